This is an optimization exercise on Yosys and OpenROAD, whose aim is small area and a short achievable clock period, not a production implementation.
RTL that was checked went through simulation tests only; none was proved equivalent to the original.
Order is by start time. A run may have started before the one above it ended, and the first run may already hold edits.
Some runs may be left out. An edit can pass the tests and still lose a function that they never use.
The RTL of runs 4, 8 to 11, 13 to 16 and 18 was laid out without a check of its function.

==> design.v <==
module dit_fft_8(clk,rst_n,in1r,in1i,in2r,in2i,in3r,in3i,in4r,in4i,in5r,in5i,in6r,in6i,in7r,in7i,in8r,in8i,y1r,y1i,y2r,y2i,y3r,y3i,y4r,y4i,y5r,y5i,y6r,y6i,y7r,y7i,y8r,y8i,write,start,ready);
input clk,rst_n,write,start;
input [15:0] in1r,in2r,in3r,in4r,in5r,in6r,in7r,in8r;
input [15:0] in1i,in2i,in3i,in4i,in5i,in6i,in7i,in8i;
output [15:0] y1r,y2r,y3r,y4r,y5r,y6r,y7r,y8r,y1i,y2i,y3i,y4i,y5i,y6i,y7i,y8i;
output ready;
reg write_n,start_n,ready;
wire [15:0] in1r,in2r,in3r,in4r,in5r,in6r,in7r,in8r,in1i,in2i,in3i,in4i,in5i,in6i,in7i,in8i;
wire [15:0] y1r,y2r,y3r,y4r,y5r,y6r,y7r,y8r,y1i,y2i,y3i,y4i,y5i,y6i,y7i,y8i;
wire signed [15:0] inc1_r,inc2_r,inc3_r,inc4_r,inc5_r,inc6_r,inc7_r,inc8_r,inc1_i,inc2_i,inc3_i,inc4_i,inc5_i,inc6_i,inc7_i,inc8_i;
reg signed [15:0] in11r,in11i,in12r,in12i,in13r,in13i,in14r,in14i,in15r,in15i,in16r,in16i,in17r,in17i,in18r,in18i;
wire [15:0] f1r,f1i,f2r,f2i,f3r,f3i,f4r,f4i,f5r,f5i,f6r,f6i,f7r,f7i,f8r,f8i;
reg signed [15:0]  m1r,m1i,m2r,m2i,m3r,m3i,m4r,m4i,m5r,m5i,m6r,m6i,m7r,m7i,m8r,m8i;
reg signed [15:0]  n1r,n1i,n2r,n2i,n3r,n3i,n4r,n4i,n5r,n5i,n6r,n6i,n7r,n7i,n8r,n8i;
wire signed [15:0] twi_1r,twi_1i,twi_2r,twi_2i,twi_3r,twi_3i,twi_4r,twi_4i,twi_5r,twi_5i,twi_6r,twi_6i,twi_7r,twi_7i,twi_8r,twi_8i;
two_comp c0i(in1i,in2i,in3i,in4i,in5i,in6i,in7i,in8i,inc1_i,inc2_i,inc3_i,inc4_i,inc5_i,inc6_i,inc7_i,inc8_i);
two_comp c0r(in1r,in2r,in3r,in4r,in5r,in6r,in7r,in8r,inc1_r,inc2_r,inc3_r,inc4_r,inc5_r,inc6_r,inc7_r,inc8_r);
inv_comp d0r(n1r,n2r,n3r,n4r,n5r,n6r,n7r,n8r,f1r,f2r,f3r,f4r,f5r,f6r,f7r,f8r);
inv_comp d0i(n1i,n2i,n3i,n4i,n5i,n6i,n7i,n8i,f1i,f2i,f3i,f4i,f5i,f6i,f7i,f8i);
bfly_stage4 S0(m1r,m1i,m3r,m3i,m5r,m5i,m7r,m7i,twi_1r,twi_1i,twi_2r,twi_2i,twi_3r,twi_3i,twi_4r,twi_4i);
bfly_stage4 S1(m2r,m2i,m4r,m4i,m6r,m6i,m8r,m8i,twi_5r,twi_5i,twi_6r,twi_6i,twi_7r,twi_7i,twi_8r,twi_8i);
assign y1r = f1r;
assign y2r = f2r;
assign y3r = f3r;
assign y4r = f4r;
assign y5r = f5r;
assign y6r = f6r;
assign y7r = f7r;
assign y8r = f8r;
assign y1i = f1i;
assign y2i = f2i;
assign y3i = f3i;
assign y4i = f4i;
assign y5i = f5i;
assign y6i = f6i;
assign y7i = f7i;
assign y8i = f8i;
always@(posedge clk) begin
if (~rst_n) begin
	ready <=1'b0;
	write_n <= 1'b0;
	start_n <= 1'b0;
end
else begin
	write_n <= write;
	start_n <= start;
        if (start_n) begin
		n1r <= twi_1r + twi_5r;
		n1i <= twi_1i + twi_5i;
		n2i <= twi_2i - ((twi_6r>>>1)+(twi_6r>>>2)-(twi_6r>>>4)+(twi_6r>>>5)-(twi_6r>>>6)+(twi_6r>>>7)-(twi_6r>>>8)) + ((twi_6i>>>1)+(twi_6i>>>2)-(twi_6i>>>4)+(twi_6i>>>5)-(twi_6i>>>6)+(twi_6i>>>7)-(twi_6i>>>8)) ;
 		n2r <= twi_2r + ((twi_6r>>>1)+(twi_6r>>>2)-(twi_6r>>>4)+(twi_6r>>>5)-(twi_6r>>>6)+(twi_6r>>>7)-(twi_6r>>>8)) + ((twi_6i>>>1)+(twi_6i>>>2)-(twi_6i>>>4)+(twi_6i>>>5)-(twi_6i>>>6)+(twi_6i>>>7)-(twi_6i>>>8))   ;
		n3r <= twi_3r + twi_7i;
 		n3i <= twi_3i - twi_7r;
 		n4r <= twi_4r + ((twi_8i>>>1)+(twi_8i>>>2)-(twi_8i>>>4)+(twi_8i>>>5)-(twi_8i>>>6)+(twi_8i>>>7)-(twi_8i>>>8)) - ((twi_8r>>>1)+(twi_8r>>>2)-(twi_8r>>>4)+(twi_8r>>>5)-(twi_8r>>>6)+(twi_8r>>>7)-(twi_8r>>>8)) ;
 		n4i <= twi_4i - ((twi_8i>>>1)+(twi_8i>>>2)-(twi_8i>>>4)+(twi_8i>>>5)-(twi_8i>>>6)+(twi_8i>>>7)-(twi_8i>>>8)) - ((twi_8r>>>1)+(twi_8r>>>2)-(twi_8r>>>4)+(twi_8r>>>5)-(twi_8r>>>6)+(twi_8r>>>7)-(twi_8r>>>8)) ;
 		n5r <= twi_1r - twi_5r;
		n5i <= twi_1i - twi_5i;
		n6i <= twi_2i + ((twi_6r>>>1)+(twi_6r>>>2)-(twi_6r>>>4)+(twi_6r>>>5)-(twi_6r>>>6)+(twi_6r>>>7)-(twi_6r>>>8)) - ((twi_6i>>>1)+(twi_6i>>>2)-(twi_6i>>>4)+(twi_6i>>>5)-(twi_6i>>>6)+(twi_6i>>>7)-(twi_6i>>>8)) ;
		n6r <= twi_2r - ((twi_6i>>>1)+(twi_6i>>>2)-(twi_6i>>>4)+(twi_6i>>>5)-(twi_6i>>>6)+(twi_6i>>>7)-(twi_6i>>>8)) - ((twi_6r>>>1)+(twi_6r>>>2)-(twi_6r>>>4)+(twi_6r>>>5)-(twi_6r>>>6)+(twi_6r>>>7)-(twi_6r>>>8)) ;
 		n7r <= twi_3r - twi_7i;
		n7i <= twi_3i + twi_7r;
		n8r <= twi_4r - ((twi_8i>>>1)+(twi_8i>>>2)-(twi_8i>>>4)+(twi_8i>>>5)-(twi_8i>>>6)+(twi_8i>>>7)-(twi_8i>>>8)) + ((twi_8r>>>1)+(twi_8r>>>2)-(twi_8r>>>4)+(twi_8r>>>5)-(twi_8r>>>6)+(twi_8r>>>7)-(twi_8r>>>8)) ;
 		n8i <= twi_4i + ((twi_8i>>>1)+(twi_8i>>>2)-(twi_8i>>>4)+(twi_8i>>>5)-(twi_8i>>>6)+(twi_8i>>>7)-(twi_8i>>>8)) + ((twi_8r>>>1)+(twi_8r>>>2)-(twi_8r>>>4)+(twi_8r>>>5)-(twi_8r>>>6)+(twi_8r>>>7)-(twi_8r>>>8)) ;
        	ready <= 1'b1;
        end
        else begin
        if (write_n) begin
        	m1r <= inc1_r;
        	m2r <= inc2_r;
        	m3r <= inc3_r;
        	m4r <= inc4_r;
        	m5r <= inc5_r;
        	m6r <= inc6_r;
        	m7r <= inc7_r;
        	m8r <= inc8_r;
        	m1i <= inc1_i;
        	m2i <= inc2_i;
        	m3i <= inc3_i;
        	m4i <= inc4_i;
        	m5i <= inc5_i;
        	m6i <= inc6_i;
        	m7i <= inc7_i;
        	m8i <= inc8_i;
        end
        ready <= 1'b0;
end
end
end
endmodule
module bfly_stage4(a1_r,a1_i,a2_r,a2_i,a3_r,a3_i,a4_r,a4_i,inX1r,inX1i,inX2r,inX2i,inX3r,inX3i,inX4r,inX4i);
input [15:0] a1_r,a1_i,a2_r,a2_i,a3_r,a3_i,a4_r,a4_i;
output [15:0] inX1r,inX1i,inX2r,inX2i,inX3r,inX3i,inX4r,inX4i;
wire signed [15:0] a1_r,a1_i,a2_r,a2_i,a3_r,a3_i,a4_r,a4_i;
wire signed [15:0] inX1r,inX1i,inX2r,inX2i,inX3r,inX3i,inX4r,inX4i;
assign inX1r = a1_r + a2_r + a3_r + a4_r;
assign inX1i = a1_i + a2_i + a3_i + a4_i;
assign inX2i = a1_i - a2_r - a3_i + a4_r;
assign inX2r = a1_r + a2_i - a3_r - a4_i;
assign inX3r = a1_r - a2_r + a3_r - a4_r;
assign inX3i = a1_i - a2_i + a3_i - a4_i;
assign inX4r = a1_r - a2_i - a3_r + a4_i;
assign inX4i = a1_i + a2_r - a3_i - a4_r ;
endmodule
module two_comp(ip1,ip2,ip3,ip4,ip5,ip6,ip7,ip8,op1,op2,op3,op4,op5,op6,op7,op8);
	input [15:0] ip1,ip2,ip3,ip4,ip5,ip6,ip7,ip8;
	output [15:0] op1,op2,op3,op4,op5,op6,op7,op8;
	reg  [15:0] op1,op2,op3,op4,op5,op6,op7,op8;
	reg  [14:0] val;
	always @* begin
	if (ip1[15]== 1) begin
		val = ~(ip1)+1'b1;
		op1 = {1'b1,val};
	end
	else begin
		op1 = ip1;
	end
	if (ip2[15]== 1) begin
		val = ~(ip2)+1'b1;
		op2 = {1'b1,val};
	end
	else begin
		op2 = ip2;
	end
	if (ip3[15]== 1) begin
		val = ~(ip3)+1'b1;
		op3 = {1'b1,val};
	end
	else begin
		op3 = ip3;
	end
	if (ip4[15]== 1) begin
		val = ~(ip4)+1'b1;
		op4 = {1'b1,val};
	end
	else begin
		op4 = ip4;
	end
	if (ip5[15]== 1) begin
		val = ~(ip5)+1'b1;
		op5 = {1'b1,val};
	end
	else begin
		op5 = ip5;
	end
	if (ip6[15]== 1) begin
		val = ~(ip6)+1'b1;
		op6 = {1'b1,val};
	end
	else begin
		op6 = ip6;
	end
	if (ip7[15]== 1) begin
		val = ~(ip7)+1'b1;
		op7 = {1'b1,val};
	end
	else begin
		op7 = ip7;
	end
	if (ip8[15]== 1) begin
		val = ~(ip8)+1'b1;
		op8 = {1'b1,val};
	end
	else begin
		op8 = ip8;
	end
	end
endmodule
module inv_comp(ip1,ip2,ip3,ip4,ip5,ip6,ip7,ip8,op1,op2,op3,op4,op5,op6,op7,op8);
	input [15:0] ip1,ip2,ip3,ip4,ip5,ip6,ip7,ip8;
	output [15:0] op1,op2,op3,op4,op5,op6,op7,op8;
	wire signed [15:0] ip1,ip2,ip3,ip4,ip5,ip6,ip7,ip8;
	reg  [15:0] op1,op2,op3,op4,op5,op6,op7,op8;
	reg  [14:0] val;
	always @* begin
	if (ip1[15]== 1) begin
		val = ip1-1;
		op1 = {1'b1,~val};
	end
	else begin
		op1 = ip1;
	end
	if (ip2[15]== 1) begin
		val = ip2-1;
		op2 = {1'b1,~val};
	end
	else begin
		op2 = ip2;
	end
	if (ip3[15]== 1) begin
		val = ip3-1;
		op3 = {1'b1,~val};
	end
	else begin
		op3 = ip3;
	end
	if (ip4[15]== 1) begin
		val = ip4-1;
		op4 = {1'b1,~val};
	end
	else begin
		op4 = ip4;
	end
	if (ip5[15]== 1) begin
		val = ip5-1;
		op5 = {1'b1,~val};
	end
	else begin
		op5 = ip5;
	end
	if (ip6[15]== 1) begin
		val = ip6-1;
		op6 = {1'b1,~val};
	end
	else begin
		op6 = ip6;
	end
	if (ip7[15]== 1) begin
		val = ip7-1;
		op7 = {1'b1,~val};
	end
	else begin
		op7 = ip7;
	end
	if (ip8[15]== 1) begin
		val = ip8-1;
		op8 = {1'b1,~val};
	end
	else begin
		op8 = ip8;
	end
	end
endmodule
==> run.sh <==
#!/bin/bash
# synth_recipe.tcl (not shown) runs the flow's synth.tcl, then flattens the netlist and writes it again
# the make line also repeats each setting of config.mk as NAME=value (left out here)
make -C /OpenROAD-flow-scripts/flow DESIGN_CONFIG=/design/flow/config.mk WORK_HOME=/design/flow/orfs CLKGATE_MAP_FILE= SYNTH_SCRIPT=/design/flow/synth_recipe.tcl finish
==> config.mk <==
export PLATFORM = sky130hd
export DESIGN_NAME = dit_fft_8
export DESIGN_NICKNAME = dit_fft_8
export VERILOG_FILES = /design/flow/design.v
export SDC_FILE = /design/flow/constraint.sdc
export NUM_CORES = 4
export LEC_CHECK = 0
export CAP_MARGIN = 20
export CORE_MARGIN = 2
export CORE_UTILIZATION = 40
export SLEW_MARGIN = 20
==> constraint.sdc <==
create_clock -name core_clock -period 10.0 [get_ports {clk}]
set_input_delay 2.0000 -clock core_clock [delete_from_list [all_inputs] [get_ports {clk}]]
set_output_delay 2.0000 -clock core_clock [all_outputs]
set_load 0.01 [all_outputs]
==> results of run 1 <==
## per-layer routing
layer  global-route usage [%]  vias to the layer above  part of all wire, %
met4                    11.65                       12                  5.2
met2                    40.69                     1625                   44
met3                    8.164                      281                  9.1
li1                         -                    24370                    -
met5                        0                        -                0.032
met1                    34.07                    25370                   42
## critical path: cells and delay by family, from the launching register on
family                     cells  cell delay, ps
xor gates and xnor gates       3             500
DFF                            1             560
buffers and inverters          9             840
adders and majority gates     10            3980
AOI/OAI and AO/OA             11            1800
muxes                          1             350
and+or+nand+nor                5            1390
## timing repair
action	CTS	global route
buffers inserted	3	23
hold buffers	0	0
gates resized for setup	23	182
pin swaps	4	85
endpoints found under the hold margin	0	0
endpoints found under the setup margin	9	41
## stage by stage
| step | worst slack, ps | cell area, um2 |
|---|---|---|
| final | 312.6 | 80830 |
| after global routing | -93.66 | 80820 |
| after CTS | 0.3597 | 79730 |
| after detailed placement | -221.3 | 77590 |
| after global placement | -145.3 | 77590 |
| after floorplan | 199.1 | 66910 |
## cell type report
type                       instances  share of cell area [%]
antenna                            4                 0.01238
clock buffer                      70                   1.957
clock inverter                    44                  0.5217
inverter                        1026                   4.765
multi-input combinational       5033                   59.78
sequential                       510                   18.91
tap                             2204                   3.412
timing repair buffer             970                   10.64
## path summary, 6_finish.rpt
check	startpoint	end	slack, ps	depth (start not counted)
worst max-delay path	m6r[1]	n6r[15]	310	39
worst min-delay path	start_n	ready	530	1
worst max register to register	m6r[1]	n6r[15]	310	39
worst min register to register	start_n	ready	530	1
## synthesized netlist by cell type, types with 99 or more instances
| cell type | number |
|---|---|
| o21ai_0 | 307 |
| inv_1 | 1022 |
| o31ai_1 | 116 |
| xor2_1 | 258 |
| a21oi_1 | 303 |
| fa_1 | 758 |
| nand3_1 | 99 |
| nor3_1 | 154 |
| a21o_1 | 121 |
| xnor2_1 | 759 |
| nor2_1 | 264 |
| edfxtp_1 | 507 |
| o21bai_1 | 99 |
| nand2_1 | 390 |
| ha_1 | 675 |
## logic make-up after synthesis
kind of cell | share of synthesized area, %
adders and majority gates | 35.39
and+or+nand+nor | 9.320
AOI/OAI and AO/OA | 12.32
buffers and inverters | 6.500
xor gates and xnor gates | 13.47
DFF | 22.84
muxes | 0.1533
==> reports/summary.txt, run 1 <==
OUTCOME
---------------------------------------------------------------------------------------
Status ...................................................................  timing/DRC/antenna clean

TIMING
---------------------------------------------------------------------------------------
# setup viols final ......................................................            0
Final critical delay including setup and external delays .................      9687 ps
Transition time at the pin with the least slew margin ....................      1187 ps
Number of failing hold endpoints at the final stage ......................            0
Worst clock skew .........................................................     37.40 ps
Final Max Tran Viols .....................................................            0
Period utilisation layout ................................................       96.87%
Worst hold slack after final layout ......................................     525.9 ps
RSZ-0062 raised after global routing .....................................         true
Sum Neg Setup Slack ......................................................         0 ps
Maximum achievable frequency .............................................    103.2 MHz
Slew headroom ............................................................       20.57%

SYNTH
---------------------------------------------------------------------------------------
Average cell area after synthesis ........................................    10.04 um2
Synthesized instance count ...............................................        6,666
Summed instance area of the synthesized netlist ..........................   66,910 um2
Library cell occupying the most area in the post-synthesis netlist .......     edfxtp_1
Ys Warns .................................................................            3
Primary FF master, synth .................................................     edfxtp_1
Share of the synthesized area in the top cell type .......................       22.75%
Seq cells post-synth .....................................................          510
Number of synthesized flops with an enable pin ...........................          507
Sequential area share after synthesis ....................................       22.84%
Cell types with the largest area share after synthesis ................... edfxtp_1 (23%), fa_1 (23%), ha_1 (13%), xnor2_1 (9.9%), inv_1 (5.7%)
Share of async-settable or async-resettable flops after synthesis ........           0%
Count of different cell masters after synthesis ..........................           80

CLOCK NETWORK
---------------------------------------------------------------------------------------
Sinks on Clock Net .......................................................          510
Reg clk slew, reported paths .............................................        70 ps
Inserted Clock Buffers ...................................................           61
Worst-skew pair later-pin latency ........................................       710 ps
Largest buffer count on any clock path ...................................            3
Buffer type at the clock tree root .......................................    clkbuf_16
CTS tree .................................................................          yes
Htree depth ..............................................................            2

GRT
---------------------------------------------------------------------------------------
Remaining global-route overflow ..........................................            0
GRT Overall Usage ........................................................       26.41%
Via count of the first global-routing pass ...............................       52,080
Largest net degree at the start of global routing ........................          136
Wire length of the first global-routing pass .............................   329,000 um
Initial antenna violation count ..........................................           13

LAYOUT
---------------------------------------------------------------------------------------
Area Overhead vs Synth ...................................................       20.81%
Seq. cell area ...........................................................   15,280 um2
Count of nets after finishing ............................................        9,295
Multi-input logic area ...................................................   48,320 um2
Fraction of final layout cells sized beyond drive strength 1 .............       10.05%
Most common cell after layout, fill and taps aside .......................        inv_1
Leading cell types in the layout, fill and taps excluded ................. inv_1 (1,014), fa_1 (741), xnor2_1 (736)
Core utilization of the finished layout ..................................       48.50%
Number of fill cells in the layout .......................................       15,620
Final instance count without filler cells ................................        9,861

FLOORPLANNING
---------------------------------------------------------------------------------------
Area of the die ..........................................................  170,600 um2
Core ar. .................................................................  166,700 um2
Chip width ...............................................................     413.0 um
Count of pins on the block boundary ......................................          517
Die span in y ............................................................     413.0 um
Starting density of the core .............................................       40.15%
FP Rows ..................................................................          150

DRT
---------------------------------------------------------------------------------------
Total via count after detailed routing ...................................       51,650
Routed via count divided by cell count ...................................        5.238
Post-route antenna net violation count ...................................            0
Number of violations reported at the end of detailed-routing iteration 0 .        3,679
WL/cell ..................................................................     23.02 um
DR DRC count .............................................................            0
Final WL .................................................................   227,000 um
DRT Pass-1 Iters .........................................................            6

SETUP PATH
---------------------------------------------------------------------------------------
Slowest stage cell on the critical path ..................................        or4_4
Crit path required time ..................................................    10,430 ps
CP peak stage delay ......................................................       600 ps
Worst Path Max Fanout ....................................................            5
Kind of end point of the critical path ...................................    flip-flop
Startpoint types .........................................................    flip-flop
Crit Path Class .......................................................... flip-flop to flip-flop
Signal arrival time at the worst endpoint ................................    10,120 ps

MIN PATH
---------------------------------------------------------------------------------------
Hold Crit Class .......................................................... flip-flop to flip-flop

PLACED DESIGN
---------------------------------------------------------------------------------------
Global placement routability congestion ..................................       0.9850
Input/output buffers .....................................................          516
Final HPWL DP ............................................................   199,300 um
Inst Count DP ............................................................        9,717

FLOW RUN
---------------------------------------------------------------------------------------
Count of max-cap constraint violations ...................................            0

Power of run 1 is not shown: default switching activity piles up to over one toggle a cycle in this logic, so the estimate is an artifact.
## Run 2: large edit since run 1, in outline
design.v: 232 -> 4862 lines; modules unchanged: 0
  dit_fft_8: edited, 89 -> 4850 lines, shown in part
  fa: new, 6 lines
  ha: new, 6 lines
  removed: bfly_stage4, two_comp, inv_comp
==> module dit_fft_8 as of run 2, first 36 of 4850 lines <==
module dit_fft_8(clk,rst_n,in1r,in1i,in2r,in2i,in3r,in3i,in4r,in4i,in5r,in5i,in6r,in6i,in7r,in7i,in8r,in8i,y1r,y1i,y2r,y2i,y3r,y3i,y4r,y4i,y5r,y5i,y6r,y6i,y7r,y7i,y8r,y8i,write,start,ready);
input clk,rst_n,write,start;
input [15:0] in1r,in2r,in3r,in4r,in5r,in6r,in7r,in8r;
input [15:0] in1i,in2i,in3i,in4i,in5i,in6i,in7i,in8i;
output [15:0] y1r,y2r,y3r,y4r,y5r,y6r,y7r,y8r,y1i,y2i,y3i,y4i,y5i,y6i,y7i,y8i;
output reg ready;
reg write_n, start_n;
function [15:0] sm;
	input [15:0] x;
	sm = x[15] ? {1'b1, ~x[14:0] + 15'd1} : x;
endfunction
wire in1r_z = ~|in1r[14:0];
wire [15:0] in1r_v = {in1r[15] & ~in1r_z, in1r[14:0] ^ {15{in1r[15]}}};
wire in1i_z = ~|in1i[14:0];
wire [15:0] in1i_v = {in1i[15] & ~in1i_z, in1i[14:0] ^ {15{in1i[15]}}};
wire in2r_z = ~|in2r[14:0];
wire [15:0] in2r_v = {in2r[15] & ~in2r_z, in2r[14:0] ^ {15{in2r[15]}}};
wire in2i_z = ~|in2i[14:0];
wire [15:0] in2i_v = {in2i[15] & ~in2i_z, in2i[14:0] ^ {15{in2i[15]}}};
wire in3r_z = ~|in3r[14:0];
wire [15:0] in3r_v = {in3r[15] & ~in3r_z, in3r[14:0] ^ {15{in3r[15]}}};
wire in3i_z = ~|in3i[14:0];
wire [15:0] in3i_v = {in3i[15] & ~in3i_z, in3i[14:0] ^ {15{in3i[15]}}};
wire in4r_z = ~|in4r[14:0];
wire [15:0] in4r_v = {in4r[15] & ~in4r_z, in4r[14:0] ^ {15{in4r[15]}}};
wire in4i_z = ~|in4i[14:0];
wire [15:0] in4i_v = {in4i[15] & ~in4i_z, in4i[14:0] ^ {15{in4i[15]}}};
wire in5r_z = ~|in5r[14:0];
wire [15:0] in5r_v = {in5r[15] & ~in5r_z, in5r[14:0] ^ {15{in5r[15]}}};
wire in5i_z = ~|in5i[14:0];
wire [15:0] in5i_v = {in5i[15] & ~in5i_z, in5i[14:0] ^ {15{in5i[15]}}};
wire in6r_z = ~|in6r[14:0];
wire [15:0] in6r_v = {in6r[15] & ~in6r_z, in6r[14:0] ^ {15{in6r[15]}}};
wire in6i_z = ~|in6i[14:0];
wire [15:0] in6i_v = {in6i[15] & ~in6i_z, in6i[14:0] ^ {15{in6i[15]}}};
wire in7r_z = ~|in7r[14:0];
==> module fa as of run 2 <==
module fa(a, b, c, s, co);
input a, b, c;
output s, co;
assign s = a ^ b ^ c;
assign co = (a & b) | (a & c) | (b & c);
endmodule
==> module ha as of run 2 <==
module ha(a, b, s, co);
input a, b;
output s, co;
assign s = a ^ b;
assign co = a & b;
endmodule
--- a/config.mk
+++ b/config.mk
@@ -9,3 +9,4 @@
 export CORE_MARGIN = 2
 export CORE_UTILIZATION = 40
 export SLEW_MARGIN = 20
+export SYNTH_HIERARCHICAL = 1
==> reports/summary.txt, run 2 <==
SETUP PATH
---------------------------------------------------------------------------------------
Worst path most repeated cell ............................................         fa_1
Crit path required time ..................................................    10,430 ps
Cell breakdown of the critical path ...................................... clkdlybuf4s50_1, buf_4, xor2_1, inv_1, fa_1, fa_1, inv_1, ha_1, ha_1, nand2_1, o31ai_1, a221oi_1, fa_1, xnor2_1, xnor2_1
Buf/Inv on CP ............................................................            4
Signal arrival time at the worst endpoint ................................      7660 ps
Crit Path Class .......................................................... primary input to flip-flop
Startpoint types ......................................................... primary input
Worst Path Max Fanout ....................................................           13
Slowest stage cell on the critical path .................................. clkdlybuf4s50_1
CP peak stage delay ......................................................      1170 ps
Top cell family by delay on the critical path ............................  adder cells
Kind of end point of the critical path ...................................    flip-flop

DRT
---------------------------------------------------------------------------------------
WL/cell ..................................................................     23.95 um
DRT Pass-1 Iters .........................................................            5
Routed via count divided by cell count ...................................        5.107
Total via count after detailed routing ...................................       43,050
Final WL .................................................................   201,900 um
DR DRC count .............................................................            0
Post-route antenna net violation count ...................................            0
Number of violations reported at the end of detailed-routing iteration 0 .        3,389

FLOORPLANNING
---------------------------------------------------------------------------------------
Starting density of the core .............................................       40.39%
Core ar. .................................................................  165,400 um2
Chip width ...............................................................     412.6 um
Die span in y ............................................................     412.6 um
Area of the die ..........................................................  170,300 um2
Count of pins on the block boundary ......................................          517
FP Rows ..................................................................          149

LAYOUT
---------------------------------------------------------------------------------------
Multi-input logic area ...................................................   46,760 um2
Fraction of final layout cells sized beyond drive strength 1 .............       2.869%
Leading cell types in the layout, fill and taps excluded ................. fa_1 (1,233), inv_1 (1,187), ha_1 (670)
Seq. cell area ...........................................................   15,160 um2
Area Overhead vs Synth ...................................................       14.91%
Most common cell after layout, fill and taps aside .......................         fa_1
Number of fill cells in the layout .......................................       15,120
Count of nets after finishing ............................................        8,356

CLOCK NETWORK
---------------------------------------------------------------------------------------
CTS tree .................................................................          yes
Number of buffers added for setup after CTS ..............................            0
Buffer type at the clock tree root .......................................    clkbuf_16
Inserted Clock Buffers ...................................................           61
Largest buffer count on any clock path ...................................            3
Sinks on Clock Net .......................................................          506
Number of hold-repair buffers added at the cts stage .....................            0
Worst-skew pair later-pin latency ........................................       700 ps
CTS resizes ..............................................................            0
Reg clk slew, reported paths .............................................        60 ps
Htree depth ..............................................................            2

GRT
---------------------------------------------------------------------------------------
Remaining global-route overflow ..........................................            0
Via count of the first global-routing pass ...............................       46,200
Largest net degree at the start of global routing ........................          133
GRT Overall Usage ........................................................       24.11%
Wire length of the first global-routing pass .............................   298,800 um
Initial antenna violation count ..........................................            5

TIMING
---------------------------------------------------------------------------------------
Slew headroom ............................................................       25.66%
Maximum achievable frequency .............................................    138.3 MHz
Transition time at the pin with the least slew margin ....................      1111 ps
Sum Neg Setup Slack ......................................................         0 ps
# setup viols final ......................................................            0
Period utilisation layout ................................................       72.31%
Final Max Tran Viols .....................................................            0
RSZ-0062 raised after global routing .....................................        false
Worst clock skew .........................................................     68.09 ps
Final critical delay including setup and external delays .................      7231 ps
Number of failing hold endpoints at the final stage ......................            0
Smallest setup slack after layout ........................................      2769 ps

SYNTH
---------------------------------------------------------------------------------------
Number of synthesized flops with an enable pin ...........................          503
Sequential area share after synthesis ....................................       22.70%
Count of different cell masters after synthesis ..........................           56
Primary FF master, synth .................................................     edfxtp_1
Most numerous cell types in the synthesized netlist ...................... fa_1 (1,233), inv_1 (1,187), ha_1 (670)
Synthesized instance count ...............................................        5,657
Share of the synthesized area in the top cell type .......................       36.96%
Most common cell in the netlist ..........................................         fa_1
Share of async-settable or async-resettable flops after synthesis ........           0%
Library cell occupying the most area in the post-synthesis netlist .......         fa_1
Seq cells post-synth .....................................................          506
Cell types with the largest area share after synthesis ................... fa_1 (37%), edfxtp_1 (23%), ha_1 (13%), inv_1 (6.7%), xnor2_1 (4.7%)
Average cell area after synthesis ........................................    11.81 um2
Summed instance area of the synthesized netlist ..........................   66,790 um2
Ys Warns .................................................................            7

PLACED DESIGN
---------------------------------------------------------------------------------------
Pre-CTS setup slack ......................................................      2099 ps
Final HPWL DP ............................................................   179,400 um
Input/output buffers .....................................................          516
Global placement routability congestion ..................................       0.9942

FLOW RUN
---------------------------------------------------------------------------------------
Count of max-cap constraint violations ...................................            0

OUTCOME
---------------------------------------------------------------------------------------
Status ...................................................................  timing/DRC/antenna clean

MIN PATH
---------------------------------------------------------------------------------------
Hold Crit Class .......................................................... flip-flop to flip-flop

run 2: cell types whose count changed in the layout (fill, tap and decap cells not counted), moves of 99 or more:
cell     before   now
inv_1      1014  1187
xor2_1      238   354
buf_4       451    30
a21oi_1     281   148
xnor2_1     736   362
o21ai_0     289   156
nor2_1      262   104
nor3_1      149    50
nand2_1     390   188
fa_1        741  1233
run 2: final timing paths:
kind / from / endpoint / slack, ps / cells after the start
min reg2reg: start_n / ready / 540 / 1
min: start_n / ready / 540 / 1
max: in1i[15] / E1i[15] / 2770 / 15
max reg2reg: O3i[12] / X3r[15] / 3290 / 16
run 2: cells by family (layout without fill, tap and decap cells):
logic type	count (synthesis)	in the layout	synth area share, %
adder cells (fa/ha/maj)	1903	1903	49.51
buffers and inverters	1283	1845	7.418
flip-flops	506	506	22.70
other	1	23	0.005614
AO/OA/AOI/OAI	652	652	6.444
AND/OR/NAND/NOR	596	596	4.533
XOR/XNOR	716	716	9.389
run 2: area by class of cell:
| type | instances | area share [%] |
|---|---|---|
| Antenna cell | 1 | 0.003260 |
| Clock buffer | 65 | 2.008 |
| Clock inverter | 45 | 0.8786 |
| Inverter | 1187 | 5.805 |
| Multi-Input combinational cell | 3889 | 60.92 |
| Sequential cell | 506 | 19.76 |
| Tap cell | 2189 | 3.568 |
| Timing Repair Buffer | 548 | 7.055 |
run 2: modules after synthesis, one instance, submodules excluded:
module / times used / cells / flops+latches / cell area [um2]
dit_fft_8: 1 / 4525 / 506 / 45470
ha: 178 / 1 / 0 / 12.51
fa: 954 / 1 / 0 / 20.02
run 2: metrics by stage:
step / utilization, % / area [um2] / hold slack [ps] / std cells
after floorplan: - / 66870 / 465.3 / 5678
after global placement: 45.08 / 74550 / 516.9 / 8319
after detailed placement: 45.08 / 74550 / 527.5 / 8319
after CTS: 46.42 / 76760 / 537.8 / 8429
after global routing: 46.41 / 76750 / 552.9 / 8429
final: 46.42 / 76750 / 538.2 / 8430
run 2: per-layer routing:
metal  routed length (um)  vias to the layer above  global-route usage (%)
met5                    9                        -                       0
met4                 6545                        2                   6.922
met3                11790                      215                   3.715
met2                93760                     1304                   38.87
met1                89780                    22250                   33.72
li1                     -                    19280                       -
Power of run 2 is left out for the same reason.
==> run 3: changes to the inputs <==
--- a/config.mk
+++ b/config.mk
@@ -8,5 +8,6 @@
 export CAP_MARGIN = 20
 export CORE_MARGIN = 2
 export CORE_UTILIZATION = 40
+export SETUP_SLACK_MARGIN = 4.5
 export SLEW_MARGIN = 20
 export SYNTH_HIERARCHICAL = 1
==> reports/summary.txt, run 3 <==
PLACED DESIGN
---------------------------------------------------------------------------------------
Placed instance area .....................................................   77,490 um2
Final HPWL DP ............................................................   181,600 um
Input/output buffers .....................................................          516
Global placement routability congestion ..................................       0.9821

CLOCK NETWORK
---------------------------------------------------------------------------------------
Sinks on Clock Net .......................................................          506
Reg clk slew, reported paths .............................................        60 ps
CTS tree .................................................................          yes
Buffer type at the clock tree root .......................................    clkbuf_16
Number of hold-repair buffers added at the cts stage .....................            0
Inserted Clock Buffers ...................................................           67
Largest buffer count on any clock path ...................................            3
Worst-skew pair later-pin latency ........................................       680 ps
Htree depth ..............................................................            3

SYNTH
---------------------------------------------------------------------------------------
Simple-gate share of the synthesized area ................................       4.533%
Sequential area share after synthesis ....................................       22.70%
Proportion of synthesized area in mux cells ..............................           0%
Synthesized instance count ...............................................        5,657
Number of synthesized flops with an enable pin ...........................          503
Combinational family with the most area after synthesis ..................  adder cells
Post-synthesis compound-gate area fraction ...............................       6.444%
Ys Warns .................................................................            7
Average cell area after synthesis ........................................    11.81 um2
Count of different cell masters after synthesis ..........................           56
Share of async-settable or async-resettable flops after synthesis ........           0%
Cell types with the largest area share after synthesis ................... fa_1 (37%), edfxtp_1 (23%), ha_1 (13%), inv_1 (6.7%), xnor2_1 (4.7%)
Seq cells post-synth .....................................................          506
Library cell occupying the most area in the post-synthesis netlist .......         fa_1
Xor/xnor cell area share of the yosys netlist ............................       9.389%
Share of the synthesized area in the top cell type .......................       36.96%
Adder and majority gate portion of the synthesized area ..................       49.51%
Primary FF master, synth .................................................     edfxtp_1
Most numerous cell types in the synthesized netlist ...................... fa_1 (1,233), inv_1 (1,187), ha_1 (670)
Summed instance area of the synthesized netlist ..........................   66,790 um2
Most common cell in the netlist ..........................................         fa_1

TIMING
---------------------------------------------------------------------------------------
# setup viols final ......................................................            0
Transition time at the pin with the least slew margin ....................      1101 ps
RSZ-0062 raised after global routing .....................................         true
Number of failing hold endpoints at the final stage ......................            0
Worst hold slack after final layout ......................................     519.1 ps
Period utilisation layout ................................................       61.69%
Final Max Tran Viols .....................................................            0
Maximum achievable frequency .............................................    162.1 MHz
Slew headroom ............................................................       26.37%
Sum Neg Setup Slack ......................................................         0 ps
Worst clock skew .........................................................     43.63 ps
Final critical delay including setup and external delays .................      6169 ps

DRT
---------------------------------------------------------------------------------------
Post-route antenna net violation count ...................................            0
DR DRC count .............................................................            0
Number of violations reported at the end of detailed-routing iteration 0 .        3,603
DRT Pass-1 Iters .........................................................            5
Final WL .................................................................   217,300 um
Routed via count divided by cell count ...................................        5.137
WL/cell ..................................................................     24.35 um
Total via count after detailed routing ...................................       45,830

SETUP PATH
---------------------------------------------------------------------------------------
Crit path required time ..................................................    10,380 ps
Setup slack on the worst flop-to-flop path ...............................      3830 ps
Worst Path Max Fanout ....................................................            4
Crit Path Class .......................................................... flip-flop to flip-flop
Capturing element of the worst setup path ................................      X1r[14]
Startpoint types .........................................................    flip-flop
CP Launch Point ..........................................................       O1r[3]
Worst Reg2Reg Path Length in Cells .......................................           19
Origin of the critical flop-to-flop path .................................       O1r[3]
Kind of end point of the critical path ...................................    flip-flop
Signal arrival time at the worst endpoint ................................      6550 ps
Worst flop-to-flop path endpoint .........................................      X1r[14]

MIN PATH
---------------------------------------------------------------------------------------
Number of cells on the worst hold path ...................................            1
Start point of the worst hold path .......................................      start_n
Hold Crit Class .......................................................... flip-flop to flip-flop

LAYOUT
---------------------------------------------------------------------------------------
Area Overhead vs Synth ...................................................       31.55%
Fraction of final layout cells sized beyond drive strength 1 .............       21.08%
Number of fill cells in the layout .......................................       13,880
Inserted Diodes ..........................................................            0
Leading cell types in the layout, fill and taps excluded ................. inv_1 (1,111), fa_1 (1,060), ha_1 (568)
Most common cell after layout, fill and taps aside .......................        inv_1
Count of nets after finishing ............................................        8,846
Final instance area ......................................................   87,870 um2

GRT
---------------------------------------------------------------------------------------
Remaining global-route overflow ..........................................            0
Via count of the first global-routing pass ...............................       48,490
GRT Overall Usage ........................................................       25.41%
Largest net degree at the start of global routing ........................          152
Wire length of the first global-routing pass .............................   311,900 um
Initial antenna violation count ..........................................            5

FLOORPLANNING
---------------------------------------------------------------------------------------
Count of pins on the block boundary ......................................          517
Core ar. .................................................................  165,400 um2
FP Rows ..................................................................          149
Die span in y ............................................................     412.6 um
Starting density of the core .............................................       40.39%
Chip width ...............................................................     412.6 um
Area of the die ..........................................................  170,300 um2

FLOW RUN
---------------------------------------------------------------------------------------
Count of max-cap constraint violations ...................................            0

OUTCOME
---------------------------------------------------------------------------------------
Status ...................................................................  timing/DRC/antenna clean

## run 3: worst min path at each step
stage                       end
after global placement    ready
after floorplan           ready
after global routing      ready
final                     ready
after detailed placement  ready
after CTS                 ready
## run 3: per-layer routing
layer  vias to the layer above  global-route usage [%]  part of all wire (%)
li1                      20180                       -                     -
met1                     23760                   34.48                    42
met2                      1566                   41.51                    47
met3                       333                   3.490                   6.2
met4                         2                   9.634                   4.5
met5                         -                       0                0.0055
## run 3: cell type report
| class | instances | area (um2) | share of cell area (%) |
|---|---|---|---|
| sequential | 506 | 15160 | 17.26 |
| inverter | 1187 | 4456 | 5.071 |
| clock inverter | 39 | 491.7 | 0.5596 |
| multi-input combinational | 3889 | 52870 | 60.17 |
| tap | 2189 | 2739 | 3.117 |
| timing repair buffer | 1032 | 10390 | 11.82 |
| clock buffer | 80 | 1757 | 1.999 |
## run 3: repair_timing
action,4_1_cts,5_1_grt
buffers inserted,247,238
endpoints found under the hold margin,0,0
endpoints found under the setup margin,246,182
pin swaps,200,195
resized for setup,515,344
cloned,2,7
## run 3: cells by family after synthesis
| kind of cell | after synthesis |
|---|---|
| compound gates | 652 |
| other cells | 1 |
| flops | 506 |
| simple gates | 596 |
| buf+inv | 1283 |
| xor+xnor | 716 |
| fa+ha+maj | 1903 |
## run 3: through the flow
stage               std cells  setup slack [ps]  utilization, %
detailed placement       8309              2799           46.86
floorplan                5678              3821               -
global placement         8309              2873           46.87
finish                   8922              3831           53.14
global route             8922              3713           53.14
CTS                      8677              3839           50.79
## run 3: modules after synthesis, one instance, submodules excluded
module,copies in the design,flip-flops and latches
dit_fft_8,1,506
fa,954,0
ha,178,0
## run 3: critical path, stage by stage (launching register included)
cell and delay, ps:
edfxtp_1 470, buf_6 160, fa_1 490, inv_2 50, fa_2 360, fa_2 370
fa_2 580, inv_2 40, fa_1 480, inv_2 40, fa_2 510, fa_1 510
inv_2 50, ha_4 250, and3b_2 200, a211oi_4 50, o31a_1 260, buf_6 140
o31ai_4 320, fa_2 540
Power of run 3 is left out for the same reason.
==> run 4: changes to the inputs <==
--- a/design.v
+++ b/design.v
@@ -9,6 +9,21 @@
 	input [15:0] x;
 	sm = x[15] ? {1'b1, ~x[14:0] + 15'd1} : x;
 endfunction
+function [15:0] tosm;
+	input [15:0] x;
+	reg [15:0] o;
+	reg g1, g2, g3;
+	integer i;
+	begin
+		g1 = |x[3:0];
+		g2 = g1 | (|x[7:4]);
+		g3 = g2 | (|x[11:8]);
+		o[0] = 1'b0;
+		for (i = 1; i < 16; i = i + 1)
+			o[i] = (i % 4 == 0) ? (i == 4 ? g1 : (i == 8 ? g2 : g3)) : (o[i-1] | x[i-1]);
+		tosm = {x[15], x[14:0] ^ ({15{x[15]}} & o[14:0])};
+	end
+endfunction
 wire in1r_z = ~|in1r[14:0];
 wire [15:0] in1r_v = {in1r[15] & ~in1r_z, in1r[14:0] ^ {15{in1r[15]}}};
 wire in1i_z = ~|in1i[14:0];
@@ -4831,22 +4846,22 @@
 		end
 	end
 end
-assign y1r = sm(X0r);
-assign y1i = sm(X0i);
-assign y2r = sm(X1r);
-assign y2i = sm(X1i);
-assign y3r = sm(X2r);
-assign y3i = sm(X2i);
-assign y4r = sm(X3r);
-assign y4i = sm(X3i);
-assign y5r = sm(X4r);
-assign y5i = sm(X4i);
-assign y6r = sm(X5r);
-assign y6i = sm(X5i);
-assign y7r = sm(X6r);
-assign y7i = sm(X6i);
-assign y8r = sm(X7r);
-assign y8i = sm(X7i);
+assign y1r = tosm(X0r);
+assign y1i = tosm(X0i);
+assign y2r = tosm(X1r);
+assign y2i = tosm(X1i);
+assign y3r = tosm(X2r);
+assign y3i = tosm(X2i);
+assign y4r = tosm(X3r);
+assign y4i = tosm(X3i);
+assign y5r = tosm(X4r);
+assign y5i = tosm(X4i);
+assign y6r = tosm(X5r);
+assign y6i = tosm(X5i);
+assign y7r = tosm(X6r);
+assign y7i = tosm(X6i);
+assign y8r = tosm(X7r);
+assign y8i = tosm(X7i);
 endmodule
 module fa(a, b, c, s, co);
 input a, b, c;
==> flow/run.sh (new file) <==
#!/bin/bash
# The standard layout, with small buffers on the ports (timing repair
# upsizes the ones that need it). make's full output goes to make.log here;
# ORFS keeps each step's own log under orfs/logs.
set -euo pipefail
export BUFFER_PORTS_ARGS="-buffer_cell sky130_fd_sc_hd__buf_2"
bash standard.sh > make.log 2>&1
==> standard.sh (new file) <==
#!/bin/bash
# synth_recipe.tcl (not shown) runs the flow's synth.tcl, then flattens the netlist and writes it again
# the make line also repeats each setting of config.mk as NAME=value (left out here)
make -C /OpenROAD-flow-scripts/flow DESIGN_CONFIG=/design/flow/config.mk WORK_HOME=/design/flow/orfs CLKGATE_MAP_FILE= SYNTH_SCRIPT=/design/flow/synth_recipe.tcl "${@:-finish}"
removed: run.sh
==> reports/summary.txt, run 4 <==
FLOORPLANNING
---------------------------------------------------------------------------------------
FP Rows ..................................................................          148
Area of the die ..........................................................  167,500 um2
Chip width ...............................................................     409.3 um
Core ar. .................................................................  163,000 um2
Die span in y ............................................................     409.3 um
Starting density of the core .............................................       40.31%
Count of pins on the block boundary ......................................          517

CLOCK NETWORK
---------------------------------------------------------------------------------------
Largest buffer count on any clock path ...................................            3
Htree depth ..............................................................            3
Inserted Clock Buffers ...................................................           68
Sinks on Clock Net .......................................................          507
Worst-skew pair later-pin latency ........................................       680 ps
Buffer type at the clock tree root .......................................    clkbuf_16
Reg clk slew, reported paths .............................................        50 ps
CTS tree .................................................................          yes
Number of hold-repair buffers added at the cts stage .....................            0

SETUP PATH
---------------------------------------------------------------------------------------
Startpoint types .........................................................    flip-flop
Slowest stage cell on the critical path ..................................         fa_2
Cell breakdown of the critical path ...................................... buf_6, buf_6, fa_1, fa_1, inv_1, fa_1, fa_2, fa_1, fa_2, fa_1, ha_1, a21o_1, a21oi_2, a211oi_4, o41a_1, fa_2, xnor2_1
Buf/Inv on CP ............................................................            3
Signal arrival time at the worst endpoint ................................      6570 ps
Top cell family by delay on the critical path ............................  adder cells
Kind of end point of the critical path ...................................    flip-flop
CP peak stage delay ......................................................       640 ps
Worst Reg2Reg Path Length in Cells .......................................           17
Setup slack on the worst flop-to-flop path ...............................      3830 ps
Worst flop-to-flop path endpoint .........................................      X3i[15]
Crit path required time ..................................................    10,400 ps
Worst path most repeated cell ............................................         fa_1
Crit Path Class .......................................................... flip-flop to flip-flop
Worst Path Max Fanout ....................................................            4
Origin of the critical flop-to-flop path .................................       O3r[9]

SYNTH
---------------------------------------------------------------------------------------
Combinational family with the most area after synthesis ..................  adder cells
Number of synthesized flops with an enable pin ...........................          504
Post-synthesis compound-gate area fraction ...............................       5.798%
Share of async-settable or async-resettable flops after synthesis ........           0%
Summed instance area of the synthesized netlist ..........................   65,690 um2
Primary FF master, synth .................................................     edfxtp_1
Xor/xnor cell area share of the yosys netlist ............................       9.759%
Average cell area after synthesis ........................................    12.02 um2
Library cell occupying the most area in the post-synthesis netlist .......         fa_1
Proportion of synthesized area in mux cells ..............................           0%
Count of different cell masters after synthesis ..........................           56
Cell types with the largest area share after synthesis ................... fa_1 (38%), edfxtp_1 (23%), ha_1 (12%), inv_1 (6.7%), xor2_1 (4.9%)
Most common cell in the netlist ..........................................         fa_1
Seq cells post-synth .....................................................          507
Sequential area share after synthesis ....................................       23.13%
Adder and majority gate portion of the synthesized area ..................       50.06%
Simple-gate share of the synthesized area ................................       3.813%
Synthesized instance count ...............................................        5,465
Share of the synthesized area in the top cell type .......................       37.60%
Ys Warns .................................................................            7
Most numerous cell types in the synthesized netlist ...................... fa_1 (1,234), inv_1 (1,172), ha_1 (654)

PLACED DESIGN
---------------------------------------------------------------------------------------
Pre-CTS setup slack ......................................................      2735 ps
Final HPWL DP ............................................................   178,200 um
Global placement routability congestion ..................................       0.9840
Input/output buffers .....................................................          516
Placed instance area .....................................................   73,590 um2

TIMING
---------------------------------------------------------------------------------------
Slew headroom ............................................................       27.57%
Number of failing hold endpoints at the final stage ......................            0
Transition time at the pin with the least slew margin ....................      1078 ps
Maximum achievable frequency .............................................    162.0 MHz
Sum Neg Setup Slack ......................................................         0 ps
Worst clock skew .........................................................     30.90 ps
RSZ-0062 raised after global routing .....................................         true
Final Max Tran Viols .....................................................            0
Smallest setup slack after layout ........................................      3828 ps
Final critical delay including setup and external delays .................      6172 ps
# setup viols final ......................................................            0
Period utilisation layout ................................................       61.72%
Worst hold slack after final layout ......................................     521.3 ps

OUTCOME
---------------------------------------------------------------------------------------
Status ...................................................................  timing/DRC/antenna clean

DRT
---------------------------------------------------------------------------------------
Post-route antenna net violation count ...................................            0
DRT Pass-1 Iters .........................................................            5
Routed via count divided by cell count ...................................        5.051
Number of violations reported at the end of detailed-routing iteration 0 .        2,937
Final WL .................................................................   211,300 um
DR DRC count .............................................................            0
Total via count after detailed routing ...................................       43,620
WL/cell ..................................................................     24.47 um

MIN PATH
---------------------------------------------------------------------------------------
End point of the most critical hold path .................................        ready
Hold Crit Class .......................................................... flip-flop to flip-flop
Number of cells on the worst hold path ...................................            1
Start point of the worst hold path .......................................      start_n

LAYOUT
---------------------------------------------------------------------------------------
Final instance area ......................................................   83,180 um2
Leading cell types in the layout, fill and taps excluded ................. inv_1 (1,101), fa_1 (1,081), ha_1 (544)
Area Overhead vs Synth ...................................................       26.62%
Most common cell after layout, fill and taps aside .......................        inv_1
Fraction of final layout cells sized beyond drive strength 1 .............       26.85%
Count of nets after finishing ............................................        8,554

FLOW RUN
---------------------------------------------------------------------------------------
Count of max-cap constraint violations ...................................            0

GRT
---------------------------------------------------------------------------------------
Wire length of the first global-routing pass .............................   304,300 um
Via count of the first global-routing pass ...............................       46,600
GRT Overall Usage ........................................................       25.22%
Initial antenna violation count ..........................................            8
Largest net degree at the start of global routing ........................          142
Remaining global-route overflow ..........................................            0

[run 4: how the worst max path moves through the flow]
stage / start / slack, ps / to / cells past startpoint
3_3_place_gp: in1r[15] / 2790 / E1r[15] / 15
5_1_grt: O1r[7] / 3660 / X5r[15] / 19
3_5_place_dp: in1r[15] / 2740 / E1r[15] / 15
4_1_cts: O3r[3] / 3850 / X7i[14] / 18
2_1_floorplan: rst_n / 3820 / E0i[0] / 2
6_report: O3r[9] / 3830 / X3i[15] / 17
[run 4: logic make-up (layout without fill, tap and decap cells)]
family	Yosys count	after routing
other	1	24
xor gates and xnor gates	732	732
buffers and inverters	1264	2237
AOI/OAI and AO/OA	591	591
DFF	507	507
adders and majority gates	1888	1888
and+or+nand+nor	482	482
[run 4: layout make-up]
class                      instances  area (um2)
fill                           14180       79780
multi-input combinational       3715       51440
sequential                       507       15190
timing repair buffer             942        7184
inverter                        1172        4404
tap                             2175        2721
clock buffer                      80        1768
clock inverter                    43       456.7
antenna                            2       5.005
[run 4: per-module statistics from Yosys, one instance, submodules excluded]
| module | flops+latches | times used |
|---|---|---|
| ha | 0 | 178 |
| dit_fft_8 | 507 | 1 |
| fa | 0 | 954 |
[run 4: layer usage]
| layer | GRT usage, % | wire [um] |
|---|---|---|
| met1 | 33.60 | 87740 |
| met2 | 42.01 | 102500 |
| met5 | 0 | 38 |
| met4 | 8.164 | 7468 |
| met3 | 4.120 | 13580 |
[run 4: through the flow]
step | utilization, % | instances
after floorplan | - | 5486
after global placement | 45.15 | 8103
after detailed placement | 45.16 | 8103
after CTS | 49.20 | 8465
after global routing | 51.04 | 8634
final | 51.04 | 8636
[run 4: worst reg2reg max path, stage by stage (launching register included)]
cell	delay, ps
edfxtp_1	500
buf_6	190
buf_6	110
fa_1	400
fa_1	410
inv_1	90
fa_1	430
fa_2	400
fa_1	520
fa_2	640
fa_1	460
ha_1	400
a21o_1	260
a21oi_2	180
a211oi_4	70
o41a_1	350
fa_2	350
xnor2_1	150
[run 4: repair_timing]
action / 4_1_cts / 5_1_grt
gates cloned: 8 / 3
resized for setup: 413 / 249
buffers inserted: 231 / 166
setup endpoints to repair: 247 / 166
pin swaps: 151 / 167
Power of run 4 is left out for the same reason.
--- run 5: outline of the changes from run 4 ---
design.v: 4877 -> 5117 lines; modules unchanged: 2
  dit_fft_8: edited, 4865 -> 5105 lines, shown in part
==> module dit_fft_8, changes in run 5, first 54 of 3761 lines <==
@@ -2729,20 +2729,32 @@
 assign nO3i[14] = nO3i_p[14] ^ g2353;
 assign nO3i[15] = nO3i_p[15] ^ g2367;
 reg [15:0] E0r, E0i, E1r, E1i, E2r, E2i, E3r, E3i, O0r, O0i, O1r, O1i, O2r, O2i, O3r, O3i;
-wire s2369, c2370;
-fa us2369 (1'b1, O1r[1], O1r[2], s2369, c2370);
+wire [15:0] nNE0r = E0r;
+wire [15:0] nNE0i = E0i;
+wire [15:0] nNO0r = O0r;
+wire [15:0] nNO0i = O0i;
+wire [15:0] nNE2r = E2r;
+wire [15:0] nNE2i = E2i;
+wire [15:0] nNO2r = O2r;
+wire [15:0] nNO2i = O2i;
+wire [15:0] nNE1r = E1r;
+wire [15:0] nNE1i = E1i;
+wire [15:0] nNE3r = E3r;
+wire [15:0] nNE3i = E3i;
+wire s2369 = ~(O1r[1] ^ O1r[2]);
+wire c2370 = O1r[1] | O1r[2];
 wire s2371, c2372;
 fa us2371 (O1r[4], O1r[6], O1r[8], s2371, c2372);
 wire s2373, c2374;
 fa us2373 (O1r[5], O1r[7], s2369, s2373, c2374);
-wire s2375, c2376;
-fa us2375 (1'b1, O1r[2], O1r[3], s2375, c2376);
+wire s2375 = ~(O1r[2] ^ O1r[3]);
+wire c2376 = O1r[2] | O1r[3];
 wire s2377, c2378;
 fa us2377 (O1r[5], O1r[7], O1r[9], s2377, c2378);
 wire s2379, c2380;
 fa us2379 (O1r[6], O1r[8], c2370, s2379, c2380);
 wire s2381, c2382;
-fa us2381 (c2372, ~s2375, s2377, s2381, c2382);
+fa us2381 (~s2375, c2372, s2377, s2381, c2382);
 wire s2383, c2384;
 ha us2383 (c2374, s2379, s2383, c2384);
 wire s2385, c2386;
@@ -2752,9 +2764,9 @@
 wire s2389, c2390;
 fa us2389 (O1r[9], c2376, s2385, s2389, c2390);
 wire s2391, c2392;
-fa us2391 (c2378, s2387, c2382, s2391, c2392);
+fa us2391 (c2378, s2387, ~c2380, s2391, c2392);
 wire s2393, c2394;
-fa us2393 (c2380, s2389, c2384, s2393, c2394);
+fa us2393 (~c2382, c2384, s2389, s2393, c2394);
 wire s2395, c2396;
 fa us2395 (O1r[4], O1r[5], O1r[8], s2395, c2396);
 wire s2397, c2398;
@@ -2764,7 +2776,7 @@
 wire s2401, c2402;
 fa us2401 (c2388, s2397, ~c2390, s2401, c2402);
 wire s2403, c2404;
==> reports/summary.txt, run 5 <==
OUTCOME
---------------------------------------------------------------------------------------
Status ...................................................................  timing/DRC/antenna clean

PLACED DESIGN
---------------------------------------------------------------------------------------
Inst Count DP ............................................................        9,175
Final HPWL DP ............................................................   192,700 um
Input/output buffers .....................................................          516
Global placement routability congestion ..................................       0.9553

SETUP PATH
---------------------------------------------------------------------------------------
Slowest stage cell on the critical path ..................................     edfxtp_1
Setup slack on the worst flop-to-flop path ...............................      4340 ps
Kind of end point of the critical path ...................................  output port
Worst flop-to-flop path endpoint .........................................      NS3[14]
Worst path most repeated cell ............................................         ha_4
Top cell family by delay on the critical path ............................ multiplexers
Startpoint types .........................................................    flip-flop
Signal arrival time at the worst endpoint ................................      3710 ps
Origin of the critical flop-to-flop path .................................       O3r[5]
Worst Reg2Reg Path Length in Cells .......................................           18
Crit Path Class .......................................................... flip-flop to output port
CP peak stage delay ......................................................       400 ps
Worst Path Max Fanout ....................................................            7
Cell breakdown of the critical path ...................................... inv_2, ha_4, inv_4, ha_4, nand4_1, a221oi_4, o21ai_2, mux2_4, nand2_8, mux2i_4, xor2_2, buf_2
Buf/Inv on CP ............................................................            3
Crit path required time ..................................................      8000 ps

DRT
---------------------------------------------------------------------------------------
Routed via count divided by cell count ...................................        5.192
Total via count after detailed routing ...................................       51,560
Post-route antenna net violation count ...................................            0
Final WL .................................................................   239,800 um
DR DRC count .............................................................            0
Number of violations reported at the end of detailed-routing iteration 0 .        3,049
WL/cell ..................................................................     24.15 um
DRT Pass-1 Iters .........................................................            5

LAYOUT
---------------------------------------------------------------------------------------
Final instance count without filler cells ................................        9,931
Leading cell types in the layout, fill and taps excluded ................. inv_1 (1,193), fa_1 (890), ha_1 (584)
Area Overhead vs Synth ...................................................       35.01%
Number of fill cells in the layout .......................................       14,790
Count of nets after finishing ............................................        9,702
Fraction of final layout cells sized beyond drive strength 1 .............       35.77%
Most common cell after layout, fill and taps aside .......................        inv_1

SYNTH
---------------------------------------------------------------------------------------
Cell types with the largest area share after synthesis ................... fa_1 (29%), edfxtp_1 (22%), ha_1 (16%), inv_1 (7.5%), xor2_1 (4.7%)
Average cell area after synthesis ........................................    10.89 um2
Share of the synthesized area in the top cell type .......................       28.51%
Summed instance area of the synthesized netlist ..........................   69,660 um2
Synthesized instance count ...............................................        6,395
Most numerous cell types in the synthesized netlist ...................... inv_1 (1,395), fa_1 (992), ha_1 (896)
Seq cells post-synth .....................................................          509
Ys Warns .................................................................            7
Sequential area share after synthesis ....................................       21.90%
Most common cell in the netlist ..........................................        inv_1
Share of async-settable or async-resettable flops after synthesis ........           0%
Primary FF master, synth .................................................     edfxtp_1
Count of different cell masters after synthesis ..........................           74
Number of synthesized flops with an enable pin ...........................          506
Library cell occupying the most area in the post-synthesis netlist .......         fa_1

CLOCK NETWORK
---------------------------------------------------------------------------------------
Reg clk slew, reported paths .............................................        70 ps
Buffer type at the clock tree root .......................................    clkbuf_16
Worst-skew pair later-pin latency ........................................       700 ps
Sinks on Clock Net .......................................................          509
CTS tree .................................................................          yes
Inserted Clock Buffers ...................................................           58
Htree depth ..............................................................            2
Largest buffer count on any clock path ...................................            3

TIMING
---------------------------------------------------------------------------------------
Period utilisation layout ................................................       57.14%
Final Max Tran Viols .....................................................            0
Transition time at the pin with the least slew margin ....................      1226 ps
# setup viols final ......................................................            0
Number of failing hold endpoints at the final stage ......................            0
RSZ-0062 raised after global routing .....................................         true
Maximum achievable frequency .............................................    175.0 MHz
Slew headroom ............................................................       18.25%
Sum Neg Setup Slack ......................................................         0 ps
Final critical delay including setup and external delays .................      5714 ps
Worst clock skew .........................................................     49.04 ps

GRT
---------------------------------------------------------------------------------------
Initial antenna violation count ..........................................           10
Remaining global-route overflow ..........................................            0
Wire length of the first global-routing pass .............................   344,000 um
GRT Overall Usage ........................................................       26.23%
Via count of the first global-routing pass ...............................       53,820
Largest net degree at the start of global routing ........................          136

FLOORPLANNING
---------------------------------------------------------------------------------------
Starting density of the core .............................................       40.17%
FP Rows ..................................................................          153
Core ar. .................................................................  173,400 um2
Count of pins on the block boundary ......................................          517
Area of the die ..........................................................  177,500 um2
Die span in y ............................................................     421.3 um
Chip width ...............................................................     421.3 um

MIN PATH
---------------------------------------------------------------------------------------
End point of the most critical hold path .................................      NE2r[1]
Number of cells on the worst hold path ...................................            0
Start point of the worst hold path .......................................       E2r[1]
Hold Crit Class .......................................................... flip-flop to flip-flop

FLOW RUN
---------------------------------------------------------------------------------------
Count of max-cap constraint violations ...................................            0

-- run 5: what timing repair did --
item | CTS | global route
setup buffers | 355 | 270
hold endpoints to repair | 0 | 0
hold buffers | 0 | 0
pin swaps | 330 | 470
gates cloned | 17 | 2
resized for setup | 911 | 720
endpoints found under the setup margin | 387 | 295
-- run 5: cells by family after synthesis --
family          share of synthesized area (%)
flops                                   21.90
other cells                          0.005383
xor+xnor                                8.361
mux                                     3.175
simple gates                            5.126
buf+inv                                 8.416
fa+ha+maj                               44.60
compound gates                          8.420
-- run 5: cell type report --
cell class / count / area (um2) / area share [%]
antenna: 5 / 12.51 / 0.01330
clock buffer: 62 / 1466 / 1.559
clock inverter: 45 / 386.6 / 0.4111
inverter: 1424 / 5423 / 5.766
multi-input combinational: 4379 / 59410 / 63.17
sequential: 509 / 15250 / 16.22
tap: 2325 / 2909 / 3.093
timing repair buffer: 1181 / 9176 / 9.757
timing repair inverter: 1 / 11.26 / 0.01197
-- run 5: routing by layer --
metal	global-route usage, %	wire length (um)
met5	0	23
met4	12.29	14720
met3	2.958	10660
met2	45.09	117700
met1	33.02	96780
-- run 5: through the flow --
step | hold WS [ps] | utilization, % | setup WS (ps) | area [um2]
floorplan | 400.3 | - | 3821 | 72730
global placement | 400.7 | 44.66 | 2782 | 77450
detailed placement | 404.5 | 44.66 | 2760 | 77460
CTS | 413.3 | 50.67 | 4248 | 87880
global route | 419.3 | 54.22 | 4160 | 94040
finish | 413.0 | 54.23 | 4286 | 94050
-- run 5: worst max-delay path by stage --
stage	startpoint	endpoint	slack [ps]	depth (start not counted)
floorplan	rst_n	E0i[0]	3820	2
global placement	in4r[15]	O2r[15]	2780	17
detailed placement	in4r[15]	O2r[15]	2760	17
CTS	NE3i[0]	y8i[8]	4250	12
global route	O3r[5]	NS3[14]	4160	18
finish	NE2i[5]	y7i[7]	4290	12
-- run 5: modules after synthesis, one instance, submodules excluded --
module / cells inside / flops+latches / area (um2) / copies in the design
dit_fft_8: 5393 / 509 / 51000 / 1
ha: 1 / 0 / 12.51 / 186
fa: 1 / 0 / 20.02 / 816
Power of run 5 is left out for the same reason.
==> run 6: changes to the inputs <==
--- a/config.mk
+++ b/config.mk
@@ -8,6 +8,6 @@
 export CAP_MARGIN = 20
 export CORE_MARGIN = 2
 export CORE_UTILIZATION = 40
-export SETUP_SLACK_MARGIN = 4.5
+export SETUP_SLACK_MARGIN = 3.0
 export SLEW_MARGIN = 20
 export SYNTH_HIERARCHICAL = 1
==> reports/summary.txt, run 6 <==
CLOCK NETWORK
---------------------------------------------------------------------------------------
Buffer type at the clock tree root .......................................    clkbuf_16
CTS tree .................................................................          yes
Worst-skew pair later-pin latency ........................................       740 ps
Reg clk slew, reported paths .............................................        60 ps
Number of buffers added for setup after CTS ..............................            0
Inserted Clock Buffers ...................................................           60
Htree depth ..............................................................            2
Number of hold-repair buffers added at the cts stage .....................            0
Sinks on Clock Net .......................................................          509
CTS resizes ..............................................................            0
Largest buffer count on any clock path ...................................            3

PLACED DESIGN
---------------------------------------------------------------------------------------
Pre-CTS setup slack ......................................................      2673 ps
Inst Count DP ............................................................        9,169
Final HPWL DP ............................................................   191,700 um
Global placement routability congestion ..................................        1.006
Input/output buffers .....................................................          516

LAYOUT
---------------------------------------------------------------------------------------
Area Overhead vs Synth ...................................................       10.82%
Final instance count without filler cells ................................        9,287
Seq. cell area ...........................................................   15,250 um2
Number of fill cells in the layout .......................................       16,530
Leading cell types in the layout, fill and taps excluded ................. inv_1 (1,395), fa_1 (992), ha_1 (896)
Core utilization of the finished layout ..................................       44.51%
Multi-input logic area ...................................................   48,640 um2
Count of nets after finishing ............................................        9,054
Most common cell after layout, fill and taps aside .......................        inv_1
Fraction of final layout cells sized beyond drive strength 1 .............       10.91%

TIMING
---------------------------------------------------------------------------------------
Maximum achievable frequency .............................................    148.2 MHz
Transition time at the pin with the least slew margin ....................      1173 ps
# setup viols final ......................................................            0
Slew headroom ............................................................       21.53%
Sum Neg Setup Slack ......................................................         0 ps
Number of failing hold endpoints at the final stage ......................            0
Final critical delay including setup and external delays .................      6749 ps
Final Max Tran Viols .....................................................            0
Period utilisation layout ................................................       67.49%
RSZ-0062 raised after global routing .....................................        false
Worst clock skew .........................................................     101.7 ps
Smallest setup slack after layout ........................................      3251 ps

GRT
---------------------------------------------------------------------------------------
GRT Overall Usage ........................................................       24.45%
Remaining global-route overflow ..........................................            0
Via count of the first global-routing pass ...............................       50,010
Largest net degree at the start of global routing ........................          161
Wire length of the first global-routing pass .............................   321,000 um
Initial antenna violation count ..........................................            6

FLOORPLANNING
---------------------------------------------------------------------------------------
Die span in y ............................................................     421.3 um
Area of the die ..........................................................  177,500 um2
FP Rows ..................................................................          153
Chip width ...............................................................     421.3 um
Core ar. .................................................................  173,400 um2
Starting density of the core .............................................       40.17%
Count of pins on the block boundary ......................................          517

SETUP PATH
---------------------------------------------------------------------------------------
Signal arrival time at the worst endpoint ................................      4750 ps
Buf/Inv on CP ............................................................            2
Worst Path Max Fanout ....................................................           15
Crit Path Class .......................................................... flip-flop to output port
Slowest stage cell on the critical path ..................................      xnor2_1
Crit path required time ..................................................      8000 ps
Kind of end point of the critical path ...................................  output port
Cell breakdown of the critical path ...................................... inv_1, ha_1, nor3_1, nand2_1, nor4_1, or4b_1, nand3_2, mux2i_1, xnor2_1, buf_2
Startpoint types .........................................................    flip-flop
CP peak stage delay ......................................................       870 ps
Setup slack on the worst flop-to-flop path ...............................      3630 ps
Top cell family by delay on the critical path ............................ simple AND/OR/NAND/NOR gates

DRT
---------------------------------------------------------------------------------------
Routed via count divided by cell count ...................................        5.123
Total via count after detailed routing ...................................       47,580
DRT Pass-1 Iters .........................................................            5
Number of violations reported at the end of detailed-routing iteration 0 .        2,922
Post-route antenna net violation count ...................................            0
Final WL .................................................................   218,300 um
WL/cell ..................................................................     23.51 um
DR DRC count .............................................................            0

SYNTH
---------------------------------------------------------------------------------------
Share of the synthesized area in the top cell type .......................       28.51%
Average cell area after synthesis ........................................    10.89 um2
Count of different cell masters after synthesis ..........................           74
Most numerous cell types in the synthesized netlist ...................... inv_1 (1,395), fa_1 (992), ha_1 (896)
Primary FF master, synth .................................................     edfxtp_1
Synthesized instance count ...............................................        6,395
Number of synthesized flops with an enable pin ...........................          506
Library cell occupying the most area in the post-synthesis netlist .......         fa_1
Sequential area share after synthesis ....................................       21.90%
Summed instance area of the synthesized netlist ..........................   69,660 um2
Cell types with the largest area share after synthesis ................... fa_1 (29%), edfxtp_1 (22%), ha_1 (16%), inv_1 (7.5%), xor2_1 (4.7%)
Ys Warns .................................................................            7
Most common cell in the netlist ..........................................        inv_1
Share of async-settable or async-resettable flops after synthesis ........           0%
Seq cells post-synth .....................................................          509

FLOW RUN
---------------------------------------------------------------------------------------
Count of max-cap constraint violations ...................................            0

OUTCOME
---------------------------------------------------------------------------------------
Status ...................................................................  timing/DRC/antenna clean

MIN PATH
---------------------------------------------------------------------------------------
Hold Crit Class .......................................................... flip-flop to flip-flop

==> run 6: cell counts after synthesis <==
Identical to the previous run, type by type.
==> run 6: metal layers <==
layer / routed length [um] / up-vias / track usage, %
met5: 41 / - / 0
met4: 11060 / 6 / 10.39
met3: 9544 / 287 / 2.738
met2: 105400 / 1223 / 41.50
met1: 92230 / 24050 / 31.64
li1: - / 22010 / -
==> run 6: worst reg2reg max path: stages (launching register included) <==
cell	delay, ps
edfxtp_1	650
fa_1	520
fa_1	370
inv_1	80
fa_1	420
fa_1	640
inv_1	100
fa_1	510
inv_1	50
fa_1	530
inv_1	60
ha_1	270
nand2_1	50
o21ai_1	200
a21boi_0	190
o21ai_1	290
nand3_1	180
a311oi_1	380
fa_1	560
==> run 6: logic make-up after synthesis <==
family | count (synthesis) | share of synthesized area, %
AO/OA/AOI/OAI | 885 | 8.420
XOR/XNOR | 654 | 8.361
adder cells (fa/ha/maj) | 1888 | 44.60
buffers and inverters | 1521 | 8.416
flip-flops | 509 | 21.90
multiplexers | 220 | 3.175
other | 1 | 0.005383
AND/OR/NAND/NOR | 717 | 5.126
==> run 6: area by class of cell <==
class,count,area share [%]
Multi-Input combinational cell,4372,63.00
Sequential cell,509,19.76
Inverter,1424,6.923
Clock buffer,64,1.964
Antenna cell,4,0.01296
Timing Repair Buffer,539,3.601
Tap cell,2325,3.768
Clock inverter,50,0.9756
==> run 6: stage by stage <==
step                      cell area [um2]  hold slack, ps
after floorplan                     69700           400.3
after global placement              74880           400.8
after detailed placement            74900           404.5
after CTS                           77170           398.2
after global routing                77200           409.5
final                               77210           410.1
==> run 6: per-module statistics from Yosys, one instance, submodules excluded <==
module / cells / copies in the design / flops+latches / cell area [um2]
dit_fft_8: 5393 / 1 / 509 / 51000
fa: 1 / 816 / 0 / 20.02
ha: 1 / 186 / 0 / 12.51
==> run 6: worst paths after layout <==
| check | start | end | cells past startpoint |
|---|---|---|---|
| setup / recovery | NE2i[6] | y3i[1] | 10 |
| hold / removal | E0i[0] | NE0i[0] | 0 |
| setup reg to reg | O3r[8] | NS3[14] | 18 |
| hold reg to reg | E0i[0] | NE0i[0] | 0 |
Power of run 6 is left out for the same reason.
==> run 7: changes to the inputs <==
--- a/config.mk
+++ b/config.mk
@@ -8,6 +8,6 @@
 export CAP_MARGIN = 20
 export CORE_MARGIN = 2
 export CORE_UTILIZATION = 40
-export SETUP_SLACK_MARGIN = 3.0
+export SETUP_SLACK_MARGIN = 4.0
 export SLEW_MARGIN = 20
 export SYNTH_HIERARCHICAL = 1
==> reports/summary.txt, run 7 <==
SYNTH
---------------------------------------------------------------------------------------
Number of synthesized flops with an enable pin ...........................          506
Primary FF master, synth .................................................     edfxtp_1
Cell types with the largest area share after synthesis ................... fa_1 (29%), edfxtp_1 (22%), ha_1 (16%), inv_1 (7.5%), xor2_1 (4.7%)
Xor/xnor cell area share of the yosys netlist ............................       8.361%
Simple-gate share of the synthesized area ................................       5.126%
Combinational family with the most area after synthesis ..................  adder cells
Seq cells post-synth .....................................................          509
Library cell occupying the most area in the post-synthesis netlist .......         fa_1
Ys Warns .................................................................            7
Adder and majority gate portion of the synthesized area ..................       44.60%
Most common cell in the netlist ..........................................        inv_1
Average cell area after synthesis ........................................    10.89 um2
Proportion of synthesized area in mux cells ..............................       3.175%
Summed instance area of the synthesized netlist ..........................   69,660 um2
Share of the synthesized area in the top cell type .......................       28.51%
Share of async-settable or async-resettable flops after synthesis ........           0%
Count of different cell masters after synthesis ..........................           74
Sequential area share after synthesis ....................................       21.90%
Post-synthesis compound-gate area fraction ...............................       8.420%
Most numerous cell types in the synthesized netlist ...................... inv_1 (1,395), fa_1 (992), ha_1 (896)
Synthesized instance count ...............................................        6,395

TIMING
---------------------------------------------------------------------------------------
Final Max Tran Viols .....................................................            0
Sum Neg Setup Slack ......................................................         0 ps
Period utilisation layout ................................................       59.69%
Final critical delay including setup and external delays .................      5969 ps
Slew headroom ............................................................       17.08%
Maximum achievable frequency .............................................    167.5 MHz
Transition time at the pin with the least slew margin ....................      1232 ps
Worst clock skew .........................................................     32.52 ps
RSZ-0062 raised after global routing .....................................         true
# setup viols final ......................................................            0
Worst hold slack after final layout ......................................     408.5 ps
Number of failing hold endpoints at the final stage ......................            0

CLOCK NETWORK
---------------------------------------------------------------------------------------
Reg clk slew, reported paths .............................................        60 ps
Number of hold-repair buffers added at the cts stage .....................            0
Htree depth ..............................................................            3
Largest buffer count on any clock path ...................................            3
CTS tree .................................................................          yes
Worst-skew pair later-pin latency ........................................       660 ps
Sinks on Clock Net .......................................................          509
Buffer type at the clock tree root .......................................    clkbuf_16
Inserted Clock Buffers ...................................................           66

LAYOUT
---------------------------------------------------------------------------------------
Fraction of final layout cells sized beyond drive strength 1 .............       15.72%
Count of nets after finishing ............................................        9,166
Core utilization of the finished layout ..................................       46.43%
Leading cell types in the layout, fill and taps excluded ................. inv_1 (1,392), fa_1 (986), ha_1 (844)
Area Overhead vs Synth ...................................................       15.59%
Most common cell after layout, fill and taps aside .......................        inv_1

SETUP PATH
---------------------------------------------------------------------------------------
Slowest stage cell on the critical path ..................................      xnor2_2
Crit path required time ..................................................      8000 ps
Buf/Inv on CP ............................................................            2
Top cell family by delay on the critical path ............................ simple AND/OR/NAND/NOR gates
Crit Path Class .......................................................... flip-flop to output port
CP peak stage delay ......................................................       590 ps
Signal arrival time at the worst endpoint ................................      3970 ps
Startpoint types .........................................................    flip-flop
Cell breakdown of the critical path ...................................... inv_1, ha_1, o21bai_1, nor4b_4, nor4_4, a221oi_1, nand3_4, mux2i_1, xnor2_2, buf_2
Worst Path Max Fanout ....................................................           12
Kind of end point of the critical path ...................................  output port

MIN PATH
---------------------------------------------------------------------------------------
Hold Crit Class .......................................................... flip-flop to flip-flop

OUTCOME
---------------------------------------------------------------------------------------
Status ...................................................................  timing/DRC/antenna clean

GRT
---------------------------------------------------------------------------------------
Via count of the first global-routing pass ...............................       50,940
GRT Overall Usage ........................................................       24.72%
Wire length of the first global-routing pass .............................   324,700 um
Remaining global-route overflow ..........................................            0
Initial antenna violation count ..........................................           14
Largest net degree at the start of global routing ........................          158

DRT
---------------------------------------------------------------------------------------
WL/cell ..................................................................     23.50 um
Final WL .................................................................   220,900 um
Post-route antenna net violation count ...................................            0
DRT Pass-1 Iters .........................................................            7
Number of violations reported at the end of detailed-routing iteration 0 .        2,937
DR DRC count .............................................................            0
Routed via count divided by cell count ...................................        5.143
Total via count after detailed routing ...................................       48,340

FLOORPLANNING
---------------------------------------------------------------------------------------
FP Rows ..................................................................          153
Count of pins on the block boundary ......................................          517
Area of the die ..........................................................  177,500 um2
Starting density of the core .............................................       40.17%
Core ar. .................................................................  173,400 um2
Chip width ...............................................................     421.3 um
Die span in y ............................................................     421.3 um

FLOW RUN
---------------------------------------------------------------------------------------
Count of max-cap constraint violations ...................................            0

PLACED DESIGN
---------------------------------------------------------------------------------------
Global placement routability congestion ..................................        1.036
Final HPWL DP ............................................................   190,700 um
Input/output buffers .....................................................          516

## run 7: area by class of cell
type / count / area (um2)
Clock inverter: 43 / 379.1
Antenna cell: 7 / 17.52
Tap cell: 2325 / 2909
Clock buffer: 74 / 1703
Timing Repair Buffer: 643 / 3871
Fill cell: 16210 / 92910
Inverter: 1424 / 5355
Multi-Input combinational cell: 4374 / 51040
Sequential cell: 509 / 15250
## run 7: cells by family after synthesis
logic type      Yosys count
buf+inv                1521
compound gates          885
fa+ha+maj              1888
other cells               1
simple gates            717
flops                   509
xor+xnor                654
mux                     220
## run 7: Yosys stat by module (local to each module, per instance)
module | copies in the design | area (um2) | flops+latches | cells inside
dit_fft_8 | 1 | 51000 | 509 | 5393
fa | 816 | 20.02 | 0 | 1
ha | 186 | 12.51 | 0 | 1
## run 7: timing repair
action                                 CTS  global route
endpoints found under the hold margin    0             0
buffers inserted                        32            70
cloned                                   0             6
setup endpoints to repair              209           196
resized for setup                      109           202
pin swaps                               14            33
## run 7: worst reg2reg max path, stage by stage, from the launching register on
cell,delay [ps]
edfxtp_1,810
fa_1,580
fa_1,510
fa_1,410
ha_1,330
fa_1,510
inv_1,50
fa_1,470
inv_1,40
ha_1,310
a21oi_1,140
a21boi_1,230
o21ai_1,140
nand3_1,150
a311oi_2,140
fa_1,410
xnor2_1,330
## run 7: per-layer routing
layer | global-route usage, % | vias up | part of all wire (%)
li1 | - | 22190 | -
met1 | 31.89 | 24520 | 42
met2 | 42.36 | 1315 | 49
met3 | 2.514 | 316 | 4.6
met4 | 10.35 | 2 | 4.9
met5 | 0 | - | 0.0059
## run 7: stage by stage
step / cells / cell area, um2 / setup WS [ps]
6_report: 9399 / 80530 / 4031
5_1_grt: 9394 / 80510 / 3918
4_1_cts: 9316 / 78760 / 3988
3_5_place_dp: 9167 / 75810 / 2856
3_3_place_gp: 9167 / 75800 / 2945
2_1_floorplan: 6402 / 70950 / 3821
## run 7: worst paths after layout
path / startpoint / to / slack [ps] / depth (start not counted)
max: NE2i[0] / y3i[1] / 4030 / 10
min: O0r[1] / NO0r[1] / 410 / 0
max reg2reg: O3i[15] / ND3[15] / 4220 / 16
min reg2reg: O0r[1] / NO0r[1] / 410 / 0
Power of run 7 is left out for the same reason.
--- run 8: outline of the changes from run 7 ---
design.v: 5117 -> 5753 lines; modules unchanged: 2
  dit_fft_8: edited, 5105 -> 5741 lines, shown in part
==> module dit_fft_8 as of run 8, first 44 of 5741 lines <==
module dit_fft_8(clk,rst_n,in1r,in1i,in2r,in2i,in3r,in3i,in4r,in4i,in5r,in5i,in6r,in6i,in7r,in7i,in8r,in8i,y1r,y1i,y2r,y2i,y3r,y3i,y4r,y4i,y5r,y5i,y6r,y6i,y7r,y7i,y8r,y8i,write,start,ready);
input clk,rst_n,write,start;
input [15:0] in1r,in2r,in3r,in4r,in5r,in6r,in7r,in8r;
input [15:0] in1i,in2i,in3i,in4i,in5i,in6i,in7i,in8i;
output [15:0] y1r,y2r,y3r,y4r,y5r,y6r,y7r,y8r,y1i,y2i,y3i,y4i,y5i,y6i,y7i,y8i;
output reg ready;
reg write_n, start_n;
function [15:0] sm;
	input [15:0] x;
	sm = x[15] ? {1'b1, ~x[14:0] + 15'd1} : x;
endfunction
function [15:0] tosm;
	input [15:0] x;
	reg [15:0] o;
	reg g1, g2, g3;
	integer i;
	begin
		g1 = |x[3:0];
		g2 = g1 | (|x[7:4]);
		g3 = g2 | (|x[11:8]);
		o[0] = 1'b0;
		for (i = 1; i < 16; i = i + 1)
			o[i] = (i % 4 == 0) ? (i == 4 ? g1 : (i == 8 ? g2 : g3)) : (o[i-1] | x[i-1]);
		tosm = {x[15], x[14:0] ^ ({15{x[15]}} & o[14:0])};
	end
endfunction
wire in1r_z = ~|in1r[14:0];
wire [15:0] in1r_v = {in1r[15] & ~in1r_z, in1r[14:0] ^ {15{in1r[15]}}};
wire in1i_z = ~|in1i[14:0];
wire [15:0] in1i_v = {in1i[15] & ~in1i_z, in1i[14:0] ^ {15{in1i[15]}}};
wire in2r_z = ~|in2r[14:0];
wire [15:0] in2r_v = {in2r[15] & ~in2r_z, in2r[14:0] ^ {15{in2r[15]}}};
wire in2i_z = ~|in2i[14:0];
wire [15:0] in2i_v = {in2i[15] & ~in2i_z, in2i[14:0] ^ {15{in2i[15]}}};
wire in3r_z = ~|in3r[14:0];
wire [15:0] in3r_v = {in3r[15] & ~in3r_z, in3r[14:0] ^ {15{in3r[15]}}};
wire in3i_z = ~|in3i[14:0];
wire [15:0] in3i_v = {in3i[15] & ~in3i_z, in3i[14:0] ^ {15{in3i[15]}}};
wire in4r_z = ~|in4r[14:0];
wire [15:0] in4r_v = {in4r[15] & ~in4r_z, in4r[14:0] ^ {15{in4r[15]}}};
wire in4i_z = ~|in4i[14:0];
wire [15:0] in4i_v = {in4i[15] & ~in4i_z, in4i[14:0] ^ {15{in4i[15]}}};
wire in5r_z = ~|in5r[14:0];
wire [15:0] in5r_v = {in5r[15] & ~in5r_z, in5r[14:0] ^ {15{in5r[15]}}};
==> reports/summary.txt, run 8 <==
SYNTH
---------------------------------------------------------------------------------------
Sequential area share after synthesis ....................................       22.15%
Synthesized instance count ...............................................        6,327
Summed instance area of the synthesized netlist ..........................   68,320 um2
Most numerous cell types in the synthesized netlist ...................... inv_1 (1,222), fa_1 (944), ha_1 (844)
Average cell area after synthesis ........................................    10.80 um2
Library cell occupying the most area in the post-synthesis netlist .......         fa_1
Share of the synthesized area in the top cell type .......................       27.66%
Count of different cell masters after synthesis ..........................           63
Share of async-settable or async-resettable flops after synthesis ........           0%
Number of synthesized flops with an enable pin ...........................          502
Cell types with the largest area share after synthesis ................... fa_1 (28%), edfxtp_1 (22%), ha_1 (15%), inv_1 (6.7%), xnor2_1 (5.4%)
Primary FF master, synth .................................................     edfxtp_1
Ys Warns .................................................................            7
Seq cells post-synth .....................................................          505
Most common cell in the netlist ..........................................        inv_1

FLOW RUN
---------------------------------------------------------------------------------------
Count of max-cap constraint violations ...................................            0

SETUP PATH
---------------------------------------------------------------------------------------
Setup slack on the worst flop-to-flop path ...............................      4120 ps
Startpoint types .........................................................    flip-flop
Signal arrival time at the worst endpoint ................................      3940 ps
Worst Reg2Reg Path Length in Cells .......................................           21
Worst flop-to-flop path endpoint .........................................      NS1[15]
Kind of end point of the critical path ...................................  output port
Crit path required time ..................................................      8000 ps
Worst Path Max Fanout ....................................................           14
Origin of the critical flop-to-flop path .................................       O1r[5]
Crit Path Class .......................................................... flip-flop to output port

FLOORPLANNING
---------------------------------------------------------------------------------------
FP Rows ..................................................................          151
Chip width ...............................................................     417.3 um
Count of pins on the block boundary ......................................          517
Core ar. .................................................................  169,500 um2
Die span in y ............................................................     417.3 um
Area of the die ..........................................................  174,100 um2
Starting density of the core .............................................       40.31%

DRT
---------------------------------------------------------------------------------------
Number of violations reported at the end of detailed-routing iteration 0 .        3,167
DR DRC count .............................................................            0
Routed via count divided by cell count ...................................        5.185
DRT Pass-1 Iters .........................................................            7
Final WL .................................................................   216,200 um
WL/cell ..................................................................     23.48 um
Post-route antenna net violation count ...................................            0
Total via count after detailed routing ...................................       47,730

LAYOUT
---------------------------------------------------------------------------------------
Number of fill cells in the layout .......................................       15,760
Count of nets after finishing ............................................        8,986
Fraction of final layout cells sized beyond drive strength 1 .............       14.97%
Final instance area ......................................................   78,160 um2
Inserted Diodes ..........................................................            0
Area Overhead vs Synth ...................................................       14.40%
Most common cell after layout, fill and taps aside .......................        inv_1
Leading cell types in the layout, fill and taps excluded ................. inv_1 (1,208), fa_1 (931), ha_1 (792)

TIMING
---------------------------------------------------------------------------------------
Transition time at the pin with the least slew margin ....................      1030 ps
Worst clock skew .........................................................     52.23 ps
Slew headroom ............................................................       30.85%
Final critical delay including setup and external delays .................      5936 ps
Sum Neg Setup Slack ......................................................         0 ps
Period utilisation layout ................................................       59.36%
Maximum achievable frequency .............................................    168.5 MHz
Worst hold slack after final layout ......................................     407.4 ps
Final Max Tran Viols .....................................................            0
# setup viols final ......................................................            0
Number of failing hold endpoints at the final stage ......................            0
RSZ-0062 raised after global routing .....................................         true

OUTCOME
---------------------------------------------------------------------------------------
Status ...................................................................  timing/DRC/antenna clean

CLOCK NETWORK
---------------------------------------------------------------------------------------
Worst-skew pair later-pin latency ........................................       710 ps
Number of hold-repair buffers added at the cts stage .....................            0
Inserted Clock Buffers ...................................................           60
Htree depth ..............................................................            2
Buffer type at the clock tree root .......................................    clkbuf_16
CTS tree .................................................................          yes
Sinks on Clock Net .......................................................          505
Largest buffer count on any clock path ...................................            3
Reg clk slew, reported paths .............................................        70 ps

GRT
---------------------------------------------------------------------------------------
M2 GR Usage ..............................................................       42.09%
Routing usage on met1 ....................................................       31.88%
Global routing usage on met3 .............................................       2.809%
Largest net degree at the start of global routing ........................          141
Via count of the first global-routing pass ...............................       50,410
Wire length of the first global-routing pass .............................   318,500 um
Initial antenna violation count ..........................................            2
Remaining global-route overflow ..........................................            0
GRT Overall Usage ........................................................       24.75%
GRT Max-Usage Layer ......................................................         met2

PLACED DESIGN
---------------------------------------------------------------------------------------
Placed instance area .....................................................   73,640 um2
Input/output buffers .....................................................          516
Final HPWL DP ............................................................   187,700 um
Global placement routability congestion ..................................        1.027

MIN PATH
---------------------------------------------------------------------------------------
Start point of the worst hold path .......................................       E1r[9]
End point of the most critical hold path .................................      NE1r[9]
Hold Crit Class .......................................................... flip-flop to flip-flop
Number of cells on the worst hold path ...................................            0

-- run 8: per-stage QoR --
stage | setup WS, ps | std cells | util [%]
global placement | 2425 | 8973 | 43.45
global route | 3892 | 9204 | 46.12
floorplan | 3821 | 6330 | -
finish | 4064 | 9204 | 46.12
CTS | 3987 | 9162 | 45.41
detailed placement | 2721 | 8973 | 43.45
-- run 8: layout make-up --
cell class | count | area, um2 | share of cell area [%]
Multi-Input combinational cell | 4496 | 49930 | 63.88
Clock inverter | 45 | 446.7 | 0.5715
Timing Repair Buffer | 653 | 3764 | 4.815
Inverter | 1222 | 4587 | 5.869
Sequential cell | 505 | 15130 | 19.36
Tap cell | 2218 | 2775 | 3.551
Clock buffer | 65 | 1520 | 1.945
-- run 8: worst max path at each step --
stage	from	to	slack (ps)	depth (start not counted)
after global routing	O1r[5]	NS1[15]	3890	21
after CTS	NE1i[3]	y2i[9]	3990	13
after global placement	in1i[15]	E1i[10]	2420	14
after floorplan	rst_n	E0i[0]	3820	2
after detailed placement	in1i[15]	E1i[10]	2720	14
final	NE1i[3]	y2i[9]	4060	13
-- run 8: timing repair --
action                                  CTS  global route
endpoints found under the setup margin  162           152
buffers inserted                         78            42
cloned                                    1             0
resized for setup                       128           152
pin swaps                                 8            41
-- run 8: per-layer routing --
metal | wire (um) | share of wire, %
met5 | 0 | 0
met4 | 11080 | 5.1
met3 | 10510 | 4.9
met2 | 104400 | 48
met1 | 90150 | 42
-- run 8: modules after synthesis, one instance, submodules excluded --
module     flops+latches  cells inside  times used
dit_fft_8            505          5329           1
fa                     0             1         816
ha                     0             1         182
-- run 8: cells by family (layout without fill, tap and decap cells) --
| logic type | count (synthesis) | count (layout) | share of synthesized area [%] |
|---|---|---|---|
| xor+xnor | 796 | 796 | 10.20 |
| flops | 505 | 505 | 22.15 |
| compound gates | 994 | 994 | 9.313 |
| simple gates | 794 | 794 | 5.989 |
| fa+ha+maj | 1788 | 1788 | 43.12 |
| mux | 120 | 120 | 1.758 |
| buf+inv | 1329 | 1985 | 7.458 |
| other cells | 1 | 4 | 0.005489 |
-- run 8: worst max-delay path, stage by stage, from the launching register on --
cell and delay [ps]:
edfxtp_1 490, inv_1 80, ha_2 380, inv_1 80, ha_1 410, a21oi_2 250
inv_1 100, a31oi_4 230, o21ai_4 100, o211ai_4 210, buf_12 190, mux2i_2 250
xor2_1 260, buf_2 180
Power of run 8 is left out for the same reason.
--- run 9: outline of the changes from run 8 ---
design.v: 5753 -> 5169 lines; modules unchanged: 2
  dit_fft_8: edited, 5741 -> 5157 lines, shown in part
==> module dit_fft_8, changes in run 9, first 54 of 10500 lines <==
@@ -57,5633 +57,5045 @@
 wire in8i_z = ~|in8i[14:0];
 wire [15:0] in8i_v = {in8i[15] & ~in8i_z, in8i[14:0] ^ {15{in8i[15]}}};
 wire s1, c2;
-fa us1 (in1r_v[0], in1r[15], in3r_v[0], s1, c2);
+ha us1 (in1r_v[0], in1r[15], s1, c2);
 wire s3, c4;
-fa us3 (in3r[15], in5r_v[0], in5r[15], s3, c4);
+ha us3 (in1r_v[1], in5r_v[1], s3, c4);
 wire s5, c6;
-ha us5 (in7r_v[0], in7r[15], s5, c6);
+ha us5 (in1r_v[2], in5r_v[2], s5, c6);
 wire s7, c8;
-fa us7 (in1r_v[1], in3r_v[1], in5r_v[1], s7, c8);
+ha us7 (in1r_v[3], in5r_v[3], s7, c8);
 wire s9, c10;
-fa us9 (in7r_v[1], c6, c2, s9, c10);
+ha us9 (in1r_v[4], in5r_v[4], s9, c10);
 wire s11, c12;
-ha us11 (c4, s7, s11, c12);
+ha us11 (in1r_v[5], in5r_v[5], s11, c12);
 wire s13, c14;
-fa us13 (in1r_v[2], in3r_v[2], in5r_v[2], s13, c14);
+ha us13 (in1r_v[6], in5r_v[6], s13, c14);
 wire s15, c16;
-fa us15 (in7r_v[2], c8, s13, s15, c16);
+ha us15 (in1r_v[7], in5r_v[7], s15, c16);
 wire s17, c18;
-ha us17 (c12, c10, s17, c18);
+ha us17 (in1r_v[8], in5r_v[8], s17, c18);
 wire s19, c20;
-fa us19 (in1r_v[3], in3r_v[3], in5r_v[3], s19, c20);
+ha us19 (in1r_v[9], in5r_v[9], s19, c20);
 wire s21, c22;
-fa us21 (in7r_v[3], c14, s19, s21, c22);
+ha us21 (in1r_v[10], in5r_v[10], s21, c22);
 wire s23, c24;
-ha us23 (c16, s21, s23, c24);
+ha us23 (in1r_v[11], in5r_v[11], s23, c24);
 wire s25, c26;
-fa us25 (in1r_v[4], in3r_v[4], in5r_v[4], s25, c26);
+ha us25 (in1r_v[12], in5r_v[12], s25, c26);
 wire s27, c28;
-fa us27 (in7r_v[4], c20, s25, s27, c28);
+ha us27 (in1r_v[13], in5r_v[13], s27, c28);
 wire s29, c30;
-ha us29 (c22, s27, s29, c30);
-wire s31, c32;
-fa us31 (in1r_v[5], in3r_v[5], in5r_v[5], s31, c32);
-wire s33, c34;
-fa us33 (in7r_v[5], c26, s31, s33, c34);
-wire s35, c36;
-ha us35 (c28, s33, s35, c36);
-wire s37, c38;
--- a/config.mk
+++ b/config.mk
@@ -8,6 +8,6 @@
 export CAP_MARGIN = 20
 export CORE_MARGIN = 2
 export CORE_UTILIZATION = 40
-export SETUP_SLACK_MARGIN = 4.0
+export SETUP_SLACK_MARGIN = 4.3
 export SLEW_MARGIN = 20
 export SYNTH_HIERARCHICAL = 1
==> reports/summary.txt, run 9 <==
LAYOUT
---------------------------------------------------------------------------------------
Multi-input logic area ...................................................   49,510 um2
Number of fill cells in the layout .......................................       15,350
Fraction of final layout cells sized beyond drive strength 1 .............       19.88%
Area Overhead vs Synth ...................................................       19.66%
Seq. cell area ...........................................................   17,240 um2
Most common cell after layout, fill and taps aside .......................        inv_1
Leading cell types in the layout, fill and taps excluded ................. inv_1 (1,228), fa_1 (879), ha_1 (785)
Final instance count without filler cells ................................        9,176
Count of nets after finishing ............................................        8,892

TIMING
---------------------------------------------------------------------------------------
Worst hold slack after final layout ......................................     520.1 ps
Period utilisation layout ................................................       62.08%
Number of failing hold endpoints at the final stage ......................            0
Transition time at the pin with the least slew margin ....................      1077 ps
Maximum achievable frequency .............................................    161.1 MHz
# setup viols final ......................................................            0
Worst clock skew .........................................................     39.29 ps
Final Max Tran Viols .....................................................            0
Sum Neg Setup Slack ......................................................         0 ps
Slew headroom ............................................................       27.67%
RSZ-0062 raised after global routing .....................................         true
Final critical delay including setup and external delays .................      6208 ps
Smallest setup slack after layout ........................................      3792 ps

SETUP PATH
---------------------------------------------------------------------------------------
Crit path required time ..................................................      8000 ps
Kind of end point of the critical path ...................................  output port
Crit Path Class .......................................................... flip-flop to output port
Worst Reg2Reg Path Length in Cells .......................................           18
Capturing element of the worst setup path ................................       y2r[1]
Worst flop-to-flop path endpoint .........................................     NS1_1[9]
Setup slack on the worst flop-to-flop path ...............................      4310 ps
Startpoint types .........................................................    flip-flop
Signal arrival time at the worst endpoint ................................      4210 ps
Worst Path Max Fanout ....................................................            5
Origin of the critical flop-to-flop path .................................      b37i[1]
CP Launch Point ..........................................................     NS1_1[5]

MIN PATH
---------------------------------------------------------------------------------------
Number of cells on the worst hold path ...................................            1
Hold Crit Class .......................................................... flip-flop to flip-flop

CLOCK NETWORK
---------------------------------------------------------------------------------------
Buffer type at the clock tree root .......................................    clkbuf_16
CTS tree .................................................................          yes
Reg clk slew, reported paths .............................................        60 ps
Htree depth ..............................................................            3
Number of hold-repair buffers added at the cts stage .....................            0
Sinks on Clock Net .......................................................          575
Worst-skew pair later-pin latency ........................................       690 ps
Largest buffer count on any clock path ...................................            3
Inserted Clock Buffers ...................................................           75

SYNTH
---------------------------------------------------------------------------------------
Cell types with the largest area share after synthesis ................... fa_1 (26%), edfxtp_1 (25%), ha_1 (16%), inv_1 (6.9%), xor2_1 (5.0%)
Number of synthesized flops with an enable pin ...........................          572
Share of the synthesized area in the top cell type .......................       26.17%
Primary FF master, synth .................................................     edfxtp_1
Summed instance area of the synthesized netlist ..........................   68,400 um2
Library cell occupying the most area in the post-synthesis netlist .......         fa_1
Share of async-settable or async-resettable flops after synthesis ........           0%
Ys Warns .................................................................            7
Seq cells post-synth .....................................................          575
Most numerous cell types in the synthesized netlist ...................... inv_1 (1,256), fa_1 (894), ha_1 (852)
Average cell area after synthesis ........................................    11.12 um2
Count of different cell masters after synthesis ..........................           63
Most common cell in the netlist ..........................................        inv_1
Sequential area share after synthesis ....................................       25.20%
Synthesized instance count ...............................................        6,151

OUTCOME
---------------------------------------------------------------------------------------
Status ...................................................................  timing/DRC/antenna clean

DRT
---------------------------------------------------------------------------------------
Number of violations reported at the end of detailed-routing iteration 0 .        2,821
DRT Pass-1 Iters .........................................................            5
WL/cell ..................................................................     22.24 um
Total via count after detailed routing ...................................       47,210
Post-route antenna net violation count ...................................            0
Final WL .................................................................   204,100 um
DR DRC count .............................................................            0
Routed via count divided by cell count ...................................        5.145

FLOW RUN
---------------------------------------------------------------------------------------
Count of max-cap constraint violations ...................................            0

FLOORPLANNING
---------------------------------------------------------------------------------------
Chip width ...............................................................     417.5 um
Core ar. .................................................................  169,700 um2
FP Rows ..................................................................          151
Die span in y ............................................................     417.5 um
Area of the die ..........................................................  174,300 um2
Starting density of the core .............................................       40.31%
Count of pins on the block boundary ......................................          517

GRT
---------------------------------------------------------------------------------------
Via count of the first global-routing pass ...............................       49,270
Wire length of the first global-routing pass .............................   303,300 um
Remaining global-route overflow ..........................................            0
GRT Overall Usage ........................................................       23.40%
Initial antenna violation count ..........................................           29
Largest net degree at the start of global routing ........................          162

PLACED DESIGN
---------------------------------------------------------------------------------------
Final HPWL DP ............................................................   171,800 um
Input/output buffers .....................................................          516
Inst Count DP ............................................................        8,791
Pre-CTS setup slack ......................................................      3700 ps
Global placement routability congestion ..................................       0.9458

## run 9: repair_timing
action                                  CTS  global route
endpoints found under the hold margin     0             0
resized for setup                       399           283
pin swaps                               146           166
endpoints found under the setup margin  219           194
gates cloned                              6             2
setup buffers                           150            78
## run 9: layer usage
layer / wire (um) / track usage, %
met3: 9316 / 2.467
met4: 9045 / 9.258
met1: 89220 / 31.86
met5: 13 / 0
met2: 96460 / 38.37
## run 9: worst min path at each step
stage / endpoint / startpoint
6_report: ready / start_n
5_1_grt: ready / start_n
4_1_cts: ready / start_n
3_5_place_dp: ready / start_n
3_3_place_gp: ready / start_n
2_1_floorplan: ready / start_n
## run 9: cell type report
class                      count  area share (%)
multi-input combinational   4207           60.49
sequential                   575           21.06
timing repair buffer         767           6.049
inverter                    1260           5.809
tap                         2218           3.391
clock buffer                  84           2.334
clock inverter                55          0.8331
antenna                       10         0.03057
## run 9: metrics by stage
step                instance area [um2]  util [%]
detailed placement                73610     43.39
finish                            81850     48.24
global placement                  73580     43.37
CTS                               79760     47.01
global route                      81830     48.23
floorplan                         68560         -
## run 9: cells by family (layout without fill, tap and decap cells)
family | Yosys count | in the layout | synth area share (%)
adders and majority gates | 1746 | 1746 | 41.75
buffers and inverters | 1373 | 2166 | 7.674
and+or+nand+nor | 672 | 673 | 5.164
xor gates and xnor gates | 777 | 780 | 9.950
other | 0 | 10 | 0
DFF | 575 | 575 | 25.20
AOI/OAI and AO/OA | 900 | 900 | 8.665
muxes | 108 | 108 | 1.595
## run 9: critical path, stage by stage, from the launching register on
cell and delay (ps):
edfxtp_1 440, fa_1 620, ha_4 220, a21o_1 180, a31o_2 270, a221o_1 420, o21ai_4 230, xnor2_4 100
buf_6 160, inv_8 100, buf_6 120, mux2i_4 220, xor2_2 260, buf_2 190
## run 9: Yosys stat by module (local to each module, per instance)
module,area (um2),flops+latches
fa,20.02,0
dit_fft_8,53400,575
ha,12.51,0
Power of run 9 is left out for the same reason.
==> run 10: changes to the inputs <==
==> design.v: back to that of run 8 <==
==> flow/run.sh (replaced) <==
#!/bin/bash
# The standard layout, with small buffers on the ports (timing repair
# upsizes the ones that need it). make's full output goes to make.log here;
# ORFS keeps each step's own log under orfs/logs.
set -euo pipefail
export BUFFER_PORTS_ARGS="-buffer_cell sky130_fd_sc_hd__buf_1"
bash standard.sh > make.log 2>&1
--- a/config.mk
+++ b/config.mk
@@ -8,6 +8,6 @@
 export CAP_MARGIN = 20
 export CORE_MARGIN = 2
 export CORE_UTILIZATION = 40
-export SETUP_SLACK_MARGIN = 4.3
+export SETUP_SLACK_MARGIN = 4.0
 export SLEW_MARGIN = 20
 export SYNTH_HIERARCHICAL = 1
==> reports/summary.txt, run 10 <==
SYNTH
---------------------------------------------------------------------------------------
Number of synthesized flops with an enable pin ...........................          502
Library cell occupying the most area in the post-synthesis netlist .......         fa_1
Ys Warns .................................................................            7
Seq cells post-synth .....................................................          505
Share of async-settable or async-resettable flops after synthesis ........           0%
Most numerous cell types in the synthesized netlist ...................... inv_1 (1,222), fa_1 (944), ha_1 (844)
Sequential area share after synthesis ....................................       22.15%
Share of the synthesized area in the top cell type .......................       27.66%
Most common cell in the netlist ..........................................        inv_1
Synthesized instance count ...............................................        6,327
Summed instance area of the synthesized netlist ..........................   68,320 um2
Cell types with the largest area share after synthesis ................... fa_1 (28%), edfxtp_1 (22%), ha_1 (15%), inv_1 (6.7%), xnor2_1 (5.4%)
Count of different cell masters after synthesis ..........................           63
Average cell area after synthesis ........................................    10.80 um2
Primary FF master, synth .................................................     edfxtp_1

GRT
---------------------------------------------------------------------------------------
GRT Overall Usage ........................................................       24.44%
Initial antenna violation count ..........................................            6
Remaining global-route overflow ..........................................            0
Via count of the first global-routing pass ...............................       49,910
Largest net degree at the start of global routing ........................          137
Wire length of the first global-routing pass .............................   314,000 um

LAYOUT
---------------------------------------------------------------------------------------
Fraction of final layout cells sized beyond drive strength 1 .............       8.716%
Leading cell types in the layout, fill and taps excluded ................. inv_1 (1,206), fa_1 (937), ha_1 (787)
Multi-input logic area ...................................................   50,380 um2
Count of nets after finishing ............................................        9,008
Inserted Diodes ..........................................................            0
Area Overhead vs Synth ...................................................       14.54%
Most common cell after layout, fill and taps aside .......................        inv_1
Number of fill cells in the layout .......................................       15,740
Seq. cell area ...........................................................   15,130 um2

FLOORPLANNING
---------------------------------------------------------------------------------------
Area of the die ..........................................................  174,100 um2
Starting density of the core .............................................       40.31%
Core ar. .................................................................  169,500 um2
FP Rows ..................................................................          151
Chip width ...............................................................     417.3 um
Die span in y ............................................................     417.3 um
Count of pins on the block boundary ......................................          517

DRT
---------------------------------------------------------------------------------------
Final WL .................................................................   214,100 um
WL/cell ..................................................................     23.20 um
Routed via count divided by cell count ...................................        5.162
Total via count after detailed routing ...................................       47,640
DRT Pass-1 Iters .........................................................            5
DR DRC count .............................................................            0
Number of violations reported at the end of detailed-routing iteration 0 .        3,194
Post-route antenna net violation count ...................................            0

CLOCK NETWORK
---------------------------------------------------------------------------------------
Reg clk slew, reported paths .............................................        60 ps
Worst-skew pair later-pin latency ........................................       690 ps
Buffer type at the clock tree root .......................................    clkbuf_16
Number of hold-repair buffers added at the cts stage .....................            0
Htree depth ..............................................................            2
Sinks on Clock Net .......................................................          505
Inserted Clock Buffers ...................................................           59
CTS tree .................................................................          yes
Largest buffer count on any clock path ...................................            3

SETUP PATH
---------------------------------------------------------------------------------------
Buf/Inv on CP ............................................................            1
Crit Path Class .......................................................... primary input to flip-flop
Crit path required time ..................................................    10,410 ps
Cell breakdown of the critical path ...................................... buf_4, xor2_1, fa_1, fa_1, ha_1, ha_1, nand4_1, or4b_2, nand3_1, a21oi_1, xnor2_1
Top cell family by delay on the critical path ............................  adder cells
Signal arrival time at the worst endpoint ................................      6330 ps
Kind of end point of the critical path ...................................    flip-flop
CP peak stage delay ......................................................       910 ps
Worst Path Max Fanout ....................................................           20
Startpoint types ......................................................... primary input
Slowest stage cell on the critical path ..................................       xor2_1

TIMING
---------------------------------------------------------------------------------------
Final critical delay including setup and external delays .................      5916 ps
Final Max Tran Viols .....................................................            0
Slew headroom ............................................................       26.83%
Number of failing hold endpoints at the final stage ......................            0
# setup viols final ......................................................            0
Period utilisation layout ................................................       59.16%
Sum Neg Setup Slack ......................................................         0 ps
Transition time at the pin with the least slew margin ....................      1094 ps
Maximum achievable frequency .............................................    169.0 MHz
RSZ-0062 raised after global routing .....................................         true
Worst clock skew .........................................................     39.47 ps

FLOW RUN
---------------------------------------------------------------------------------------
Count of max-cap constraint violations ...................................            0

PLACED DESIGN
---------------------------------------------------------------------------------------
Global placement routability congestion ..................................        1.000
Input/output buffers .....................................................          516
Final HPWL DP ............................................................   185,100 um

OUTCOME
---------------------------------------------------------------------------------------
Status ...................................................................  timing/DRC/antenna clean

MIN PATH
---------------------------------------------------------------------------------------
Hold Crit Class .......................................................... flip-flop to flip-flop

[run 10: worst paths after layout]
kind / start / end / slack, ps / cells past startpoint
max: in1r[15] / E1r[15] / 4080 / 11
min: E1i[9] / NE1i[9] / 390 / 0
max reg2reg: O3r[4] / NS3[15] / 4140 / 21
min reg2reg: E1i[9] / NE1i[9] / 390 / 0
[run 10: per-module statistics from Yosys (local to each module, per instance)]
module     copies in the design  flops+latches  cells
fa                          816              0      1
ha                          182              0      1
dit_fft_8                     1            505   5329
[run 10: through the flow]
step | setup slack (ps) | utilization (%) | hold slack, ps | instances | instance area, um2
2_1_floorplan | 3821 | - | 400.3 | 6330 | 68670
4_1_cts | 3994 | 45.09 | 373.4 | 9171 | 76410
5_1_grt | 3828 | 46.17 | 395.0 | 9228 | 78250
3_5_place_dp | 2734 | 43.14 | 404.5 | 8987 | 73120
6_report | 4084 | 46.17 | 392.9 | 9228 | 78250
3_3_place_gp | 2783 | 43.14 | 401.0 | 8987 | 73120
[run 10: logic make-up (layout without fill, tap and decap cells)]
kind of cell,Yosys count,in the layout,share of synthesized area [%]
multiplexers,120,120,1.758
AO/OA/AOI/OAI,994,994,9.313
XOR/XNOR,796,796,10.20
AND/OR/NAND/NOR,794,794,5.989
flip-flops,505,505,22.15
adder cells (fa/ha/maj),1788,1788,43.12
other,1,4,0.005489
buffers and inverters,1329,2009,7.458
[run 10: area by class of cell]
class	instances	share of cell area (%)
clock buffer	66	1.920
clock inverter	45	0.6732
multi-input combinational	4496	64.38
timing repair buffer	676	4.266
sequential	505	19.34
tap	2218	3.547
inverter	1222	5.868
[run 10: worst reg2reg max path, cell delays in order (launching register included)]
cell	delay, ps
edfxtp_1	430
buf_4	170
fa_1	480
fa_1	380
inv_1	90
fa_1	430
fa_1	540
inv_1	60
fa_1	490
inv_1	50
fa_1	530
inv_1	60
ha_1	270
nand2_1	90
o21ai_2	70
a31o_2	280
a21boi_2	190
o21ai_2	100
a21o_1	180
a21o_1	180
fa_1	370
xnor2_1	150
[run 10: timing repair]
action | in CTS | in global routing
setup buffers | 71 | 56
endpoints found under the hold margin | 0 | 0
resized for setup | 130 | 225
setup endpoints to repair | 187 | 174
gates cloned | 2 | 1
pin swaps | 14 | 40
[run 10: per-layer routing]
layer / global-route usage, % / part of all wire (%) / vias to the layer above
met1: 31.69 / 42 / 24020
met5: 0 / 0 / -
met3: 2.546 / 4.6 / 309
li1: - / - / 22070
met2: 41.59 / 48 / 1236
met4: 10.26 / 5.2 / 0
Power of run 10 is left out for the same reason.
==> run 11: changes to the inputs <==
==> flow/run.sh (replaced) <==
#!/bin/bash
# The standard layout, with small buffers on the ports (timing repair
# upsizes the ones that need it). make's full output goes to make.log here;
# ORFS keeps each step's own log under orfs/logs.
set -euo pipefail
export BUFFER_PORTS_ARGS="-buffer_cell sky130_fd_sc_hd__buf_2"
bash standard.sh > make.log 2>&1
--- a/config.mk
+++ b/config.mk
@@ -8,6 +8,6 @@
 export CAP_MARGIN = 20
 export CORE_MARGIN = 2
 export CORE_UTILIZATION = 40
-export SETUP_SLACK_MARGIN = 4.0
+export SETUP_SLACK_MARGIN = 4.2
 export SLEW_MARGIN = 20
 export SYNTH_HIERARCHICAL = 1
==> reports/summary.txt, run 11 <==
OUTCOME
---------------------------------------------------------------------------------------
Status ...................................................................  timing/DRC/antenna clean

CLOCK NETWORK
---------------------------------------------------------------------------------------
Htree depth ..............................................................            2
Reg clk slew, reported paths .............................................        60 ps
Sinks on Clock Net .......................................................          505
CTS tree .................................................................          yes
Largest buffer count on any clock path ...................................            3
Buffer type at the clock tree root .......................................    clkbuf_16
Number of hold-repair buffers added at the cts stage .....................            0
Inserted Clock Buffers ...................................................           60
Worst-skew pair later-pin latency ........................................       710 ps

DRT
---------------------------------------------------------------------------------------
Highest signal layer in the routed design ................................         met4
DRT Pass-1 Iters .........................................................            6
Post-route antenna net violation count ...................................            0
Routed via count divided by cell count ...................................        5.195
WL/cell ..................................................................     23.57 um
DR DRC count .............................................................            0
Amount of wire on met3 after detailed routing ............................      9421 um
Total via count after detailed routing ...................................       48,430
Number of violations reported at the end of detailed-routing iteration 0 .        3,094
Final WL .................................................................   219,800 um
Sum of met2 wire segment lengths after detailed routing ..................   106,600 um
Length of routed wiring on met1 ..........................................    93,020 um

GRT
---------------------------------------------------------------------------------------
Via count of the first global-routing pass ...............................       50,510
Initial antenna violation count ..........................................            6
Remaining global-route overflow ..........................................            0
Wire length of the first global-routing pass .............................   320,000 um
GRT Overall Usage ........................................................       24.97%
Largest net degree at the start of global routing ........................          157

SYNTH
---------------------------------------------------------------------------------------
Ys Warns .................................................................            7
Cell types with the largest area share after synthesis ................... fa_1 (28%), edfxtp_1 (22%), ha_1 (15%), inv_1 (6.7%), xnor2_1 (5.4%)
Primary FF master, synth .................................................     edfxtp_1
Share of async-settable or async-resettable flops after synthesis ........           0%
Average cell area after synthesis ........................................    10.80 um2
Sequential area share after synthesis ....................................       22.15%
Share of the synthesized area in the top cell type .......................       27.66%
Most common cell in the netlist ..........................................        inv_1
Library cell occupying the most area in the post-synthesis netlist .......         fa_1
Number of synthesized flops with an enable pin ...........................          502
Seq cells post-synth .....................................................          505
Count of different cell masters after synthesis ..........................           63
Summed instance area of the synthesized netlist ..........................   68,320 um2
Synthesized instance count ...............................................        6,327
Most numerous cell types in the synthesized netlist ...................... inv_1 (1,222), fa_1 (944), ha_1 (844)

SETUP PATH
---------------------------------------------------------------------------------------
Kind of end point of the critical path ...................................  output port
Worst path most repeated cell ............................................        or3_4
Crit Path Class .......................................................... flip-flop to output port
Startpoint types .........................................................    flip-flop
Crit path required time ..................................................      8000 ps
Slowest stage cell on the critical path ..................................        or4_4
Signal arrival time at the worst endpoint ................................      3770 ps
Cell breakdown of the critical path ...................................... buf_4, or4_4, or4_4, or3_4, or3_4, or3_4, o21ai_4, xnor2_4, buf_6
Worst Path Max Fanout ....................................................            3
CP peak stage delay ......................................................       460 ps

FLOW RUN
---------------------------------------------------------------------------------------
Count of max-cap constraint violations ...................................            0

FLOORPLANNING
---------------------------------------------------------------------------------------
Count of pins on the block boundary ......................................          517
Area of the die ..........................................................  174,100 um2
Chip width ...............................................................     417.3 um
FP Rows ..................................................................          151
Starting density of the core .............................................       40.31%
Core ar. .................................................................  169,500 um2
Die span in y ............................................................     417.3 um

TIMING
---------------------------------------------------------------------------------------
Period utilisation layout ................................................       57.71%
Final critical delay including setup and external delays .................      5771 ps
RSZ-0062 raised after global routing .....................................         true
Transition time at the pin with the least slew margin ....................      1020 ps
Maximum achievable frequency .............................................    173.3 MHz
Worst clock skew .........................................................     55.01 ps
Slew headroom ............................................................       32.02%
Final Max Tran Viols .....................................................            0
Sum Neg Setup Slack ......................................................         0 ps
# setup viols final ......................................................            0
Number of failing hold endpoints at the final stage ......................            0

LAYOUT
---------------------------------------------------------------------------------------
Area Overhead vs Synth ...................................................       18.64%
Final instance count without filler cells ................................        9,323
Most common cell after layout, fill and taps aside .......................        inv_1
Count of nets after finishing ............................................        9,099
Fraction of final layout cells sized beyond drive strength 1 .............       19.32%
Number of fill cells in the layout .......................................       15,390
Leading cell types in the layout, fill and taps excluded ................. inv_1 (1,172), fa_1 (907), ha_1 (750)

PLACED DESIGN
---------------------------------------------------------------------------------------
Global placement routability congestion ..................................       0.9716
Final HPWL DP ............................................................   188,100 um
Input/output buffers .....................................................          516
Inst Count DP ............................................................        8,971

MIN PATH
---------------------------------------------------------------------------------------
Hold Crit Class .......................................................... flip-flop to flip-flop

[run 11: through the flow]
step / hold slack, ps / area, um2 / utilization (%) / setup slack [ps]
detailed placement: 404.5 / 73980 / 43.66 / 2857
floorplan: 400.3 / 69100 / - / 3821
CTS: 388.4 / 78690 / 46.43 / 4118
finish: 394.9 / 81050 / 47.83 / 4229
global placement: 400.2 / 73980 / 43.65 / 2817
global route: 410.6 / 81040 / 47.82 / 4086
[run 11: logic make-up after synthesis]
group / synth area share (%)
buffers and inverters: 7.458
AO/OA/AOI/OAI: 9.313
XOR/XNOR: 10.20
flip-flops: 22.15
AND/OR/NAND/NOR: 5.989
adder cells (fa/ha/maj): 43.12
multiplexers: 1.758
other: 0.005489
[run 11: critical path, delay by kind of cell (launching register included)]
kind	cells	cell delay, ps
buf+inv	2	320
compound gates	1	190
simple gates	5	1960
flops	1	400
xor+xnor	1	210
[run 11: timing repair]
item                       4_1_cts  5_1_grt
gates resized for setup        276      283
gates cloned                     4        2
hold endpoints to repair         0        0
setup buffers                  125      105
pin swaps                       67      144
setup endpoints to repair      244      201
[run 11: metal layers]
| metal | track usage, % | up-vias |
|---|---|---|
| met5 | 0 | - |
| met4 | 10.23 | 0 |
| met3 | 2.406 | 319 |
| met2 | 42.38 | 1251 |
| met1 | 32.73 | 24580 |
| li1 | - | 22280 |
[run 11: worst paths after layout]
check / start / to / slack (ps) / depth (start not counted)
min reg2reg: E1r[6] / NE1r[6] / 390 / 0
min: E1r[6] / NE1r[6] / 390 / 0
max: X6r[0] / y3r[14] / 4230 / 9
max reg2reg: O1r[5] / NS1[15] / 4270 / 20
[run 11: area by class of cell]
type | instances | area [um2] | area share, %
diodes | 4 | 10.01 | 0.01235
clock buffers | 67 | 1528 | 1.885
clock inverters | 45 | 515.5 | 0.6360
inverters | 1222 | 4603 | 5.679
multi-input cells | 4497 | 51680 | 63.76
flip-flops and latches | 505 | 15130 | 18.67
well taps | 2218 | 2775 | 3.424
repair buffers | 765 | 4803 | 5.926
[run 11: modules after synthesis, one instance, submodules excluded]
module / copies in the design / flip-flops and latches
dit_fft_8: 1 / 505
fa: 816 / 0
ha: 182 / 0
Power of run 11 is left out for the same reason.
## Run 12: large edit since run 11, in outline
design.v: 5753 -> 5266 lines; modules unchanged: 2
  dit_fft_8: edited, 5741 -> 5254 lines, shown in part
==> module dit_fft_8, changes in run 12, first 49 of 10525 lines <==
@@ -9,6 +9,19 @@
 	input [15:0] x;
 	sm = x[15] ? {1'b1, ~x[14:0] + 15'd1} : x;
 endfunction
+function [14:0] orpre;
+	input [14:0] x;
+	reg g1, g2, g3;
+	integer i;
+	begin
+		g1 = |x[3:0];
+		g2 = g1 | (|x[7:4]);
+		g3 = g2 | (|x[11:8]);
+		orpre[0] = 1'b0;
+		for (i = 1; i < 15; i = i + 1)
+			orpre[i] = (i % 4 == 0) ? (i == 4 ? g1 : (i == 8 ? g2 : g3)) : (orpre[i-1] | x[i-1]);
+	end
+endfunction
 function [15:0] tosm;
 	input [15:0] x;
 	reg [15:0] o;
@@ -24,14 +37,10 @@
 		tosm = {x[15], x[14:0] ^ ({15{x[15]}} & o[14:0])};
 	end
 endfunction
-wire in1r_z = ~|in1r[14:0];
-wire [15:0] in1r_v = {in1r[15] & ~in1r_z, in1r[14:0] ^ {15{in1r[15]}}};
-wire in1i_z = ~|in1i[14:0];
-wire [15:0] in1i_v = {in1i[15] & ~in1i_z, in1i[14:0] ^ {15{in1i[15]}}};
-wire in2r_z = ~|in2r[14:0];
-wire [15:0] in2r_v = {in2r[15] & ~in2r_z, in2r[14:0] ^ {15{in2r[15]}}};
-wire in2i_z = ~|in2i[14:0];
-wire [15:0] in2i_v = {in2i[15] & ~in2i_z, in2i[14:0] ^ {15{in2i[15]}}};
+wire [15:0] in1r_t = {in1r[15], in1r[14:0] ^ ({15{in1r[15]}} & orpre(in1r[14:0]))};
+wire [15:0] in1i_t = {in1i[15], in1i[14:0] ^ ({15{in1i[15]}} & orpre(in1i[14:0]))};
+wire [15:0] in2r_t = {in2r[15], in2r[14:0] ^ ({15{in2r[15]}} & orpre(in2r[14:0]))};
+wire [15:0] in2i_t = {in2i[15], in2i[14:0] ^ ({15{in2i[15]}} & orpre(in2i[14:0]))};
 wire in3r_z = ~|in3r[14:0];
 wire [15:0] in3r_v = {in3r[15] & ~in3r_z, in3r[14:0] ^ {15{in3r[15]}}};
 wire in3i_z = ~|in3i[14:0];
@@ -57,995 +66,1014 @@
 wire in8i_z = ~|in8i[14:0];
 wire [15:0] in8i_v = {in8i[15] & ~in8i_z, in8i[14:0] ^ {15{in8i[15]}}};
 wire s1, c2;
-fa us1 (in1r_v[0], in1r[15], in3r_v[0], s1, c2);
+fa us1 (in3r_v[0], in3r[15], in5r_v[0], s1, c2);
 wire s3, c4;
-fa us3 (in3r[15], in5r_v[0], in5r[15], s3, c4);
+fa us3 (in5r[15], in7r_v[0], in7r[15], s3, c4);
 wire s5, c6;
--- a/config.mk
+++ b/config.mk
@@ -8,6 +8,6 @@
 export CAP_MARGIN = 20
 export CORE_MARGIN = 2
 export CORE_UTILIZATION = 40
-export SETUP_SLACK_MARGIN = 4.2
+export SETUP_SLACK_MARGIN = 4.4
 export SLEW_MARGIN = 20
 export SYNTH_HIERARCHICAL = 1
==> reports/summary.txt, run 12 <==
CLOCK NETWORK
---------------------------------------------------------------------------------------
Largest buffer count on any clock path ...................................            3
Htree depth ..............................................................            2
Reg clk slew, reported paths .............................................        70 ps
Buffer type at the clock tree root .......................................    clkbuf_16
CTS tree .................................................................          yes
Sinks on Clock Net .......................................................          505
Inserted Clock Buffers ...................................................           61
Number of hold-repair buffers added at the cts stage .....................            0
Worst-skew pair later-pin latency ........................................       690 ps

SYNTH
---------------------------------------------------------------------------------------
Number of synthesized flops with an enable pin ...........................          502
Share of async-settable or async-resettable flops after synthesis ........           0%
Average cell area after synthesis ........................................    10.51 um2
Synthesized instance count ...............................................        6,226
Summed instance area of the synthesized netlist ..........................   65,440 um2
Ys Warns .................................................................            7
Most numerous cell types in the synthesized netlist ...................... inv_1 (1,420), fa_1 (944), ha_1 (604)
Sequential area share after synthesis ....................................       23.13%
Share of the synthesized area in the top cell type .......................       28.88%
Seq cells post-synth .....................................................          505
Most common cell in the netlist ..........................................        inv_1
Primary FF master, synth .................................................     edfxtp_1
Count of different cell masters after synthesis ..........................           68
Cell types with the largest area share after synthesis ................... fa_1 (29%), edfxtp_1 (23%), ha_1 (12%), inv_1 (8.1%), xnor2_1 (6.4%)
Library cell occupying the most area in the post-synthesis netlist .......         fa_1

LAYOUT
---------------------------------------------------------------------------------------
Number of fill cells in the layout .......................................       14,530
Leading cell types in the layout, fill and taps excluded ................. inv_1 (1,257), fa_1 (897), edfxtp_1 (502)
Multi-input logic area ...................................................   50,460 um2
Most common cell after layout, fill and taps aside .......................        inv_1
Fraction of final layout cells sized beyond drive strength 1 .............       27.65%
Count of nets after finishing ............................................        8,977
Seq. cell area ...........................................................   15,130 um2
Area Overhead vs Synth ...................................................       25.91%

GRT
---------------------------------------------------------------------------------------
Initial antenna violation count ..........................................           17
Via count of the first global-routing pass ...............................       50,550
GRT Overall Usage ........................................................       25.32%
Remaining global-route overflow ..........................................            0
Largest net degree at the start of global routing ........................          144
Wire length of the first global-routing pass .............................   314,300 um

SETUP PATH
---------------------------------------------------------------------------------------
Top cell family by delay on the critical path ............................ compound AO/OA/AOI/OAI gates
Crit Path Class .......................................................... flip-flop to output port
Worst Path Max Fanout ....................................................            5
Slowest stage cell on the critical path ..................................     edfxtp_1
Crit path required time ..................................................      8000 ps
Cell breakdown of the critical path ...................................... inv_2, ha_4, inv_4, ha_4, a21o_1, a21o_1, a221oi_4, a31o_4, xor2_4, buf_6, a21oi_1, a31oi_1, xnor2_1, buf_2
Startpoint types .........................................................    flip-flop
Buf/Inv on CP ............................................................            4
Kind of end point of the critical path ...................................  output port
Setup slack on the worst flop-to-flop path ...............................      4210 ps
Signal arrival time at the worst endpoint ................................      3850 ps
CP peak stage delay ......................................................       410 ps

TIMING
---------------------------------------------------------------------------------------
Final Max Tran Viols .....................................................            0
Smallest setup slack after layout ........................................      4154 ps
# setup viols final ......................................................            0
Number of failing hold endpoints at the final stage ......................            0
Slew headroom ............................................................       21.89%
Transition time at the pin with the least slew margin ....................      1172 ps
Maximum achievable frequency .............................................    171.0 MHz
Worst clock skew .........................................................     48.92 ps
Period utilisation layout ................................................       58.46%
Final critical delay including setup and external delays .................      5846 ps
RSZ-0062 raised after global routing .....................................         true
Sum Neg Setup Slack ......................................................         0 ps

DRT
---------------------------------------------------------------------------------------
Final WL .................................................................   215,300 um
Routed via count divided by cell count ...................................        5.124
Post-route antenna net violation count ...................................            0
DRT Pass-1 Iters .........................................................            6
WL/cell ..................................................................     22.90 um
DR DRC count .............................................................            0
Total via count after detailed routing ...................................       48,170
Number of violations reported at the end of detailed-routing iteration 0 .        3,530

PLACED DESIGN
---------------------------------------------------------------------------------------
Pre-CTS setup slack ......................................................      3214 ps
Final HPWL DP ............................................................   179,200 um
Global placement routability congestion ..................................       0.9644
Input/output buffers .....................................................          516

MIN PATH
---------------------------------------------------------------------------------------
Hold Crit Class .......................................................... flip-flop to flip-flop

FLOORPLANNING
---------------------------------------------------------------------------------------
Count of pins on the block boundary ......................................          517
Area of the die ..........................................................  166,800 um2
FP Rows ..................................................................          148
Starting density of the core .............................................       40.25%
Core ar. .................................................................  162,600 um2
Die span in y ............................................................     408.5 um
Chip width ...............................................................     408.5 um

OUTCOME
---------------------------------------------------------------------------------------
Status ...................................................................  timing/DRC/antenna clean

FLOW RUN
---------------------------------------------------------------------------------------
Count of max-cap constraint violations ...................................            0

## run 12: through the flow
step / std cells / cell area (um2) / util, % / hold slack, ps
floorplan: 6229 / 67040 / - / 400.3
global placement: 8875 / 72240 / 44.43 / 402.3
detailed placement: 8875 / 72250 / 44.44 / 404.5
CTS: 9254 / 79260 / 48.75 / 408.2
global route: 9397 / 82380 / 50.67 / 410.5
finish: 9402 / 82390 / 50.68 / 411.1
## run 12: cells by family (layout without fill, tap and decap cells)
family / count (synthesis) / count (layout) / synth area share, %
buffers and inverters: 1506 / 2494 / 8.797
adder cells (fa/ha/maj): 1548 / 1548 / 40.43
flip-flops: 505 / 505 / 23.13
other: 1 / 11 / 0.005731
AND/OR/NAND/NOR: 777 / 777 / 5.954
AO/OA/AOI/OAI: 1016 / 1016 / 9.828
XOR/XNOR: 790 / 793 / 10.59
multiplexers: 83 / 83 / 1.273
## run 12: layer usage
layer | global-route usage (%) | share of wire, % | vias up
li1 | - | - | 21920
met5 | 0 | 0.021 | -
met3 | 2.982 | 5.5 | 333
met4 | 9.238 | 4.4 | 8
met1 | 34.32 | 43 | 24440
met2 | 41.76 | 47 | 1468
## run 12: final timing paths
check	cells after the start	from	endpoint
worst max-delay path	14	NE3r[9]	y4r[7]
worst min-delay path	0	E1i[11]	NE1i[11]
worst max register to register	18	O1i[4]	ND1[15]
worst min register to register	0	E1i[11]	NE1i[11]
## run 12: final cells by class
class                           count  area share [%]
Antenna cell                        7         0.02126
Inverter                         1420           6.519
Multi-Input combinational cell   4221           61.24
Timing Repair Buffer              960           8.041
Clock inverter                     49          0.6120
Sequential cell                   505           18.37
Clock buffer                       65           1.897
Tap cell                         2175           3.303
## run 12: what timing repair did
item / 4_1_cts / 5_1_grt
gates resized for setup: 529 / 407
buffers inserted: 260 / 138
gates cloned: 5 / 3
pin swaps: 207 / 242
endpoints found under the setup margin: 246 / 226
## run 12: modules after synthesis, one instance, submodules excluded
module,area (um2),flops+latches
fa,20.02,0
ha,12.51,0
dit_fft_8,48930,505
## run 12: worst register-to-register path, cell delays in order (launching register included)
cell	delay, ps
edfxtp_1	540
buf_6	190
fa_1	400
fa_1	410
inv_1	90
fa_1	430
fa_1	450
fa_1	510
fa_1	490
inv_1	70
ha_1	300
a21o_1	180
a31o_2	230
nand4_1	80
and4b_2	290
a21oi_4	90
a31o_4	230
fa_2	350
xnor2_2	170
Power of run 12 is left out for the same reason.
==> run 13: too many edits to list; what changed since run 12 <==
design.v: 5266 -> 5268 lines; modules unchanged: 2
  dit_fft_8: edited, 5254 -> 5256 lines, shown in part
==> module dit_fft_8, changes in run 13, first 26 of 3819 lines <==
@@ -493,9 +493,9 @@
 fa us387 (~in3i_v[15], in5r_v[15], in7i_v[15], s387, c388);
 wire s389, c390;
 fa us389 (~in1r_t[15], c384, s387, s389, c390);
-wire [15:0] nE1r_a = {~c386, ~c382, ~c378, ~c374, ~c370, ~c366, ~c362, ~c358, ~c354, ~c350, ~c346, ~c342, ~c338, c334, ~s331, in1r_t[0]}, nE1r_b = {~s389, ~s385, ~s381, ~s377, ~s373, ~s369, ~s365, ~s361, ~s357, ~s353, ~s349, ~s345, ~s341, ~s337, s333, ~s327};
+wire [15:0] nE1r_a = {c386, c382, c378, c374, c370, c366, c362, c358, c354, c350, c346, c342, c338, ~c334, s331, ~in1r_t[0]}, nE1r_b = {s389, s385, s381, s377, s373, s369, s365, s361, s357, s353, s349, s345, s341, s337, ~s333, s327};
 wire [15:0] nE1r_p = nE1r_a ^ nE1r_b, nE1r_g0 = nE1r_a & nE1r_b;
-wire g391 = nE1r_g0[0] | (nE1r_p[0] & s329);
+wire g391 = nE1r_g0[0] | (nE1r_p[0] & ~s329);
 wire g392 = nE1r_g0[1] | (nE1r_p[1] & g391);
 wire p393 = nE1r_p[1] & nE1r_p[0];
 wire g394 = nE1r_g0[2] | (nE1r_p[2] & nE1r_g0[1]);
@@ -595,7 +595,7 @@
 wire g488 = g472 | (p473 & g456);
 wire p489 = p473 & p457;
 wire [15:0] nE1r;
-assign nE1r[0] = nE1r_p[0] ^ s329;
+assign nE1r[0] = nE1r_p[0] ^ ~s329;
 assign nE1r[1] = nE1r_p[1] ^ g391;
 assign nE1r[2] = nE1r_p[2] ^ g392;
 assign nE1r[3] = nE1r_p[3] ^ g422;
@@ -675,9 +675,9 @@
 fa us550 (in3r_v[15], in5i_v[15], ~in7r_v[15], s550, c551);
 wire s552, c553;
 fa us552 (~in1i_t[15], c547, s550, s552, c553);
-wire [15:0] nE1i_a = {~c549, ~c545, ~c541, ~c537, ~c533, ~c529, ~c525, ~c521, ~c517, ~c513, ~c509, ~c505, ~c501, c497, ~s494, in1i_t[0]}, nE1i_b = {~s552, ~s548, ~s544, ~s540, ~s536, ~s532, ~s528, ~s524, ~s520, ~s516, ~s512, ~s508, ~s504, ~s500, s496, ~s490};
--- a/config.mk
+++ b/config.mk
@@ -8,6 +8,6 @@
 export CAP_MARGIN = 20
 export CORE_MARGIN = 2
 export CORE_UTILIZATION = 40
-export SETUP_SLACK_MARGIN = 4.4
+export SETUP_SLACK_MARGIN = 4.2
 export SLEW_MARGIN = 20
 export SYNTH_HIERARCHICAL = 1
==> reports/summary.txt, run 13 <==
FLOORPLANNING
---------------------------------------------------------------------------------------
Die span in y ............................................................     411.9 um
Area of the die ..........................................................  169,600 um2
Core ar. .................................................................  165,200 um2
Count of pins on the block boundary ......................................          517
Starting density of the core .............................................       40.29%
Chip width ...............................................................     411.9 um
FP Rows ..................................................................          149

SYNTH
---------------------------------------------------------------------------------------
Most common cell in the netlist ..........................................        inv_1
Share of the synthesized area in the top cell type .......................       28.40%
Seq cells post-synth .....................................................          507
Primary FF master, synth .................................................     edfxtp_1
Library cell occupying the most area in the post-synthesis netlist .......         fa_1
Most numerous cell types in the synthesized netlist ...................... inv_1 (1,051), fa_1 (944), ha_1 (592)
Share of async-settable or async-resettable flops after synthesis ........           0%
Count of different cell masters after synthesis ..........................           74
Synthesized instance count ...............................................        6,306
Cell types with the largest area share after synthesis ................... fa_1 (28%), edfxtp_1 (23%), ha_1 (11%), inv_1 (5.9%), xnor2_1 (5.7%)
Average cell area after synthesis ........................................    10.55 um2
Number of synthesized flops with an enable pin ...........................          504
Summed instance area of the synthesized netlist ..........................   66,550 um2
Sequential area share after synthesis ....................................       22.83%
Ys Warns .................................................................            7

GRT
---------------------------------------------------------------------------------------
Largest net degree at the start of global routing ........................          137
Initial antenna violation count ..........................................           16
Wire length of the first global-routing pass .............................   329,800 um
Remaining global-route overflow ..........................................            0
Via count of the first global-routing pass ...............................       51,020
GRT Overall Usage ........................................................       26.32%

SETUP PATH
---------------------------------------------------------------------------------------
Crit Path Class .......................................................... flip-flop to output port
Top cell family by delay on the critical path ............................ simple AND/OR/NAND/NOR gates
Worst Path Max Fanout ....................................................            7
CP peak stage delay ......................................................       570 ps
Startpoint types .........................................................    flip-flop
Setup slack on the worst flop-to-flop path ...............................      4350 ps
Buf/Inv on CP ............................................................            3
Worst Reg2Reg Path Length in Cells .......................................           17
Worst flop-to-flop path endpoint .........................................      NS1[14]
Slowest stage cell on the critical path ..................................        or4_4
Crit path required time ..................................................      8000 ps
Origin of the critical flop-to-flop path .................................       O1r[3]
Signal arrival time at the worst endpoint ................................      3870 ps
Cell breakdown of the critical path ...................................... inv_2, ha_4, or4_4, a21oi_4, o211ai_1, nor3b_4, and3_4, nor2_4, clkinvlp_4, a2111oi_4, buf_2
Kind of end point of the critical path ...................................  output port

PLACED DESIGN
---------------------------------------------------------------------------------------
Global placement routability congestion ..................................       0.9899
Input/output buffers .....................................................          516
Final HPWL DP ............................................................   189,500 um

CLOCK NETWORK
---------------------------------------------------------------------------------------
CTS tree .................................................................          yes
Buffer type at the clock tree root .......................................    clkbuf_16
Htree depth ..............................................................            2
Sinks on Clock Net .......................................................          507
Worst-skew pair later-pin latency ........................................       720 ps
Reg clk slew, reported paths .............................................        60 ps
Largest buffer count on any clock path ...................................            3
Inserted Clock Buffers ...................................................           60
Number of hold-repair buffers added at the cts stage .....................            0

LAYOUT
---------------------------------------------------------------------------------------
Multi-input logic area ...................................................   51,410 um2
Leading cell types in the layout, fill and taps excluded ................. inv_1 (990), fa_1 (922), edfxtp_1 (504)
Seq. cell area ...........................................................   15,190 um2
Number of fill cells in the layout .......................................       15,100
Count of nets after finishing ............................................        8,870
Area Overhead vs Synth ...................................................       21.33%
Fraction of final layout cells sized beyond drive strength 1 .............       22.50%
Most common cell after layout, fill and taps aside .......................        inv_1

MIN PATH
---------------------------------------------------------------------------------------
Start point of the worst hold path .......................................       E3i[1]
Number of cells on the worst hold path ...................................            0
Hold Crit Class .......................................................... flip-flop to flip-flop
End point of the most critical hold path .................................      NE3i[1]

TIMING
---------------------------------------------------------------------------------------
Slew headroom ............................................................       30.02%
RSZ-0062 raised after global routing .....................................         true
Period utilisation layout ................................................       58.74%
Number of failing hold endpoints at the final stage ......................            0
Transition time at the pin with the least slew margin ....................      1050 ps
Final critical delay including setup and external delays .................      5874 ps
Sum Neg Setup Slack ......................................................         0 ps
# setup viols final ......................................................            0
Maximum achievable frequency .............................................    170.2 MHz
Worst hold slack after final layout ......................................     413.5 ps
Final Max Tran Viols .....................................................            0
Worst clock skew .........................................................     65.80 ps

DRT
---------------------------------------------------------------------------------------
Total via count after detailed routing ...................................       50,420
DRT Pass-1 Iters .........................................................            6
Post-route antenna net violation count ...................................            0
Final WL .................................................................   227,400 um
Amount of wire on met3 after detailed routing ............................    15,490 um
Highest signal layer in the routed design ................................         met5
WL/cell ..................................................................     24.40 um
Number of violations reported at the end of detailed-routing iteration 0 .        4,007
Length of routed wiring on met1 ..........................................    98,400 um
DR DRC count .............................................................            0
Routed via count divided by cell count ...................................        5.409
Sum of met2 wire segment lengths after detailed routing ..................   104,100 um

OUTCOME
---------------------------------------------------------------------------------------
Status ...................................................................  timing/DRC/antenna clean

FLOW RUN
---------------------------------------------------------------------------------------
Count of max-cap constraint violations ...................................            0

run 13: worst max-delay path by stage:
stage / slack (ps) / to / depth (start not counted) / startpoint
2_1_floorplan: 3820 / E0i[0] / 2 / rst_n
3_3_place_gp: 3200 / O2r[15] / 16 / in2r[0]
3_5_place_dp: 3210 / O2r[15] / 16 / in2r[0]
4_1_cts: 4100 / y8r[13] / 11 / NS3[0]
5_1_grt: 4050 / E3i[15] / 17 / in1i[1]
6_report: 4130 / y6i[8] / 11 / ND1[4]
run 13: area by class of cell:
cell class	count	area share, %
Antenna cell	5	0.01550
Clock buffer	65	1.883
Inverter	1051	4.948
Sequential cell	507	18.82
Timing Repair Buffer	819	6.524
Tap cell	2189	3.392
Clock inverter	49	0.7531
Multi-Input combinational cell	4635	63.67
run 13: what timing repair did:
item                                    4_1_cts  5_1_grt
setup buffers                               122      150
endpoints found under the setup margin      170      183
pin swaps                                    78      194
resized for setup                           343      397
cloned                                        5        5
run 13: cell families after synthesis:
| logic type | count (synthesis) | synth area share (%) |
|---|---|---|
| flops | 507 | 22.83 |
| compound gates | 1192 | 11.88 |
| fa+ha+maj | 1536 | 39.53 |
| mux | 60 | 0.9025 |
| simple gates | 1106 | 8.389 |
| buf+inv | 1167 | 6.748 |
| xor+xnor | 738 | 9.713 |
run 13: metrics by stage:
step,utilization (%),std cells,setup WS (ps),instance area [um2]
after floorplan,-,6306,3821,67450
after global placement,43.85,8919,3197,72440
after detailed placement,43.86,8919,3206,72440
after CTS,46.88,9160,4104,77440
after global routing,48.88,9318,4048,80740
final,48.88,9320,4126,80740
run 13: Yosys stat by module, one instance, submodules excluded:
module / flip-flops and latches / cells inside / copies in the design
dit_fft_8: 507 / 5484 / 1
fa: 0 / 1 / 816
ha: 0 / 1 / 6
run 13: routing by layer:
| layer | vias up | track usage, % |
|---|---|---|
| met5 | - | 0 |
| met2 | 1829 | 41.69 |
| met4 | 10 | 9.363 |
| li1 | 22720 | - |
| met3 | 327 | 4.174 |
| met1 | 25530 | 36.54 |
run 13: worst register-to-register path: stages, from the launching register on:
cell and delay, ps:
edfxtp_1 480, fa_1 520, fa_1 380, inv_1 80, fa_1 440, fa_2 600
inv_1 80, fa_1 510, inv_1 50, fa_1 480, ha_4 310, a21oi_4 70
o21ai_4 180, a31oi_4 120, o21ai_2 160, nand3_1 140, a31oi_2 250, fa_2 510
Power of run 13 is left out for the same reason.
==> run 14: changes to the inputs <==
--- a/config.mk
+++ b/config.mk
@@ -7,7 +7,8 @@
 export LEC_CHECK = 0
 export CAP_MARGIN = 20
 export CORE_MARGIN = 2
-export CORE_UTILIZATION = 40
-export SETUP_SLACK_MARGIN = 4.2
+export CORE_UTILIZATION = 60
+export PLACE_DENSITY = 0.72
+export SETUP_SLACK_MARGIN = 4.1
 export SLEW_MARGIN = 20
 export SYNTH_HIERARCHICAL = 1
==> reports/summary.txt, run 14 <==
FLOORPLANNING
---------------------------------------------------------------------------------------
Area of the die ..........................................................  113,600 um2
Chip width ...............................................................     337.0 um
FP Rows ..................................................................          122
Core ar. .................................................................  110,400 um2
Count of pins on the block boundary ......................................          517
Starting density of the core .............................................       60.30%
Die span in y ............................................................     337.0 um

CLOCK NETWORK
---------------------------------------------------------------------------------------
Htree depth ..............................................................            2
Reg clk slew, reported paths .............................................        60 ps
Worst-skew pair later-pin latency ........................................       700 ps
Sinks on Clock Net .......................................................          507
Buffer type at the clock tree root .......................................    clkbuf_16
Largest buffer count on any clock path ...................................            3
CTS tree .................................................................          yes
Inserted Clock Buffers ...................................................           59

SYNTH
---------------------------------------------------------------------------------------
Average cell area after synthesis ........................................    10.55 um2
Number of synthesized flops with an enable pin ...........................          504
Share of async-settable or async-resettable flops after synthesis ........           0%
Summed instance area of the synthesized netlist ..........................   66,550 um2
Ys Warns .................................................................            7
Share of the synthesized area in the top cell type .......................       28.40%
Most common cell in the netlist ..........................................        inv_1
Sequential area share after synthesis ....................................       22.83%
Seq cells post-synth .....................................................          507
Synthesized instance count ...............................................        6,306
Library cell occupying the most area in the post-synthesis netlist .......         fa_1
Cell types with the largest area share after synthesis ................... fa_1 (28%), edfxtp_1 (23%), ha_1 (11%), inv_1 (5.9%), xnor2_1 (5.7%)
Primary FF master, synth .................................................     edfxtp_1
Most numerous cell types in the synthesized netlist ...................... inv_1 (1,051), fa_1 (944), ha_1 (592)
Count of different cell masters after synthesis ..........................           74

TIMING
---------------------------------------------------------------------------------------
Period utilisation layout ................................................       59.44%
Number of failing hold endpoints at the final stage ......................            0
Sum Neg Setup Slack ......................................................         0 ps
RSZ-0062 raised after global routing .....................................         true
Worst clock skew .........................................................     50.40 ps
# setup viols final ......................................................            0
Slew headroom ............................................................       19.55%
Final critical delay including setup and external delays .................      5944 ps
Maximum achievable frequency .............................................    168.2 MHz
Transition time at the pin with the least slew margin ....................      1203 ps
Final Max Tran Viols .....................................................            0

DRT
---------------------------------------------------------------------------------------
Total via count after detailed routing ...................................       50,680
Routed via count divided by cell count ...................................        5.979
WL/cell ..................................................................     25.50 um
DR DRC count .............................................................            0
DRT Pass-1 Iters .........................................................            7
Final WL .................................................................   216,100 um
Number of violations reported at the end of detailed-routing iteration 0 .        4,445
Post-route antenna net violation count ...................................            0

LAYOUT
---------------------------------------------------------------------------------------
Leading cell types in the layout, fill and taps excluded ................. inv_1 (1,020), fa_1 (934), buf_2 (509)
Most common cell after layout, fill and taps aside .......................        inv_1
Count of nets after finishing ............................................        8,737
Fraction of final layout cells sized beyond drive strength 1 .............       17.46%
Area Overhead vs Synth ...................................................       14.90%

SETUP PATH
---------------------------------------------------------------------------------------
Kind of end point of the critical path ...................................  output port
CP peak stage delay ......................................................       530 ps
Cell breakdown of the critical path ...................................... buf_4, ha_4, nand2b_1, a21oi_2, o211ai_1, nor3b_4, and3_4, nor2_4, buf_4, a2111oi_1, buf_2
Startpoint types .........................................................    flip-flop
Slowest stage cell on the critical path ..................................     edfxtp_1
Buf/Inv on CP ............................................................            3
Signal arrival time at the worst endpoint ................................      3940 ps
Top cell family by delay on the critical path ............................ simple AND/OR/NAND/NOR gates
Crit Path Class .......................................................... flip-flop to output port
Worst Path Max Fanout ....................................................            8
Worst path most repeated cell ............................................        buf_4
Crit path required time ..................................................      8000 ps

FLOW RUN
---------------------------------------------------------------------------------------
Count of max-cap constraint violations ...................................            0

GRT
---------------------------------------------------------------------------------------
GRT Overall Usage ........................................................       37.72%
Remaining global-route overflow ..........................................            0
Largest net degree at the start of global routing ........................          137
Via count of the first global-routing pass ...............................       50,680
Wire length of the first global-routing pass .............................   314,100 um
Initial antenna violation count ..........................................           15

PLACED DESIGN
---------------------------------------------------------------------------------------
Global placement routability congestion ..................................        1.035
Input/output buffers .....................................................          516
Final HPWL DP ............................................................   179,200 um

OUTCOME
---------------------------------------------------------------------------------------
Status ...................................................................  timing/DRC/antenna clean

MIN PATH
---------------------------------------------------------------------------------------
Hold Crit Class .......................................................... flip-flop to flip-flop

## run 14: per-layer routing
metal | share of wire (%) | wire length, um | up-vias | GRT usage [%]
met2 | 46 | 98360 | 2341 | 58.83
met1 | 40 | 86090 | 25420 | 50.88
met5 | 0.016 | 34 | - | 0
li1 | - | - | 22440 | -
met3 | 8.2 | 17780 | 465 | 6.355
met4 | 6.4 | 13810 | 6 | 19.87
## run 14: what timing repair did
item / in CTS / in global routing
resized for setup: 196 / 240
setup buffers: 64 / 85
pin swaps: 40 / 62
hold buffers: 0 / 0
cloned: 2 / 5
setup endpoints to repair: 145 / 163
## run 14: path summary, 6_finish.rpt
| check | start | endpoint | slack (ps) | depth (start not counted) |
|---|---|---|---|---|
| setup / recovery | NE3r[0] | y8r[3] | 4060 | 11 |
| hold / removal | E3i[3] | NE3i[3] | 410 | 0 |
| setup reg to reg | O1r[3] | NS1[14] | 4150 | 17 |
| hold reg to reg | E3i[3] | NE3i[3] | 410 | 0 |
## run 14: modules after synthesis, one instance, submodules excluded
module / copies in the design / area (um2)
dit_fft_8: 1 / 50140
fa: 816 / 20.02
ha: 6 / 12.51
## run 14: cells by family (layout without fill, tap and decap cells)
group / after synthesis / in the layout / share of synthesized area (%)
adder cells (fa/ha/maj): 1536 / 1536 / 39.53
XOR/XNOR: 738 / 738 / 9.713
other: 0 / 4 / 0
flip-flops: 507 / 507 / 22.83
buffers and inverters: 1167 / 1840 / 6.748
AO/OA/AOI/OAI: 1192 / 1194 / 11.88
multiplexers: 60 / 60 / 0.9025
AND/OR/NAND/NOR: 1106 / 1108 / 8.389
## run 14: layout make-up
cell class	instances	area, um2
multi-input cells	4636	49450
fillers	8508	33900
flip-flops and latches	507	15190
repair buffers	686	4078
inverters	1051	3950
well taps	1488	1862
clock buffers	69	1514
clock inverters	34	406.6
diodes	4	10.01
## run 14: worst reg2reg max path: cells and delay by family, from the launching register on
kind            cells  cell delay (ps)
buf+inv             3              210
flops               1              490
simple gates        1              150
fa+ha+maj           8             3820
compound gates      5              890
## run 14: through the flow
| stage | cell area (um2) | setup WS [ps] | std cells | utilization [%] | hold WS [ps] |
|---|---|---|---|---|---|
| 3_5_place_dp | 71070 | 3286 | 8212 | 64.40 | 404.5 |
| 3_3_place_gp | 71070 | 3361 | 8212 | 64.40 | 402.3 |
| 2_1_floorplan | 66990 | 3821 | 6306 | - | 400.3 |
| 4_1_cts | 74460 | 4095 | 8381 | 67.47 | 415.7 |
| 6_report | 76460 | 4056 | 8475 | 69.28 | 413.3 |
| 5_1_grt | 76450 | 3907 | 8471 | 69.28 | 415.5 |
Power of run 14 is left out for the same reason.
==> run 15: changes to the inputs <==
--- a/design.v
+++ b/design.v
@@ -11,15 +11,19 @@
 endfunction
 function [14:0] orpre;
 	input [14:0] x;
-	reg g1, g2, g3;
-	integer i;
+	reg a0, a1, a2;
+	reg [3:0] gp;
+	integer i, j;
 	begin
-		g1 = |x[3:0];
-		g2 = g1 | (|x[7:4]);
-		g3 = g2 | (|x[11:8]);
-		orpre[0] = 1'b0;
-		for (i = 1; i < 15; i = i + 1)
-			orpre[i] = (i % 4 == 0) ? (i == 4 ? g1 : (i == 8 ? g2 : g3)) : (orpre[i-1] | x[i-1]);
+		a0 = |x[3:0];
+		a1 = |x[7:4];
+		a2 = |x[11:8];
+		gp = {a0 | a1 | a2, a0 | a1, a0, 1'b0};
+		for (i = 0; i < 15; i = i + 1) begin
+			orpre[i] = gp[i / 4];
+			for (j = (i / 4) * 4; j < i; j = j + 1)
+				orpre[i] = orpre[i] | x[j];
+		end
 	end
 endfunction
 function [15:0] tosm;
--- a/config.mk
+++ b/config.mk
@@ -7,8 +7,7 @@
 export LEC_CHECK = 0
 export CAP_MARGIN = 20
 export CORE_MARGIN = 2
-export CORE_UTILIZATION = 60
-export PLACE_DENSITY = 0.72
-export SETUP_SLACK_MARGIN = 4.1
+export CORE_UTILIZATION = 40
+export SETUP_SLACK_MARGIN = 4.0
 export SLEW_MARGIN = 20
 export SYNTH_HIERARCHICAL = 1
==> reports/summary.txt, run 15 <==
PLACED DESIGN
---------------------------------------------------------------------------------------
Global placement routability congestion ..................................       0.9872
Final HPWL DP ............................................................   181,500 um
Input/output buffers .....................................................          516
Placed instance area .....................................................   69,940 um2

SETUP PATH
---------------------------------------------------------------------------------------
CP Launch Point ..........................................................     in5i[15]
Origin of the critical flop-to-flop path .................................      O3r[13]
Worst flop-to-flop path endpoint .........................................      NS3[15]
Crit Path Class .......................................................... primary input to flip-flop
Crit path required time ..................................................    10,450 ps
Worst Reg2Reg Path Length in Cells .......................................           15
Worst Path Max Fanout ....................................................           20
Setup slack on the worst flop-to-flop path ...............................      3990 ps
Startpoint types ......................................................... primary input
Capturing element of the worst setup path ................................      E2i[14]
Kind of end point of the critical path ...................................    flip-flop
Signal arrival time at the worst endpoint ................................      6500 ps

LAYOUT
---------------------------------------------------------------------------------------
Core utilization of the finished layout ..................................       46.57%
Area Overhead vs Synth ...................................................       15.74%
Number of fill cells in the layout .......................................       14,980
Final instance area ......................................................   74,690 um2
Most common cell after layout, fill and taps aside .......................        inv_1
Fraction of final layout cells sized beyond drive strength 1 .............       16.69%
Count of nets after finishing ............................................        8,354
Leading cell types in the layout, fill and taps excluded ................. inv_1 (999), fa_1 (929), ha_1 (540)

SYNTH
---------------------------------------------------------------------------------------
Summed instance area of the synthesized netlist ..........................   64,530 um2
Ys Warns .................................................................            7
Primary FF master, synth .................................................     edfxtp_1
Average cell area after synthesis ........................................    10.98 um2
Count of different cell masters after synthesis ..........................           76
Synthesized instance count ...............................................        5,875
Most numerous cell types in the synthesized netlist ...................... inv_1 (1,027), fa_1 (944), ha_1 (592)
Number of synthesized flops with an enable pin ...........................          504
Share of the synthesized area in the top cell type .......................       29.29%
Cell types with the largest area share after synthesis ................... fa_1 (29%), edfxtp_1 (23%), ha_1 (11%), xnor2_1 (6.7%), inv_1 (6.0%)
Most common cell in the netlist ..........................................        inv_1
Sequential area share after synthesis ....................................       23.55%
Library cell occupying the most area in the post-synthesis netlist .......         fa_1
Seq cells post-synth .....................................................          507
Share of async-settable or async-resettable flops after synthesis ........           0%

TIMING
---------------------------------------------------------------------------------------
Worst clock skew .........................................................     42.91 ps
# setup viols final ......................................................            0
Worst hold slack after final layout ......................................     409.2 ps
Slew headroom ............................................................       20.96%
Number of failing hold endpoints at the final stage ......................            0
RSZ-0062 raised after global routing .....................................         true
Sum Neg Setup Slack ......................................................         0 ps
Maximum achievable frequency .............................................    165.1 MHz
Final Max Tran Viols .....................................................            0
Period utilisation layout ................................................       60.57%
Transition time at the pin with the least slew margin ....................      1182 ps
Final critical delay including setup and external delays .................      6057 ps

CLOCK NETWORK
---------------------------------------------------------------------------------------
Htree depth ..............................................................            2
Inserted Clock Buffers ...................................................           60
Largest buffer count on any clock path ...................................            3
CTS tree .................................................................          yes
Buffer type at the clock tree root .......................................    clkbuf_16
Reg clk slew, reported paths .............................................        60 ps
Sinks on Clock Net .......................................................          507
Worst-skew pair later-pin latency ........................................       700 ps

FLOORPLANNING
---------------------------------------------------------------------------------------
Chip width ...............................................................     405.6 um
FP Rows ..................................................................          147
Starting density of the core .............................................       40.23%
Area of the die ..........................................................  164,500 um2
Core ar. .................................................................  160,400 um2
Die span in y ............................................................     405.6 um
Count of pins on the block boundary ......................................          517

FLOW RUN
---------------------------------------------------------------------------------------
Count of max-cap constraint violations ...................................            0

DRT
---------------------------------------------------------------------------------------
Post-route antenna net violation count ...................................            0
DR DRC count .............................................................            0
DRT Pass-1 Iters .........................................................            6
Number of violations reported at the end of detailed-routing iteration 0 .        3,375
WL/cell ..................................................................     23.86 um
Final WL .................................................................   209,300 um
Routed via count divided by cell count ...................................        5.223
Total via count after detailed routing ...................................       45,810

GRT
---------------------------------------------------------------------------------------
Remaining global-route overflow ..........................................            0
Global routing usage on met3 .............................................       3.454%
Largest net degree at the start of global routing ........................          105
GRT Overall Usage ........................................................       25.34%
Wire length of the first global-routing pass .............................   303,700 um
Routing usage on met1 ....................................................       34.26%
Via count of the first global-routing pass ...............................       47,060
M2 GR Usage ..............................................................       42.09%
GRT Max-Usage Layer ......................................................         met2
Initial antenna violation count ..........................................           14

MIN PATH
---------------------------------------------------------------------------------------
Hold Crit Class .......................................................... flip-flop to flip-flop

OUTCOME
---------------------------------------------------------------------------------------
Status ...................................................................  timing/DRC/antenna clean

run 15: changes by cell type in the layout (fill, tap and decap cells not counted), moves of 39 or more:
cell      delta
a211oi_1    -59
ha_1        +39
mux2i_1     +45
nand2_1    -114
nor2_1      -62
o21ai_0     -95
xnor2_1     +63
run 15: timing repair:
item,4_1_cts,5_1_grt
gates resized for setup,98,160
gates cloned,1,3
setup endpoints to repair,107,129
pin swaps,40,79
setup buffers,52,69
hold buffers,0,0
run 15: per-layer routing:
metal | share of wire (%) | vias to the layer above
met5 | 0.022 | -
met1 | 43 | 23330
met4 | 3.8 | 6
met2 | 47 | 1383
met3 | 5.8 | 259
li1 | - | 20830
run 15: logic make-up (layout without fill, tap and decap cells):
family          count (synthesis)  count (layout)  synth area share (%)
flops                         507             507                 23.55
xor+xnor                      790             790                 10.76
compound gates                938             938                 9.600
other cells                     0               3                     0
simple gates                  878             878                 6.934
fa+ha+maj                    1536            1536                 40.77
buf+inv                      1118            1850                 6.719
mux                           108             108                 1.675
run 15: modules after synthesis, one instance, submodules excluded:
module / cells / flip-flops and latches
fa: 1 / 0
dit_fft_8: 5053 / 507
ha: 1 / 0
run 15: worst max-delay path, cell delays in order:
cell	delay (ps)
clkbuf_4	380
xor2_2	500
inv_1	150
fa_1	540
fa_1	460
ha_1	350
nor2b_1	150
o21ai_0	310
a21boi_0	260
o41ai_1	600
o211ai_1	240
a31o_2	270
a21oi_1	180
xnor2_1	90
run 15: through the flow:
step,worst slack [ps],instances
2_1_floorplan,3821,5875
3_3_place_gp,2919,8531
3_5_place_dp,2926,8531
4_1_cts,3920,8695
5_1_grt,3774,8767
6_report,3943,8770
run 15: worst min-delay path by stage:
stage,start,to,slack [ps],cells past startpoint
5_1_grt,E1i[6],NE1i[6],420,0
2_1_floorplan,E1i[0],NE1i[0],400,0
3_5_place_dp,E3i[10],NE3i[10],400,0
4_1_cts,E3i[5],NE3i[5],400,0
3_3_place_gp,E3i[10],NE3i[10],400,0
6_report,E1i[4],NE1i[4],410,0
run 15: layout make-up:
cell class / instances / area (um2) / area share [%]
multi-input cells: 4250 / 46570 / 62.36
flip-flops and latches: 507 / 15190 / 20.34
repair buffers: 705 / 4168 / 5.580
inverters: 1034 / 3894 / 5.213
well taps: 2160 / 2703 / 3.619
clock buffers: 65 / 1520 / 2.035
clock inverters: 46 / 626.9 / 0.8393
diodes: 3 / 7.507 / 0.01005
Power of run 15 is left out for the same reason.
==> run 16: changes to the inputs <==
--- a/config.mk
+++ b/config.mk
@@ -8,6 +8,7 @@
 export CAP_MARGIN = 20
 export CORE_MARGIN = 2
 export CORE_UTILIZATION = 40
-export SETUP_SLACK_MARGIN = 4.0
+export SETUP_SLACK_MARGIN = 4.3
 export SLEW_MARGIN = 20
 export SYNTH_HIERARCHICAL = 1
+export TNS_END_PERCENT = 10
==> reports/summary.txt, run 16 <==
DRT
---------------------------------------------------------------------------------------
WL/cell ..................................................................     23.68 um
Total via count after detailed routing ...................................       45,820
Post-route antenna net violation count ...................................            0
Routed via count divided by cell count ...................................        5.210
DR DRC count .............................................................            0
Final WL .................................................................   208,300 um
Number of violations reported at the end of detailed-routing iteration 0 .        3,090
DRT Pass-1 Iters .........................................................            5

FLOORPLANNING
---------------------------------------------------------------------------------------
Starting density of the core .............................................       40.23%
Core ar. .................................................................  160,400 um2
Area of the die ..........................................................  164,500 um2
Die span in y ............................................................     405.6 um
Count of pins on the block boundary ......................................          517
Chip width ...............................................................     405.6 um
FP Rows ..................................................................          147

TIMING
---------------------------------------------------------------------------------------
Worst clock skew .........................................................     48.15 ps
Smallest setup slack after layout ........................................      3975 ps
RSZ-0062 raised after global routing .....................................         true
# setup viols final ......................................................            0
Sum Neg Setup Slack ......................................................         0 ps
Final Max Tran Viols .....................................................            0
Maximum achievable frequency .............................................    166.0 MHz
Final critical delay including setup and external delays .................      6025 ps
Period utilisation layout ................................................       60.25%
Slew headroom ............................................................       22.50%
Transition time at the pin with the least slew margin ....................      1159 ps
Number of failing hold endpoints at the final stage ......................            0

FLOW RUN
---------------------------------------------------------------------------------------
Count of max-cap constraint violations ...................................            0

MIN PATH
---------------------------------------------------------------------------------------
Number of cells on the worst hold path ...................................            0
Start point of the worst hold path .......................................       E1r[3]
Hold Crit Class .......................................................... flip-flop to flip-flop
End point of the most critical hold path .................................      NE1r[3]

SETUP PATH
---------------------------------------------------------------------------------------
Worst Path Max Fanout ....................................................            2
Startpoint types .........................................................    flip-flop
Origin of the critical flop-to-flop path .................................       O3r[3]
Worst path most repeated cell ............................................         fa_1
Crit path required time ..................................................    10,390 ps
Crit Path Class .......................................................... flip-flop to flip-flop
Slowest stage cell on the critical path ..................................         fa_2
Cell breakdown of the critical path ...................................... fa_1, fa_2, inv_2, fa_1, fa_2, inv_2, fa_1, inv_2, fa_1, ha_4, a21oi_4, o21bai_4, a31oi_4, o2111ai_2, a21o_1, a21o_1, a31o_2, fa_2, xnor2_4
Top cell family by delay on the critical path ............................  adder cells
Buf/Inv on CP ............................................................            3
Worst flop-to-flop path endpoint .........................................      NS3[15]
Kind of end point of the critical path ...................................    flip-flop
Worst Reg2Reg Path Length in Cells .......................................           19
CP peak stage delay ......................................................       600 ps
Signal arrival time at the worst endpoint ................................      6420 ps
Setup slack on the worst flop-to-flop path ...............................      3980 ps

SYNTH
---------------------------------------------------------------------------------------
Ys Warns .................................................................            7
Most numerous cell types in the synthesized netlist ...................... inv_1 (1,027), fa_1 (944), ha_1 (592)
Sequential area share after synthesis ....................................       23.55%
Primary FF master, synth .................................................     edfxtp_1
Number of synthesized flops with an enable pin ...........................          504
Share of async-settable or async-resettable flops after synthesis ........           0%
Library cell occupying the most area in the post-synthesis netlist .......         fa_1
Average cell area after synthesis ........................................    10.98 um2
Most common cell in the netlist ..........................................        inv_1
Summed instance area of the synthesized netlist ..........................   64,530 um2
Cell types with the largest area share after synthesis ................... fa_1 (29%), edfxtp_1 (23%), ha_1 (11%), xnor2_1 (6.7%), inv_1 (6.0%)
Count of different cell masters after synthesis ..........................           76
Seq cells post-synth .....................................................          507
Share of the synthesized area in the top cell type .......................       29.29%
Synthesized instance count ...............................................        5,875

CLOCK NETWORK
---------------------------------------------------------------------------------------
Sinks on Clock Net .......................................................          507
Worst-skew pair later-pin latency ........................................       700 ps
Buffer type at the clock tree root .......................................    clkbuf_16
Htree depth ..............................................................            2
Number of hold-repair buffers added at the cts stage .....................            0
Reg clk slew, reported paths .............................................        60 ps
CTS tree .................................................................          yes
Largest buffer count on any clock path ...................................            3
Inserted Clock Buffers ...................................................           58

LAYOUT
---------------------------------------------------------------------------------------
Count of nets after finishing ............................................        8,377
Leading cell types in the layout, fill and taps excluded ................. inv_1 (992), fa_1 (928), ha_1 (534)
Area Overhead vs Synth ...................................................       16.55%
Fraction of final layout cells sized beyond drive strength 1 .............       17.29%
Most common cell after layout, fill and taps aside .......................        inv_1
Core utilization of the finished layout ..................................       46.89%

GRT
---------------------------------------------------------------------------------------
Remaining global-route overflow ..........................................            0
Via count of the first global-routing pass ...............................       47,110
Initial antenna violation count ..........................................           22
GRT Overall Usage ........................................................       25.17%
Wire length of the first global-routing pass .............................   302,700 um
Largest net degree at the start of global routing ........................          142

PLACED DESIGN
---------------------------------------------------------------------------------------
Input/output buffers .....................................................          516
Final HPWL DP ............................................................   178,500 um
Global placement routability congestion ..................................        1.012
Pre-CTS setup slack ......................................................      3104 ps

OUTCOME
---------------------------------------------------------------------------------------
Status ...................................................................  timing/DRC/antenna clean

## run 16: cell count changes in the layout (fill, tap and decap cells not counted), moves of 7 or more
| cell | before | now |
|---|---|---|
| buf_4 | 179 | 198 |
| xnor2_2 | 4 | 11 |
| inv_1 | 999 | 992 |
| ha_4 | 43 | 54 |
| xor2_2 | 26 | 19 |
| xnor2_1 | 488 | 480 |
## run 16: final cells by class
class | instances | area [um2]
antenna | 6 | 15.01
clock buffer | 68 | 1489
clock inverter | 40 | 566.8
fill | 14980 | 85180
inverter | 1034 | 3899
multi-input combinational | 4250 | 46890
sequential | 507 | 15190
tap | 2160 | 2703
timing repair buffer | 730 | 4449
## run 16: layer usage
metal / track usage [%] / vias up / routed length, um
met3: 4.033 / 320 / 13670
met2: 40.93 / 1457 / 97260
met5: 0 / - / 66
met1: 34.03 / 23120 / 88730
li1: - / 20910 / -
met4: 8.915 / 10 / 8590
## run 16: cell families after synthesis
logic type	after synthesis	share of synthesized area, %
adder cells (fa/ha/maj)	1536	40.77
AND/OR/NAND/NOR	878	6.934
flip-flops	507	23.55
XOR/XNOR	790	10.76
AO/OA/AOI/OAI	938	9.600
multiplexers	108	1.675
buffers and inverters	1118	6.719
## run 16: worst max-delay path by stage
stage	start	to	slack, ps	cells after the start
3_3_place_gp	in5i[15]	E2i[14]	3180	14
4_1_cts	ND3[4]	y4r[8]	3930	15
3_5_place_dp	in5r[15]	E2r[14]	3100	14
5_1_grt	O3r[3]	NS3[15]	3800	19
2_1_floorplan	in3r[15]	E2r[13]	3800	16
6_report	O3r[3]	NS3[15]	3980	19
## run 16: timing repair
action,in CTS,in global routing
gates resized for setup,129,192
setup buffers,78,90
cloned,2,1
pin swaps,60,79
endpoints found under the setup margin,186,243
endpoints found under the hold margin,0,0
## run 16: through the flow
stage	cells	hold slack (ps)	area [um2]
floorplan	5875	400.3	64550
global placement	8510	405.4	69730
detailed placement	8510	404.5	69750
CTS	8698	396.7	73400
global route	8791	412.3	75190
finish	8795	400.7	75200
## run 16: Yosys stat by module (local to each module, per instance)
module | times used | area [um2] | flops+latches | cells
dit_fft_8 | 1 | 48120 | 507 | 5053
fa | 816 | 20.02 | 0 | 1
ha | 6 | 12.51 | 0 | 1
## run 16: worst register-to-register path: cells and delay by family, from the launching register on
| family | cells | cell delay, ps |
|---|---|---|
| flip-flops | 1 | 480 |
| AO/OA/AOI/OAI | 7 | 1290 |
| adder cells (fa/ha/maj) | 8 | 3660 |
| XOR/XNOR | 1 | 180 |
| buffers and inverters | 3 | 150 |
Power of run 16 is left out for the same reason.
==> run 17: changes to the inputs <==
==> design.v: back to that of run 12 <==
--- a/config.mk
+++ b/config.mk
@@ -8,7 +8,6 @@
 export CAP_MARGIN = 20
 export CORE_MARGIN = 2
 export CORE_UTILIZATION = 40
-export SETUP_SLACK_MARGIN = 4.3
+export SETUP_SLACK_MARGIN = 4.1
 export SLEW_MARGIN = 20
 export SYNTH_HIERARCHICAL = 1
-export TNS_END_PERCENT = 10
==> reports/summary.txt, run 17 <==
OUTCOME
---------------------------------------------------------------------------------------
Status ...................................................................  timing/DRC/antenna clean

GRT
---------------------------------------------------------------------------------------
Via count of the first global-routing pass ...............................       49,010
GRT Overall Usage ........................................................       24.95%
Initial antenna violation count ..........................................           12
Largest net degree at the start of global routing ........................          136
Wire length of the first global-routing pass .............................   309,000 um
Remaining global-route overflow ..........................................            0

SYNTH
---------------------------------------------------------------------------------------
Library cell occupying the most area in the post-synthesis netlist .......         fa_1
Share of async-settable or async-resettable flops after synthesis ........           0%
Combinational family with the most area after synthesis ..................  adder cells
Post-synthesis compound-gate area fraction ...............................       9.828%
Synthesized instance count ...............................................        6,226
Ys Warns .................................................................            7
Share of the synthesized area in the top cell type .......................       28.88%
Most numerous cell types in the synthesized netlist ...................... inv_1 (1,420), fa_1 (944), ha_1 (604)
Sequential area share after synthesis ....................................       23.13%
Summed instance area of the synthesized netlist ..........................   65,440 um2
Count of different cell masters after synthesis ..........................           68
Proportion of synthesized area in mux cells ..............................       1.273%
Primary FF master, synth .................................................     edfxtp_1
Adder and majority gate portion of the synthesized area ..................       40.43%
Xor/xnor cell area share of the yosys netlist ............................       10.59%
Cell types with the largest area share after synthesis ................... fa_1 (29%), edfxtp_1 (23%), ha_1 (12%), inv_1 (8.1%), xnor2_1 (6.4%)
Most common cell in the netlist ..........................................        inv_1
Average cell area after synthesis ........................................    10.51 um2
Seq cells post-synth .....................................................          505
Number of synthesized flops with an enable pin ...........................          502
Simple-gate share of the synthesized area ................................       5.954%

FLOORPLANNING
---------------------------------------------------------------------------------------
Count of pins on the block boundary ......................................          517
Die span in y ............................................................     408.5 um
Starting density of the core .............................................       40.25%
Core ar. .................................................................  162,600 um2
Area of the die ..........................................................  166,800 um2
Chip width ...............................................................     408.5 um
FP Rows ..................................................................          148

SETUP PATH
---------------------------------------------------------------------------------------
Signal arrival time at the worst endpoint ................................      3930 ps
Crit path required time ..................................................      8000 ps
Kind of end point of the critical path ...................................  output port
Worst Path Max Fanout ....................................................            8
Setup slack on the worst flop-to-flop path ...............................      4200 ps
Startpoint types .........................................................    flip-flop
Crit Path Class .......................................................... flip-flop to output port

MIN PATH
---------------------------------------------------------------------------------------
Hold Crit Class .......................................................... flip-flop to flip-flop

DRT
---------------------------------------------------------------------------------------
DR DRC count .............................................................            0
Total via count after detailed routing ...................................       46,970
Final WL .................................................................   210,500 um
DRT Pass-1 Iters .........................................................            5
Number of violations reported at the end of detailed-routing iteration 0 .        3,394
Routed via count divided by cell count ...................................        5.125
WL/cell ..................................................................     22.97 um
Post-route antenna net violation count ...................................            0

CLOCK NETWORK
---------------------------------------------------------------------------------------
Largest buffer count on any clock path ...................................            3
Inserted Clock Buffers ...................................................           59
Buffer type at the clock tree root .......................................    clkbuf_16
Worst-skew pair later-pin latency ........................................       700 ps
CTS tree .................................................................          yes
Reg clk slew, reported paths .............................................        70 ps
Htree depth ..............................................................            2
Number of hold-repair buffers added at the cts stage .....................            0
Sinks on Clock Net .......................................................          505

LAYOUT
---------------------------------------------------------------------------------------
Fraction of final layout cells sized beyond drive strength 1 .............       18.62%
Seq. cell area ...........................................................   15,130 um2
Count of nets after finishing ............................................        8,740
Core utilization of the finished layout ..................................       47.24%
Area Overhead vs Synth ...................................................       17.38%
Leading cell types in the layout, fill and taps excluded ................. inv_1 (1,346), fa_1 (926), ha_1 (522)
Number of fill cells in the layout .......................................       15,210
Most common cell after layout, fill and taps aside .......................        inv_1
Multi-input logic area ...................................................   47,230 um2

TIMING
---------------------------------------------------------------------------------------
Final critical delay including setup and external delays .................      5926 ps
RSZ-0062 raised after global routing .....................................         true
Final Max Tran Viols .....................................................            0
Slew headroom ............................................................       24.55%
Number of failing hold endpoints at the final stage ......................            0
Maximum achievable frequency .............................................    168.7 MHz
Worst clock skew .........................................................     35.27 ps
Period utilisation layout ................................................       59.26%
Sum Neg Setup Slack ......................................................         0 ps
Transition time at the pin with the least slew margin ....................      1132 ps
# setup viols final ......................................................            0

PLACED DESIGN
---------------------------------------------------------------------------------------
Input/output buffers .....................................................          516
Final HPWL DP ............................................................   180,400 um
Global placement routability congestion ..................................       0.9585

FLOW RUN
---------------------------------------------------------------------------------------
Count of max-cap constraint violations ...................................            0

run 17: changes by cell type after synthesis, sizes merged, moves of 28 or more:
cell / previous run / this run
nand3: 63 / 27
nand2b: 47 / 19
inv: 1034 / 1420
or2: 41 / 7
nor3: 113 / 57
o21ai: 147 / 177
a21oi: 281 / 354
run 17: critical path, cell delays in order, from the launching register on:
cell and delay [ps]:
edfxtp_1 500, inv_2 100, ha_4 320, clkinvlp_4 120
ha_4 180, a21o_1 180, a21o_1 220, a221oi_4 360
a31o_4 290, xor2_4 210, buf_6 190, a21oi_2 40
a31oi_2 200, xnor2_2 160, buf_2 170
run 17: through the flow:
step           cell area (um2)  hold slack (ps)  instances  setup slack (ps)
6_report                 76810            413.2       9165              4074
4_1_cts                  74960            416.3       9083              4024
2_1_floorplan            65810            400.3       6229              3821
3_3_place_gp             70980            400.3       8867              3095
5_1_grt                  76790            419.6       9159              3846
3_5_place_dp             71030            404.5       8868              2956
run 17: what timing repair did:
item,in CTS,in global routing
setup endpoints to repair,160,190
gates resized for setup,181,255
buffers inserted,99,75
pin swaps,42,98
gates cloned,4,0
run 17: worst paths after layout:
check	to	start	depth (start not counted)
hold / removal	NE3i[0]	E3i[0]	0
setup / recovery	y4r[7]	ND3[8]	14
setup reg to reg	NS1[14]	O1r[4]	19
hold reg to reg	NE3i[0]	E3i[0]	0
run 17: metal layers:
metal	vias to the layer above	wire length [um]	part of all wire, %	GRT usage, %
met4	4	7179	3.4	7.603
met1	23820	91690	44	34.27
met5	-	22	0.010	0
li1	21410	-	-	-
met2	1477	99670	47	41.39
met3	254	11930	5.7	2.805
run 17: logic make-up (layout without fill, tap and decap cells):
| kind of cell | count (synthesis) | after routing |
|---|---|---|
| adder cells (fa/ha/maj) | 1548 | 1548 |
| XOR/XNOR | 790 | 793 |
| buffers and inverters | 1506 | 2257 |
| multiplexers | 83 | 83 |
| AND/OR/NAND/NOR | 777 | 777 |
| AO/OA/AOI/OAI | 1016 | 1016 |
| other | 1 | 11 |
| flip-flops | 505 | 505 |
run 17: area by class of cell:
class / instances / area share (%)
diodes: 7 / 0.02281
clock buffers: 67 / 1.974
clock inverters: 45 / 0.5864
inverters: 1420 / 6.970
multi-input cells: 4221 / 61.49
flip-flops and latches: 505 / 19.70
well taps: 2175 / 3.543
repair buffers: 725 / 5.705
run 17: per-module statistics from Yosys, one instance, submodules excluded:
module / flops+latches / cells / copies in the design / cell area (um2)
dit_fft_8: 505 / 5396 / 1 / 48930
fa: 0 / 1 / 816 / 20.02
ha: 0 / 1 / 14 / 12.51
Power of run 17 is left out for the same reason.
==> run 18: changes to the inputs <==
==> design.v: back to that of run 15 <==
--- a/config.mk
+++ b/config.mk
@@ -7,7 +7,8 @@
 export LEC_CHECK = 0
 export CAP_MARGIN = 20
 export CORE_MARGIN = 2
-export CORE_UTILIZATION = 40
+export CORE_UTILIZATION = 50
+export GPL_ROUTABILITY_DRIVEN = 0
 export SETUP_SLACK_MARGIN = 4.1
 export SLEW_MARGIN = 20
 export SYNTH_HIERARCHICAL = 1
==> reports/summary.txt, run 18 <==
LAYOUT
---------------------------------------------------------------------------------------
Fraction of final layout cells sized beyond drive strength 1 .............       17.98%
Leading cell types in the layout, fill and taps excluded ................. inv_1 (980), fa_1 (914), ha_1 (531)
Most common cell after layout, fill and taps aside .......................        inv_1
Area Overhead vs Synth ...................................................       15.49%
Core utilization of the finished layout ..................................       58.29%
Count of nets after finishing ............................................        8,343

SYNTH
---------------------------------------------------------------------------------------
Ys Warns .................................................................            7
Number of synthesized flops with an enable pin ...........................          504
Share of async-settable or async-resettable flops after synthesis ........           0%
Synthesized instance count ...............................................        5,875
Seq cells post-synth .....................................................          507
Count of different cell masters after synthesis ..........................           76
Cell types with the largest area share after synthesis ................... fa_1 (29%), edfxtp_1 (23%), ha_1 (11%), xnor2_1 (6.7%), inv_1 (6.0%)
Most numerous cell types in the synthesized netlist ...................... inv_1 (1,027), fa_1 (944), ha_1 (592)
Primary FF master, synth .................................................     edfxtp_1
Share of the synthesized area in the top cell type .......................       29.29%
Library cell occupying the most area in the post-synthesis netlist .......         fa_1
Most common cell in the netlist ..........................................        inv_1
Summed instance area of the synthesized netlist ..........................   64,530 um2
Sequential area share after synthesis ....................................       23.55%
Average cell area after synthesis ........................................    10.98 um2

SETUP PATH
---------------------------------------------------------------------------------------
Kind of end point of the critical path ...................................  output port
Worst Path Max Fanout ....................................................            7
Crit Path Class .......................................................... flip-flop to output port
Crit path required time ..................................................      8000 ps
Signal arrival time at the worst endpoint ................................      3940 ps
Startpoint types .........................................................    flip-flop

DRT
---------------------------------------------------------------------------------------
DR DRC count .............................................................            0
WL/cell ..................................................................     23.89 um
Routed via count divided by cell count ...................................        5.593
Total via count after detailed routing ...................................       46,220
Post-route antenna net violation count ...................................            0
DRT Pass-1 Iters .........................................................            5
Final WL .................................................................   197,400 um
Number of violations reported at the end of detailed-routing iteration 0 .        3,670

TIMING
---------------------------------------------------------------------------------------
Smallest setup slack after layout ........................................      4057 ps
# setup viols final ......................................................            0
Worst hold slack after final layout ......................................     405.0 ps
Final critical delay including setup and external delays .................      5943 ps
RSZ-0062 raised after global routing .....................................         true
Worst clock skew .........................................................     38.98 ps
Slew headroom ............................................................       26.90%
Final Max Tran Viols .....................................................            0
Maximum achievable frequency .............................................    168.3 MHz
Sum Neg Setup Slack ......................................................         0 ps
Transition time at the pin with the least slew margin ....................      1097 ps
Number of failing hold endpoints at the final stage ......................            0
Period utilisation layout ................................................       59.43%

FLOORPLANNING
---------------------------------------------------------------------------------------
Count of pins on the block boundary ......................................          517
Core ar. .................................................................  127,800 um2
Chip width ...............................................................     363.2 um
Area of the die ..........................................................  131,900 um2
Starting density of the core .............................................       50.47%
Die span in y ............................................................     363.2 um
FP Rows ..................................................................          131

PLACED DESIGN
---------------------------------------------------------------------------------------
Final HPWL DP ............................................................   167,500 um
Pre-CTS setup slack ......................................................      3217 ps
Input/output buffers .....................................................          516

GRT
---------------------------------------------------------------------------------------
Via count of the first global-routing pass ...............................       46,580
Initial antenna violation count ..........................................           12
GRT Overall Usage ........................................................       29.74%
Largest net degree at the start of global routing ........................          172
Wire length of the first global-routing pass .............................   287,800 um
Remaining global-route overflow ..........................................            0

CLOCK NETWORK
---------------------------------------------------------------------------------------
Reg clk slew, reported paths .............................................        70 ps
Largest buffer count on any clock path ...................................            3
Sinks on Clock Net .......................................................          507
Inserted Clock Buffers ...................................................           60
CTS tree .................................................................          yes
Worst-skew pair later-pin latency ........................................       700 ps
Htree depth ..............................................................            2
Buffer type at the clock tree root .......................................    clkbuf_16

FLOW RUN
---------------------------------------------------------------------------------------
Count of max-cap constraint violations ...................................            0

MIN PATH
---------------------------------------------------------------------------------------
Hold Crit Class .......................................................... flip-flop to flip-flop

OUTCOME
---------------------------------------------------------------------------------------
Status ...................................................................  timing/DRC/antenna clean

## run 18: changes by cell type in the layout (fill, tap and decap cells not counted), sizes merged, moves of 28 or more
cell,delta
nand2b,+28
or2,+34
inv,-389
a21oi,-73
buf,-32
nor3,+56
o21ai,-30
nand3,+36
## run 18: Yosys stat by module (local to each module, per instance)
module | cells | flip-flops and latches | copies in the design | cell area, um2
dit_fft_8 | 5053 | 507 | 1 | 48120
ha | 1 | 0 | 6 | 12.51
fa | 1 | 0 | 816 | 20.02
## run 18: area by class of cell
type	count	area, um2
diodes	5	12.51
clock buffers	66	1524
clock inverters	46	554.3
fillers	10770	53320
inverters	1034	3909
multi-input cells	4250	47060
flip-flops and latches	507	15190
well taps	1662	2079
repair buffers	694	4189
## run 18: worst paths after layout
kind / start / endpoint / slack (ps) / depth (start not counted)
setup / recovery: NE3r[5] / y4r[10] / 4060 / 14
hold / removal: E3r[11] / NE3r[11] / 410 / 0
setup reg to reg: O3i[4] / ND3[15] / 4130 / 17
hold reg to reg: E3r[11] / NE3r[11] / 410 / 0
## run 18: critical path, cell delays in order, from the launching register on
cell       delay, ps
edfxtp_1         430
ha_4             320
inv_4             40
ha_4             210
a211o_1          300
a2111oi_4        340
o22ai_2          150
a21o_1           250
and3_4           200
nor3_4           240
buf_6            150
buf_16           130
mux2i_2          220
xnor2_1          130
buf_2            140
## run 18: metrics by stage
stage               area, um2  std cells
finish                  74530       8264
global route            74510       8259
CTS                     72630       8163
detailed placement      69030       7982
global placement        69030       7982
floorplan               64700       5875
## run 18: timing repair
| action | 4_1_cts | 5_1_grt |
|---|---|---|
| setup buffers | 65 | 96 |
| gates cloned | 4 | 0 |
| endpoints found under the setup margin | 115 | 161 |
| resized for setup | 133 | 224 |
| pin swaps | 60 | 113 |
| hold buffers | 0 | 0 |
## run 18: per-layer routing
metal | global-route usage, % | wire length, um
met5 | 0 | 23
met1 | 40.76 | 83010
met2 | 46.82 | 89600
met3 | 4.782 | 14580
met4 | 13.16 | 10200
## run 18: cells by family after synthesis
| kind of cell | count (synthesis) | share of synthesized area (%) |
|---|---|---|
| xor gates and xnor gates | 790 | 10.76 |
| buffers and inverters | 1118 | 6.719 |
| muxes | 108 | 1.675 |
| AOI/OAI and AO/OA | 938 | 9.600 |
| and+or+nand+nor | 878 | 6.934 |
| DFF | 507 | 23.55 |
| adders and majority gates | 1536 | 40.77 |
Power of run 18 is left out for the same reason.
--- run 19: outline of the changes from run 18 ---
design.v: 5272 -> 4872 lines; modules unchanged: 2
  dit_fft_8: edited, 5260 -> 4860 lines, shown in part
==> module dit_fft_8 as of run 19, first 51 of 4860 lines <==
module dit_fft_8(clk,rst_n,in1r,in1i,in2r,in2i,in3r,in3i,in4r,in4i,in5r,in5i,in6r,in6i,in7r,in7i,in8r,in8i,y1r,y1i,y2r,y2i,y3r,y3i,y4r,y4i,y5r,y5i,y6r,y6i,y7r,y7i,y8r,y8i,write,start,ready);
input clk,rst_n,write,start;
input [15:0] in1r,in2r,in3r,in4r,in5r,in6r,in7r,in8r;
input [15:0] in1i,in2i,in3i,in4i,in5i,in6i,in7i,in8i;
output [15:0] y1r,y2r,y3r,y4r,y5r,y6r,y7r,y8r,y1i,y2i,y3i,y4i,y5i,y6i,y7i,y8i;
output reg ready;
reg write_n, start_n;
function [15:0] sm;
	input [15:0] x;
	sm = x[15] ? {1'b1, ~x[14:0] + 15'd1} : x;
endfunction
function [14:0] orpre;
	input [14:0] x;
	reg a0, a1, a2;
	reg [3:0] gp;
	integer i, j;
	begin
		a0 = |x[3:0];
		a1 = |x[7:4];
		a2 = |x[11:8];
		gp = {a0 | a1 | a2, a0 | a1, a0, 1'b0};
		for (i = 0; i < 15; i = i + 1) begin
			orpre[i] = gp[i / 4];
			for (j = (i / 4) * 4; j < i; j = j + 1)
				orpre[i] = orpre[i] | x[j];
		end
	end
endfunction
function [15:0] tosm;
	input [15:0] x;
	reg [15:0] o;
	reg g1, g2, g3;
	integer i;
	begin
		g1 = |x[3:0];
		g2 = g1 | (|x[7:4]);
		g3 = g2 | (|x[11:8]);
		o[0] = 1'b0;
		for (i = 1; i < 16; i = i + 1)
			o[i] = (i % 4 == 0) ? (i == 4 ? g1 : (i == 8 ? g2 : g3)) : (o[i-1] | x[i-1]);
		tosm = {x[15], x[14:0] ^ ({15{x[15]}} & o[14:0])};
	end
endfunction
wire [15:0] in1r_t = {in1r[15], in1r[14:0] ^ ({15{in1r[15]}} & orpre(in1r[14:0]))};
wire [15:0] in1i_t = {in1i[15], in1i[14:0] ^ ({15{in1i[15]}} & orpre(in1i[14:0]))};
wire [15:0] in2r_t = {in2r[15], in2r[14:0] ^ ({15{in2r[15]}} & orpre(in2r[14:0]))};
wire [15:0] in2i_t = {in2i[15], in2i[14:0] ^ ({15{in2i[15]}} & orpre(in2i[14:0]))};
wire in3r_z = ~|in3r[14:0];
wire [15:0] in3r_v = {in3r[15] & ~in3r_z, in3r[14:0] ^ {15{in3r[15]}}};
wire in3i_z = ~|in3i[14:0];
wire [15:0] in3i_v = {in3i[15] & ~in3i_z, in3i[14:0] ^ {15{in3i[15]}}};
--- a/config.mk
+++ b/config.mk
@@ -9,6 +9,6 @@
 export CORE_MARGIN = 2
 export CORE_UTILIZATION = 50
 export GPL_ROUTABILITY_DRIVEN = 0
-export SETUP_SLACK_MARGIN = 4.1
+export SETUP_SLACK_MARGIN = 4.25
 export SLEW_MARGIN = 20
 export SYNTH_HIERARCHICAL = 1
==> reports/summary.txt, run 19 <==
GRT
---------------------------------------------------------------------------------------
Remaining global-route overflow ..........................................            0
Wire length of the first global-routing pass .............................   275,600 um
Largest net degree at the start of global routing ........................          150
Initial antenna violation count ..........................................           16
Via count of the first global-routing pass ...............................       44,640
GRT Overall Usage ........................................................       29.39%

TIMING
---------------------------------------------------------------------------------------
Final Max Tran Viols .....................................................            0
Maximum achievable frequency .............................................    174.0 MHz
# setup viols final ......................................................            0
Sum Neg Setup Slack ......................................................         0 ps
Worst clock skew .........................................................     55.83 ps
Transition time at the pin with the least slew margin ....................      1192 ps
Period utilisation layout ................................................       57.48%
RSZ-0062 raised after global routing .....................................         true
Slew headroom ............................................................       20.55%
Number of failing hold endpoints at the final stage ......................            0
Final critical delay including setup and external delays .................      5748 ps

FLOORPLANNING
---------------------------------------------------------------------------------------
FP Rows ..................................................................          129
Count of pins on the block boundary ......................................          517
Starting density of the core .............................................       50.50%
Core ar. .................................................................  124,000 um2
Area of the die ..........................................................  128,000 um2
Chip width ...............................................................     357.8 um
Die span in y ............................................................     357.8 um

CLOCK NETWORK
---------------------------------------------------------------------------------------
Number of hold-repair buffers added at the cts stage .....................            0
Buffer type at the clock tree root .......................................    clkbuf_16
Htree depth ..............................................................            2
Reg clk slew, reported paths .............................................        60 ps
CTS tree .................................................................          yes
Largest buffer count on any clock path ...................................            3
Inserted Clock Buffers ...................................................           59
Sinks on Clock Net .......................................................          507
Worst-skew pair later-pin latency ........................................       690 ps

DRT
---------------------------------------------------------------------------------------
DRT Pass-1 Iters .........................................................            5
DR DRC count .............................................................            0
WL/cell ..................................................................     23.36 um
Total via count after detailed routing ...................................       43,820
Routed via count divided by cell count ...................................        5.425
Post-route antenna net violation count ...................................            0
Number of violations reported at the end of detailed-routing iteration 0 .        3,454
Final WL .................................................................   188,700 um

SYNTH
---------------------------------------------------------------------------------------
Proportion of synthesized area in mux cells ..............................       1.007%
Combinational family with the most area after synthesis ..................  adder cells
Most numerous cell types in the synthesized netlist ...................... inv_1 (1,027), fa_1 (944), ha_1 (588)
Seq cells post-synth .....................................................          507
Summed instance area of the synthesized netlist ..........................   62,590 um2
Most common cell in the netlist ..........................................        inv_1
Library cell occupying the most area in the post-synthesis netlist .......         fa_1
Synthesized instance count ...............................................        5,679
Post-synthesis compound-gate area fraction ...............................       9.151%
Adder and majority gate portion of the synthesized area ..................       41.95%
Primary FF master, synth .................................................     edfxtp_1
Share of async-settable or async-resettable flops after synthesis ........           0%
Average cell area after synthesis ........................................    11.02 um2
Number of synthesized flops with an enable pin ...........................          504
Xor/xnor cell area share of the yosys netlist ............................       10.36%
Simple-gate share of the synthesized area ................................       6.439%
Cell types with the largest area share after synthesis ................... fa_1 (30%), edfxtp_1 (24%), ha_1 (12%), inv_1 (6.2%), xnor2_1 (5.6%)
Ys Warns .................................................................            7
Sequential area share after synthesis ....................................       24.27%
Share of the synthesized area in the top cell type .......................       30.19%
Count of different cell masters after synthesis ..........................           56

SETUP PATH
---------------------------------------------------------------------------------------
Cell breakdown of the critical path ...................................... buf_2, or4_4, or3_4, or4_4, or2_4, o21ai_4, xnor2_2, inv_2, buf_4, fa_1, ha_4, a21oi_2, a311oi_2, o21a_1, o21ai_1, nor2b_2, xnor2_1
Kind of end point of the critical path ...................................    flip-flop
Signal arrival time at the worst endpoint ................................      6190 ps
Crit Path Class .......................................................... primary input to flip-flop
Setup slack on the worst flop-to-flop path ...............................      4330 ps
Slowest stage cell on the critical path ..................................        or4_4
Startpoint types ......................................................... primary input
Crit path required time ..................................................    10,450 ps
CP peak stage delay ......................................................       540 ps
Worst path most repeated cell ............................................        or4_4
Worst Path Max Fanout ....................................................            4

LAYOUT
---------------------------------------------------------------------------------------
Multi-input logic area ...................................................   46,550 um2
Leading cell types in the layout, fill and taps excluded ................. inv_1 (971), fa_1 (925), edfxtp_1 (504)
Area Overhead vs Synth ...................................................       18.22%
Most common cell after layout, fill and taps aside .......................        inv_1
Seq. cell area ...........................................................   15,190 um2
Number of fill cells in the layout .......................................       10,330
Count of nets after finishing ............................................        8,181
Fraction of final layout cells sized beyond drive strength 1 .............       21.01%

OUTCOME
---------------------------------------------------------------------------------------
Status ...................................................................  timing/DRC/antenna clean

PLACED DESIGN
---------------------------------------------------------------------------------------
Input/output buffers .....................................................          516
Final HPWL DP ............................................................   159,800 um

FLOW RUN
---------------------------------------------------------------------------------------
Count of max-cap constraint violations ...................................            0

MIN PATH
---------------------------------------------------------------------------------------
Hold Crit Class .......................................................... flip-flop to flip-flop

[run 19: cell families after synthesis]
group	after synthesis
adder cells (fa/ha/maj)	1532
buffers and inverters	1112
AO/OA/AOI/OAI	901
AND/OR/NAND/NOR	826
XOR/XNOR	738
flip-flops	507
multiplexers	63
[run 19: worst paths after layout]
path                                end  cells after the start  startpoint
worst max-delay path            E2i[15]                     17     in1i[1]
worst min-delay path            NE3r[2]                      0      E3r[2]
worst max register to register  ND1[14]                     18      O1i[7]
worst min register to register  NE3r[2]                      0      E3r[2]
[run 19: layout make-up]
cell class	instances	share of cell area (%)
Antenna cell	5	0.01691
Clock buffer	70	2.051
Clock inverter	37	0.4633
Inverter	1035	5.284
Multi-Input combinational cell	4060	62.91
Sequential cell	507	20.53
Tap cell	1637	2.768
Timing Repair Buffer	726	5.977
[run 19: critical path: cells and delay by family]
family	cells	cell delay, ps
AOI/OAI and AO/OA	5	790
xor gates and xnor gates	2	270
adders and majority gates	2	780
buffers and inverters	3	380
and+or+nand+nor	5	1960
[run 19: per-module statistics from Yosys, one instance, submodules excluded]
module,times used,cells,flops+latches,area [um2]
dit_fft_8,1,4857,507,46180
fa,816,1,0,20.02
ha,6,1,0,12.51
[run 19: what timing repair did]
| item | CTS | global route |
|---|---|---|
| pin swaps | 49 | 132 |
| gates resized for setup | 194 | 338 |
| gates cloned | 3 | 3 |
| setup endpoints to repair | 170 | 190 |
| buffers inserted | 108 | 82 |
[run 19: stage by stage]
step / hold slack (ps) / area (um2) / setup WS [ps] / util (%) / instances
after global placement: 402.9 / 67610 / 3245 / 54.54 / 7768
after global routing: 425.5 / 73990 / 4155 / 59.69 / 8074
after detailed placement: 404.5 / 67640 / 3160 / 54.57 / 7769
after CTS: 418.2 / 71510 / 4251 / 57.69 / 7987
after floorplan: 400.3 / 63260 / 3821 / - / 5679
final: 417.4 / 74000 / 4252 / 59.70 / 8077
[run 19: metal layers]
metal	part of all wire, %	global-route usage (%)
met5	0	0
met4	4.3	10.26
met3	6.8	4.585
met2	47	48.27
met1	42	39.81
Power of run 19 is left out for the same reason.
==> run 20: changes to the inputs <==
--- a/config.mk
+++ b/config.mk
@@ -7,8 +7,7 @@
 export LEC_CHECK = 0
 export CAP_MARGIN = 20
 export CORE_MARGIN = 2
-export CORE_UTILIZATION = 50
-export GPL_ROUTABILITY_DRIVEN = 0
-export SETUP_SLACK_MARGIN = 4.25
+export CORE_UTILIZATION = 40
+export SETUP_SLACK_MARGIN = 4.1
 export SLEW_MARGIN = 20
 export SYNTH_HIERARCHICAL = 1
==> reports/summary.txt, run 20 <==
SYNTH
---------------------------------------------------------------------------------------
Count of different cell masters after synthesis ..........................           56
Library cell occupying the most area in the post-synthesis netlist .......         fa_1
Ys Warns .................................................................            7
Share of the synthesized area in the top cell type .......................       30.19%
Primary FF master, synth .................................................     edfxtp_1
Seq cells post-synth .....................................................          507
Average cell area after synthesis ........................................    11.02 um2
Number of synthesized flops with an enable pin ...........................          504
Cell types with the largest area share after synthesis ................... fa_1 (30%), edfxtp_1 (24%), ha_1 (12%), inv_1 (6.2%), xnor2_1 (5.6%)
Most common cell in the netlist ..........................................        inv_1
Summed instance area of the synthesized netlist ..........................   62,590 um2
Share of async-settable or async-resettable flops after synthesis ........           0%
Sequential area share after synthesis ....................................       24.27%
Synthesized instance count ...............................................        5,679
Most numerous cell types in the synthesized netlist ...................... inv_1 (1,027), fa_1 (944), ha_1 (588)

OUTCOME
---------------------------------------------------------------------------------------
Status ...................................................................  timing/DRC/antenna clean

LAYOUT
---------------------------------------------------------------------------------------
Final instance area ......................................................   73,030 um2
Most common cell after layout, fill and taps aside .......................        inv_1
Core utilization of the finished layout ..................................       46.86%
Area Overhead vs Synth ...................................................       16.68%
Count of nets after finishing ............................................        8,158
Seq. cell area ...........................................................   15,190 um2
Fraction of final layout cells sized beyond drive strength 1 .............       17.81%
Number of fill cells in the layout .......................................       14,440
Multi-input logic area ...................................................   45,070 um2
Leading cell types in the layout, fill and taps excluded ................. inv_1 (987), fa_1 (941), ha_1 (533)

PLACED DESIGN
---------------------------------------------------------------------------------------
Pre-CTS setup slack ......................................................      3129 ps
Final HPWL DP ............................................................   169,600 um
Global placement routability congestion ..................................       0.9559
Placed instance area .....................................................   68,070 um2
Input/output buffers .....................................................          516

FLOORPLANNING
---------------------------------------------------------------------------------------
Chip width ...............................................................     399.6 um
Starting density of the core .............................................       40.16%
FP Rows ..................................................................          145
Area of the die ..........................................................  159,700 um2
Die span in y ............................................................     399.6 um
Core ar. .................................................................  155,800 um2
Count of pins on the block boundary ......................................          517

DRT
---------------------------------------------------------------------------------------
Total via count after detailed routing ...................................       43,950
WL/cell ..................................................................     23.30 um
Routed via count divided by cell count ...................................        5.181
Final WL .................................................................   197,700 um
DRT Pass-1 Iters .........................................................            5
Number of violations reported at the end of detailed-routing iteration 0 .        3,307
Post-route antenna net violation count ...................................            0
DR DRC count .............................................................            0

MIN PATH
---------------------------------------------------------------------------------------
End point of the most critical hold path .................................      NE1r[0]
Number of cells on the worst hold path ...................................            0
Start point of the worst hold path .......................................       E1r[0]
Hold Crit Class .......................................................... flip-flop to flip-flop

GRT
---------------------------------------------------------------------------------------
Via count of the first global-routing pass ...............................       44,770
Largest net degree at the start of global routing ........................          162
Initial antenna violation count ..........................................           19
Remaining global-route overflow ..........................................            0
GRT Overall Usage ........................................................       24.60%
Wire length of the first global-routing pass .............................   286,100 um

CLOCK NETWORK
---------------------------------------------------------------------------------------
Buffer type at the clock tree root .......................................    clkbuf_16
Sinks on Clock Net .......................................................          507
Number of hold-repair buffers added at the cts stage .....................            0
Htree depth ..............................................................            3
CTS tree .................................................................          yes
Largest buffer count on any clock path ...................................            3
Reg clk slew, reported paths .............................................        70 ps
Worst-skew pair later-pin latency ........................................       660 ps
Inserted Clock Buffers ...................................................           66

SETUP PATH
---------------------------------------------------------------------------------------
Signal arrival time at the worst endpoint ................................      6260 ps
Crit Path Class .......................................................... primary input to flip-flop
Kind of end point of the critical path ...................................    flip-flop
Setup slack on the worst flop-to-flop path ...............................      4290 ps
Crit path required time ..................................................    10,400 ps
Worst Path Max Fanout ....................................................            4
Worst flop-to-flop path endpoint .........................................      NS3[15]
Origin of the critical flop-to-flop path .................................       O3r[7]
Worst Reg2Reg Path Length in Cells .......................................           19
Startpoint types ......................................................... primary input

TIMING
---------------------------------------------------------------------------------------
# setup viols final ......................................................            0
Maximum achievable frequency .............................................    170.5 MHz
Sum Neg Setup Slack ......................................................         0 ps
Transition time at the pin with the least slew margin ....................      1167 ps
Period utilisation layout ................................................       58.65%
Final Max Tran Viols .....................................................            0
RSZ-0062 raised after global routing .....................................         true
Final critical delay including setup and external delays .................      5865 ps
Number of failing hold endpoints at the final stage ......................            0
Slew headroom ............................................................       22.18%
Smallest setup slack after layout ........................................      4135 ps
Worst clock skew .........................................................     31.12 ps

FLOW RUN
---------------------------------------------------------------------------------------
Count of max-cap constraint violations ...................................            0

==> run 20: cell counts after synthesis <==
Identical to the previous run, type by type.
==> run 20: timing repair <==
item,4_1_cts,5_1_grt
endpoints found under the setup margin,141,181
gates cloned,1,4
buffers inserted,34,105
pin swaps,23,48
gates resized for setup,108,204
==> run 20: how the worst max path moves through the flow <==
stage	start	to	slack [ps]	cells after the start
2_1_floorplan	rst_n	E0i[0]	3820	2
3_3_place_gp	in7r[15]	E0r[15]	3120	12
3_5_place_dp	in7r[15]	E0r[15]	3130	12
4_1_cts	NE1r[7]	y2r[11]	4090	13
5_1_grt	NE3i[1]	y8i[13]	4040	13
6_report	in1i[3]	E1i[15]	4130	16
==> run 20: layout make-up <==
type / count / area share, %
Antenna cell: 9 / 0.03084
Clock inverter: 45 / 0.5482
Multi-Input combinational cell: 4060 / 61.71
Sequential cell: 507 / 20.81
Timing Repair Buffer: 696 / 5.750
Tap cell: 2058 / 3.526
Inverter: 1035 / 5.337
Clock buffer: 73 / 2.297
==> run 20: cell families after synthesis <==
| logic type | count (synthesis) | synth area share (%) |
|---|---|---|
| buffers and inverters | 1112 | 6.820 |
| AOI/OAI and AO/OA | 901 | 9.151 |
| muxes | 63 | 1.007 |
| and+or+nand+nor | 826 | 6.439 |
| adders and majority gates | 1532 | 41.95 |
| DFF | 507 | 24.27 |
| xor gates and xnor gates | 738 | 10.36 |
==> run 20: routing by layer <==
| metal | track usage (%) | vias to the layer above | share of wire (%) |
|---|---|---|---|
| met2 | 40.43 | 1300 | 48 |
| met3 | 4.231 | 262 | 6.2 |
| met1 | 33.44 | 22300 | 43 |
| li1 | - | 20070 | - |
| met5 | 0 | - | 0.074 |
| met4 | 6.841 | 18 | 3.0 |
==> run 20: worst max-delay path: stages <==
cell and delay [ps]:
buf_2 130, or4_4 580, or3_4 440, or4_4 450, or2_4 280, o21ai_2 180, xnor2_2 170, inv_2 110
fa_1 570, ha_4 330, a21oi_2 50, a311oi_2 360, o21a_1 250, o21ai_2 70, nor2b_2 150, xnor2_1 120
==> run 20: per-stage QoR <==
step           instances  hold WS (ps)
2_1_floorplan       5679         400.3
3_3_place_gp        8211         400.2
3_5_place_dp        8211         404.5
4_1_cts             8364         409.2
5_1_grt             8476         412.4
6_report            8483         406.4
==> run 20: per-module statistics from Yosys, one instance, submodules excluded <==
module / copies in the design / flip-flops and latches / cell area [um2]
ha: 6 / 0 / 12.51
dit_fft_8: 1 / 507 / 46180
fa: 816 / 0 / 20.02
Power of run 20 is left out for the same reason.
==> run 21: changes to the inputs <==
--- a/config.mk
+++ b/config.mk
@@ -7,7 +7,8 @@
 export LEC_CHECK = 0
 export CAP_MARGIN = 20
 export CORE_MARGIN = 2
-export CORE_UTILIZATION = 40
+export CORE_UTILIZATION = 50
+export GPL_ROUTABILITY_DRIVEN = 0
 export SETUP_SLACK_MARGIN = 4.1
 export SLEW_MARGIN = 20
 export SYNTH_HIERARCHICAL = 1
==> reports/summary.txt, run 21 <==
SETUP PATH
---------------------------------------------------------------------------------------
Worst path most repeated cell ............................................       buf_12
Top cell family by delay on the critical path ............................ compound AO/OA/AOI/OAI gates
Slowest stage cell on the critical path ..................................     edfxtp_1
Buf/Inv on CP ............................................................            4
Crit Path Class .......................................................... flip-flop to output port
Worst flop-to-flop path endpoint .........................................      ND1[15]
Kind of end point of the critical path ...................................  output port
Startpoint types .........................................................    flip-flop
Cell breakdown of the critical path ...................................... inv_1, ha_1, a41oi_2, o21ai_2, a311oi_2, a21o_1, xor2_4, buf_12, buf_12, nand2_1, o21ai_0, xnor2_1, buf_2
Crit path required time ..................................................      8000 ps
CP peak stage delay ......................................................       560 ps
Signal arrival time at the worst endpoint ................................      3830 ps
Worst Path Max Fanout ....................................................            9
Worst Reg2Reg Path Length in Cells .......................................           17
Setup slack on the worst flop-to-flop path ...............................      4190 ps
Origin of the critical flop-to-flop path .................................       O1i[6]

FLOORPLANNING
---------------------------------------------------------------------------------------
FP Rows ..................................................................          129
Area of the die ..........................................................  128,000 um2
Die span in y ............................................................     357.8 um
Count of pins on the block boundary ......................................          517
Starting density of the core .............................................       50.50%
Core ar. .................................................................  124,000 um2
Chip width ...............................................................     357.8 um

DRT
---------------------------------------------------------------------------------------
Routed via count divided by cell count ...................................        5.484
Number of violations reported at the end of detailed-routing iteration 0 .        3,214
DR DRC count .............................................................            0
Total via count after detailed routing ...................................       44,060
Post-route antenna net violation count ...................................            0
Final WL .................................................................   191,500 um
DRT Pass-1 Iters .........................................................            6
WL/cell ..................................................................     23.84 um

SYNTH
---------------------------------------------------------------------------------------
Summed instance area of the synthesized netlist ..........................   62,590 um2
Synthesized instance count ...............................................        5,679
Primary FF master, synth .................................................     edfxtp_1
Average cell area after synthesis ........................................    11.02 um2
Library cell occupying the most area in the post-synthesis netlist .......         fa_1
Seq cells post-synth .....................................................          507
Ys Warns .................................................................            7
Cell types with the largest area share after synthesis ................... fa_1 (30%), edfxtp_1 (24%), ha_1 (12%), inv_1 (6.2%), xnor2_1 (5.6%)
Most common cell in the netlist ..........................................        inv_1
Most numerous cell types in the synthesized netlist ...................... inv_1 (1,027), fa_1 (944), ha_1 (588)
Share of async-settable or async-resettable flops after synthesis ........           0%
Count of different cell masters after synthesis ..........................           56
Share of the synthesized area in the top cell type .......................       30.19%
Sequential area share after synthesis ....................................       24.27%
Number of synthesized flops with an enable pin ...........................          504

LAYOUT
---------------------------------------------------------------------------------------
Fraction of final layout cells sized beyond drive strength 1 .............       18.11%
Area Overhead vs Synth ...................................................       15.99%
Leading cell types in the layout, fill and taps excluded ................. inv_1 (984), fa_1 (936), ha_1 (511)
Most common cell after layout, fill and taps aside .......................        inv_1
Core utilization of the finished layout ..................................       58.57%
Count of nets after finishing ............................................        8,131

CLOCK NETWORK
---------------------------------------------------------------------------------------
Largest buffer count on any clock path ...................................            3
Sinks on Clock Net .......................................................          507
CTS tree .................................................................          yes
Worst-skew pair later-pin latency ........................................       680 ps
Buffer type at the clock tree root .......................................    clkbuf_16
Inserted Clock Buffers ...................................................           61
Htree depth ..............................................................            2
Number of hold-repair buffers added at the cts stage .....................            0
Reg clk slew, reported paths .............................................        60 ps

MIN PATH
---------------------------------------------------------------------------------------
Number of cells on the worst hold path ...................................            0
Hold Crit Class .......................................................... flip-flop to flip-flop
Start point of the worst hold path .......................................      E1i[11]
End point of the most critical hold path .................................     NE1i[11]

GRT
---------------------------------------------------------------------------------------
Global routing usage on met3 .............................................       5.384%
Largest net degree at the start of global routing ........................          111
Wire length of the first global-routing pass .............................   280,300 um
GRT Overall Usage ........................................................       29.89%
Via count of the first global-routing pass ...............................       44,720
Remaining global-route overflow ..........................................            0
M2 GR Usage ..............................................................       48.04%
Initial antenna violation count ..........................................           14
GRT Max-Usage Layer ......................................................         met2
Routing usage on met1 ....................................................       40.82%

TIMING
---------------------------------------------------------------------------------------
Transition time at the pin with the least slew margin ....................      1078 ps
Maximum achievable frequency .............................................    171.5 MHz
Worst clock skew .........................................................     36.57 ps
RSZ-0062 raised after global routing .....................................         true
Sum Neg Setup Slack ......................................................         0 ps
Final Max Tran Viols .....................................................            0
# setup viols final ......................................................            0
Worst hold slack after final layout ......................................     407.6 ps
Slew headroom ............................................................       28.13%
Number of failing hold endpoints at the final stage ......................            0
Final critical delay including setup and external delays .................      5831 ps
Period utilisation layout ................................................       58.31%

FLOW RUN
---------------------------------------------------------------------------------------
Count of max-cap constraint violations ...................................            0

OUTCOME
---------------------------------------------------------------------------------------
Status ...................................................................  timing/DRC/antenna clean

PLACED DESIGN
---------------------------------------------------------------------------------------
Final HPWL DP ............................................................   163,000 um
Input/output buffers .....................................................          516

[run 21: cell types whose count changed in the layout (fill, tap and decap cells not counted), sizes merged]
cell      before   now
clkinv        23    25
bufinv         3     7
buf          686   661
clkinvlp       7    10
clkbuf        83    82
inv         1047  1037
[run 21: cell families after synthesis]
family | Yosys count | synth area share, %
mux | 63 | 1.007
buf+inv | 1112 | 6.820
xor+xnor | 738 | 10.36
compound gates | 901 | 9.151
flops | 507 | 24.27
simple gates | 826 | 6.439
fa+ha+maj | 1532 | 41.95
[run 21: timing repair]
item	4_1_cts	5_1_grt
gates cloned	1	3
pin swaps	16	74
setup buffers	50	80
gates resized for setup	102	263
endpoints found under the setup margin	117	187
[run 21: layer usage]
metal	up-vias	share of wire, %
met2	1514	47
met3	318	7.1
met4	0	4.2
li1	20010	-
met1	22220	42
met5	-	0
[run 21: how the worst max path moves through the flow]
| stage | from | end | slack, ps | cells past startpoint |
|---|---|---|---|---|
| 2_1_floorplan | rst_n | E0i[0] | 3820 | 2 |
| 3_3_place_gp | in6r[15] | O2r[15] | 3180 | 14 |
| 3_5_place_dp | in6r[15] | O2r[15] | 3140 | 14 |
| 4_1_cts | NE3r[1] | y4r[1] | 4100 | 12 |
| 5_1_grt | ND1[1] | y2i[6] | 4010 | 16 |
| 6_report | NS1[0] | y2r[4] | 4170 | 13 |
[run 21: modules after synthesis (local to each module, per instance)]
module,cells,area (um2),flops+latches,times used
fa,1,20.02,0,816
dit_fft_8,4857,46180,507,1
ha,1,12.51,0,6
[run 21: worst reg2reg max path: stages (launching register included)]
cell and delay (ps):
edfxtp_1 540, buf_4 210, fa_1 490, fa_1 370, inv_1 70, fa_1 430
fa_2 590, fa_1 440, fa_1 490, ha_1 270, o21ai_0 140, a211oi_2 260
o41ai_4 140, a311oi_2 390, o21a_1 240, o21a_2 190, nor2_4 60, xnor2_4 290
[run 21: through the flow]
step / std cells / area [um2] / worst slack (ps)
2_1_floorplan: 5679 / 62970 / 3821
3_3_place_gp: 7779 / 67420 / 3176
3_5_place_dp: 7779 / 67430 / 3139
4_1_cts: 7943 / 70470 / 4100
5_1_grt: 8030 / 72590 / 4007
6_report: 8035 / 72600 / 4169
[run 21: area by class of cell]
class                      count  area [um2]
clock inverter                44       485.5
tap                         1637        2048
clock buffer                  69        1578
sequential                   507       15190
antenna                        9       22.52
timing repair buffer         674        3946
inverter                    1035        3910
multi-input combinational   4060       45420
fill                       10500       51360
Power of run 21 is left out for the same reason.
==> run 22: changes to the inputs <==
--- a/config.mk
+++ b/config.mk
@@ -7,8 +7,9 @@
 export LEC_CHECK = 0
 export CAP_MARGIN = 20
 export CORE_MARGIN = 2
-export CORE_UTILIZATION = 50
+export CORE_UTILIZATION = 60
 export GPL_ROUTABILITY_DRIVEN = 0
+export PLACE_DENSITY = 0.7
 export SETUP_SLACK_MARGIN = 4.1
 export SLEW_MARGIN = 20
 export SYNTH_HIERARCHICAL = 1
==> reports/summary.txt, run 22 <==
SYNTH
---------------------------------------------------------------------------------------
Most common cell in the netlist ..........................................        inv_1
Synthesized instance count ...............................................        5,679
Average cell area after synthesis ........................................    11.02 um2
Number of synthesized flops with an enable pin ...........................          504
Ys Warns .................................................................            7
Share of the synthesized area in the top cell type .......................       30.19%
Primary FF master, synth .................................................     edfxtp_1
Seq cells post-synth .....................................................          507
Summed instance area of the synthesized netlist ..........................   62,590 um2
Sequential area share after synthesis ....................................       24.27%
Most numerous cell types in the synthesized netlist ...................... inv_1 (1,027), fa_1 (944), ha_1 (588)
Count of different cell masters after synthesis ..........................           56
Library cell occupying the most area in the post-synthesis netlist .......         fa_1
Cell types with the largest area share after synthesis ................... fa_1 (30%), edfxtp_1 (24%), ha_1 (12%), inv_1 (6.2%), xnor2_1 (5.6%)
Share of async-settable or async-resettable flops after synthesis ........           0%

SETUP PATH
---------------------------------------------------------------------------------------
Kind of end point of the critical path ...................................  output port
Crit Path Class .......................................................... flip-flop to output port
Signal arrival time at the worst endpoint ................................      3930 ps
Startpoint types .........................................................    flip-flop
Crit path required time ..................................................      8000 ps
Worst Path Max Fanout ....................................................            5

TIMING
---------------------------------------------------------------------------------------
Transition time at the pin with the least slew margin ....................      1161 ps
Final Max Tran Viols .....................................................            0
Worst clock skew .........................................................     52.87 ps
Final critical delay including setup and external delays .................      5928 ps
RSZ-0062 raised after global routing .....................................         true
Sum Neg Setup Slack ......................................................         0 ps
# setup viols final ......................................................            0
Number of failing hold endpoints at the final stage ......................            0
Maximum achievable frequency .............................................    168.7 MHz
Period utilisation layout ................................................       59.28%
Slew headroom ............................................................       22.33%

CLOCK NETWORK
---------------------------------------------------------------------------------------
Reg clk slew, reported paths .............................................        60 ps
Inserted Clock Buffers ...................................................           60
Largest buffer count on any clock path ...................................            3
Sinks on Clock Net .......................................................          507
Htree depth ..............................................................            2
Buffer type at the clock tree root .......................................    clkbuf_16
CTS tree .................................................................          yes
Worst-skew pair later-pin latency ........................................       710 ps
Number of hold-repair buffers added at the cts stage .....................            0

DRT
---------------------------------------------------------------------------------------
Number of violations reported at the end of detailed-routing iteration 0 .        3,691
Length of routed wiring on met1 ..........................................    70,760 um
WL/cell ..................................................................     23.50 um
Amount of wire on met3 after detailed routing ............................    15,870 um
Total via count after detailed routing ...................................       44,640
Post-route antenna net violation count ...................................            0
DRT Pass-1 Iters .........................................................            7
Sum of met2 wire segment lengths after detailed routing ..................    84,320 um
DR DRC count .............................................................            0
Final WL .................................................................   182,500 um
Routed via count divided by cell count ...................................        5.750
Highest signal layer in the routed design ................................         met5

FLOORPLANNING
---------------------------------------------------------------------------------------
Core ar. .................................................................  103,500 um2
Chip width ...............................................................     327.0 um
FP Rows ..................................................................          118
Count of pins on the block boundary ......................................          517
Starting density of the core .............................................       60.48%
Die span in y ............................................................     327.0 um
Area of the die ..........................................................  106,900 um2

FLOW RUN
---------------------------------------------------------------------------------------
Count of max-cap constraint violations ...................................            0

LAYOUT
---------------------------------------------------------------------------------------
Leading cell types in the layout, fill and taps excluded ................. inv_1 (989), fa_1 (943), ha_1 (526)
Count of nets after finishing ............................................        8,117
Number of fill cells in the layout .......................................        7,769
Most common cell after layout, fill and taps aside .......................        inv_1
Fraction of final layout cells sized beyond drive strength 1 .............       16.94%
Area Overhead vs Synth ...................................................       14.44%

GRT
---------------------------------------------------------------------------------------
Wire length of the first global-routing pass .............................   268,200 um
Via count of the first global-routing pass ...............................       45,020
GRT Overall Usage ........................................................       34.00%
Initial antenna violation count ..........................................           17
Largest net degree at the start of global routing ........................          152
Remaining global-route overflow ..........................................            0

OUTCOME
---------------------------------------------------------------------------------------
Status ...................................................................  timing/DRC/antenna clean

PLACED DESIGN
---------------------------------------------------------------------------------------
Input/output buffers .....................................................          516
Final HPWL DP ............................................................   153,700 um

MIN PATH
---------------------------------------------------------------------------------------
Hold Crit Class .......................................................... flip-flop to flip-flop

==> run 22: worst paths after layout <==
check / startpoint / to / slack (ps) / cells after the start
worst max-delay path: NE3i[9] / y8i[6] / 4070 / 13
worst min-delay path: E1r[5] / NE1r[5] / 420 / 0
worst max register to register: O3i[3] / ND3[15] / 4160 / 17
worst min register to register: E1r[5] / NE1r[5] / 420 / 0
==> run 22: cell type report <==
class                           instances  area, um2  area share, %
Antenna cell                           10      25.02        0.03493
Inverter                             1035       3899          5.443
Clock inverter                         47      533.0         0.7441
Timing Repair Buffer                  660       3856          5.383
Multi-Input combinational cell       4060      44870          62.64
Tap cell                             1380       1727          2.410
Clock buffer                           64       1516          2.117
Timing Repair inverter                  1      7.507        0.01048
Sequential cell                       507      15190          21.21
==> run 22: modules after synthesis, one instance, submodules excluded <==
module	flops+latches	cells
dit_fft_8	507	4857
fa	0	1
ha	0	1
==> run 22: metal layers <==
| layer | up-vias | global-route usage [%] |
|---|---|---|
| li1 | 19980 | - |
| met1 | 22290 | 44.68 |
| met2 | 1919 | 53.63 |
| met3 | 447 | 6.891 |
| met4 | 6 | 17.99 |
| met5 | - | 0 |
==> run 22: critical path, stage by stage (launching register included) <==
cell and delay, ps:
edfxtp_1 530, ha_4 360, inv_4 50, ha_4 240
buf_4 150, nand3_2 90, nor2_2 70, a221oi_2 330
a21o_1 260, xor2_4 350, clkinvlp_4 270, a21oi_2 180
xor2_1 200, buf_2 170
==> run 22: cells by family after synthesis <==
| group | after synthesis | synth area share, % |
|---|---|---|
| adders and majority gates | 1532 | 41.95 |
| buffers and inverters | 1112 | 6.820 |
| AOI/OAI and AO/OA | 901 | 9.151 |
| and+or+nand+nor | 826 | 6.439 |
| xor gates and xnor gates | 738 | 10.36 |
| DFF | 507 | 24.27 |
| muxes | 63 | 1.007 |
==> run 22: timing repair <==
action                     in CTS  in global routing
setup endpoints to repair     106                188
hold endpoints to repair        0                  0
gates resized for setup        61                214
pin swaps                      10                 48
setup buffers                  35                 89
gates cloned                    1                  6
==> run 22: metrics by stage <==
step           std cells  hold slack, ps  area, um2  util [%]  worst slack (ps)
2_1_floorplan       5679           400.3      62970         -              3821
3_3_place_gp        7512           402.3      67030     64.77              3319
3_5_place_dp        7512           404.5      67040     64.78              3164
4_1_cts             7659           418.9      69710     67.36              4054
5_1_grt             7759           422.8      71620     69.20              4023
6_report            7764           418.1      71630     69.21              4072
Power of run 22 is left out for the same reason.

re-timing with driven ports:
The flow's constraints put no driver on any port. The routed layouts listed below were extracted and timed again, unchanged, in two steps. Step 1 (the two cells are an assumption about what drives the block):
set clk [get_ports {clk}]
set_driving_cell -lib_cell sky130_fd_sc_hd__clkbuf_16 $clk
set_driving_cell -lib_cell sky130_fd_sc_hd__buf_2 [delete_from_list [all_inputs] $clk]
Step 2, shift: input delay + t, output delay - t, t = (earliest + latest rising clock arrival at the registers) / 2. This alone moves slack from input paths to output paths. Slacks: no drivers / after step 1 / after step 2; pairs: no drivers / after step 1.
run | t, ns | slack for setup (ns) | hold slack, ns | latest minus earliest clock arrival (ns)
run 1 | 0.769 | 0.313 / 0.313 / 0.313 | 0.526 / 0.526 / 0.526 | 0.038 / 0.038
run 2 | 0.760 | 2.769 / 2.822 / 2.063 | 0.538 / 0.538 / 0.538 | 0.090 / 0.089
run 3 | 0.745 | 3.831 / 3.831 / 3.756 | 0.519 / 0.519 / 0.519 | 0.044 / 0.044
run 4 | 0.751 | 3.828 / 3.828 / 3.760 | 0.521 / 0.521 / 0.521 | 0.042 / 0.042
run 5 | 0.759 | 4.286 / 4.209 / 3.708 | 0.413 / 0.413 / 0.413 | 0.057 / 0.056
run 6 | 0.763 | 3.251 / 3.172 / 2.622 | 0.410 / 0.410 / 0.410 | 0.105 / 0.105
run 7 | 0.728 | 4.031 / 3.950 / 3.403 | 0.409 / 0.409 / 0.409 | 0.044 / 0.043
run 8 | 0.760 | 4.064 / 3.985 / 3.401 | 0.407 / 0.407 / 0.407 | 0.056 / 0.056
run 9 | 0.743 | 3.792 / 3.718 / 3.861 | 0.520 / 0.520 / 0.520 | 0.040 / 0.040
run 10 | 0.756 | 4.084 / 4.017 / 3.376 | 0.393 / 0.393 / 0.393 | 0.049 / 0.049
run 11 | 0.766 | 4.229 / 4.141 / 3.584 | 0.395 / 0.395 / 0.395 | 0.064 / 0.063
run 12 | 0.740 | 4.154 / 4.081 / 3.590 | 0.411 / 0.411 / 0.411 | 0.055 / 0.055
run 13 | 0.777 | 4.126 / 4.041 / 3.396 | 0.414 / 0.414 / 0.414 | 0.072 / 0.072
run 14 | 0.752 | 4.056 / 3.977 / 3.381 | 0.413 / 0.413 / 0.413 | 0.056 / 0.056
run 15 | 0.754 | 3.943 / 3.898 / 3.237 | 0.409 / 0.409 / 0.409 | 0.044 / 0.045
run 16 | 0.746 | 3.975 / 3.921 / 3.339 | 0.401 / 0.401 / 0.401 | 0.050 / 0.050
run 17 | 0.749 | 4.074 / 4.000 / 3.472 | 0.413 / 0.413 / 0.413 | 0.042 / 0.042
run 18 | 0.752 | 4.057 / 3.984 / 3.422 | 0.405 / 0.405 / 0.405 | 0.045 / 0.044
run 19 | 0.740 | 4.252 / 4.237 / 3.545 | 0.417 / 0.417 / 0.417 | 0.059 / 0.060
run 20 | 0.723 | 4.135 / 4.089 / 3.435 | 0.406 / 0.406 / 0.406 | 0.031 / 0.032
run 21 | 0.745 | 4.169 / 4.091 / 3.437 | 0.408 / 0.408 / 0.408 | 0.039 / 0.040
run 22 | 0.762 | 4.072 / 3.995 / 3.444 | 0.418 / 0.418 / 0.418 | 0.053 / 0.053
After both steps every run listed still meets setup and hold. The setup slack of run 21, which loses most, moves by -0.078 ns with the drivers and by -0.732 ns with both steps.
